From an optimization exercise on the open Yosys and OpenROAD flow, aimed at small area and a short achievable clock period; shortcuts taken in it are not production practice. Only simulation tests tie the RTL to the original design; equivalence was not proved. Order is by start time. A run may have started before the one above it ended, and the first run may already hold edits. Some runs may be left out. An edit can pass the tests and still lose a function that they never use.

<file path="flow/run.sh">
#!/bin/bash
# synth_recipe.tcl (not shown) runs the flow's synth.tcl, then flattens the netlist and writes it again
# the make line also repeats each setting of config.mk as NAME=value (left out here)
make -C /OpenROAD-flow-scripts/flow DESIGN_CONFIG=/design/flow/config.mk WORK_HOME=/design/flow/orfs CLKGATE_MAP_FILE= SYNTH_SCRIPT=/design/flow/synth_recipe.tcl finish
</file>
<file path="flow/config.mk">
export PLATFORM = sky130hd
export DESIGN_NAME = nios_2
export DESIGN_NICKNAME = nios_2
export VERILOG_FILES = /design/flow/design.v
export SDC_FILE = /design/flow/constraint.sdc
export NUM_CORES = 4
export LEC_CHECK = 0
export CAP_MARGIN = 20
export CORE_MARGIN = 2
export CORE_UTILIZATION = 25
export PLACE_DENSITY = 0.3
export SLEW_MARGIN = 20
</file>
<file path="flow/constraint.sdc">
create_clock -name core_clock -period 10.0 [get_ports {clk}]
set_input_delay 2.0000 -clock core_clock [delete_from_list [all_inputs] [get_ports {clk}]]
set_output_delay 2.0000 -clock core_clock [all_outputs]
set_load 0.01 [all_outputs]
</file>
<file path="flow/design.v">
module nios_2 (
input clk,
input rst,
input enable,   
input  [31:0] inst_fetch,
output wire [7:0] prog_count_o,
output wire        data_mem_wr_o,     
output wire        data_mem_rd_o,     
output wire [31:0] data_mem_addr_o,   
output wire [31:0] data_mem_wdata_o,   
input       [31:0] data_mem_rdata_i    
);
wire  [7:0] prog_count_c;
wire  [5:0] opcode_c;   
wire [10:0] opcode_ext_c;   
wire [31:0] immi_val_c;   
wire  [4:0] rega_addr_c;  
wire  [4:0] regb_addr_c;  
wire  [4:0] regc_addr_c;  
reg   [4:0] rega_addr;  
reg   [4:0] regb_addr;  
reg   [4:0] regc_addr;  
reg   [4:0] rega_addr_mem;  
reg   [4:0] regb_addr_mem;  
reg   [4:0] regc_addr_mem;  
reg   [4:0] rega_addr_wb;  
reg   [4:0] regb_addr_wb;  
reg   [4:0] regc_addr_wb;  
reg         forwarding;    
wire [31:0] twos_comp;   
wire [31:0] alu_op_c;   
wire  [1:0] alu_opr_c;  
wire        mem_op_c;        
wire        wb_exec;       
wire [31:0] wb_data;       
wire  [4:0] wb_reg_addr;   
wire        cmp_op_c;      
wire        branch_taken;  
wire        equ_chk_c;     
wire        non_equ_c;     
wire        uncnd_jmp_inst_r_typ;  
wire        uncnd_jmp_inst_j_typ;  
wire        i_type_c;      
wire        j_type_c;      
wire        r_type_c;      
wire        i_type_wb_c;   
wire        j_type_wb_c;   
reg [31:0] reg_mem [31:0];
reg  [7:0] prog_count;
reg  [7:0] prog_count_de;  
reg  [7:0] prog_count_ex;  
reg  [5:0] opcode_ex;    
reg  [5:0] opcode_mem;   
reg [10:0] opcode_ext_ex;   
reg [10:0] opcode_ext_mem;   
reg [31:0] immi_val;     
reg [31:0] regA;         
reg [31:0] regB;         
reg [31:0] regC;         
reg [31:0] regA_mem;     
reg [31:0] regB_mem;     
reg [31:0] regC_mem;     
reg [31:0] alu_op;       
reg [31:0] alu_op_wb;    
reg        i_type;       
reg        j_type;       
reg        r_type;       
reg        i_type_mem;  
reg        j_type_mem;  
reg        r_type_mem;  
reg        i_type_wb;  
reg        j_type_wb;  
reg        r_type_wb;  
reg        data_mem_rd_d;
assign prog_count_o = prog_count;
assign prog_count_c={8{enable & !branch_taken & !uncnd_jmp_inst_r_typ & !uncnd_jmp_inst_j_typ}} & (prog_count + 8'h04)  |
                    {8{enable & !branch_taken &  uncnd_jmp_inst_r_typ}} & (regA)                |
                    {8{enable & !branch_taken &  uncnd_jmp_inst_j_typ}} & (immi_val)            |
                    {8{enable &  branch_taken &  cmp_op_c}} & (immi_val)                        |
                    {8{enable &  branch_taken }} & (alu_op_c)            | 
                    {8{~enable}} & prog_count;
assign opcode_c = inst_fetch[5:0];
assign i_type_c = ( (opcode_c == 6'h04) |
                    (opcode_c == 6'h15) |
                    (opcode_c == 6'h16) |
                    (opcode_c == 6'h17) |
                    (opcode_c == 6'h1E) |
                    (opcode_c == 6'h26));
assign j_type_c = (opcode_c == 6'h06) |
                  (opcode_c == 6'h00);
assign r_type_c = ( (opcode_c == 6'h3A) |
                    (opcode_c == 6'h31));
assign rega_addr_c = {5{(i_type_c | r_type_c)}} & inst_fetch[31:27];
assign regb_addr_c = {5{(i_type_c | r_type_c)}} & inst_fetch[26:22];
assign regc_addr_c = {5{r_type_c}} & inst_fetch[21:17] |
                     {5{(opcode_c == 6'h00)}} & 6'h1F;   
assign immi_val_c = {32{i_type_c}} & {{16{inst_fetch[21]}}, inst_fetch[21:6]} |
                    {32{j_type_c}} & {5'h00,inst_fetch[31:6]};
assign opcode_ext_c = {11{r_type_c}} & inst_fetch[16:6];
assign cmp_op_c =  (opcode_ex == 6'h16);
assign equ_chk_c =  (opcode_ex == 6'h26);   
assign non_equ_c = (opcode_ex == 6'h1E);   
assign alu_opr_c = {2{((opcode_ex == 6'h31) | 
                       (opcode_ex == 6'h04 & !immi_val[31]) | 
                       (opcode_ex == 6'h15) | 
                       (opcode_ex == 6'h1E) | 
                       (opcode_ex == 6'h26) | 
                       (opcode_ex == 6'h00) | 
                       (opcode_ex == 6'h17))}} & 2'b01 |
                   {2{(opcode_ex == 6'h04 & immi_val[31])}} & 2'b10 | 
                   {2{((opcode_ex == 6'h3A) & (opcode_ext_ex == 6'h27))}} & 2'b11;
assign branch_taken = ((cmp_op_c)  & (regB > regA))  |
                      ((non_equ_c) & (regB != regA)) |
                      ((equ_chk_c) & (regB == regA));
assign uncnd_jmp_inst_r_typ = ((opcode_ex == 6'h3A) & (opcode_ext_ex == 6'h1D));   
assign uncnd_jmp_inst_j_typ = (opcode_ex == 6'h00);   
assign twos_comp = ((~immi_val) + 1'b1);              
assign alu_op_c = {32{(alu_opr_c == 2'b01) & i_type & !branch_taken}} & (regA + immi_val) |
                  {32{(alu_opr_c == 2'b01) & i_type &  branch_taken}} & (prog_count_ex + immi_val) |
                  {32{(alu_opr_c == 2'b01) & uncnd_jmp_inst_j_typ}} & (prog_count_ex + 32'h04) |
                  {32{(alu_opr_c == 2'b01) & r_type}} & (regA + regB)     |
                  {32{(alu_opr_c == 2'b10) & i_type}} & (regA - twos_comp)  |
                  {32{(alu_opr_c == 2'b11) & i_type}} & (regA * immi_val) |
                  {32{(alu_opr_c == 2'b11) & r_type}} & (regA * regB);
assign mem_op_c         = (data_mem_rd_o | data_mem_wr_o);
assign data_mem_rd_o    = (opcode_mem == 6'h17);
assign data_mem_wr_o    = (opcode_mem == 6'h15);
assign data_mem_addr_o  = {32{mem_op_c}} & alu_op;
assign data_mem_wdata_o = {32{mem_op_c}} & regB_mem;
assign i_type_wb_c = (i_type_mem & (opcode_mem == 6'h04));
assign j_type_wb_c = (j_type_mem & (opcode_mem == 6'h00));
assign wb_exec     =  data_mem_rd_d | r_type_wb | i_type_wb | j_type_wb;
assign wb_data     = {32{data_mem_rd_d}} & data_mem_rdata_i |
                     {32{r_type_wb | i_type_wb | j_type_wb}}     & alu_op_wb;
assign wb_reg_addr = {5{data_mem_rd_d | i_type_wb}} & regb_addr_wb |
                     {5{r_type_wb | j_type_wb}}     & regc_addr_wb;
always @ (posedge clk or negedge rst)
begin
  if(!rst) 
  begin
    prog_count    <= 8'h00;
    prog_count_de <= 8'h00;
    prog_count_ex <= 8'h00;
    immi_val      <= 32'h00;
    opcode_ext_ex <= 10'h00;
    opcode_ext_mem<= 10'h00;
    regA          <= 32'h00;
    regB          <= 32'h00;
    regC          <= 32'h00;
    rega_addr     <= 'h00; 
    regb_addr     <= 'h00; 
    regc_addr     <= 'h00; 
    rega_addr_mem <= 'h00; 
    regb_addr_mem <= 'h00; 
    regc_addr_mem <= 'h00; 
    rega_addr_wb  <= 'h00; 
    regb_addr_wb  <= 'h00; 
    regc_addr_wb  <= 'h00; 
    regA_mem      <= 32'h00;
    regB_mem      <= 32'h00;
    regC_mem      <= 32'h00;
    opcode_ex     <= 'h00;
    opcode_mem    <= 'h00;
    i_type        <= 'b0;
    j_type        <= 'b0;
    r_type        <= 'b0;
    i_type_mem    <= 'b0;
    j_type_mem    <= 'b0;
    r_type_mem    <= 'b0;
    i_type_wb     <= 'b0;
    j_type_wb     <= 'b0;
    r_type_wb     <= 'b0;
    alu_op        <= 32'h0000;
    alu_op_wb     <= 32'h0000;
    data_mem_rd_d <= 'h0;
    forwarding    <= 1'b0;
  end
  else
  begin
    if((rega_addr_c == regb_addr) & (rega_addr_c != 5'b0) & (opcode_ex != 5'h15)) begin
     regA          <= alu_op_c;
     forwarding    <= 1'b1;
    end 
    else if( (rega_addr_c == regb_addr_mem) & (rega_addr_c != 5'b0)) begin
     regA          <= alu_op;
     forwarding    <= 1'b1;
    end
    else begin
     regA          <= reg_mem[rega_addr_c];
     forwarding    <= 1'b0;
    end
     regB           <= reg_mem[regb_addr_c];
     regC           <= reg_mem[regc_addr_c];
     regA_mem       <= regA;
     regB_mem       <= regB;
     regC_mem       <= regC;
     rega_addr      <= rega_addr_c;
     regb_addr      <= regb_addr_c;
     regc_addr      <= regc_addr_c;
     rega_addr_mem  <= rega_addr;
     regb_addr_mem  <= regb_addr;
     regc_addr_mem  <= regc_addr;
     rega_addr_wb   <= rega_addr_mem;
     regb_addr_wb   <= regb_addr_mem;
     regc_addr_wb   <= regc_addr_mem;
     prog_count     <= prog_count_c;
     prog_count_de  <= prog_count;
     prog_count_ex  <= prog_count_de;
     opcode_ext_ex  <= opcode_ext_c;
     opcode_ext_mem <= opcode_ext_ex;
     immi_val       <= immi_val_c;
     opcode_ex      <= opcode_c;
     opcode_mem     <= opcode_ex;
     i_type         <= i_type_c;
     j_type         <= j_type_c;
     r_type         <= r_type_c;
     i_type_mem     <= i_type;
     j_type_mem     <= j_type;
     r_type_mem     <= r_type;
     i_type_wb      <= i_type_wb_c;
     j_type_wb      <= j_type_wb_c;
     r_type_wb      <= r_type_mem;
     alu_op         <= alu_op_c;
     alu_op_wb      <= alu_op;
     data_mem_rd_d  <= data_mem_rd_o;
  end
end
genvar gi;
generate
  for (gi = 0; gi < 32; gi = gi + 1) begin : g_reg
    always @ (posedge clk or negedge rst)
    begin
      if(!rst)
        reg_mem[gi] <= (gi == 4)    ? 32'h00000004 :
                       (gi == 8'h1D) ? 32'h0000FFFF :
                       (gi == 8'h1F) ? 32'h000000A0 : 32'h00000000;
      else if (wb_exec & (wb_reg_addr == gi))
        reg_mem[gi] <= wb_data;
    end
  end
endgenerate
endmodule
</file>
==> results of run 1 <==
==> critical path, stage by stage (launching register included) <==
cell	delay [ps]
dfrtp_1	970
ha_1	460
inv_1	120
fa_1	370
inv_1	70
fa_1	430
fa_1	520
inv_1	50
fa_1	480
inv_1	50
fa_1	480
fa_1	520
fa_1	550
fa_1	440
ha_1	380
or3_1	390
o21ai_0	90
a21oi_1	90
a31o_2	260
a311oi_1	400
a21oi_1	150
xnor2_1	650
o221ai_1	410
mux2_2	350
==> logic make-up (layout without fill, tap and decap cells) <==
kind of cell | count (synthesis) | in the layout
AOI/OAI and AO/OA | 2643 | 2643
and+or+nand+nor | 3187 | 3187
buffers and inverters | 1657 | 1764
other | 0 | 18
xor gates and xnor gates | 264 | 264
DFF | 1298 | 1298
adders and majority gates | 1168 | 1168
muxes | 66 | 66
==> cell type report <==
type | instances | share of cell area [%]
multi-input cells | 7328 | 51.8
flip-flops and latches | 1298 | 29.5
well taps | 5016 | 5.70
clock buffers | 269 | 4.76
repair buffers | 585 | 4.71
inverters | 868 | 2.96
clock inverters | 42 | 0.463
diodes | 18 | 0.0409
==> sequential cells by signal, indices dropped and copies added (netlist names), 11 cells and up <==
signal / count
opcode_ext_ex: 11
regA: 32
regB: 32
alu_op: 32
reg_mem: 1024
regB_mem: 32
alu_op_wb: 32
immi_val: 27
==> worst max-delay path by stage <==
stage / depth (start not counted) / from / slack, ps / end
after floorplan: 27 / regA[12] / 2410 / regA[30]
after global placement: 23 / regA[20] / 1030 / regA[31]
after detailed placement: 23 / immi_val[9] / 1140 / regA[25]
after CTS: 23 / immi_val[9] / 1050 / regA[25]
after global routing: 23 / immi_val[9] / 630 / regA[25]
final: 23 / immi_val[9] / 1180 / regA[25]
==> cell usage in the layout, fill, tap and decap left out, types with 33 or more instances in the layout <==
master and n:
a21o_1 55, a21oi_1 712, a221oi_1 169, a222oi_1 58, a22o_1 72, a22oi_1 560, and2_1 659, buf_12 33
buf_4 409, clkbuf_1 49, clkbuf_16 180, clkbuf_8 40, clkdlybuf4s50_1 137, dfrtp_1 1258, fa_1 819, ha_1 349
inv_1 867, mux2i_1 55, nand2_1 1288, nand3_1 94, nand4_1 137, nor2_1 681, nor3_1 52, o21ai_0 638
xnor2_1 201, xor2_1 63
==> through the flow <==
| step | setup WS [ps] | hold WS [ps] | utilization [%] | area, um^2 |
|---|---|---|---|---|
| finish | 1180 | 346 | 29.1 | 110000 |
| global route | 631 | 355 | 29.1 | 110000 |
| CTS | 1050 | 346 | 29.1 | 110000 |
| detailed placement | 1140 | 335 | 27.5 | 104000 |
| global placement | 1030 | 334 | 27.5 | 104000 |
| floorplan | 2410 | 331 | - | 95000 |
==> routing by layer <==
metal	up-vias	share of wire (%)
li1	34900	-
met1	43600	41
met2	3599	48
met3	1055	5.5
met4	16	5.3
met5	-	0.020
==> flow_summary_export.csv, run 1 <==
group,metric,value,unit
run_status,status,"finished clean",
synth,synth_fa_ha_area_share,21.8,%
route,final_antenna_net_count,0,
clock_network,cts_tree,"yes",
route,drt-total-wl,583000,um
global_route,grt_max_degree,137,
synth,netlist_area,95000,um^2
min_path,holdPathEnd,"regc_addr_mem[4]",
setup_path,endpoint_kind,"flop",
floorplanning,row_count,226,
place,io_buffer_count,140,
floorplanning,die_w,621,um
timing,rsz0062_at_grt,"false",
synth,synth-main-ff-cell,"dfrtp_1",
synth,netlist-cell-type-count,96,
synth,async_flop_share,100,%
clock_network,cts_setup_buffers,0,
synth,ys_seq_elements,1298,
synth,synth_edf_count,0,
cells_and_area,fin_nets,11500,
timing,fmax,113,MHz
synth,yosys-top-cells-count,"1300 x nand2_1, 1279 x dfrtp_1, 867 x inv_1, 819 x fa_1, 712 x a21oi_1",
timing,tns,0,ps
synth,synth-simple-area-share,15.8,%
synth,synth_top_family_by_area,"adder cells",
clock_network,clock_path_buffers,4,
route,first_iter_violations,8346,
synth,synthesis.nets,11500,
synth,syn_avg_cell_area,9.24,um^2
synth,yosysMostFrequentCell,"nand2_1",
cells_and_area,multi_input_area,57100,um^2
timing,timing.final.max_slew_violations,0,
setup_path,worstPathMaxFanout,17,
synth,synth_mux_area_share,0.710,%
timing,final-setup-viol-count,0,
setup_path,r2r_start,"immi_val[9]",
global_route,grt_busiest_layer,"met2",
floorplanning,die_h,621,um
route,dr.pass1.iters,9,
min_path,hold_class,"flop to flop",
floorplanning,core_area,379000,um^2
global_route,grt_util_met3,4.37,%
timing,slew_headroom,11.1,%
floorplanning,die-area,385000,um^2
floorplanning,initial_core_util,25.1,%
synth,synth_xor_area_share,2.43,%
floorplanning,io_pins,141,
route,wire_per_inst,37.8,um
setup_path,criticalPathCategory,"flop to flop",
clock_network,h-tree-depth,4,
global_route,antenna_found_initial,49,
cells_and_area,syn_to_final_growth,15.9,%
clock_network,clkLatencyLatePin,880,ps
synth,synth_top_cell_by_area,"dfrtp_1",
cells_and_area,final_cells,15400,
cells_and_area,fill_cells,40000,
cells_and_area,drive_gt1_share,9.14,%
setup_path,r2r_cells,23,
job,maxCapViolCount,0,
clock_network,cts_resized,0,
synth,yosysWarnings,2,
global_route,grt_pass1_wl,789000,um
clock_network,holdBufCountCts,0,
synth,syn_inst,10300,
timing,min_period,8820,ps
synth,yosysSeqAreaShare,34.2,%
global_route,met1_usage,37.6,%
global_route,grt_pass1_vias,85500,
clock_network,path_clk_slew,60,ps
setup_path,r2r_slack,1180,ps
route,route.vias.total,83200,
timing,worst_pin_slew,1330,ps
place,place_congestion,0.905,
min_path,min-delay-start,"regc_addr[4]",
route,vias_per_cell,5.39,
place,hpwl,399000,um
timing,post-route-period-util,88.2,%
setup_path,cp_data_arrival_time,9560,ps
clock_network,cts_sinks,1298,
min_path,whs_path_depth,0,
setup_path,r2r-end,"regA[25]",
global_route,grtUsageTotal,30.1,%
global_route,globalRouteMet2Util,51.2,%
setup_path,required,10740,ps
synth,synth_area_leaders,"dfrtp_1 34%, fa_1 17%, nand2_1 5.1%",
place,dp_cells,15100,
clock_network,cts_buffers,174,
timing,hold_viol_final,0,
synth,synth_compound_gate_area_share,18.1,%
clock_network,cts-root-buf,"clkbuf_16",
setup_path,cp-start-kind,"flop",
route,drc,0,
global_route,overflow,0,
timing,finalClockSkew,49.3,ps
synth,synth_top_area_share,33.7,%
cells_and_area,seqCellArea,32500,um^2
Power of run 1 is left out: the tool's default activity adds up to more than one toggle a clock period on the data nets, which glitch-free logic cannot reach.
==> run 2, diff against run 1 <==
==> flow/design.v (replaced) <==
module nios_2 (
input clk,
input rst,
input enable,   
input  [31:0] inst_fetch,
output wire [7:0] prog_count_o,
output wire        data_mem_wr_o,     
output wire        data_mem_rd_o,     
output wire [31:0] data_mem_addr_o,   
output wire [31:0] data_mem_wdata_o,   
input       [31:0] data_mem_rdata_i    
);
wire [5:0] op_c = inst_fetch[5:0];
wire i_type_c = (op_c == 6'h04) | (op_c == 6'h15) | (op_c == 6'h16) |
                (op_c == 6'h17) | (op_c == 6'h1E) | (op_c == 6'h26);
wire r_type_c = (op_c == 6'h3A) | (op_c == 6'h31);
wire call_c   = (op_c == 6'h00);
wire ir_c     = i_type_c | r_type_c;
wire [4:0] rega_addr_c = {5{ir_c}} & inst_fetch[31:27];
wire [4:0] regb_addr_c = {5{ir_c}} & inst_fetch[26:22];
wire       dst_b_c     = (op_c == 6'h04) | (op_c == 6'h17);
wire [4:0] dst_c       = dst_b_c  ? inst_fetch[26:22] :
                         r_type_c ? inst_fetch[21:17] : 5'h1F;
wire       ext_mul_c   = (inst_fetch[16:6] == 11'h027);
wire       ext_jmp_c   = (inst_fetch[16:6] == 11'h01D);
reg  [7:0] prog_count;
reg  [7:0] prog_count_de;
reg  [7:0] prog_count_ex;
reg [15:0] imm;           
reg [31:0] regA;
reg [31:0] regB;
reg [31:0] regB_mem;
reg [31:0] alu_op;
reg [31:0] alu_op_wb;
reg  [4:0] regb_addr;
reg  [4:0] regb_addr_mem;
reg  [4:0] dst_ex;
reg  [4:0] dst_mem;
reg  [4:0] dst_wb;
reg        e_call;        
reg        e_callwb;      
reg        e_addi;        
reg        e_wbb;         
reg        e_st;          
reg        e_ld;          
reg        e_blt;         
reg        e_bne;         
reg        e_beq;         
reg        e_add;         
reg        e_r;           
reg        e_mul;         
reg        e_jmp;         
reg        m_ld;
reg        m_st;
reg        m_wb;          
reg        w_ld;
reg        w_alu;
reg [31:0] rf [31:0];
reg [31:0] rf_rst;
wire        wb_exec = w_ld | w_alu;
wire [31:0] wb_data = w_ld ? data_mem_rdata_i : alu_op_wb;
function [31:0] rst_val(input integer k);
  rst_val = (k == 4)  ? 32'h00000004 :
            (k == 29) ? 32'h0000FFFF :
            (k == 31) ? 32'h000000A0 : 32'h00000000;
endfunction
wire [31:0] selA = 32'h1 << rega_addr_c;
wire [31:0] selB = 32'h1 << regb_addr_c;
reg  [31:0] rdA, rdB;
integer k;
always @* begin
  rdA = 32'h0;
  rdB = 32'h0;
  for (k = 0; k < 32; k = k + 1) begin
    rdA = rdA | ({32{selA[k] & ~rf_rst[k]}} & rf[k]) | ({32{selA[k] & rf_rst[k]}} & rst_val(k));
    rdB = rdB | ({32{selB[k] & ~rf_rst[k]}} & rf[k]) | ({32{selB[k] & rf_rst[k]}} & rst_val(k));
  end
end
genvar gi;
generate
  for (gi = 0; gi < 32; gi = gi + 1) begin : g_reg
    always @ (posedge clk)
      if (wb_exec & (dst_wb == gi))
        rf[gi] <= wb_data;
    always @ (posedge clk or negedge rst)
      if (!rst)
        rf_rst[gi] <= 1'b1;
      else if (wb_exec & (dst_wb == gi))
        rf_rst[gi] <= 1'b0;
  end
endgenerate
wire [31:0] simm = {{16{imm[15]}}, imm};
wire        b_gt = regB > regA;
wire        b_eq = regB == regA;
wire        branch_taken = (e_blt & b_gt) | (e_bne & ~b_eq) | (e_beq & b_eq);
wire        use_pc = e_call | ((e_bne | e_beq) & branch_taken);
wire [31:0] add_x  = use_pc ? {24'h0, prog_count_ex} : regA;
wire [31:0] add_y  = e_add ? regB : e_call ? 32'h4 : simm;
wire [31:0] sum    = add_x + add_y;
wire [31:0] prod   = regA * regB;
wire        sum_en = e_addi | e_bne | e_beq | e_call | e_add;
wire [31:0] alu_op_c = e_mul ? prod : ({32{sum_en}} & sum);
wire [7:0] prog_count_c = !enable      ? prog_count :
                          branch_taken ? (e_blt ? imm[7:0] : prog_count_ex + imm[7:0]) :
                          e_jmp        ? regA[7:0] :
                          e_call       ? imm[7:0] :
                                         prog_count + 8'h04;
wire fwd1 = (rega_addr_c == regb_addr)     & (rega_addr_c != 5'b0) & ~e_st;
wire fwd2 = (rega_addr_c == regb_addr_mem) & (rega_addr_c != 5'b0);
wire mem_op = m_ld | m_st;
assign prog_count_o     = prog_count;
assign data_mem_rd_o    = m_ld;
assign data_mem_wr_o    = m_st;
assign data_mem_addr_o  = {32{mem_op}} & alu_op;
assign data_mem_wdata_o = {32{mem_op}} & regB_mem;
always @ (posedge clk or negedge rst)
begin
  if (!rst) begin
    prog_count    <= 8'h00;
    prog_count_de <= 8'h00;
    prog_count_ex <= 8'h00;
    imm           <= 16'h0;
    regA          <= 32'h0;
    regB          <= 32'h0;
    regB_mem      <= 32'h0;
    alu_op        <= 32'h0;
    alu_op_wb     <= 32'h0;
    regb_addr     <= 5'h0;
    regb_addr_mem <= 5'h0;
    dst_ex        <= 5'h0;
    dst_mem       <= 5'h0;
    dst_wb        <= 5'h0;
    e_call        <= 1'b1;
    e_callwb      <= 1'b0;
    e_addi        <= 1'b0;
    e_wbb         <= 1'b0;
    e_st          <= 1'b0;
    e_ld          <= 1'b0;
    e_blt         <= 1'b0;
    e_bne         <= 1'b0;
    e_beq         <= 1'b0;
    e_add         <= 1'b0;
    e_r           <= 1'b0;
    e_mul         <= 1'b0;
    e_jmp         <= 1'b0;
    m_ld          <= 1'b0;
    m_st          <= 1'b0;
    m_wb          <= 1'b0;
    w_ld          <= 1'b0;
    w_alu         <= 1'b0;
  end else begin
    prog_count    <= prog_count_c;
    prog_count_de <= prog_count;
    prog_count_ex <= prog_count_de;
    imm           <= inst_fetch[21:6];
    regA          <= fwd1 ? alu_op_c : fwd2 ? alu_op : rdA;
    regB          <= rdB;
    regB_mem      <= regB;
    alu_op        <= alu_op_c;
    alu_op_wb     <= alu_op;
    regb_addr     <= regb_addr_c;
    regb_addr_mem <= regb_addr;
    dst_ex        <= dst_c;
    dst_mem       <= dst_ex;
    dst_wb        <= dst_mem;
    e_call        <= call_c;
    e_callwb      <= call_c;
    e_addi        <= (op_c == 6'h04) | (op_c == 6'h15) | (op_c == 6'h17);
    e_wbb         <= (op_c == 6'h04);
    e_st          <= (op_c == 6'h15);
    e_ld          <= (op_c == 6'h17);
    e_blt         <= (op_c == 6'h16);
    e_bne         <= (op_c == 6'h1E);
    e_beq         <= (op_c == 6'h26);
    e_add         <= (op_c == 6'h31);
    e_r           <= r_type_c;
    e_mul         <= (op_c == 6'h3A) & ext_mul_c;
    e_jmp         <= (op_c == 6'h3A) & ext_jmp_c;
    m_ld          <= e_ld;
    m_st          <= e_st;
    m_wb          <= e_wbb | e_callwb | e_r;
    w_ld          <= m_ld;
    w_alu         <= m_wb;
  end
end
endmodule
--- a/flow/config.mk
+++ b/flow/config.mk
@@ -7,6 +7,6 @@
 export LEC_CHECK = 0
 export CAP_MARGIN = 20
 export CORE_MARGIN = 2
-export CORE_UTILIZATION = 25
-export PLACE_DENSITY = 0.3
+export CORE_UTILIZATION = 45
+export PLACE_DENSITY = 0.55
 export SLEW_MARGIN = 20
==> run 2 against run 1 <==
Still clean on timing, DRC and antenna; critical path depth rose by 3; flip-flop and latch count rose by 1; clock skew fell by 2.9 ps; global-route usage rose by 12 points; fmax rose by 6.2%; utilization rose by 23 points.
==> flow_summary_export.csv, run 2 <==
group,metric,value,unit
run_status,status,"finished clean",
floorplanning,initial_core_util,45.2,%
setup_path,r2r-end,"regA[27]",
timing,tns,0,ps
cells_and_area,most-common-layout-cells,"1024 x edfxtp_1, 599 x inv_1, 588 x nand2_1",
setup_path,cp_data_arrival_time,9010,ps
clock_network,cts_sinks,1299,
route,final_antenna_net_count,0,
synth,yosys-top-cells-count,"1024 x edfxtp_1, 599 x inv_1, 588 x nand2_1, 410 x fa_1, 345 x a22oi_1",
clock_network,clock_path_buffers,3,
timing,timing.final.max_slew_violations,0,
cells_and_area,final_cells,8206,
global_route,grt_pass1_wl,469000,um
clock_network,path_clk_slew,60,ps
global_route,grtUsageTotal,42.2,%
cells_and_area,final_common_cell,"edfxtp_1",
timing,hold_viol_final,0,
min_path,min-delay-start,"prog_count_de[2]",
synth,yosysWarnings,2,
clock_network,cts_resized,0,
timing,worst_pin_slew,1330,ps
synth,synth_top_cell_by_area,"edfxtp_1",
global_route,grt_pass1_vias,57100,
setup_path,r2r_start,"regA[6]",
clock_network,holdBufCountCts,0,
clock_network,clkLatencyLatePin,820,ps
clock_network,cts_tree,"yes",
cells_and_area,fin_area,81700,um^2
setup_path,r2r_cells,26,
global_route,grt_max_degree,96,
synth,syn_avg_cell_area,12.3,um^2
route,wire_per_inst,42.2,um
timing,post-route-period-util,83.0,%
synth,synthesis.nets,6507,
synth,netlist-cell-type-count,88,
synth,synth_edf_count,1024,
cells_and_area,drive_gt1_share,11.0,%
timing,finalClockSkew,46.4,ps
route,vias_per_cell,7.15,
timing,final-setup-viol-count,0,
job,maxCapViolCount,0,
synth,synth-main-ff-cell,"edfxtp_1",
global_route,antenna_found_initial,24,
timing,min_period,8300,ps
timing,slew_headroom,11.5,%
cells_and_area,regMostFlops,"rf",
synth,ys_seq_elements,1299,
floorplanning,die-area,162000,um^2
setup_path,criticalPathCategory,"flop to flop",
floorplanning,io_pins,141,
clock_network,h-tree-depth,4,
cells_and_area,largest_reg_flops,1024,
route,drt-total-wl,346000,um
synth,synth_area_leaders,"edfxtp_1 43%, fa_1 11%, dfrtp_1 8.5%",
setup_path,worstPathMaxFanout,18,
setup_path,r2r_slack,1700,ps
cells_and_area,fill_cells,13700,
synth,yosysMostFrequentCell,"edfxtp_1",
min_path,holdPathEnd,"prog_count_ex[2]",
setup_path,required,10710,ps
cells_and_area,fin_nets,6676,
route,first_iter_violations,11200,
place,io_buffer_count,140,
floorplanning,core_area,158000,um^2
clock_network,cts_buffers,141,
global_route,overflow,0,
floorplanning,die_h,403,um
timing,rsz0062_at_grt,"false",
min_path,whs_path_depth,0,
floorplanning,row_count,146,
synth,async_flop_share,21.2,%
route,drc,0,
route,route.vias.total,58700,
floorplanning,die_w,403,um
cells_and_area,syn_to_final_growth,14.2,%
clock_network,cts-root-buf,"clkbuf_16",
route,dr.pass1.iters,10,
setup_path,endpoint_kind,"flop",
place,place_congestion,0.986,
synth,synth_top_area_share,43.0,%
setup_path,cp-start-kind,"flop",
synth,syn_inst,5820,
synth,netlist_area,71500,um^2
min_path,hold_class,"flop to flop",
timing,fmax,120,MHz
place,post_dp_cell_area,76800,um^2
place,hpwl,214000,um
place,dp_cells,7918,
clock_network,cts_setup_buffers,0,
synth,yosysSeqAreaShare,52.7,%
run 2: cell families after synthesis:
kind of cell    Yosys count  share of synthesized area (%)
simple gates           1416                           9.80
xor+xnor                129                           1.60
mux                      46                          0.721
flops                  1299                           52.7
compound gates         1358                           14.9
fa+ha+maj               620                           15.1
buf+inv                 952                           5.17
run 2: layout make-up:
class / instances / area, um^2 / share of cell area [%]
diodes: 28 / 70.1 / 0.0858
clock buffers: 193 / 3940 / 4.82
clock inverters: 67 / 855 / 1.05
inverters: 602 / 2260 / 2.77
multi-input cells: 3569 / 31100 / 38.0
flip-flops and latches: 1299 / 37700 / 46.1
well taps: 2072 / 2590 / 3.17
repair buffers: 376 / 3210 / 3.93
run 2: layer usage:
layer | share of wire, % | global-route usage (%) | vias to the layer above | wire [um]
met5 | 0.049 | 0 | - | 171
met4 | 8.7 | 30.0 | 22 | 30300
met3 | 14 | 15.2 | 1557 | 49800
met2 | 42 | 60.5 | 5603 | 145000
met1 | 35 | 53.0 | 29500 | 121000
li1 | - | - | 22000 | -
run 2: worst max-delay path, stage by stage (launching register included):
cell and delay (ps):
dfrtp_1 1120, ha_1 290, inv_1 50, fa_1 480
inv_1 60, fa_1 510, inv_1 60, fa_1 410
fa_1 530, inv_1 50, ha_1 270, ha_1 270
inv_1 40, fa_1 460, fa_1 510, inv_1 50
ha_1 320, a21oi_1 180, o21ai_0 160, a2111oi_0 350
o21bai_1 220, a21oi_1 670, o21ai_1 180, a21oi_1 210
nor4bb_1 70, or3_1 390, mux2_2 270
run 2: stage by stage:
stage / worst slack, ps / hold WS (ps) / util (%)
floorplan: 2670 / 331 / -
global placement: 1730 / 333 / 48.5
detailed placement: 1530 / 335 / 48.5
CTS: 1510 / 345 / 51.6
global route: 1300 / 353 / 51.6
finish: 1700 / 343 / 51.6
run 2: worst max-delay path by stage:
stage                  from  endpoint  slack [ps]
global route        regA[6]  regA[27]        1300
finish              regA[6]  regA[27]        1700
detailed placement  regB[6]  regA[27]        1530
CTS                 regB[6]  regA[27]        1510
floorplan           regB[3]  regA[30]        2670
global placement    regB[6]  regA[27]        1730
Power of run 2 is not shown: the default activity estimate is doubtful for this run.
==> run 3, diff against run 2 <==
--- a/flow/design.v
+++ b/flow/design.v
@@ -55,6 +55,7 @@
 reg        m_wb;          
 reg        w_ld;
 reg        w_alu;
+reg [15:0] bo_one, bo_two, bo_neg;
 reg [31:0] rf [31:0];
 reg [31:0] rf_rst;
 wire        wb_exec = w_ld | w_alu;
@@ -76,12 +77,23 @@
     rdB = rdB | ({32{selB[k] & ~rf_rst[k]}} & rf[k]) | ({32{selB[k] & rf_rst[k]}} & rst_val(k));
   end
 end
+wire [32:0] rdB_x = {rdB, 1'b0};
+wire [15:0] bo_one_c, bo_two_c, bo_neg_c;
+genvar gj;
+generate
+  for (gj = 0; gj < 16; gj = gj + 1) begin : g_booth
+    assign bo_one_c[gj] = rdB_x[2*gj+1] ^ rdB_x[2*gj];
+    assign bo_two_c[gj] = (rdB_x[2*gj+2] & ~rdB_x[2*gj+1] & ~rdB_x[2*gj]) |
+                          (~rdB_x[2*gj+2] & rdB_x[2*gj+1] & rdB_x[2*gj]);
+    assign bo_neg_c[gj] = rdB_x[2*gj+2];
+  end
+endgenerate
 genvar gi;
 generate
   for (gi = 0; gi < 32; gi = gi + 1) begin : g_reg
+    wire we = wb_exec & (dst_wb == gi);
     always @ (posedge clk)
-      if (wb_exec & (dst_wb == gi))
-        rf[gi] <= wb_data;
+      rf[gi] <= ({32{we}} & wb_data) | ({32{~we}} & rf[gi]);
     always @ (posedge clk or negedge rst)
       if (!rst)
         rf_rst[gi] <= 1'b1;
@@ -96,10 +108,735 @@
 wire        use_pc = e_call | ((e_bne | e_beq) & branch_taken);
 wire [31:0] add_x  = use_pc ? {24'h0, prog_count_ex} : regA;
 wire [31:0] add_y  = e_add ? regB : e_call ? 32'h4 : simm;
-wire [31:0] sum    = add_x + add_y;
-wire [31:0] prod   = regA * regB;
 wire        sum_en = e_addi | e_bne | e_beq | e_call | e_add;
-wire [31:0] alu_op_c = e_mul ? prod : ({32{sum_en}} & sum);
+wire pp0_0 = bo_one[0] & regA[0];
+wire ng0 = bo_neg[0] & ~pp0_0;
+wire pp0_1 = ((bo_one[0] & regA[1]) | (bo_two[0] & regA[0])) ^ bo_neg[0];
+wire pp0_2 = ((bo_one[0] & regA[2]) | (bo_two[0] & regA[1])) ^ bo_neg[0];
+wire pp0_3 = ((bo_one[0] & regA[3]) | (bo_two[0] & regA[2])) ^ bo_neg[0];
+wire pp0_4 = ((bo_one[0] & regA[4]) | (bo_two[0] & regA[3])) ^ bo_neg[0];
+wire pp0_5 = ((bo_one[0] & regA[5]) | (bo_two[0] & regA[4])) ^ bo_neg[0];
+wire pp0_6 = ((bo_one[0] & regA[6]) | (bo_two[0] & regA[5])) ^ bo_neg[0];
+wire pp0_7 = ((bo_one[0] & regA[7]) | (bo_two[0] & regA[6])) ^ bo_neg[0];
+wire pp0_8 = ((bo_one[0] & regA[8]) | (bo_two[0] & regA[7])) ^ bo_neg[0];
+wire pp0_9 = ((bo_one[0] & regA[9]) | (bo_two[0] & regA[8])) ^ bo_neg[0];
+wire pp0_10 = ((bo_one[0] & regA[10]) | (bo_two[0] & regA[9])) ^ bo_neg[0];
+wire pp0_11 = ((bo_one[0] & regA[11]) | (bo_two[0] & regA[10])) ^ bo_neg[0];
+wire pp0_12 = ((bo_one[0] & regA[12]) | (bo_two[0] & regA[11])) ^ bo_neg[0];
+wire pp0_13 = ((bo_one[0] & regA[13]) | (bo_two[0] & regA[12])) ^ bo_neg[0];
+wire pp0_14 = ((bo_one[0] & regA[14]) | (bo_two[0] & regA[13])) ^ bo_neg[0];
+wire pp0_15 = ((bo_one[0] & regA[15]) | (bo_two[0] & regA[14])) ^ bo_neg[0];
+wire pp0_16 = ((bo_one[0] & regA[16]) | (bo_two[0] & regA[15])) ^ bo_neg[0];
+wire pp0_17 = ((bo_one[0] & regA[17]) | (bo_two[0] & regA[16])) ^ bo_neg[0];
+wire pp0_18 = ((bo_one[0] & regA[18]) | (bo_two[0] & regA[17])) ^ bo_neg[0];
+wire pp0_19 = ((bo_one[0] & regA[19]) | (bo_two[0] & regA[18])) ^ bo_neg[0];
+wire pp0_20 = ((bo_one[0] & regA[20]) | (bo_two[0] & regA[19])) ^ bo_neg[0];
+wire pp0_21 = ((bo_one[0] & regA[21]) | (bo_two[0] & regA[20])) ^ bo_neg[0];
+wire pp0_22 = ((bo_one[0] & regA[22]) | (bo_two[0] & regA[21])) ^ bo_neg[0];
+wire pp0_23 = ((bo_one[0] & regA[23]) | (bo_two[0] & regA[22])) ^ bo_neg[0];
+wire pp0_24 = ((bo_one[0] & regA[24]) | (bo_two[0] & regA[23])) ^ bo_neg[0];
+wire pp0_25 = ((bo_one[0] & regA[25]) | (bo_two[0] & regA[24])) ^ bo_neg[0];
+wire pp0_26 = ((bo_one[0] & regA[26]) | (bo_two[0] & regA[25])) ^ bo_neg[0];
+wire pp0_27 = ((bo_one[0] & regA[27]) | (bo_two[0] & regA[26])) ^ bo_neg[0];
+wire pp0_28 = ((bo_one[0] & regA[28]) | (bo_two[0] & regA[27])) ^ bo_neg[0];
+wire pp0_29 = ((bo_one[0] & regA[29]) | (bo_two[0] & regA[28])) ^ bo_neg[0];
+wire pp0_30 = ((bo_one[0] & regA[30]) | (bo_two[0] & regA[29])) ^ bo_neg[0];
+wire pp0_31 = ((bo_one[0] & regA[31]) | (bo_two[0] & regA[30])) ^ bo_neg[0];
+wire pp1_0 = bo_one[1] & regA[0];
+wire ng1 = bo_neg[1] & ~pp1_0;
+wire pp1_1 = ((bo_one[1] & regA[1]) | (bo_two[1] & regA[0])) ^ bo_neg[1];
+wire pp1_2 = ((bo_one[1] & regA[2]) | (bo_two[1] & regA[1])) ^ bo_neg[1];
+wire pp1_3 = ((bo_one[1] & regA[3]) | (bo_two[1] & regA[2])) ^ bo_neg[1];
+wire pp1_4 = ((bo_one[1] & regA[4]) | (bo_two[1] & regA[3])) ^ bo_neg[1];
+wire pp1_5 = ((bo_one[1] & regA[5]) | (bo_two[1] & regA[4])) ^ bo_neg[1];
+wire pp1_6 = ((bo_one[1] & regA[6]) | (bo_two[1] & regA[5])) ^ bo_neg[1];
+wire pp1_7 = ((bo_one[1] & regA[7]) | (bo_two[1] & regA[6])) ^ bo_neg[1];
+wire pp1_8 = ((bo_one[1] & regA[8]) | (bo_two[1] & regA[7])) ^ bo_neg[1];
+wire pp1_9 = ((bo_one[1] & regA[9]) | (bo_two[1] & regA[8])) ^ bo_neg[1];
+wire pp1_10 = ((bo_one[1] & regA[10]) | (bo_two[1] & regA[9])) ^ bo_neg[1];
+wire pp1_11 = ((bo_one[1] & regA[11]) | (bo_two[1] & regA[10])) ^ bo_neg[1];
+wire pp1_12 = ((bo_one[1] & regA[12]) | (bo_two[1] & regA[11])) ^ bo_neg[1];
+wire pp1_13 = ((bo_one[1] & regA[13]) | (bo_two[1] & regA[12])) ^ bo_neg[1];
+wire pp1_14 = ((bo_one[1] & regA[14]) | (bo_two[1] & regA[13])) ^ bo_neg[1];
+wire pp1_15 = ((bo_one[1] & regA[15]) | (bo_two[1] & regA[14])) ^ bo_neg[1];
+wire pp1_16 = ((bo_one[1] & regA[16]) | (bo_two[1] & regA[15])) ^ bo_neg[1];
+wire pp1_17 = ((bo_one[1] & regA[17]) | (bo_two[1] & regA[16])) ^ bo_neg[1];
+wire pp1_18 = ((bo_one[1] & regA[18]) | (bo_two[1] & regA[17])) ^ bo_neg[1];
+wire pp1_19 = ((bo_one[1] & regA[19]) | (bo_two[1] & regA[18])) ^ bo_neg[1];
+wire pp1_20 = ((bo_one[1] & regA[20]) | (bo_two[1] & regA[19])) ^ bo_neg[1];
+wire pp1_21 = ((bo_one[1] & regA[21]) | (bo_two[1] & regA[20])) ^ bo_neg[1];
+wire pp1_22 = ((bo_one[1] & regA[22]) | (bo_two[1] & regA[21])) ^ bo_neg[1];
+wire pp1_23 = ((bo_one[1] & regA[23]) | (bo_two[1] & regA[22])) ^ bo_neg[1];
+wire pp1_24 = ((bo_one[1] & regA[24]) | (bo_two[1] & regA[23])) ^ bo_neg[1];
+wire pp1_25 = ((bo_one[1] & regA[25]) | (bo_two[1] & regA[24])) ^ bo_neg[1];
+wire pp1_26 = ((bo_one[1] & regA[26]) | (bo_two[1] & regA[25])) ^ bo_neg[1];
+wire pp1_27 = ((bo_one[1] & regA[27]) | (bo_two[1] & regA[26])) ^ bo_neg[1];
+wire pp1_28 = ((bo_one[1] & regA[28]) | (bo_two[1] & regA[27])) ^ bo_neg[1];
+wire pp1_29 = ((bo_one[1] & regA[29]) | (bo_two[1] & regA[28])) ^ bo_neg[1];
+wire pp2_0 = bo_one[2] & regA[0];
+wire ng2 = bo_neg[2] & ~pp2_0;
+wire pp2_1 = ((bo_one[2] & regA[1]) | (bo_two[2] & regA[0])) ^ bo_neg[2];
+wire pp2_2 = ((bo_one[2] & regA[2]) | (bo_two[2] & regA[1])) ^ bo_neg[2];
+wire pp2_3 = ((bo_one[2] & regA[3]) | (bo_two[2] & regA[2])) ^ bo_neg[2];
+wire pp2_4 = ((bo_one[2] & regA[4]) | (bo_two[2] & regA[3])) ^ bo_neg[2];
+wire pp2_5 = ((bo_one[2] & regA[5]) | (bo_two[2] & regA[4])) ^ bo_neg[2];
+wire pp2_6 = ((bo_one[2] & regA[6]) | (bo_two[2] & regA[5])) ^ bo_neg[2];
+wire pp2_7 = ((bo_one[2] & regA[7]) | (bo_two[2] & regA[6])) ^ bo_neg[2];
+wire pp2_8 = ((bo_one[2] & regA[8]) | (bo_two[2] & regA[7])) ^ bo_neg[2];
+wire pp2_9 = ((bo_one[2] & regA[9]) | (bo_two[2] & regA[8])) ^ bo_neg[2];
+wire pp2_10 = ((bo_one[2] & regA[10]) | (bo_two[2] & regA[9])) ^ bo_neg[2];
+wire pp2_11 = ((bo_one[2] & regA[11]) | (bo_two[2] & regA[10])) ^ bo_neg[2];
+wire pp2_12 = ((bo_one[2] & regA[12]) | (bo_two[2] & regA[11])) ^ bo_neg[2];
+wire pp2_13 = ((bo_one[2] & regA[13]) | (bo_two[2] & regA[12])) ^ bo_neg[2];
+wire pp2_14 = ((bo_one[2] & regA[14]) | (bo_two[2] & regA[13])) ^ bo_neg[2];
+wire pp2_15 = ((bo_one[2] & regA[15]) | (bo_two[2] & regA[14])) ^ bo_neg[2];
+wire pp2_16 = ((bo_one[2] & regA[16]) | (bo_two[2] & regA[15])) ^ bo_neg[2];
+wire pp2_17 = ((bo_one[2] & regA[17]) | (bo_two[2] & regA[16])) ^ bo_neg[2];
+wire pp2_18 = ((bo_one[2] & regA[18]) | (bo_two[2] & regA[17])) ^ bo_neg[2];
+wire pp2_19 = ((bo_one[2] & regA[19]) | (bo_two[2] & regA[18])) ^ bo_neg[2];
+wire pp2_20 = ((bo_one[2] & regA[20]) | (bo_two[2] & regA[19])) ^ bo_neg[2];
+wire pp2_21 = ((bo_one[2] & regA[21]) | (bo_two[2] & regA[20])) ^ bo_neg[2];
+wire pp2_22 = ((bo_one[2] & regA[22]) | (bo_two[2] & regA[21])) ^ bo_neg[2];
+wire pp2_23 = ((bo_one[2] & regA[23]) | (bo_two[2] & regA[22])) ^ bo_neg[2];
+wire pp2_24 = ((bo_one[2] & regA[24]) | (bo_two[2] & regA[23])) ^ bo_neg[2];
+wire pp2_25 = ((bo_one[2] & regA[25]) | (bo_two[2] & regA[24])) ^ bo_neg[2];
+wire pp2_26 = ((bo_one[2] & regA[26]) | (bo_two[2] & regA[25])) ^ bo_neg[2];
+wire pp2_27 = ((bo_one[2] & regA[27]) | (bo_two[2] & regA[26])) ^ bo_neg[2];
+wire pp3_0 = bo_one[3] & regA[0];
+wire ng3 = bo_neg[3] & ~pp3_0;
+wire pp3_1 = ((bo_one[3] & regA[1]) | (bo_two[3] & regA[0])) ^ bo_neg[3];
+wire pp3_2 = ((bo_one[3] & regA[2]) | (bo_two[3] & regA[1])) ^ bo_neg[3];
+wire pp3_3 = ((bo_one[3] & regA[3]) | (bo_two[3] & regA[2])) ^ bo_neg[3];
+wire pp3_4 = ((bo_one[3] & regA[4]) | (bo_two[3] & regA[3])) ^ bo_neg[3];
+wire pp3_5 = ((bo_one[3] & regA[5]) | (bo_two[3] & regA[4])) ^ bo_neg[3];
+wire pp3_6 = ((bo_one[3] & regA[6]) | (bo_two[3] & regA[5])) ^ bo_neg[3];
+wire pp3_7 = ((bo_one[3] & regA[7]) | (bo_two[3] & regA[6])) ^ bo_neg[3];
+wire pp3_8 = ((bo_one[3] & regA[8]) | (bo_two[3] & regA[7])) ^ bo_neg[3];
+wire pp3_9 = ((bo_one[3] & regA[9]) | (bo_two[3] & regA[8])) ^ bo_neg[3];
+wire pp3_10 = ((bo_one[3] & regA[10]) | (bo_two[3] & regA[9])) ^ bo_neg[3];
+wire pp3_11 = ((bo_one[3] & regA[11]) | (bo_two[3] & regA[10])) ^ bo_neg[3];
+wire pp3_12 = ((bo_one[3] & regA[12]) | (bo_two[3] & regA[11])) ^ bo_neg[3];
+wire pp3_13 = ((bo_one[3] & regA[13]) | (bo_two[3] & regA[12])) ^ bo_neg[3];
+wire pp3_14 = ((bo_one[3] & regA[14]) | (bo_two[3] & regA[13])) ^ bo_neg[3];
+wire pp3_15 = ((bo_one[3] & regA[15]) | (bo_two[3] & regA[14])) ^ bo_neg[3];
+wire pp3_16 = ((bo_one[3] & regA[16]) | (bo_two[3] & regA[15])) ^ bo_neg[3];
+wire pp3_17 = ((bo_one[3] & regA[17]) | (bo_two[3] & regA[16])) ^ bo_neg[3];
+wire pp3_18 = ((bo_one[3] & regA[18]) | (bo_two[3] & regA[17])) ^ bo_neg[3];
+wire pp3_19 = ((bo_one[3] & regA[19]) | (bo_two[3] & regA[18])) ^ bo_neg[3];
+wire pp3_20 = ((bo_one[3] & regA[20]) | (bo_two[3] & regA[19])) ^ bo_neg[3];
+wire pp3_21 = ((bo_one[3] & regA[21]) | (bo_two[3] & regA[20])) ^ bo_neg[3];
+wire pp3_22 = ((bo_one[3] & regA[22]) | (bo_two[3] & regA[21])) ^ bo_neg[3];
+wire pp3_23 = ((bo_one[3] & regA[23]) | (bo_two[3] & regA[22])) ^ bo_neg[3];
+wire pp3_24 = ((bo_one[3] & regA[24]) | (bo_two[3] & regA[23])) ^ bo_neg[3];
+wire pp3_25 = ((bo_one[3] & regA[25]) | (bo_two[3] & regA[24])) ^ bo_neg[3];
+wire pp4_0 = bo_one[4] & regA[0];
+wire ng4 = bo_neg[4] & ~pp4_0;
+wire pp4_1 = ((bo_one[4] & regA[1]) | (bo_two[4] & regA[0])) ^ bo_neg[4];
+wire pp4_2 = ((bo_one[4] & regA[2]) | (bo_two[4] & regA[1])) ^ bo_neg[4];
+wire pp4_3 = ((bo_one[4] & regA[3]) | (bo_two[4] & regA[2])) ^ bo_neg[4];
+wire pp4_4 = ((bo_one[4] & regA[4]) | (bo_two[4] & regA[3])) ^ bo_neg[4];
+wire pp4_5 = ((bo_one[4] & regA[5]) | (bo_two[4] & regA[4])) ^ bo_neg[4];
+wire pp4_6 = ((bo_one[4] & regA[6]) | (bo_two[4] & regA[5])) ^ bo_neg[4];
+wire pp4_7 = ((bo_one[4] & regA[7]) | (bo_two[4] & regA[6])) ^ bo_neg[4];
+wire pp4_8 = ((bo_one[4] & regA[8]) | (bo_two[4] & regA[7])) ^ bo_neg[4];
+wire pp4_9 = ((bo_one[4] & regA[9]) | (bo_two[4] & regA[8])) ^ bo_neg[4];
+wire pp4_10 = ((bo_one[4] & regA[10]) | (bo_two[4] & regA[9])) ^ bo_neg[4];
+wire pp4_11 = ((bo_one[4] & regA[11]) | (bo_two[4] & regA[10])) ^ bo_neg[4];
+wire pp4_12 = ((bo_one[4] & regA[12]) | (bo_two[4] & regA[11])) ^ bo_neg[4];
+wire pp4_13 = ((bo_one[4] & regA[13]) | (bo_two[4] & regA[12])) ^ bo_neg[4];
+wire pp4_14 = ((bo_one[4] & regA[14]) | (bo_two[4] & regA[13])) ^ bo_neg[4];
+wire pp4_15 = ((bo_one[4] & regA[15]) | (bo_two[4] & regA[14])) ^ bo_neg[4];
+wire pp4_16 = ((bo_one[4] & regA[16]) | (bo_two[4] & regA[15])) ^ bo_neg[4];
+wire pp4_17 = ((bo_one[4] & regA[17]) | (bo_two[4] & regA[16])) ^ bo_neg[4];
+wire pp4_18 = ((bo_one[4] & regA[18]) | (bo_two[4] & regA[17])) ^ bo_neg[4];
+wire pp4_19 = ((bo_one[4] & regA[19]) | (bo_two[4] & regA[18])) ^ bo_neg[4];
+wire pp4_20 = ((bo_one[4] & regA[20]) | (bo_two[4] & regA[19])) ^ bo_neg[4];
+wire pp4_21 = ((bo_one[4] & regA[21]) | (bo_two[4] & regA[20])) ^ bo_neg[4];
+wire pp4_22 = ((bo_one[4] & regA[22]) | (bo_two[4] & regA[21])) ^ bo_neg[4];
+wire pp4_23 = ((bo_one[4] & regA[23]) | (bo_two[4] & regA[22])) ^ bo_neg[4];
+wire pp5_0 = bo_one[5] & regA[0];
+wire ng5 = bo_neg[5] & ~pp5_0;
+wire pp5_1 = ((bo_one[5] & regA[1]) | (bo_two[5] & regA[0])) ^ bo_neg[5];
+wire pp5_2 = ((bo_one[5] & regA[2]) | (bo_two[5] & regA[1])) ^ bo_neg[5];
+wire pp5_3 = ((bo_one[5] & regA[3]) | (bo_two[5] & regA[2])) ^ bo_neg[5];
+wire pp5_4 = ((bo_one[5] & regA[4]) | (bo_two[5] & regA[3])) ^ bo_neg[5];
+wire pp5_5 = ((bo_one[5] & regA[5]) | (bo_two[5] & regA[4])) ^ bo_neg[5];
+wire pp5_6 = ((bo_one[5] & regA[6]) | (bo_two[5] & regA[5])) ^ bo_neg[5];
+wire pp5_7 = ((bo_one[5] & regA[7]) | (bo_two[5] & regA[6])) ^ bo_neg[5];
+wire pp5_8 = ((bo_one[5] & regA[8]) | (bo_two[5] & regA[7])) ^ bo_neg[5];
+wire pp5_9 = ((bo_one[5] & regA[9]) | (bo_two[5] & regA[8])) ^ bo_neg[5];
+wire pp5_10 = ((bo_one[5] & regA[10]) | (bo_two[5] & regA[9])) ^ bo_neg[5];
+wire pp5_11 = ((bo_one[5] & regA[11]) | (bo_two[5] & regA[10])) ^ bo_neg[5];
+wire pp5_12 = ((bo_one[5] & regA[12]) | (bo_two[5] & regA[11])) ^ bo_neg[5];
+wire pp5_13 = ((bo_one[5] & regA[13]) | (bo_two[5] & regA[12])) ^ bo_neg[5];
+wire pp5_14 = ((bo_one[5] & regA[14]) | (bo_two[5] & regA[13])) ^ bo_neg[5];
+wire pp5_15 = ((bo_one[5] & regA[15]) | (bo_two[5] & regA[14])) ^ bo_neg[5];
+wire pp5_16 = ((bo_one[5] & regA[16]) | (bo_two[5] & regA[15])) ^ bo_neg[5];
+wire pp5_17 = ((bo_one[5] & regA[17]) | (bo_two[5] & regA[16])) ^ bo_neg[5];
+wire pp5_18 = ((bo_one[5] & regA[18]) | (bo_two[5] & regA[17])) ^ bo_neg[5];
+wire pp5_19 = ((bo_one[5] & regA[19]) | (bo_two[5] & regA[18])) ^ bo_neg[5];
+wire pp5_20 = ((bo_one[5] & regA[20]) | (bo_two[5] & regA[19])) ^ bo_neg[5];
+wire pp5_21 = ((bo_one[5] & regA[21]) | (bo_two[5] & regA[20])) ^ bo_neg[5];
+wire pp6_0 = bo_one[6] & regA[0];
+wire ng6 = bo_neg[6] & ~pp6_0;
+wire pp6_1 = ((bo_one[6] & regA[1]) | (bo_two[6] & regA[0])) ^ bo_neg[6];
+wire pp6_2 = ((bo_one[6] & regA[2]) | (bo_two[6] & regA[1])) ^ bo_neg[6];
+wire pp6_3 = ((bo_one[6] & regA[3]) | (bo_two[6] & regA[2])) ^ bo_neg[6];
+wire pp6_4 = ((bo_one[6] & regA[4]) | (bo_two[6] & regA[3])) ^ bo_neg[6];
+wire pp6_5 = ((bo_one[6] & regA[5]) | (bo_two[6] & regA[4])) ^ bo_neg[6];
+wire pp6_6 = ((bo_one[6] & regA[6]) | (bo_two[6] & regA[5])) ^ bo_neg[6];
+wire pp6_7 = ((bo_one[6] & regA[7]) | (bo_two[6] & regA[6])) ^ bo_neg[6];
+wire pp6_8 = ((bo_one[6] & regA[8]) | (bo_two[6] & regA[7])) ^ bo_neg[6];
+wire pp6_9 = ((bo_one[6] & regA[9]) | (bo_two[6] & regA[8])) ^ bo_neg[6];
+wire pp6_10 = ((bo_one[6] & regA[10]) | (bo_two[6] & regA[9])) ^ bo_neg[6];
+wire pp6_11 = ((bo_one[6] & regA[11]) | (bo_two[6] & regA[10])) ^ bo_neg[6];
+wire pp6_12 = ((bo_one[6] & regA[12]) | (bo_two[6] & regA[11])) ^ bo_neg[6];
+wire pp6_13 = ((bo_one[6] & regA[13]) | (bo_two[6] & regA[12])) ^ bo_neg[6];
+wire pp6_14 = ((bo_one[6] & regA[14]) | (bo_two[6] & regA[13])) ^ bo_neg[6];
+wire pp6_15 = ((bo_one[6] & regA[15]) | (bo_two[6] & regA[14])) ^ bo_neg[6];
+wire pp6_16 = ((bo_one[6] & regA[16]) | (bo_two[6] & regA[15])) ^ bo_neg[6];
+wire pp6_17 = ((bo_one[6] & regA[17]) | (bo_two[6] & regA[16])) ^ bo_neg[6];
+wire pp6_18 = ((bo_one[6] & regA[18]) | (bo_two[6] & regA[17])) ^ bo_neg[6];
+wire pp6_19 = ((bo_one[6] & regA[19]) | (bo_two[6] & regA[18])) ^ bo_neg[6];
+wire pp7_0 = bo_one[7] & regA[0];
+wire ng7 = bo_neg[7] & ~pp7_0;
+wire pp7_1 = ((bo_one[7] & regA[1]) | (bo_two[7] & regA[0])) ^ bo_neg[7];
+wire pp7_2 = ((bo_one[7] & regA[2]) | (bo_two[7] & regA[1])) ^ bo_neg[7];
+wire pp7_3 = ((bo_one[7] & regA[3]) | (bo_two[7] & regA[2])) ^ bo_neg[7];
+wire pp7_4 = ((bo_one[7] & regA[4]) | (bo_two[7] & regA[3])) ^ bo_neg[7];
+wire pp7_5 = ((bo_one[7] & regA[5]) | (bo_two[7] & regA[4])) ^ bo_neg[7];
+wire pp7_6 = ((bo_one[7] & regA[6]) | (bo_two[7] & regA[5])) ^ bo_neg[7];
+wire pp7_7 = ((bo_one[7] & regA[7]) | (bo_two[7] & regA[6])) ^ bo_neg[7];
+wire pp7_8 = ((bo_one[7] & regA[8]) | (bo_two[7] & regA[7])) ^ bo_neg[7];
+wire pp7_9 = ((bo_one[7] & regA[9]) | (bo_two[7] & regA[8])) ^ bo_neg[7];
+wire pp7_10 = ((bo_one[7] & regA[10]) | (bo_two[7] & regA[9])) ^ bo_neg[7];
+wire pp7_11 = ((bo_one[7] & regA[11]) | (bo_two[7] & regA[10])) ^ bo_neg[7];
+wire pp7_12 = ((bo_one[7] & regA[12]) | (bo_two[7] & regA[11])) ^ bo_neg[7];
+wire pp7_13 = ((bo_one[7] & regA[13]) | (bo_two[7] & regA[12])) ^ bo_neg[7];
+wire pp7_14 = ((bo_one[7] & regA[14]) | (bo_two[7] & regA[13])) ^ bo_neg[7];
+wire pp7_15 = ((bo_one[7] & regA[15]) | (bo_two[7] & regA[14])) ^ bo_neg[7];
+wire pp7_16 = ((bo_one[7] & regA[16]) | (bo_two[7] & regA[15])) ^ bo_neg[7];
+wire pp7_17 = ((bo_one[7] & regA[17]) | (bo_two[7] & regA[16])) ^ bo_neg[7];
+wire pp8_0 = bo_one[8] & regA[0];
+wire ng8 = bo_neg[8] & ~pp8_0;
+wire pp8_1 = ((bo_one[8] & regA[1]) | (bo_two[8] & regA[0])) ^ bo_neg[8];
+wire pp8_2 = ((bo_one[8] & regA[2]) | (bo_two[8] & regA[1])) ^ bo_neg[8];
+wire pp8_3 = ((bo_one[8] & regA[3]) | (bo_two[8] & regA[2])) ^ bo_neg[8];
+wire pp8_4 = ((bo_one[8] & regA[4]) | (bo_two[8] & regA[3])) ^ bo_neg[8];
+wire pp8_5 = ((bo_one[8] & regA[5]) | (bo_two[8] & regA[4])) ^ bo_neg[8];
+wire pp8_6 = ((bo_one[8] & regA[6]) | (bo_two[8] & regA[5])) ^ bo_neg[8];
+wire pp8_7 = ((bo_one[8] & regA[7]) | (bo_two[8] & regA[6])) ^ bo_neg[8];
+wire pp8_8 = ((bo_one[8] & regA[8]) | (bo_two[8] & regA[7])) ^ bo_neg[8];
+wire pp8_9 = ((bo_one[8] & regA[9]) | (bo_two[8] & regA[8])) ^ bo_neg[8];
+wire pp8_10 = ((bo_one[8] & regA[10]) | (bo_two[8] & regA[9])) ^ bo_neg[8];
+wire pp8_11 = ((bo_one[8] & regA[11]) | (bo_two[8] & regA[10])) ^ bo_neg[8];
+wire pp8_12 = ((bo_one[8] & regA[12]) | (bo_two[8] & regA[11])) ^ bo_neg[8];
+wire pp8_13 = ((bo_one[8] & regA[13]) | (bo_two[8] & regA[12])) ^ bo_neg[8];
+wire pp8_14 = ((bo_one[8] & regA[14]) | (bo_two[8] & regA[13])) ^ bo_neg[8];
+wire pp8_15 = ((bo_one[8] & regA[15]) | (bo_two[8] & regA[14])) ^ bo_neg[8];
+wire pp9_0 = bo_one[9] & regA[0];
+wire ng9 = bo_neg[9] & ~pp9_0;
+wire pp9_1 = ((bo_one[9] & regA[1]) | (bo_two[9] & regA[0])) ^ bo_neg[9];
+wire pp9_2 = ((bo_one[9] & regA[2]) | (bo_two[9] & regA[1])) ^ bo_neg[9];
+wire pp9_3 = ((bo_one[9] & regA[3]) | (bo_two[9] & regA[2])) ^ bo_neg[9];
+wire pp9_4 = ((bo_one[9] & regA[4]) | (bo_two[9] & regA[3])) ^ bo_neg[9];
+wire pp9_5 = ((bo_one[9] & regA[5]) | (bo_two[9] & regA[4])) ^ bo_neg[9];
+wire pp9_6 = ((bo_one[9] & regA[6]) | (bo_two[9] & regA[5])) ^ bo_neg[9];
+wire pp9_7 = ((bo_one[9] & regA[7]) | (bo_two[9] & regA[6])) ^ bo_neg[9];
+wire pp9_8 = ((bo_one[9] & regA[8]) | (bo_two[9] & regA[7])) ^ bo_neg[9];
+wire pp9_9 = ((bo_one[9] & regA[9]) | (bo_two[9] & regA[8])) ^ bo_neg[9];
+wire pp9_10 = ((bo_one[9] & regA[10]) | (bo_two[9] & regA[9])) ^ bo_neg[9];
+wire pp9_11 = ((bo_one[9] & regA[11]) | (bo_two[9] & regA[10])) ^ bo_neg[9];
+wire pp9_12 = ((bo_one[9] & regA[12]) | (bo_two[9] & regA[11])) ^ bo_neg[9];
+wire pp9_13 = ((bo_one[9] & regA[13]) | (bo_two[9] & regA[12])) ^ bo_neg[9];
+wire pp10_0 = bo_one[10] & regA[0];
+wire ng10 = bo_neg[10] & ~pp10_0;
+wire pp10_1 = ((bo_one[10] & regA[1]) | (bo_two[10] & regA[0])) ^ bo_neg[10];
+wire pp10_2 = ((bo_one[10] & regA[2]) | (bo_two[10] & regA[1])) ^ bo_neg[10];
+wire pp10_3 = ((bo_one[10] & regA[3]) | (bo_two[10] & regA[2])) ^ bo_neg[10];
+wire pp10_4 = ((bo_one[10] & regA[4]) | (bo_two[10] & regA[3])) ^ bo_neg[10];
+wire pp10_5 = ((bo_one[10] & regA[5]) | (bo_two[10] & regA[4])) ^ bo_neg[10];
+wire pp10_6 = ((bo_one[10] & regA[6]) | (bo_two[10] & regA[5])) ^ bo_neg[10];
+wire pp10_7 = ((bo_one[10] & regA[7]) | (bo_two[10] & regA[6])) ^ bo_neg[10];
+wire pp10_8 = ((bo_one[10] & regA[8]) | (bo_two[10] & regA[7])) ^ bo_neg[10];
+wire pp10_9 = ((bo_one[10] & regA[9]) | (bo_two[10] & regA[8])) ^ bo_neg[10];
+wire pp10_10 = ((bo_one[10] & regA[10]) | (bo_two[10] & regA[9])) ^ bo_neg[10];
+wire pp10_11 = ((bo_one[10] & regA[11]) | (bo_two[10] & regA[10])) ^ bo_neg[10];
+wire pp11_0 = bo_one[11] & regA[0];
+wire ng11 = bo_neg[11] & ~pp11_0;
+wire pp11_1 = ((bo_one[11] & regA[1]) | (bo_two[11] & regA[0])) ^ bo_neg[11];
+wire pp11_2 = ((bo_one[11] & regA[2]) | (bo_two[11] & regA[1])) ^ bo_neg[11];
+wire pp11_3 = ((bo_one[11] & regA[3]) | (bo_two[11] & regA[2])) ^ bo_neg[11];
+wire pp11_4 = ((bo_one[11] & regA[4]) | (bo_two[11] & regA[3])) ^ bo_neg[11];
+wire pp11_5 = ((bo_one[11] & regA[5]) | (bo_two[11] & regA[4])) ^ bo_neg[11];
+wire pp11_6 = ((bo_one[11] & regA[6]) | (bo_two[11] & regA[5])) ^ bo_neg[11];
+wire pp11_7 = ((bo_one[11] & regA[7]) | (bo_two[11] & regA[6])) ^ bo_neg[11];
+wire pp11_8 = ((bo_one[11] & regA[8]) | (bo_two[11] & regA[7])) ^ bo_neg[11];
+wire pp11_9 = ((bo_one[11] & regA[9]) | (bo_two[11] & regA[8])) ^ bo_neg[11];
+wire pp12_0 = bo_one[12] & regA[0];
+wire ng12 = bo_neg[12] & ~pp12_0;
+wire pp12_1 = ((bo_one[12] & regA[1]) | (bo_two[12] & regA[0])) ^ bo_neg[12];
+wire pp12_2 = ((bo_one[12] & regA[2]) | (bo_two[12] & regA[1])) ^ bo_neg[12];
+wire pp12_3 = ((bo_one[12] & regA[3]) | (bo_two[12] & regA[2])) ^ bo_neg[12];
+wire pp12_4 = ((bo_one[12] & regA[4]) | (bo_two[12] & regA[3])) ^ bo_neg[12];
+wire pp12_5 = ((bo_one[12] & regA[5]) | (bo_two[12] & regA[4])) ^ bo_neg[12];
+wire pp12_6 = ((bo_one[12] & regA[6]) | (bo_two[12] & regA[5])) ^ bo_neg[12];
+wire pp12_7 = ((bo_one[12] & regA[7]) | (bo_two[12] & regA[6])) ^ bo_neg[12];
+wire pp13_0 = bo_one[13] & regA[0];
+wire ng13 = bo_neg[13] & ~pp13_0;
+wire pp13_1 = ((bo_one[13] & regA[1]) | (bo_two[13] & regA[0])) ^ bo_neg[13];
+wire pp13_2 = ((bo_one[13] & regA[2]) | (bo_two[13] & regA[1])) ^ bo_neg[13];
+wire pp13_3 = ((bo_one[13] & regA[3]) | (bo_two[13] & regA[2])) ^ bo_neg[13];
+wire pp13_4 = ((bo_one[13] & regA[4]) | (bo_two[13] & regA[3])) ^ bo_neg[13];
+wire pp13_5 = ((bo_one[13] & regA[5]) | (bo_two[13] & regA[4])) ^ bo_neg[13];
+wire pp14_0 = bo_one[14] & regA[0];
+wire ng14 = bo_neg[14] & ~pp14_0;
+wire pp14_1 = ((bo_one[14] & regA[1]) | (bo_two[14] & regA[0])) ^ bo_neg[14];
+wire pp14_2 = ((bo_one[14] & regA[2]) | (bo_two[14] & regA[1])) ^ bo_neg[14];
+wire pp14_3 = ((bo_one[14] & regA[3]) | (bo_two[14] & regA[2])) ^ bo_neg[14];
+wire pp15_0 = bo_one[15] & regA[0];
+wire ng15 = bo_neg[15] & ~pp15_0;
+wire pp15_1 = ((bo_one[15] & regA[1]) | (bo_two[15] & regA[0])) ^ bo_neg[15];
+wire hs1 = ng12 ^ pp0_25;
+wire hc2 = ng12 & pp0_25;
+wire fs3 = pp0_26 ^ pp10_6 ^ pp11_4;
+wire fc4 = (pp0_26 & pp10_6) | (pp0_26 & pp11_4) | (pp10_6 & pp11_4);
+wire fs5 = ng13 ^ pp0_27 ^ pp10_7;
+wire fc6 = (ng13 & pp0_27) | (ng13 & pp10_7) | (pp0_27 & pp10_7);
+wire hs7 = pp11_5 ^ pp12_3;
+wire hc8 = pp11_5 & pp12_3;
+wire fs9 = pp0_28 ^ pp10_8 ^ pp11_6;
+wire fc10 = (pp0_28 & pp10_8) | (pp0_28 & pp11_6) | (pp10_8 & pp11_6);
+wire fs11 = pp12_4 ^ pp13_2 ^ pp14_0;
+wire fc12 = (pp12_4 & pp13_2) | (pp12_4 & pp14_0) | (pp13_2 & pp14_0);
+wire fs13 = ng14 ^ pp0_29 ^ pp10_9;
+wire fc14 = (ng14 & pp0_29) | (ng14 & pp10_9) | (pp0_29 & pp10_9);
+wire fs15 = pp11_7 ^ pp12_5 ^ pp13_3;
+wire fc16 = (pp11_7 & pp12_5) | (pp11_7 & pp13_3) | (pp12_5 & pp13_3);
+wire hs17 = pp14_1 ^ pp1_27;
+wire hc18 = pp14_1 & pp1_27;
+wire fs19 = pp0_30 ^ pp10_10 ^ pp11_8;
+wire fc20 = (pp0_30 & pp10_10) | (pp0_30 & pp11_8) | (pp10_10 & pp11_8);
+wire fs21 = pp12_6 ^ pp13_4 ^ pp14_2;
+wire fc22 = (pp12_6 & pp13_4) | (pp12_6 & pp14_2) | (pp13_4 & pp14_2);
+wire fs23 = pp15_0 ^ pp1_28 ^ pp2_26;
+wire fc24 = (pp15_0 & pp1_28) | (pp15_0 & pp2_26) | (pp1_28 & pp2_26);
+wire fs25 = ng15 ^ pp0_31 ^ pp10_11;
+wire fs26 = pp11_9 ^ pp12_7 ^ pp13_5;
+wire fs27 = pp14_3 ^ pp15_1 ^ pp1_29;
+wire hs28 = pp2_27 ^ pp3_25;
+wire hs29 = ng8 ^ pp0_17;
+wire hc30 = ng8 & pp0_17;
+wire fs31 = pp0_18 ^ pp1_16 ^ pp2_14;
+wire fc32 = (pp0_18 & pp1_16) | (pp0_18 & pp2_14) | (pp1_16 & pp2_14);
+wire fs33 = ng9 ^ pp0_19 ^ pp1_17;
+wire fc34 = (ng9 & pp0_19) | (ng9 & pp1_17) | (pp0_19 & pp1_17);
+wire hs35 = pp2_15 ^ pp3_13;
+wire hc36 = pp2_15 & pp3_13;
+wire fs37 = pp0_20 ^ pp10_0 ^ pp1_18;
+wire fc38 = (pp0_20 & pp10_0) | (pp0_20 & pp1_18) | (pp10_0 & pp1_18);
+wire fs39 = pp2_16 ^ pp3_14 ^ pp4_12;
+wire fc40 = (pp2_16 & pp3_14) | (pp2_16 & pp4_12) | (pp3_14 & pp4_12);
+wire fs41 = ng10 ^ pp0_21 ^ pp10_1;
+wire fc42 = (ng10 & pp0_21) | (ng10 & pp10_1) | (pp0_21 & pp10_1);
+wire fs43 = pp1_19 ^ pp2_17 ^ pp3_15;
+wire fc44 = (pp1_19 & pp2_17) | (pp1_19 & pp3_15) | (pp2_17 & pp3_15);
+wire hs45 = pp4_13 ^ pp5_11;
+wire hc46 = pp4_13 & pp5_11;
+wire fs47 = pp0_22 ^ pp10_2 ^ pp11_0;
+wire fc48 = (pp0_22 & pp10_2) | (pp0_22 & pp11_0) | (pp10_2 & pp11_0);
+wire fs49 = pp1_20 ^ pp2_18 ^ pp3_16;
+wire fc50 = (pp1_20 & pp2_18) | (pp1_20 & pp3_16) | (pp2_18 & pp3_16);
+wire fs51 = pp4_14 ^ pp5_12 ^ pp6_10;
+wire fc52 = (pp4_14 & pp5_12) | (pp4_14 & pp6_10) | (pp5_12 & pp6_10);
+wire fs53 = ng11 ^ pp0_23 ^ pp10_3;
+wire fc54 = (ng11 & pp0_23) | (ng11 & pp10_3) | (pp0_23 & pp10_3);
+wire fs55 = pp11_1 ^ pp1_21 ^ pp2_19;
+wire fc56 = (pp11_1 & pp1_21) | (pp11_1 & pp2_19) | (pp1_21 & pp2_19);
+wire fs57 = pp3_17 ^ pp4_15 ^ pp5_13;
+wire fc58 = (pp3_17 & pp4_15) | (pp3_17 & pp5_13) | (pp4_15 & pp5_13);
+wire hs59 = pp6_11 ^ pp7_9;
+wire hc60 = pp6_11 & pp7_9;
+wire fs61 = pp0_24 ^ pp10_4 ^ pp11_2;
+wire fc62 = (pp0_24 & pp10_4) | (pp0_24 & pp11_2) | (pp10_4 & pp11_2);
+wire fs63 = pp12_0 ^ pp1_22 ^ pp2_20;
+wire fc64 = (pp12_0 & pp1_22) | (pp12_0 & pp2_20) | (pp1_22 & pp2_20);
+wire fs65 = pp3_18 ^ pp4_16 ^ pp5_14;
+wire fc66 = (pp3_18 & pp4_16) | (pp3_18 & pp5_14) | (pp4_16 & pp5_14);
+wire fs67 = pp6_12 ^ pp7_10 ^ pp8_8;
+wire fc68 = (pp6_12 & pp7_10) | (pp6_12 & pp8_8) | (pp7_10 & pp8_8);
+wire fs69 = pp10_5 ^ pp11_3 ^ pp12_1;
+wire fc70 = (pp10_5 & pp11_3) | (pp10_5 & pp12_1) | (pp11_3 & pp12_1);
+wire fs71 = pp1_23 ^ pp2_21 ^ pp3_19;
+wire fc72 = (pp1_23 & pp2_21) | (pp1_23 & pp3_19) | (pp2_21 & pp3_19);
+wire fs73 = pp4_17 ^ pp5_15 ^ pp6_13;
+wire fc74 = (pp4_17 & pp5_15) | (pp4_17 & pp6_13) | (pp5_15 & pp6_13);
+wire fs75 = pp7_11 ^ pp8_9 ^ pp9_7;
+wire fc76 = (pp7_11 & pp8_9) | (pp7_11 & pp9_7) | (pp8_9 & pp9_7);
+wire fs77 = pp12_2 ^ pp13_0 ^ pp1_24;
+wire fc78 = (pp12_2 & pp13_0) | (pp12_2 & pp1_24) | (pp13_0 & pp1_24);
+wire fs79 = pp2_22 ^ pp3_20 ^ pp4_18;
+wire fc80 = (pp2_22 & pp3_20) | (pp2_22 & pp4_18) | (pp3_20 & pp4_18);
+wire fs81 = pp5_16 ^ pp6_14 ^ pp7_12;
+wire fc82 = (pp5_16 & pp6_14) | (pp5_16 & pp7_12) | (pp6_14 & pp7_12);
+wire fs83 = pp8_10 ^ pp9_8 ^ fs3;
+wire fc84 = (pp8_10 & pp9_8) | (pp8_10 & fs3) | (pp9_8 & fs3);
+wire fs85 = pp13_1 ^ pp1_25 ^ pp2_23;
+wire fc86 = (pp13_1 & pp1_25) | (pp13_1 & pp2_23) | (pp1_25 & pp2_23);
+wire fs87 = pp3_21 ^ pp4_19 ^ pp5_17;
+wire fc88 = (pp3_21 & pp4_19) | (pp3_21 & pp5_17) | (pp4_19 & pp5_17);
+wire fs89 = pp6_15 ^ pp7_13 ^ pp8_11;
+wire fc90 = (pp6_15 & pp7_13) | (pp6_15 & pp8_11) | (pp7_13 & pp8_11);
+wire fs91 = pp9_9 ^ fc4 ^ fs5;
+wire fc92 = (pp9_9 & fc4) | (pp9_9 & fs5) | (fc4 & fs5);
+wire fs93 = pp1_26 ^ pp2_24 ^ pp3_22;
+wire fc94 = (pp1_26 & pp2_24) | (pp1_26 & pp3_22) | (pp2_24 & pp3_22);
+wire fs95 = pp4_20 ^ pp5_18 ^ pp6_16;
+wire fc96 = (pp4_20 & pp5_18) | (pp4_20 & pp6_16) | (pp5_18 & pp6_16);
+wire fs97 = pp7_14 ^ pp8_12 ^ pp9_10;
+wire fc98 = (pp7_14 & pp8_12) | (pp7_14 & pp9_10) | (pp8_12 & pp9_10);
+wire fs99 = fc6 ^ fs11 ^ fs9;
+wire fc100 = (fc6 & fs11) | (fc6 & fs9) | (fs11 & fs9);
+wire fs101 = pp2_25 ^ pp3_23 ^ pp4_21;
+wire fc102 = (pp2_25 & pp3_23) | (pp2_25 & pp4_21) | (pp3_23 & pp4_21);
+wire fs103 = pp5_19 ^ pp6_17 ^ pp7_15;
+wire fc104 = (pp5_19 & pp6_17) | (pp5_19 & pp7_15) | (pp6_17 & pp7_15);
+wire fs105 = pp8_13 ^ pp9_11 ^ fc10;
+wire fc106 = (pp8_13 & pp9_11) | (pp8_13 & fc10) | (pp9_11 & fc10);
+wire fs107 = fc12 ^ fs13 ^ fs15;
+wire fc108 = (fc12 & fs13) | (fc12 & fs15) | (fs13 & fs15);
+wire fs109 = pp3_24 ^ pp4_22 ^ pp5_20;
+wire fc110 = (pp3_24 & pp4_22) | (pp3_24 & pp5_20) | (pp4_22 & pp5_20);
+wire fs111 = pp6_18 ^ pp7_16 ^ pp8_14;
+wire fc112 = (pp6_18 & pp7_16) | (pp6_18 & pp8_14) | (pp7_16 & pp8_14);
+wire fs113 = pp9_12 ^ fc14 ^ fc16;
+wire fc114 = (pp9_12 & fc14) | (pp9_12 & fc16) | (fc14 & fc16);
+wire fs115 = fs19 ^ fs21 ^ fs23;
+wire fc116 = (fs19 & fs21) | (fs19 & fs23) | (fs21 & fs23);
+wire fs117 = pp4_23 ^ pp5_21 ^ pp6_19;
+wire fs118 = pp7_17 ^ pp8_15 ^ pp9_13;
+wire fs119 = fc20 ^ fc22 ^ fc24;
+wire fs120 = fs25 ^ fs26 ^ fs27;
+wire hs121 = ng5 ^ pp0_11;
+wire hc122 = ng5 & pp0_11;
+wire fs123 = pp0_12 ^ pp1_10 ^ pp2_8;
+wire fc124 = (pp0_12 & pp1_10) | (pp0_12 & pp2_8) | (pp1_10 & pp2_8);
+wire fs125 = ng6 ^ pp0_13 ^ pp1_11;
+wire fc126 = (ng6 & pp0_13) | (ng6 & pp1_11) | (pp0_13 & pp1_11);
+wire hs127 = pp2_9 ^ pp3_7;
+wire hc128 = pp2_9 & pp3_7;
+wire fs129 = pp0_14 ^ pp1_12 ^ pp2_10;
+wire fc130 = (pp0_14 & pp1_12) | (pp0_14 & pp2_10) | (pp1_12 & pp2_10);
+wire fs131 = pp3_8 ^ pp4_6 ^ pp5_4;
+wire fc132 = (pp3_8 & pp4_6) | (pp3_8 & pp5_4) | (pp4_6 & pp5_4);
+wire fs133 = ng7 ^ pp0_15 ^ pp1_13;
+wire fc134 = (ng7 & pp0_15) | (ng7 & pp1_13) | (pp0_15 & pp1_13);
+wire fs135 = pp2_11 ^ pp3_9 ^ pp4_7;
+wire fc136 = (pp2_11 & pp3_9) | (pp2_11 & pp4_7) | (pp3_9 & pp4_7);
+wire hs137 = pp5_5 ^ pp6_3;
+wire hc138 = pp5_5 & pp6_3;
+wire fs139 = pp0_16 ^ pp1_14 ^ pp2_12;
+wire fc140 = (pp0_16 & pp1_14) | (pp0_16 & pp2_12) | (pp1_14 & pp2_12);
+wire fs141 = pp3_10 ^ pp4_8 ^ pp5_6;
+wire fc142 = (pp3_10 & pp4_8) | (pp3_10 & pp5_6) | (pp4_8 & pp5_6);
+wire fs143 = pp6_4 ^ pp7_2 ^ pp8_0;
+wire fc144 = (pp6_4 & pp7_2) | (pp6_4 & pp8_0) | (pp7_2 & pp8_0);
+wire fs145 = pp1_15 ^ pp2_13 ^ pp3_11;
+wire fc146 = (pp1_15 & pp2_13) | (pp1_15 & pp3_11) | (pp2_13 & pp3_11);
+wire fs147 = pp4_9 ^ pp5_7 ^ pp6_5;
+wire fc148 = (pp4_9 & pp5_7) | (pp4_9 & pp6_5) | (pp5_7 & pp6_5);
+wire fs149 = pp7_3 ^ pp8_1 ^ hs29;
+wire fc150 = (pp7_3 & pp8_1) | (pp7_3 & hs29) | (pp8_1 & hs29);
+wire fs151 = pp3_12 ^ pp4_10 ^ pp5_8;
+wire fc152 = (pp3_12 & pp4_10) | (pp3_12 & pp5_8) | (pp4_10 & pp5_8);
+wire fs153 = pp6_6 ^ pp7_4 ^ pp8_2;
+wire fc154 = (pp6_6 & pp7_4) | (pp6_6 & pp8_2) | (pp7_4 & pp8_2);
+wire fs155 = pp9_0 ^ fs31 ^ hc30;
+wire fc156 = (pp9_0 & fs31) | (pp9_0 & hc30) | (fs31 & hc30);
+wire fs157 = pp4_11 ^ pp5_9 ^ pp6_7;
+wire fc158 = (pp4_11 & pp5_9) | (pp4_11 & pp6_7) | (pp5_9 & pp6_7);
+wire fs159 = pp7_5 ^ pp8_3 ^ pp9_1;
+wire fc160 = (pp7_5 & pp8_3) | (pp7_5 & pp9_1) | (pp8_3 & pp9_1);
+wire fs161 = fc32 ^ fs33 ^ hs35;
+wire fc162 = (fc32 & fs33) | (fc32 & hs35) | (fs33 & hs35);
+wire fs163 = pp5_10 ^ pp6_8 ^ pp7_6;
+wire fc164 = (pp5_10 & pp6_8) | (pp5_10 & pp7_6) | (pp6_8 & pp7_6);
+wire fs165 = pp8_4 ^ pp9_2 ^ fc34;
+wire fc166 = (pp8_4 & pp9_2) | (pp8_4 & fc34) | (pp9_2 & fc34);
+wire fs167 = fs37 ^ fs39 ^ hc36;
+wire fc168 = (fs37 & fs39) | (fs37 & hc36) | (fs39 & hc36);
+wire fs169 = pp6_9 ^ pp7_7 ^ pp8_5;
+wire fc170 = (pp6_9 & pp7_7) | (pp6_9 & pp8_5) | (pp7_7 & pp8_5);
+wire fs171 = pp9_3 ^ fc38 ^ fc40;
+wire fc172 = (pp9_3 & fc38) | (pp9_3 & fc40) | (fc38 & fc40);
+wire fs173 = fs41 ^ fs43 ^ hs45;
+wire fc174 = (fs41 & fs43) | (fs41 & hs45) | (fs43 & hs45);
+wire fs175 = pp7_8 ^ pp8_6 ^ pp9_4;
+wire fc176 = (pp7_8 & pp8_6) | (pp7_8 & pp9_4) | (pp8_6 & pp9_4);
+wire fs177 = fc42 ^ fc44 ^ fs47;
+wire fc178 = (fc42 & fc44) | (fc42 & fs47) | (fc44 & fs47);
+wire fs179 = fs49 ^ fs51 ^ hc46;
+wire fc180 = (fs49 & fs51) | (fs49 & hc46) | (fs51 & hc46);
+wire fs181 = pp8_7 ^ pp9_5 ^ fc48;
+wire fc182 = (pp8_7 & pp9_5) | (pp8_7 & fc48) | (pp9_5 & fc48);
+wire fs183 = fc50 ^ fc52 ^ fs53;
+wire fc184 = (fc50 & fc52) | (fc50 & fs53) | (fc52 & fs53);
+wire fs185 = fs55 ^ fs57 ^ hs59;
+wire fc186 = (fs55 & fs57) | (fs55 & hs59) | (fs57 & hs59);
+wire fs187 = pp9_6 ^ fc54 ^ fc56;
+wire fc188 = (pp9_6 & fc54) | (pp9_6 & fc56) | (fc54 & fc56);
+wire fs189 = fc58 ^ fs61 ^ fs63;
+wire fc190 = (fc58 & fs61) | (fc58 & fs63) | (fs61 & fs63);
+wire fs191 = fs65 ^ fs67 ^ hc60;
+wire fc192 = (fs65 & fs67) | (fs65 & hc60) | (fs67 & hc60);
+wire fs193 = fc62 ^ fc64 ^ fc66;
+wire fc194 = (fc62 & fc64) | (fc62 & fc66) | (fc64 & fc66);
+wire fs195 = fc68 ^ fs69 ^ fs71;
+wire fc196 = (fc68 & fs69) | (fc68 & fs71) | (fs69 & fs71);
+wire fs197 = fs73 ^ fs75 ^ hs1;
+wire fc198 = (fs73 & fs75) | (fs73 & hs1) | (fs75 & hs1);
+wire fs199 = fc70 ^ fc72 ^ fc74;
+wire fc200 = (fc70 & fc72) | (fc70 & fc74) | (fc72 & fc74);
+wire fs201 = fc76 ^ fs77 ^ fs79;
+wire fc202 = (fc76 & fs77) | (fc76 & fs79) | (fs77 & fs79);
+wire fs203 = fs81 ^ hc2 ^ fs83;
+wire fc204 = (fs81 & hc2) | (fs81 & fs83) | (hc2 & fs83);
+wire fs205 = fc78 ^ fc80 ^ fc82;
+wire fc206 = (fc78 & fc80) | (fc78 & fc82) | (fc80 & fc82);
+wire fs207 = fs85 ^ fs87 ^ fs89;
+wire fc208 = (fs85 & fs87) | (fs85 & fs89) | (fs87 & fs89);
+wire fs209 = hs7 ^ fc84 ^ fs91;
+wire fc210 = (hs7 & fc84) | (hs7 & fs91) | (fc84 & fs91);
+wire fs211 = fc86 ^ fc88 ^ fc90;
+wire fc212 = (fc86 & fc88) | (fc86 & fc90) | (fc88 & fc90);
+wire fs213 = fs93 ^ fs95 ^ fs97;
+wire fc214 = (fs93 & fs95) | (fs93 & fs97) | (fs95 & fs97);
+wire fs215 = hc8 ^ fc92 ^ fs99;
+wire fc216 = (hc8 & fc92) | (hc8 & fs99) | (fc92 & fs99);
+wire fs217 = fc94 ^ fc96 ^ fc98;
+wire fc218 = (fc94 & fc96) | (fc94 & fc98) | (fc96 & fc98);
+wire fs219 = fs101 ^ fs103 ^ hs17;
+wire fc220 = (fs101 & fs103) | (fs101 & hs17) | (fs103 & hs17);
+wire fs221 = fc100 ^ fs105 ^ fs107;
+wire fc222 = (fc100 & fs105) | (fc100 & fs107) | (fs105 & fs107);
+wire fs223 = fc102 ^ fc104 ^ fs109;
+wire fc224 = (fc102 & fc104) | (fc102 & fs109) | (fc104 & fs109);
+wire fs225 = fs111 ^ hc18 ^ fc106;
+wire fc226 = (fs111 & hc18) | (fs111 & fc106) | (hc18 & fc106);
+wire fs227 = fc108 ^ fs113 ^ fs115;
+wire fc228 = (fc108 & fs113) | (fc108 & fs115) | (fs113 & fs115);
+wire fs229 = fc110 ^ fc112 ^ fs117;
+wire fs230 = fs118 ^ hs28 ^ fc114;
+wire fs231 = fc116 ^ fs119 ^ fs120;
+wire hs232 = ng3 ^ pp0_7;
+wire hc233 = ng3 & pp0_7;
+wire fs234 = pp0_8 ^ pp1_6 ^ pp2_4;
+wire fc235 = (pp0_8 & pp1_6) | (pp0_8 & pp2_4) | (pp1_6 & pp2_4);
+wire fs236 = ng4 ^ pp0_9 ^ pp1_7;
+wire fc237 = (ng4 & pp0_9) | (ng4 & pp1_7) | (pp0_9 & pp1_7);
+wire hs238 = pp2_5 ^ pp3_3;
+wire hc239 = pp2_5 & pp3_3;
+wire fs240 = pp0_10 ^ pp1_8 ^ pp2_6;
+wire fc241 = (pp0_10 & pp1_8) | (pp0_10 & pp2_6) | (pp1_8 & pp2_6);
+wire fs242 = pp3_4 ^ pp4_2 ^ pp5_0;
+wire fc243 = (pp3_4 & pp4_2) | (pp3_4 & pp5_0) | (pp4_2 & pp5_0);
+wire fs244 = pp1_9 ^ pp2_7 ^ pp3_5;
+wire fc245 = (pp1_9 & pp2_7) | (pp1_9 & pp3_5) | (pp2_7 & pp3_5);
+wire fs246 = pp4_3 ^ pp5_1 ^ hs121;
+wire fc247 = (pp4_3 & pp5_1) | (pp4_3 & hs121) | (pp5_1 & hs121);
+wire fs248 = pp3_6 ^ pp4_4 ^ pp5_2;
+wire fc249 = (pp3_6 & pp4_4) | (pp3_6 & pp5_2) | (pp4_4 & pp5_2);
+wire fs250 = pp6_0 ^ fs123 ^ hc122;
+wire fc251 = (pp6_0 & fs123) | (pp6_0 & hc122) | (fs123 & hc122);
+wire fs252 = pp4_5 ^ pp5_3 ^ pp6_1;
+wire fc253 = (pp4_5 & pp5_3) | (pp4_5 & pp6_1) | (pp5_3 & pp6_1);
+wire fs254 = fc124 ^ fs125 ^ hs127;
+wire fc255 = (fc124 & fs125) | (fc124 & hs127) | (fs125 & hs127);
+wire fs256 = pp6_2 ^ pp7_0 ^ fc126;
+wire fc257 = (pp6_2 & pp7_0) | (pp6_2 & fc126) | (pp7_0 & fc126);
+wire fs258 = fs129 ^ fs131 ^ hc128;
+wire fc259 = (fs129 & fs131) | (fs129 & hc128) | (fs131 & hc128);
+wire fs260 = pp7_1 ^ fc130 ^ fc132;
+wire fc261 = (pp7_1 & fc130) | (pp7_1 & fc132) | (fc130 & fc132);
+wire fs262 = fs133 ^ fs135 ^ hs137;
+wire fc263 = (fs133 & fs135) | (fs133 & hs137) | (fs135 & hs137);
+wire fs264 = fc134 ^ fc136 ^ fs139;
+wire fc265 = (fc134 & fc136) | (fc134 & fs139) | (fc136 & fs139);
+wire fs266 = fs141 ^ fs143 ^ hc138;
+wire fc267 = (fs141 & fs143) | (fs141 & hc138) | (fs143 & hc138);
+wire fs268 = fc140 ^ fc142 ^ fc144;
+wire fc269 = (fc140 & fc142) | (fc140 & fc144) | (fc142 & fc144);
+wire fs270 = fs145 ^ fs147 ^ fs149;
+wire fc271 = (fs145 & fs147) | (fs145 & fs149) | (fs147 & fs149);
+wire fs272 = fc146 ^ fc148 ^ fs151;
+wire fc273 = (fc146 & fc148) | (fc146 & fs151) | (fc148 & fs151);
+wire fs274 = fs153 ^ fc150 ^ fs155;
+wire fc275 = (fs153 & fc150) | (fs153 & fs155) | (fc150 & fs155);
+wire fs276 = fc152 ^ fc154 ^ fs157;
+wire fc277 = (fc152 & fc154) | (fc152 & fs157) | (fc154 & fs157);
+wire fs278 = fs159 ^ fc156 ^ fs161;
+wire fc279 = (fs159 & fc156) | (fs159 & fs161) | (fc156 & fs161);
+wire fs280 = fc158 ^ fc160 ^ fs163;
+wire fc281 = (fc158 & fc160) | (fc158 & fs163) | (fc160 & fs163);
+wire fs282 = fc162 ^ fs165 ^ fs167;
+wire fc283 = (fc162 & fs165) | (fc162 & fs167) | (fs165 & fs167);
+wire fs284 = fc164 ^ fs169 ^ fc166;
+wire fc285 = (fc164 & fs169) | (fc164 & fc166) | (fs169 & fc166);
+wire fs286 = fc168 ^ fs171 ^ fs173;
+wire fc287 = (fc168 & fs171) | (fc168 & fs173) | (fs171 & fs173);
+wire fs288 = fc170 ^ fs175 ^ fc172;
+wire fc289 = (fc170 & fs175) | (fc170 & fc172) | (fs175 & fc172);
+wire fs290 = fc174 ^ fs177 ^ fs179;
+wire fc291 = (fc174 & fs177) | (fc174 & fs179) | (fs177 & fs179);
+wire fs292 = fc176 ^ fc178 ^ fc180;
+wire fc293 = (fc176 & fc178) | (fc176 & fc180) | (fc178 & fc180);
+wire fs294 = fs181 ^ fs183 ^ fs185;
+wire fc295 = (fs181 & fs183) | (fs181 & fs185) | (fs183 & fs185);
+wire fs296 = fc182 ^ fc184 ^ fc186;
+wire fc297 = (fc182 & fc184) | (fc182 & fc186) | (fc184 & fc186);
+wire fs298 = fs187 ^ fs189 ^ fs191;
+wire fc299 = (fs187 & fs189) | (fs187 & fs191) | (fs189 & fs191);
+wire fs300 = fc188 ^ fc190 ^ fc192;
+wire fc301 = (fc188 & fc190) | (fc188 & fc192) | (fc190 & fc192);
+wire fs302 = fs193 ^ fs195 ^ fs197;
+wire fc303 = (fs193 & fs195) | (fs193 & fs197) | (fs195 & fs197);
+wire fs304 = fc194 ^ fc196 ^ fc198;
+wire fc305 = (fc194 & fc196) | (fc194 & fc198) | (fc196 & fc198);
+wire fs306 = fs199 ^ fs201 ^ fs203;
+wire fc307 = (fs199 & fs201) | (fs199 & fs203) | (fs201 & fs203);
+wire fs308 = fc200 ^ fc202 ^ fs205;
+wire fc309 = (fc200 & fc202) | (fc200 & fs205) | (fc202 & fs205);
+wire fs310 = fs207 ^ fc204 ^ fs209;
+wire fc311 = (fs207 & fc204) | (fs207 & fs209) | (fc204 & fs209);
+wire fs312 = fc206 ^ fc208 ^ fs211;
+wire fc313 = (fc206 & fc208) | (fc206 & fs211) | (fc208 & fs211);
+wire fs314 = fs213 ^ fc210 ^ fs215;
+wire fc315 = (fs213 & fc210) | (fs213 & fs215) | (fc210 & fs215);
+wire fs316 = fc212 ^ fc214 ^ fs217;
+wire fc317 = (fc212 & fc214) | (fc212 & fs217) | (fc214 & fs217);
+wire fs318 = fs219 ^ fc216 ^ fs221;
+wire fc319 = (fs219 & fc216) | (fs219 & fs221) | (fc216 & fs221);
+wire fs320 = fc218 ^ fc220 ^ fs223;
+wire fc321 = (fc218 & fc220) | (fc218 & fs223) | (fc220 & fs223);
+wire fs322 = fs225 ^ fc222 ^ fs227;
+wire fc323 = (fs225 & fc222) | (fs225 & fs227) | (fc222 & fs227);
+wire fs324 = fc224 ^ fs229 ^ fc226;
+wire fs325 = fs230 ^ fc228 ^ fs231;
+wire hs326 = ng2 ^ pp0_5;
+wire hc327 = ng2 & pp0_5;
+wire fs328 = pp0_6 ^ pp1_4 ^ pp2_2;
+wire fc329 = (pp0_6 & pp1_4) | (pp0_6 & pp2_2) | (pp1_4 & pp2_2);
+wire fs330 = pp1_5 ^ pp2_3 ^ pp3_1;
+wire fc331 = (pp1_5 & pp2_3) | (pp1_5 & pp3_1) | (pp2_3 & pp3_1);
+wire fs332 = pp3_2 ^ pp4_0 ^ fs234;
+wire fc333 = (pp3_2 & pp4_0) | (pp3_2 & fs234) | (pp4_0 & fs234);
+wire fs334 = pp4_1 ^ fc235 ^ fs236;
+wire fc335 = (pp4_1 & fc235) | (pp4_1 & fs236) | (fc235 & fs236);
+wire fs336 = fc237 ^ fs240 ^ fs242;
+wire fc337 = (fc237 & fs240) | (fc237 & fs242) | (fs240 & fs242);
+wire fs338 = fc241 ^ fc243 ^ fs244;
+wire fc339 = (fc241 & fc243) | (fc241 & fs244) | (fc243 & fs244);
+wire fs340 = fc245 ^ fs248 ^ fc247;
+wire fc341 = (fc245 & fs248) | (fc245 & fc247) | (fs248 & fc247);
+wire fs342 = fc249 ^ fs252 ^ fc251;
+wire fc343 = (fc249 & fs252) | (fc249 & fc251) | (fs252 & fc251);
+wire fs344 = fc253 ^ fc255 ^ fs256;
+wire fc345 = (fc253 & fc255) | (fc253 & fs256) | (fc255 & fs256);
+wire fs346 = fc257 ^ fc259 ^ fs260;
+wire fc347 = (fc257 & fc259) | (fc257 & fs260) | (fc259 & fs260);
+wire fs348 = fc261 ^ fc263 ^ fs264;
+wire fc349 = (fc261 & fc263) | (fc261 & fs264) | (fc263 & fs264);
+wire fs350 = fc265 ^ fc267 ^ fs268;
+wire fc351 = (fc265 & fc267) | (fc265 & fs268) | (fc267 & fs268);
+wire fs352 = fc269 ^ fs272 ^ fc271;
+wire fc353 = (fc269 & fs272) | (fc269 & fc271) | (fs272 & fc271);
+wire fs354 = fc273 ^ fs276 ^ fc275;
+wire fc355 = (fc273 & fs276) | (fc273 & fc275) | (fs276 & fc275);
+wire fs356 = fc277 ^ fs280 ^ fc279;
+wire fc357 = (fc277 & fs280) | (fc277 & fc279) | (fs280 & fc279);
+wire fs358 = fc281 ^ fs284 ^ fc283;
+wire fc359 = (fc281 & fs284) | (fc281 & fc283) | (fs284 & fc283);
+wire fs360 = fc285 ^ fs288 ^ fc287;
+wire fc361 = (fc285 & fs288) | (fc285 & fc287) | (fs288 & fc287);
+wire fs362 = fc289 ^ fc291 ^ fs292;
+wire fc363 = (fc289 & fc291) | (fc289 & fs292) | (fc291 & fs292);
+wire fs364 = fc293 ^ fc295 ^ fs296;
+wire fc365 = (fc293 & fc295) | (fc293 & fs296) | (fc295 & fs296);
+wire fs366 = fc297 ^ fc299 ^ fs300;
+wire fc367 = (fc297 & fc299) | (fc297 & fs300) | (fc299 & fs300);
+wire fs368 = fc301 ^ fc303 ^ fs304;
+wire fc369 = (fc301 & fc303) | (fc301 & fs304) | (fc303 & fs304);
+wire fs370 = fc305 ^ fs308 ^ fc307;
+wire fc371 = (fc305 & fs308) | (fc305 & fc307) | (fs308 & fc307);
+wire fs372 = fc309 ^ fs312 ^ fc311;
+wire fc373 = (fc309 & fs312) | (fc309 & fc311) | (fs312 & fc311);
+wire fs374 = fc313 ^ fs316 ^ fc315;
+wire fc375 = (fc313 & fs316) | (fc313 & fc315) | (fs316 & fc315);
+wire fs376 = fc317 ^ fs320 ^ fc319;
+wire fc377 = (fc317 & fs320) | (fc317 & fc319) | (fs320 & fc319);
+wire fs378 = fc321 ^ fs324 ^ fc323;
+wire hs379 = ng1 ^ pp0_3;
+wire hc380 = ng1 & pp0_3;
+wire fs381 = pp0_4 ^ pp1_2 ^ pp2_0;
+wire fc382 = (pp0_4 & pp1_2) | (pp0_4 & pp2_0) | (pp1_2 & pp2_0);
+wire fs383 = pp1_3 ^ pp2_1 ^ hs326;
+wire fc384 = (pp1_3 & pp2_1) | (pp1_3 & hs326) | (pp2_1 & hs326);
+wire fs385 = pp3_0 ^ fs328 ^ hc327;
+wire fc386 = (pp3_0 & fs328) | (pp3_0 & hc327) | (fs328 & hc327);
+wire fs387 = fc329 ^ fs330 ^ hs232;
+wire fc388 = (fc329 & fs330) | (fc329 & hs232) | (fs330 & hs232);
+wire fs389 = fc331 ^ hc233 ^ fs332;
+wire fc390 = (fc331 & hc233) | (fc331 & fs332) | (hc233 & fs332);
+wire fs391 = hs238 ^ fc333 ^ fs334;
+wire fc392 = (hs238 & fc333) | (hs238 & fs334) | (fc333 & fs334);
+wire fs393 = hc239 ^ fc335 ^ fs336;
+wire fc394 = (hc239 & fc335) | (hc239 & fs336) | (fc335 & fs336);
+wire fs395 = fc337 ^ fs246 ^ fs338;
+wire fc396 = (fc337 & fs246) | (fc337 & fs338) | (fs246 & fs338);
+wire fs397 = fc339 ^ fs250 ^ fs340;
+wire fc398 = (fc339 & fs250) | (fc339 & fs340) | (fs250 & fs340);
+wire fs399 = fs254 ^ fc341 ^ fs342;
+wire fc400 = (fs254 & fc341) | (fs254 & fs342) | (fc341 & fs342);
+wire fs401 = fs258 ^ fc343 ^ fs344;
+wire fc402 = (fs258 & fc343) | (fs258 & fs344) | (fc343 & fs344);
+wire fs403 = fs262 ^ fc345 ^ fs346;
+wire fc404 = (fs262 & fc345) | (fs262 & fs346) | (fc345 & fs346);
+wire fs405 = fs266 ^ fc347 ^ fs348;
+wire fc406 = (fs266 & fc347) | (fs266 & fs348) | (fc347 & fs348);
+wire fs407 = fc349 ^ fs350 ^ fs270;
+wire fc408 = (fc349 & fs350) | (fc349 & fs270) | (fs350 & fs270);
+wire fs409 = fc351 ^ fs274 ^ fs352;
+wire fc410 = (fc351 & fs274) | (fc351 & fs352) | (fs274 & fs352);
+wire fs411 = fs278 ^ fc353 ^ fs354;
+wire fc412 = (fs278 & fc353) | (fs278 & fs354) | (fc353 & fs354);
+wire fs413 = fs282 ^ fc355 ^ fs356;
+wire fc414 = (fs282 & fc355) | (fs282 & fs356) | (fc355 & fs356);
+wire fs415 = fs286 ^ fc357 ^ fs358;
+wire fc416 = (fs286 & fc357) | (fs286 & fs358) | (fc357 & fs358);
+wire fs417 = fs290 ^ fc359 ^ fs360;
+wire fc418 = (fs290 & fc359) | (fs290 & fs360) | (fc359 & fs360);
+wire fs419 = fs294 ^ fc361 ^ fs362;
+wire fc420 = (fs294 & fc361) | (fs294 & fs362) | (fc361 & fs362);
+wire fs421 = fs298 ^ fc363 ^ fs364;
+wire fc422 = (fs298 & fc363) | (fs298 & fs364) | (fc363 & fs364);
+wire fs423 = fs302 ^ fc365 ^ fs366;
+wire fc424 = (fs302 & fc365) | (fs302 & fs366) | (fc365 & fs366);
+wire fs425 = fc367 ^ fs368 ^ fs306;
+wire fc426 = (fc367 & fs368) | (fc367 & fs306) | (fs368 & fs306);
+wire fs427 = fc369 ^ fs310 ^ fs370;
+wire fc428 = (fc369 & fs310) | (fc369 & fs370) | (fs310 & fs370);
+wire fs429 = fs314 ^ fc371 ^ fs372;
+wire fc430 = (fs314 & fc371) | (fs314 & fs372) | (fc371 & fs372);
+wire fs431 = fs318 ^ fc373 ^ fs374;
+wire fc432 = (fs318 & fc373) | (fs318 & fs374) | (fc373 & fs374);
+wire fs433 = fs322 ^ fc375 ^ fs376;
+wire fc434 = (fs322 & fc375) | (fs322 & fs376) | (fc375 & fs376);
+wire fs435 = fs325 ^ fc377 ^ fs378;
+wire [31:0] mul_s = {fc434, fc432, fc430, fc428, fc426, fc424, fc422, fc420, fc418, fc416, fc414, fc412, fc410, fc408, fc406, fc404, fc402, fc400, fc398, fc396, fc394, fc392, fc390, fc388, fc386, fc384, fc382, hc380, hs379, pp0_2, ng0, pp0_0};
+wire [31:0] mul_c = {fs435, fs433, fs431, fs429, fs427, fs425, fs423, fs421, fs419, fs417, fs415, fs413, fs411, fs409, fs407, fs405, fs403, fs401, fs399, fs397, fs395, fs393, fs391, fs389, fs387, fs385, fs383, fs381, pp1_1, pp1_0, pp0_1, 1'b0};
+wire [31:0] cpa_x = e_mul ? mul_s : ({32{sum_en}} & add_x);
+wire [31:0] cpa_y = e_mul ? mul_c : ({32{sum_en}} & add_y);
+wire [31:0] alu_op_c = cpa_x + cpa_y;
 wire [7:0] prog_count_c = !enable      ? prog_count :
                           branch_taken ? (e_blt ? imm[7:0] : prog_count_ex + imm[7:0]) :
                           e_jmp        ? regA[7:0] :
@@ -122,6 +859,9 @@
     imm           <= 16'h0;
     regA          <= 32'h0;
     regB          <= 32'h0;
+    bo_one        <= 16'h0;
+    bo_two        <= 16'h0;
+    bo_neg        <= 16'h0;
     regB_mem      <= 32'h0;
     alu_op        <= 32'h0;
     alu_op_wb     <= 32'h0;
@@ -155,6 +895,9 @@
     imm           <= inst_fetch[21:6];
     regA          <= fwd1 ? alu_op_c : fwd2 ? alu_op : rdA;
     regB          <= rdB;
+    bo_one        <= bo_one_c;
+    bo_two        <= bo_two_c;
+    bo_neg        <= bo_neg_c;
     regB_mem      <= regB;
     alu_op        <= alu_op_c;
     alu_op_wb     <= alu_op;
==> run 3 against run 2 <==
Via count shrank 2.6%; sequential share of layout area grew 3.2 points; wire length shrank 0.63%; first-iteration DRC count grew 11%; global-route usage grew 1.2 points; flip-flop and latch count grew 31; setup slack gained 530 ps; critical path type unchanged; largest cell class unchanged.
==> flow_summary_export.csv, run 3 <==
group,metric,value,unit
setup_path,r2r_start,"bo_neg[12]",
job,maxCapViolCount,0,
synth,yosysMostFrequentCell,"edfxtp_1",
cells_and_area,drive_gt1_share,12.7,%
global_route,grtUsageTotal,43.4,%
timing,finalClockSkew,53.9,ps
synth,synthesis.nets,5700,
global_route,grt_pass1_vias,54300,
setup_path,required,10700,ps
synth,ys_seq_elements,1330,
cells_and_area,syn_to_final_growth,14.2,%
setup_path,criticalPathCategory,"flop to flop",
setup_path,r2r_slack,2220,ps
synth,netlist_area,68300,um^2
min_path,holdPathEnd,"dst_wb[1]",
timing,min_period,7780,ps
floorplanning,die-area,155000,um^2
clock_network,cts_sinks,1330,
setup_path,cp_data_arrival_time,8480,ps
clock_network,path_clk_slew,60,ps
floorplanning,core_area,150000,um^2
clock_network,cts-root-buf,"clkbuf_16",
synth,syn_inst,5349,
floorplanning,die_w,394,um
route,wire_per_inst,45.4,um
route,vias_per_cell,7.53,
global_route,overflow,0,
floorplanning,row_count,142,
timing,tns,0,ps
cells_and_area,fin_nets,5788,
synth,synth_edf_count,1024,
synth,synth_top_cell_by_area,"edfxtp_1",
timing,worst_pin_slew,1280,ps
clock_network,cts_setup_buffers,0,
synth,yosysSeqAreaShare,56.3,%
setup_path,r2r_cells,21,
synth,synth_top_area_share,45.0,%
synth,yosys-top-cells-count,"1024 x edfxtp_1, 687 x a22oi_1, 273 x dfrtp_1, 254 x inv_1, 252 x clkbuf_1",
floorplanning,initial_core_util,45.4,%
route,first_iter_violations,12500,
synth,synth-main-ff-cell,"edfxtp_1",
clock_network,holdBufCountCts,0,
clock_network,clock_path_buffers,3,
setup_path,crit_path_start,"bo_neg[12]",
clock_network,h-tree-depth,4,
synth,async_flop_share,23.0,%
route,route.vias.total,57100,
min_path,whs_path_depth,0,
run_status,status,"finished clean",
timing,final-setup-viol-count,0,
timing,fin_ws,2220,ps
timing,fmax,129,MHz
setup_path,worstPathMaxFanout,11,
cells_and_area,final_common_cell,"edfxtp_1",
place,io_buffer_count,140,
floorplanning,die_h,394,um
setup_path,cp-start-kind,"flop",
global_route,antenna_found_initial,15,
timing,post-route-period-util,77.8,%
timing,slew_headroom,13.9,%
route,final_antenna_net_count,0,
setup_path,r2r-end,"regA[24]",
clock_network,cts_resized,0,
synth,syn_avg_cell_area,12.8,um^2
timing,rsz0062_at_grt,"false",
floorplanning,io_pins,141,
route,drt-total-wl,344000,um
synth,yosysWarnings,2,
synth,netlist-cell-type-count,97,
min_path,hold_class,"flop to flop",
global_route,grt_pass1_wl,464000,um
place,hpwl,211000,um
route,drc,0,
clock_network,clkLatencyLatePin,830,ps
min_path,min-delay-start,"dst_mem[1]",
place,pre_cts_slack,2290,ps
clock_network,cts_buffers,146,
timing,whs,343,ps
synth,synth_area_leaders,"edfxtp_1 45%, dfrtp_1 10%, a22oi_1 7.6%",
place,place_congestion,1.02,
timing,timing.final.max_slew_violations,0,
global_route,grt_max_degree,148,
route,dr.pass1.iters,10,
clock_network,cts_tree,"yes",
timing,hold_viol_final,0,
cells_and_area,most-common-layout-cells,"1024 x edfxtp_1, 687 x a22oi_1, 267 x dfrtp_1",
setup_path,endpoint_kind,"flop",
==> run 3: cell types whose count changed after synthesis, sizes merged, moves of 26 or more <==
cell	delta
xnor2	+45
fa	-212
a22oi	+342
a221oi	-59
dfrtp	+31
nand2	-392
inv	-346
and2	-68
a22o	-55
xor2	+163
buf	+89
a21oi	-26
ha	-124
==> run 3: cell type report <==
cell class | instances | area [um^2]
antenna | 16 | 40.0
clock buffer | 182 | 3920
clock inverter | 86 | 1060
fill | 13000 | 72300
inverter | 255 | 957
multi-input combinational | 3322 | 27800
sequential | 1330 | 38500
tap | 2016 | 2520
timing repair buffer | 382 | 3260
==> run 3: through the flow <==
stage / std cells / instance area (um^2) / util, %
floorplan: 5349 / 68300 / -
global placement: 7303 / 72900 / 48.5
detailed placement: 7304 / 72900 / 48.5
CTS: 7572 / 77900 / 51.8
global route: 7573 / 78000 / 51.9
finish: 7589 / 78000 / 51.9
==> run 3: per-layer routing <==
metal	routed length (um)	up-vias	global-route usage (%)
li1	-	21100	-
met1	117000	28300	53.6
met2	142000	6034	62.5
met3	56200	1737	19.1
met4	28400	22	26.3
met5	254	-	0.369
==> run 3: worst max-delay path by stage <==
stage | endpoint | slack, ps | cells after the start
3_5_place_dp | regA[24] | 2290 | 21
4_1_cts | regA[24] | 2250 | 21
6_report | regA[24] | 2220 | 21
2_1_floorplan | regA[31] | 4010 | 22
5_1_grt | regA[22] | 1870 | 21
3_3_place_gp | regA[24] | 2280 | 21
==> run 3: cells by family after synthesis <==
kind of cell / Yosys count / share of synthesized area (%)
buffers and inverters: 697 / 4.30
adder cells (fa/ha/maj): 284 / 7.38
XOR/XNOR: 341 / 4.47
AND/OR/NAND/NOR: 1017 / 7.95
multiplexers: 58 / 0.916
AO/OA/AOI/OAI: 1622 / 18.7
flip-flops: 1330 / 56.3
==> run 3: critical path, stage by stage, from the launching register on <==
cell and delay [ps]:
dfrtp_1 590, ha_1 410, nand4_1 130, nor3_1 910, nand3_1 150, a21oi_1 160, o41ai_1 100, a21boi_0 850
nand2b_1 560, mux2i_1 240, o21ai_0 110, ha_1 240, fa_1 470, a21o_1 190, a221oi_1 440, o211a_1 300
nor4_1 110, o41ai_1 920, o2111ai_1 220, a21oi_1 240, xnor2_1 180, o2bb2ai_1 150
Power of run 3 is not shown: the default activity estimate is doubtful for this run.
==> run 4, diff against run 3 <==
--- a/flow/design.v
+++ b/flow/design.v
@@ -855,21 +855,9 @@
   if (!rst) begin
     prog_count    <= 8'h00;
     prog_count_de <= 8'h00;
-    prog_count_ex <= 8'h00;
-    imm           <= 16'h0;
-    regA          <= 32'h0;
-    regB          <= 32'h0;
-    bo_one        <= 16'h0;
-    bo_two        <= 16'h0;
-    bo_neg        <= 16'h0;
-    regB_mem      <= 32'h0;
-    alu_op        <= 32'h0;
-    alu_op_wb     <= 32'h0;
+    imm[7:0]      <= 8'h0;
     regb_addr     <= 5'h0;
     regb_addr_mem <= 5'h0;
-    dst_ex        <= 5'h0;
-    dst_mem       <= 5'h0;
-    dst_wb        <= 5'h0;
     e_call        <= 1'b1;
     e_callwb      <= 1'b0;
     e_addi        <= 1'b0;
@@ -891,21 +879,9 @@
   end else begin
     prog_count    <= prog_count_c;
     prog_count_de <= prog_count;
-    prog_count_ex <= prog_count_de;
-    imm           <= inst_fetch[21:6];
-    regA          <= fwd1 ? alu_op_c : fwd2 ? alu_op : rdA;
-    regB          <= rdB;
-    bo_one        <= bo_one_c;
-    bo_two        <= bo_two_c;
-    bo_neg        <= bo_neg_c;
-    regB_mem      <= regB;
-    alu_op        <= alu_op_c;
-    alu_op_wb     <= alu_op;
+    imm[7:0]      <= inst_fetch[13:6];
     regb_addr     <= regb_addr_c;
     regb_addr_mem <= regb_addr;
-    dst_ex        <= dst_c;
-    dst_mem       <= dst_ex;
-    dst_wb        <= dst_mem;
     e_call        <= call_c;
     e_callwb      <= call_c;
     e_addi        <= (op_c == 6'h04) | (op_c == 6'h15) | (op_c == 6'h17);
@@ -926,4 +902,20 @@
     w_alu         <= m_wb;
   end
 end
+always @ (posedge clk)
+begin
+    imm[15:8]     <= inst_fetch[21:14];
+    prog_count_ex <= prog_count_de;
+    regA          <= fwd1 ? alu_op_c : fwd2 ? alu_op : rdA;
+    regB          <= rdB;
+    bo_one        <= bo_one_c;
+    bo_two        <= bo_two_c;
+    bo_neg        <= bo_neg_c;
+    regB_mem      <= regB;
+    alu_op        <= alu_op_c;
+    alu_op_wb     <= alu_op;
+    dst_ex        <= dst_c;
+    dst_mem       <= dst_ex;
+    dst_wb        <= dst_mem;
+end
 endmodule
--- a/flow/config.mk
+++ b/flow/config.mk
@@ -7,6 +7,8 @@
 export LEC_CHECK = 0
 export CAP_MARGIN = 20
 export CORE_MARGIN = 2
-export CORE_UTILIZATION = 45
-export PLACE_DENSITY = 0.55
+export CORE_UTILIZATION = 40
+export PLACE_DENSITY = 0.5
+export SETUP_SLACK_MARGIN = 4.0
 export SLEW_MARGIN = 20
+export TNS_END_PERCENT = 20
==> run 4 against run 3 <==
Still clean; synthesized cell count rose by 11%; final area grew 8.4%; cell count grew 15%; largest cell class unchanged.
==> flow_summary_export.csv, run 4 <==
group,metric,value,unit
setup_path,worstPathMaxFanout,15,
route,route.vias.total,67200,
synth,synth_area_leaders,"edfxtp_1 43%, dfxtp_1 6.3%, fa_1 5.6%",
clock_network,path_clk_slew,60,ps
timing,post-route-period-util,63.3,%
timing,fmax,158,MHz
route,vias_per_cell,7.72,
setup_path,r2r_start,"regA[18]",
setup_path,cp_data_arrival_time,7090,ps
min_path,min-delay-start,"dst_ex[3]",
floorplanning,initial_core_util,40.2,%
cells_and_area,final_util,48.0,%
clock_network,clock_path_buffers,3,
clock_network,cts_buffers,151,
setup_path,endpoint_kind,"flop",
floorplanning,die-area,180000,um^2
timing,tns,0,ps
setup_path,crit_path_start,"inst_fetch[25]",
setup_path,slowest_delay,910,ps
clock_network,cts_tree,"yes",
synth,syn_inst,5933,
cells_and_area,most-common-layout-cells,"1024 x edfxtp_1, 499 x a22oi_1, 374 x buf_4",
clock_network,cts-root-buf,"clkbuf_16",
cells_and_area,fin_nets,6531,
cells_and_area,syn_to_final_growth,19.4,%
global_route,overflow,0,
timing,slew_headroom,11.0,%
synth,yosysMostFrequentCell,"edfxtp_1",
timing,whs,325,ps
setup_path,crit_slowest_cell,"nand4b_1",
run_status,status,"finished clean",
floorplanning,die_h,425,um
route,dr.pass1.iters,10,
synth,ys_seq_elements,1330,
route,wire_per_inst,53.3,um
timing,timing.final.max_slew_violations,0,
synth,yosysWarnings,2,
timing,min_period,6330,ps
setup_path,cp-start-kind,"input pin",
route,drt-total-wl,464000,um
job,maxCapViolCount,0,
synth,synth-main-ff-cell,"edfxtp_1",
synth,synthesis.nets,6284,
min_path,hold_class,"flop to flop",
synth,syn_avg_cell_area,11.9,um^2
cells_and_area,drive_gt1_share,17.5,%
timing,hold_viol_final,0,
synth,synth_top_area_share,43.4,%
setup_path,cpMostUsedCell,"buf_4",
synth,netlist_area,70800,um^2
synth,async_flop_share,6.32,%
synth,synth_top_cell_by_area,"edfxtp_1",
setup_path,criticalPathCategory,"input pin to flop",
timing,final-setup-viol-count,0,
clock_network,cts_sinks,1330,
floorplanning,core_area,176000,um^2
place,io_buffer_count,140,
global_route,grtUsageTotal,50.0,%
timing,worst_pin_slew,1320,ps
global_route,grt_pass1_wl,597000,um
clock_network,holdBufCountCts,0,
synth,netlist-cell-type-count,97,
route,final_antenna_net_count,0,
timing,rsz0062_at_grt,"true",
global_route,grt_max_degree,127,
route,drc,0,
cells_and_area,final_common_cell,"edfxtp_1",
global_route,antenna_found_initial,50,
setup_path,required,10760,ps
clock_network,clkLatencyLatePin,880,ps
synth,yosysSeqAreaShare,52.7,%
clock_network,h-tree-depth,4,
global_route,grt_pass1_vias,61700,
place,hpwl,303000,um
place,place_congestion,1.07,
synth,yosys-top-cells-count,"1024 x edfxtp_1, 523 x a22oi_1, 375 x clkbuf_1, 293 x inv_1, 233 x nand2_1",
route,first_iter_violations,14200,
synth,synth_edf_count,1024,
floorplanning,die_w,425,um
floorplanning,row_count,154,
setup_path,path_cells,"clkdlybuf4s50_1 -> buf_4 -> nand2b_1 -> buf_4 -> nor3_1 -> buf_4 -> a21boi_1 -> a32o_1 -> nor4_1 -> nand4b_1 -> nand2b_1 -> o22ai_1",
floorplanning,io_pins,141,
timing,finalClockSkew,39.0,ps
-- run 4: repair_timing --
action	CTS	global route
cloned	4	3
gates resized for setup	172	116
setup endpoints to repair	68	47
pin swaps	47	88
setup buffers	39	34
-- run 4: final timing paths --
check                      slack (ps)  cells after the start         end
max                              3670                     12  bo_two[14]
min                               330                      0  dst_mem[3]
max reg2reg                      3850                     20    regA[14]
min reg2reg                       330                      0  dst_mem[3]
max in group asynchronous        7530                      2       e_mul
min in group asynchronous        1500                      1  rf_rst[13]
-- run 4: metrics by stage --
| stage | setup slack, ps | std cells | instance area [um^2] |
|---|---|---|---|
| final | 3670 | 8702 | 84600 |
| after global routing | 3810 | 8659 | 84500 |
| after CTS | 3950 | 8611 | 83500 |
| after detailed placement | 2370 | 8285 | 77200 |
| after global placement | 918 | 8270 | 77000 |
| after floorplan | 4060 | 5933 | 70800 |
-- run 4: critical path: cells and delay by family --
family	cells	cell delay [ps]
and+or+nand+nor	5	2290
AOI/OAI and AO/OA	3	800
buffers and inverters	4	1940
-- run 4: cell families (layout without fill, tap and decap cells) --
group	Yosys count	after routing	share of synthesized area (%)
AO/OA/AOI/OAI	1841	1841	20.9
flip-flops	1330	1330	52.7
AND/OR/NAND/NOR	1290	1290	9.68
buffers and inverters	799	1176	4.48
XOR/XNOR	340	340	4.30
adder cells (fa/ha/maj)	284	284	7.12
multiplexers	49	49	0.754
other	0	52	0
-- run 4: routing by layer --
metal	part of all wire [%]	GRT usage, %
met4	11	43.3
met2	40	69.5
met3	15	21.7
met1	34	58.9
met5	0.050	0
-- run 4: cell type report --
cell class | instances | area (um^2)
Fill cell | 15800 | 91600
Sequential cell | 1330 | 37400
Multi-Input combinational cell | 3804 | 32100
Timing Repair Buffer | 597 | 5590
Clock buffer | 193 | 4130
Tap cell | 2340 | 2930
Clock inverter | 90 | 1160
Inverter | 296 | 1110
Antenna cell | 52 | 130
Power of run 4 is not shown: the default activity estimate is doubtful for this run.
==> run 5, diff against run 4 <==
--- a/flow/design.v
+++ b/flow/design.v
@@ -16,13 +16,13 @@
 wire r_type_c = (op_c == 6'h3A) | (op_c == 6'h31);
 wire call_c   = (op_c == 6'h00);
 wire ir_c     = i_type_c | r_type_c;
-wire [4:0] rega_addr_c = {5{ir_c}} & inst_fetch[31:27];
 wire [4:0] regb_addr_c = {5{ir_c}} & inst_fetch[26:22];
 wire       dst_b_c     = (op_c == 6'h04) | (op_c == 6'h17);
 wire [4:0] dst_c       = dst_b_c  ? inst_fetch[26:22] :
                          r_type_c ? inst_fetch[21:17] : 5'h1F;
 wire       ext_mul_c   = (inst_fetch[16:6] == 11'h027);
 wire       ext_jmp_c   = (inst_fetch[16:6] == 11'h01D);
+wire       is_mul_c    = (op_c == 6'h3A) & ext_mul_c;
 reg  [7:0] prog_count;
 reg  [7:0] prog_count_de;
 reg  [7:0] prog_count_ex;
@@ -65,8 +65,10 @@
             (k == 29) ? 32'h0000FFFF :
             (k == 31) ? 32'h000000A0 : 32'h00000000;
 endfunction
-wire [31:0] selA = 32'h1 << rega_addr_c;
-wire [31:0] selB = 32'h1 << regb_addr_c;
+wire [31:0] decA = 32'h1 << inst_fetch[31:27];
+wire [31:0] decB = 32'h1 << inst_fetch[26:22];
+wire [31:0] selA = ir_c ? decA : 32'h1;
+wire [31:0] selB = ir_c ? decB : 32'h1;
 reg  [31:0] rdA, rdB;
 integer k;
 always @* begin
@@ -105,7 +107,7 @@
 wire        b_gt = regB > regA;
 wire        b_eq = regB == regA;
 wire        branch_taken = (e_blt & b_gt) | (e_bne & ~b_eq) | (e_beq & b_eq);
-wire        use_pc = e_call | ((e_bne | e_beq) & branch_taken);
+wire        use_pc = e_call | (e_bne & ~b_eq) | (e_beq & b_eq);
 wire [31:0] add_x  = use_pc ? {24'h0, prog_count_ex} : regA;
 wire [31:0] add_y  = e_add ? regB : e_call ? 32'h4 : simm;
 wire        sum_en = e_addi | e_bne | e_beq | e_call | e_add;
@@ -834,16 +836,17 @@
 wire fs435 = fs325 ^ fc377 ^ fs378;
 wire [31:0] mul_s = {fc434, fc432, fc430, fc428, fc426, fc424, fc422, fc420, fc418, fc416, fc414, fc412, fc410, fc408, fc406, fc404, fc402, fc400, fc398, fc396, fc394, fc392, fc390, fc388, fc386, fc384, fc382, hc380, hs379, pp0_2, ng0, pp0_0};
 wire [31:0] mul_c = {fs435, fs433, fs431, fs429, fs427, fs425, fs423, fs421, fs419, fs417, fs415, fs413, fs411, fs409, fs407, fs405, fs403, fs401, fs399, fs397, fs395, fs393, fs391, fs389, fs387, fs385, fs383, fs381, pp1_1, pp1_0, pp0_1, 1'b0};
-wire [31:0] cpa_x = e_mul ? mul_s : ({32{sum_en}} & add_x);
-wire [31:0] cpa_y = e_mul ? mul_c : ({32{sum_en}} & add_y);
+wire [31:0] cpa_x = mul_s | ({32{sum_en}} & add_x);
+wire [31:0] cpa_y = mul_c | ({32{sum_en}} & add_y);
 wire [31:0] alu_op_c = cpa_x + cpa_y;
 wire [7:0] prog_count_c = !enable      ? prog_count :
                           branch_taken ? (e_blt ? imm[7:0] : prog_count_ex + imm[7:0]) :
                           e_jmp        ? regA[7:0] :
                           e_call       ? imm[7:0] :
                                          prog_count + 8'h04;
-wire fwd1 = (rega_addr_c == regb_addr)     & (rega_addr_c != 5'b0) & ~e_st;
-wire fwd2 = (rega_addr_c == regb_addr_mem) & (rega_addr_c != 5'b0);
+wire a_nz = ir_c & (inst_fetch[31:27] != 5'b0);
+wire fwd1 = a_nz & (inst_fetch[31:27] == regb_addr)     & ~e_st;
+wire fwd2 = a_nz & (inst_fetch[31:27] == regb_addr_mem);
 wire mem_op = m_ld | m_st;
 assign prog_count_o     = prog_count;
 assign data_mem_rd_o    = m_ld;
@@ -893,7 +896,7 @@
     e_beq         <= (op_c == 6'h26);
     e_add         <= (op_c == 6'h31);
     e_r           <= r_type_c;
-    e_mul         <= (op_c == 6'h3A) & ext_mul_c;
+    e_mul         <= is_mul_c;
     e_jmp         <= (op_c == 6'h3A) & ext_jmp_c;
     m_ld          <= e_ld;
     m_st          <= e_st;
@@ -908,9 +911,9 @@
     prog_count_ex <= prog_count_de;
     regA          <= fwd1 ? alu_op_c : fwd2 ? alu_op : rdA;
     regB          <= rdB;
-    bo_one        <= bo_one_c;
-    bo_two        <= bo_two_c;
-    bo_neg        <= bo_neg_c;
+    bo_one        <= {16{is_mul_c}} & bo_one_c;
+    bo_two        <= {16{is_mul_c}} & bo_two_c;
+    bo_neg        <= {16{is_mul_c}} & bo_neg_c;
     regB_mem      <= regB;
     alu_op        <= alu_op_c;
     alu_op_wb     <= alu_op;
--- a/flow/config.mk
+++ b/flow/config.mk
@@ -9,6 +9,6 @@
 export CORE_MARGIN = 2
 export CORE_UTILIZATION = 40
 export PLACE_DENSITY = 0.5
-export SETUP_SLACK_MARGIN = 4.0
+export SETUP_SLACK_MARGIN = 5.0
 export SLEW_MARGIN = 20
 export TNS_END_PERCENT = 20
==> run 5 against run 4 <==
Still clean on timing, DRC and antenna; fmax increased by 12%; setup slack gained 670 ps; wire length is 25% lower; flip-flop and latch count is 16 higher; clock-buffer cell count is 12 lower; final area is 5.3% lower; critical path depth grew 6; critical endpoint is now regA[31].
==> flow_summary_export.csv, run 5 <==
group,metric,value,unit
run_status,status,"finished clean",
setup_path,r2r_cells,18,
cells_and_area,most-common-layout-cells,"1024 x edfxtp_1, 677 x a22oi_1, 278 x buf_4",
synth,async_flop_share,6.17,%
synth,synth_top_area_share,46.1,%
timing,final-setup-viol-count,0,
route,drc,0,
setup_path,required,10660,ps
route,first_iter_violations,11600,
synth,yosysSeqAreaShare,56.5,%
synth,synth-main-ff-cell,"edfxtp_1",
floorplanning,core_area,165000,um^2
clock_network,cts_sinks,1346,
place,pre_cts_slack,2970,ps
global_route,antenna_found_initial,15,
cells_and_area,fin_nets,5871,
global_route,grt_max_degree,66,
setup_path,cp_data_arrival_time,6320,ps
clock_network,clock_path_buffers,3,
setup_path,r2r_slack,4340,ps
floorplanning,io_pins,141,
timing,hold_viol_final,0,
synth,syn_inst,5256,
min_path,min-delay-start,"dst_ex[4]",
synth,synthesis.nets,5606,
floorplanning,die-area,170000,um^2
place,hpwl,205000,um
clock_network,holdBufCountCts,0,
synth,netlist-cell-type-count,89,
route,wire_per_inst,44.5,um
cells_and_area,drive_gt1_share,18.5,%
global_route,grt_pass1_wl,463000,um
floorplanning,die_h,412,um
synth,syn_avg_cell_area,12.7,um^2
floorplanning,row_count,149,
place,io_buffer_count,140,
min_path,hold_class,"flop to flop",
timing,slew_headroom,18.6,%
route,drt-total-wl,349000,um
timing,fmax,177,MHz
synth,yosysWarnings,2,
job,maxCapViolCount,0,
timing,min_period,5660,ps
timing,post-route-period-util,56.6,%
setup_path,r2r-end,"regA[31]",
setup_path,worstPathMaxFanout,12,
setup_path,cp-start-kind,"flop",
synth,yosys-top-cells-count,"1024 x edfxtp_1, 715 x a22oi_1, 280 x clkbuf_1, 241 x inv_1, 239 x dfxtp_1",
setup_path,r2r_start,"regA[7]",
clock_network,cts_tree,"yes",
route,final_antenna_net_count,0,
synth,netlist_area,66600,um^2
place,place_congestion,0.969,
setup_path,endpoint_kind,"flop",
clock_network,clkLatencyLatePin,810,ps
clock_network,h-tree-depth,4,
synth,synth_top_cell_by_area,"edfxtp_1",
floorplanning,die_w,412,um
global_route,grt_pass1_vias,53400,
timing,tns,0,ps
timing,rsz0062_at_grt,"true",
clock_network,path_clk_slew,60,ps
global_route,overflow,0,
synth,ys_seq_elements,1346,
clock_network,cts_buffers,147,
timing,timing.final.max_slew_violations,0,
route,dr.pass1.iters,22,
route,vias_per_cell,7.23,
cells_and_area,syn_to_final_growth,20.1,%
route,route.vias.total,56700,
global_route,grtUsageTotal,39.9,%
timing,whs,318,ps
timing,finalClockSkew,47.3,ps
cells_and_area,final_common_cell,"edfxtp_1",
timing,fin_ws,4340,ps
synth,synth_area_leaders,"edfxtp_1 46%, a22oi_1 8.1%, dfxtp_1 7.2%",
clock_network,cts-root-buf,"clkbuf_16",
setup_path,criticalPathCategory,"flop to flop",
timing,worst_pin_slew,1220,ps
min_path,holdPathEnd,"dst_mem[4]",
synth,synth_edf_count,1024,
floorplanning,initial_core_util,40.3,%
min_path,whs_path_depth,0,
synth,yosysMostFrequentCell,"edfxtp_1",
[run 5: area by class of cell]
| type | count | area, um^2 |
|---|---|---|
| tap | 2189 | 2740 |
| timing repair buffer | 534 | 5640 |
| sequential | 1346 | 37800 |
| antenna | 12 | 30.0 |
| clock inverter | 87 | 857 |
| multi-input combinational | 3251 | 28200 |
| fill | 14500 | 85100 |
| inverter | 241 | 905 |
| clock buffer | 181 | 3880 |
[run 5: metal layers]
layer | up-vias | part of all wire, % | global-route usage (%) | routed length [um]
li1 | 21100 | - | - | -
met1 | 28000 | 34 | 49.1 | 119000
met2 | 5836 | 42 | 59.1 | 147000
met3 | 1759 | 15 | 14.3 | 50700
met4 | 15 | 9.1 | 25.8 | 31600
met5 | - | 0.15 | 0.594 | 511
[run 5: kinds of logic (layout without fill, tap and decap cells)]
family	Yosys count	count (layout)	share of synthesized area, %
other	0	12	0
buffers and inverters	661	1043	3.98
xor gates and xnor gates	349	349	4.60
and+or+nand+nor	1001	1003	8.38
adders and majority gates	283	283	7.54
muxes	47	47	0.779
DFF	1346	1346	56.5
AOI/OAI and AO/OA	1569	1569	18.2
[run 5: stage by stage]
stage / utilization, % / cells / area (um^2)
after detailed placement: 43.4 / 7395 / 71800
after CTS: 47.6 / 7764 / 78700
final: 48.5 / 7841 / 80000
after floorplan: - / 5256 / 67200
after global placement: 43.4 / 7393 / 71700
after global routing: 48.4 / 7829 / 80000
[run 5: worst max-delay path by stage]
| stage | from | slack [ps] | depth (start not counted) | to |
|---|---|---|---|---|
| finish | regA[7] | 4340 | 18 | regA[31] |
| floorplan | bo_one[3] | 4830 | 22 | regA[31] |
| detailed placement | regA[16] | 2970 | 24 | regA[20] |
| global placement | inst_fetch[5] | 3000 | 12 | bo_two[10] |
| CTS | bo_one[0] | 4320 | 21 | regA[31] |
| global route | regA[9] | 4210 | 21 | regA[30] |
[run 5: critical path, cell delays in order (launching register included)]
cell	delay, ps
dfxtp_4	420
buf_12	170
buf_4	180
a22oi_2	60
xor2_1	180
fa_1	560
inv_1	60
fa_1	550
fa_1	450
fa_2	410
fa_1	510
fa_1	460
o21bai_1	220
ha_4	270
a21o_1	160
a21o_1	180
a221oi_2	330
xnor2_2	150
o21a_1	190
[run 5: timing repair]
item	4_1_cts	5_1_grt
buffers inserted	85	59
pin swaps	75	65
resized for setup	276	176
endpoints found under the setup margin	137	128
cloned	16	5
Power of run 5 is not shown: the default activity estimate is doubtful for this run.
==> run 6, diff against run 5 <==
--- a/flow/config.mk
+++ b/flow/config.mk
@@ -8,6 +8,8 @@
 export CAP_MARGIN = 20
 export CORE_MARGIN = 2
 export CORE_UTILIZATION = 40
+export CTS_CLUSTER_DIAMETER = 60
+export CTS_CLUSTER_SIZE = 20
 export PLACE_DENSITY = 0.5
 export SETUP_SLACK_MARGIN = 5.0
 export SLEW_MARGIN = 20
==> run 6 against run 5 <==
Die area unchanged; via count down 0.22%; non-clock buffer count up 22; critical endpoint unchanged; critical path depth up 2; wire length up 0.28%; final area down 0.69%; still clean on timing, DRC and antenna; highest routed layer unchanged; setup slack better by 31 ps; utilization down 0.33 points; cell count down 0.41%; fmax up 0.54%; clock-buffer cell count down 51; largest cell class unchanged.
==> flow_summary_export.csv, run 6 <==
group,metric,value,unit
global_route,grt_max_degree,66,
timing,hold_viol_final,0,
cells_and_area,seqCellArea,37800,um^2
synth,async_flop_share,6.17,%
route,final_antenna_net_count,0,
cells_and_area,multi_input_area,28200,um^2
floorplanning,die_h,412,um
run_status,status,"finished clean",
route,vias_per_cell,7.25,
synth,synth-main-ff-cell,"edfxtp_1",
setup_path,path_cells,"buf_12 -> a22oi_2 -> xor2_1 -> fa_1 -> fa_1 -> inv_1 -> fa_2 -> fa_1 -> fa_1 -> o21bai_1 -> ha_1 -> nand2_2 -> o21ai_4 -> nor4_4 -> o32ai_4 -> o31ai_4 -> nand2b_1 -> a221oi_2 -> xnor2_2 -> o21a_1",
setup_path,path_buf_inv,2,
clock_network,holdBufCountCts,0,
floorplanning,die_w,412,um
timing,timing.final.max_slew_violations,0,
synth,netlist_area,66600,um^2
setup_path,cp_data_arrival_time,6260,ps
synth,synth_area_leaders,"edfxtp_1 46%, a22oi_1 8.1%, dfxtp_1 7.2%",
clock_network,clkLatencyLatePin,790,ps
clock_network,clock_path_buffers,3,
place,hpwl,205000,um
timing,slew_headroom,15.4,%
setup_path,required,10630,ps
route,dr.pass1.iters,12,
job,maxCapViolCount,0,
setup_path,criticalPathCategory,"flop to flop",
synth,yosysSeqAreaShare,56.5,%
timing,final-setup-viol-count,0,
synth,synth_mux_area_share,0.779,%
global_route,antenna_found_initial,20,
synth,yosysWarnings,2,
route,drt-total-wl,350000,um
clock_network,cts_tree,"yes",
place,io_buffer_count,140,
synth,synth-simple-area-share,8.38,%
timing,post-route-period-util,56.3,%
setup_path,r2r_start,"bo_two[2]",
timing,finalClockSkew,70.8,ps
setup_path,worstPathMaxFanout,14,
min_path,whs_path_depth,0,
synth,netlist-cell-type-count,89,
synth,yosysMostFrequentCell,"edfxtp_1",
route,route.vias.total,56600,
cells_and_area,drive_gt1_share,18.9,%
timing,worst_pin_slew,1270,ps
synth,ys_seq_elements,1346,
floorplanning,io_pins,141,
global_route,grt_pass1_wl,465000,um
cells_and_area,fill_cells,14600,
cells_and_area,fin_nets,5859,
route,first_iter_violations,11500,
setup_path,cpMostUsedCell,"fa_1",
timing,whs,311,ps
route,drc,0,
clock_network,cts_buffers,112,
timing,tns,0,ps
min_path,hold_class,"flop to flop",
setup_path,r2r-end,"regA[31]",
global_route,grt_pass1_vias,53300,
setup_path,slowest_delay,560,ps
setup_path,endpoint_kind,"flop",
floorplanning,row_count,149,
route,wire_per_inst,44.8,um
setup_path,crit_path_start,"bo_two[2]",
cells_and_area,syn_to_final_growth,19.3,%
synth,syn_inst,5256,
timing,min_period,5630,ps
min_path,min-delay-start,"dst_mem[1]",
clock_network,cts_sinks,1346,
floorplanning,die-area,170000,um^2
setup_path,r2r_cells,20,
min_path,holdPathEnd,"dst_wb[1]",
cells_and_area,most-common-layout-cells,"1024 x edfxtp_1, 681 x a22oi_1, 290 x buf_4",
global_route,grtUsageTotal,40.1,%
synth,yosys-top-cells-count,"1024 x edfxtp_1, 715 x a22oi_1, 280 x clkbuf_1, 241 x inv_1, 239 x dfxtp_1",
clock_network,cts-root-buf,"clkbuf_16",
synth,synth_edf_count,1024,
floorplanning,core_area,165000,um^2
synth,synth_top_cell_by_area,"edfxtp_1",
clock_network,h-tree-depth,3,
synth,synth_xor_area_share,4.60,%
place,place_congestion,0.969,
synth,syn_avg_cell_area,12.7,um^2
global_route,overflow,0,
cells_and_area,final_common_cell,"edfxtp_1",
synth,synthesis.nets,5606,
synth,synth_top_family_by_area,"compound AO/OA/AOI/OAI gates",
timing,rsz0062_at_grt,"true",
setup_path,crit_family,"adder cells",
clock_network,path_clk_slew,80,ps
setup_path,r2r_slack,4370,ps
floorplanning,initial_core_util,40.3,%
synth,synth_top_area_share,46.1,%
setup_path,cp-start-kind,"flop",
setup_path,crit_slowest_cell,"fa_1",
synth,synth_fa_ha_area_share,7.54,%
synth,synth_compound_gate_area_share,18.2,%
timing,fmax,178,MHz
## run 6: cell counts after synthesis
Identical to the previous run, type by type.
## run 6: logic make-up (layout without fill, tap and decap cells)
logic type               count (synthesis)  in the layout
AND/OR/NAND/NOR                       1001           1004
XOR/XNOR                               349            349
AO/OA/AOI/OAI                         1569           1569
adder cells (fa/ha/maj)                283            283
buffers and inverters                  661           1011
multiplexers                            47             47
other                                    0             11
flip-flops                            1346           1346
## run 6: what timing repair did
action / 4_1_cts / 5_1_grt
setup buffers: 114 / 53
endpoints found under the hold margin: 0 / 0
resized for setup: 351 / 119
cloned: 19 / 3
pin swaps: 117 / 42
endpoints found under the setup margin: 136 / 130
## run 6: per-layer routing
| metal | vias up | track usage, % | part of all wire [%] |
|---|---|---|---|
| li1 | 21000 | - | - |
| met3 | 1735 | 14.2 | 15 |
| met1 | 28100 | 49.2 | 34 |
| met2 | 5748 | 58.9 | 42 |
| met4 | 22 | 27.5 | 9.3 |
| met5 | - | 0.0848 | 0.090 |
## run 6: metrics by stage
step	area [um^2]	std cells	setup slack, ps	util [%]
2_1_floorplan	67200	5256	4830	-
3_3_place_gp	71700	7393	3000	43.4
3_5_place_dp	71800	7395	2970	43.4
4_1_cts	78500	7742	4300	47.5
5_1_grt	79500	7800	4150	48.1
6_report	79500	7809	4370	48.1
## run 6: worst max-delay path by stage
stage	end	slack [ps]	cells after the start
after floorplan	regA[31]	4830	22
after global placement	bo_two[10]	3000	12
after global routing	regA[30]	4150	21
final	regA[31]	4370	20
after CTS	bo_two[6]	4300	12
after detailed placement	regA[20]	2970	24
## run 6: final cells by class
cell class	instances	area share, %
multi-input combinational	3252	35.5
clock buffer	130	3.76
inverter	241	1.14
clock inverter	84	1.26
tap	2189	3.45
antenna	11	0.0346
timing repair buffer	556	7.37
sequential	1346	47.5
## run 6: worst register-to-register path: cells and delay by family, from the launching register on
kind,cells,cell delay (ps)
AO/OA/AOI/OAI,7,1330
XOR/XNOR,2,350
adder cells (fa/ha/maj),6,2630
buffers and inverters,2,210
flip-flops,1,360
AND/OR/NAND/NOR,3,610
Power of run 6 is not shown: the default activity estimate is doubtful for this run.
==> run 7, diff against run 6 <==
--- a/flow/config.mk
+++ b/flow/config.mk
@@ -7,10 +7,10 @@
 export LEC_CHECK = 0
 export CAP_MARGIN = 20
 export CORE_MARGIN = 2
-export CORE_UTILIZATION = 40
+export CORE_UTILIZATION = 45
 export CTS_CLUSTER_DIAMETER = 60
 export CTS_CLUSTER_SIZE = 20
-export PLACE_DENSITY = 0.5
+export PLACE_DENSITY = 0.55
 export SETUP_SLACK_MARGIN = 5.0
 export SLEW_MARGIN = 20
 export TNS_END_PERCENT = 20
==> run 7 against run 6 <==
Sequential share of layout area is essentially flat; die area decreased by 11%; clock-buffer cell count is 10 lower; non-clock buffer count is 11 higher; critical path type unchanged; first-iteration DRC count rose by 6.1%; global-route usage increased by 3.8 points; setup slack lost 30 ps; register-to-register slack worse by 30 ps; fmax decreased by 0.53%; flip-flop and latch count unchanged.
==> flow_summary_export.csv, run 7 <==
group,metric,value,unit
min_path,min-delay-start,"dst_ex[2]",
cells_and_area,syn_to_final_growth,19.4,%
synth,netlist_area,66600,um^2
route,drc,0,
setup_path,criticalPathCategory,"flop to flop",
setup_path,slowest_delay,580,ps
setup_path,cp-start-kind,"flop",
setup_path,crit_family,"adder cells",
clock_network,holdBufCountCts,0,
clock_network,cts_buffers,109,
synth,synth_top_cell_by_area,"edfxtp_1",
floorplanning,die_w,389,um
setup_path,r2r_start,"bo_one[2]",
floorplanning,die_h,389,um
timing,timing.final.max_slew_violations,0,
synth,async_flop_share,6.17,%
synth,synth_area_leaders,"edfxtp_1 46%, a22oi_1 8.1%, dfxtp_1 7.2%",
route,wire_per_inst,45.0,um
setup_path,path_buf_inv,2,
timing,worst_pin_slew,1230,ps
setup_path,crit_slowest_cell,"fa_2",
global_route,grt_max_degree,74,
place,place_congestion,0.956,
clock_network,cts_sinks,1346,
clock_network,path_clk_slew,80,ps
global_route,grtUsageTotal,43.8,%
place,io_buffer_count,140,
timing,rsz0062_at_grt,"true",
route,vias_per_cell,7.54,
floorplanning,io_pins,141,
clock_network,cts_tree,"yes",
synth,yosysSeqAreaShare,56.5,%
clock_network,clock_path_buffers,3,
timing,finalClockSkew,68.8,ps
synth,ys_seq_elements,1346,
setup_path,endpoint_kind,"flop",
clock_network,clkLatencyLatePin,780,ps
timing,min_period,5660,ps
synth,syn_avg_cell_area,12.7,um^2
route,route.vias.total,57000,
synth,yosysMostFrequentCell,"edfxtp_1",
cells_and_area,final_common_cell,"edfxtp_1",
synth,yosys-top-cells-count,"1024 x edfxtp_1, 715 x a22oi_1, 280 x clkbuf_1, 241 x inv_1, 239 x dfxtp_1",
setup_path,worstPathMaxFanout,5,
cells_and_area,fin_nets,5865,
timing,whs,331,ps
clock_network,h-tree-depth,3,
setup_path,path_cells,"buf_4 -> a22oi_2 -> xor2_1 -> fa_1 -> fa_1 -> inv_1 -> fa_2 -> fa_2 -> fa_1 -> o21bai_1 -> ha_1 -> a21o_1 -> a21o_1 -> a21oi_2 -> nor3b_2 -> a211oi_2 -> o21ai_2 -> a21oi_2 -> nand2b_1 -> o32a_1 -> o21ai_2",
synth,netlist-cell-type-count,89,
cells_and_area,drive_gt1_share,19.5,%
timing,fmax,177,MHz
timing,tns,0,ps
floorplanning,die-area,151000,um^2
timing,hold_viol_final,0,
synth,syn_inst,5256,
synth,synth_top_area_share,46.1,%
global_route,grt_pass1_vias,53600,
timing,final-setup-viol-count,0,
job,maxCapViolCount,0,
clock_network,cts-root-buf,"clkbuf_16",
synth,yosysWarnings,2,
synth,synth_edf_count,1024,
synth,synth-main-ff-cell,"edfxtp_1",
setup_path,cpMostUsedCell,"fa_1",
global_route,antenna_found_initial,26,
global_route,grt_pass1_wl,454000,um
cells_and_area,fill_cells,12300,
route,dr.pass1.iters,16,
global_route,overflow,0,
floorplanning,core_area,147000,um^2
route,first_iter_violations,12200,
place,hpwl,194000,um
setup_path,cp_data_arrival_time,6330,ps
min_path,hold_class,"flop to flop",
timing,post-route-period-util,56.6,%
setup_path,crit_path_start,"bo_one[2]",
timing,slew_headroom,18.3,%
floorplanning,initial_core_util,45.2,%
route,drt-total-wl,340000,um
setup_path,required,10670,ps
route,final_antenna_net_count,0,
run_status,status,"finished clean",
cells_and_area,most-common-layout-cells,"1024 x edfxtp_1, 653 x a22oi_1, 293 x buf_4",
synth,synthesis.nets,5606,
floorplanning,row_count,141,
==> run 7: cell counts after synthesis <==
No cell type changed its count.
==> run 7: kinds of logic (layout without fill, tap and decap cells) <==
family / count (synthesis) / count (layout) / synth area share [%]
AO/OA/AOI/OAI: 1569 / 1569 / 18.2
flip-flops: 1346 / 1346 / 56.5
AND/OR/NAND/NOR: 1001 / 1002 / 8.38
buffers and inverters: 661 / 1013 / 3.98
XOR/XNOR: 349 / 349 / 4.60
adder cells (fa/ha/maj): 283 / 283 / 7.54
multiplexers: 47 / 47 / 0.779
other: 0 / 27 / 0
==> run 7: final timing paths <==
| kind | depth (start not counted) | slack, ps | endpoint |
|---|---|---|---|
| worst max-delay path | 21 | 4340 | regA[30] |
| worst min-delay path | 0 | 330 | dst_mem[2] |
| worst max register to register | 21 | 4340 | regA[30] |
| worst min register to register | 0 | 330 | dst_mem[2] |
| max in group asynchronous | 3 | 8020 | rf_rst[17] |
| min in group asynchronous | 1 | 1050 | prog_count[5] |
==> run 7: per-layer routing <==
metal  global-route usage (%)  wire (um)  share of wire, %  vias to the layer above
met5                    0.351        387              0.11                        -
met1                     52.3     111000                33                    27900
met4                     33.2      33900                10                       24
met3                     18.0      54100                16                     1913
li1                         -          -                 -                    21100
met2                     63.2     140000                41                     6079
==> run 7: worst register-to-register path, stage by stage, from the launching register on <==
cell,delay (ps)
dfxtp_4,400
buf_4,160
a22oi_2,150
xor2_1,200
fa_1,460
fa_1,490
inv_1,50
fa_2,350
fa_2,580
fa_1,460
o21bai_1,180
ha_1,340
a21o_1,210
a21o_1,190
a21oi_2,170
nor3b_2,80
a211oi_2,260
o21ai_2,140
a21oi_2,160
nand2b_1,90
o32a_1,310
o21ai_2,110
==> run 7: stage by stage <==
| step | util, % | area, um^2 | cells | setup slack [ps] |
|---|---|---|---|---|
| floorplan | - | 67200 | 5256 | 4830 |
| global placement | 48.4 | 71300 | 7120 | 2810 |
| detailed placement | 48.4 | 71300 | 7121 | 3090 |
| CTS | 53.3 | 78500 | 7478 | 4360 |
| global route | 54.0 | 79500 | 7541 | 4230 |
| finish | 54.0 | 79500 | 7566 | 4340 |
==> run 7: cell type report <==
cell class	count	area (um^2)	area share, %
Sequential cell	1346	37800	47.5
Multi-Input combinational cell	3250	28400	35.7
Timing Repair Buffer	567	6130	7.70
Clock buffer	120	2800	3.52
Tap cell	1930	2410	3.04
Clock inverter	85	1050	1.32
Inverter	241	905	1.14
Antenna cell	27	67.6	0.0849
==> run 7: what timing repair did <==
item	in CTS	in global routing
setup endpoints to repair	142	126
cloned	24	1
setup buffers	128	56
gates resized for setup	409	101
pin swaps	113	51
Power of run 7 is not shown: the default activity estimate is doubtful for this run.
==> run 8, diff against run 7 <==
--- a/flow/config.mk
+++ b/flow/config.mk
@@ -7,10 +7,9 @@
 export LEC_CHECK = 0
 export CAP_MARGIN = 20
 export CORE_MARGIN = 2
-export CORE_UTILIZATION = 45
-export CTS_CLUSTER_DIAMETER = 60
-export CTS_CLUSTER_SIZE = 20
-export PLACE_DENSITY = 0.55
+export CORE_UTILIZATION = 40
+export CTS_BUF_LIST = sky130_fd_sc_hd__clkbuf_8
+export PLACE_DENSITY = 0.5
 export SETUP_SLACK_MARGIN = 5.0
 export SLEW_MARGIN = 20
 export TNS_END_PERCENT = 20
==> run 8 against run 7 <==
Die area increased by 12%; clock skew increased by 27 ps; utilization decreased by 5.7 points; setup slack got worse by 69 ps; sequential share of layout area decreased by 0.16 points; non-clock buffer count decreased by 18; via count increased by 0.51%; clock-buffer cell count increased by 110; still clean on timing, DRC and antenna.
==> flow_summary_export.csv, run 8 <==
group,metric,value,unit
synth,synth_edf_count,1024,
synth,synth_mux_area_share,0.779,%
timing,finalClockSkew,95.6,ps
synth,synth_fa_ha_area_share,7.54,%
route,route.vias.total,57300,
clock_network,clkLatencyLatePin,1050,ps
place,hpwl,205000,um
setup_path,r2r_slack,4270,ps
setup_path,cp_data_arrival_time,6610,ps
global_route,grt_pass1_vias,54100,
setup_path,crit_slowest_cell,"fa_2",
setup_path,required,10880,ps
timing,whs,321,ps
cells_and_area,final_common_cell,"edfxtp_1",
setup_path,worstPathMaxFanout,7,
clock_network,holdBufCountCts,0,
synth,yosysMostFrequentCell,"edfxtp_1",
global_route,grt_pass1_wl,463000,um
clock_network,cts_tree,"yes",
synth,synthesis.nets,5606,
setup_path,crit_path_start,"bo_one[0]",
synth,synth_xor_area_share,4.60,%
route,final_antenna_net_count,0,
timing,post-route-period-util,57.3,%
floorplanning,die_w,412,um
route,drc,0,
synth,synth_top_cell_by_area,"edfxtp_1",
clock_network,path_clk_slew,60,ps
setup_path,endpoint_kind,"flop",
timing,fmax,175,MHz
synth,synth_area_leaders,"edfxtp_1 46%, a22oi_1 8.1%, dfxtp_1 7.2%",
synth,syn_avg_cell_area,12.7,um^2
place,place_congestion,0.969,
job,maxCapViolCount,0,
synth,yosys-top-cells-count,"1024 x edfxtp_1, 715 x a22oi_1, 280 x clkbuf_1, 241 x inv_1, 239 x dfxtp_1",
clock_network,h-tree-depth,4,
synth,netlist_area,66600,um^2
global_route,grtUsageTotal,39.9,%
setup_path,r2r_cells,20,
floorplanning,die-area,170000,um^2
timing,worst_pin_slew,1280,ps
setup_path,crit_family,"adder cells",
synth,yosysWarnings,2,
floorplanning,die_h,412,um
synth,synth-main-ff-cell,"edfxtp_1",
place,pre_cts_slack,2970,ps
floorplanning,io_pins,141,
route,dr.pass1.iters,10,
floorplanning,row_count,149,
synth,synth_top_family_by_area,"compound AO/OA/AOI/OAI gates",
timing,final-setup-viol-count,0,
cells_and_area,multi_input_area,28300,um^2
setup_path,cp-start-kind,"flop",
timing,tns,0,ps
timing,min_period,5730,ps
synth,synth-simple-area-share,8.38,%
timing,hold_viol_final,0,
route,first_iter_violations,11700,
synth,synth_top_area_share,46.1,%
synth,syn_inst,5256,
synth,yosysSeqAreaShare,56.5,%
setup_path,cp-endpoint,"regA[30]",
floorplanning,core_area,165000,um^2
synth,synth_compound_gate_area_share,18.2,%
setup_path,crit_cells,20,
floorplanning,initial_core_util,40.3,%
setup_path,cpMostUsedCell,"fa_2",
route,wire_per_inst,43.8,um
timing,fin_ws,4270,ps
setup_path,r2r-end,"regA[30]",
setup_path,r2r_start,"bo_one[0]",
clock_network,clock_path_buffers,3,
synth,ys_seq_elements,1346,
setup_path,criticalPathCategory,"flop to flop",
min_path,hold_class,"flop to flop",
cells_and_area,drive_gt1_share,20.0,%
cells_and_area,fin_nets,5958,
setup_path,slowest_delay,590,ps
setup_path,path_cells,"buf_12 -> a22oi_2 -> xnor2_1 -> fa_2 -> fa_2 -> inv_2 -> fa_2 -> inv_2 -> fa_2 -> fa_1 -> o21bai_1 -> ha_1 -> buf_6 -> a21o_1 -> a211oi_2 -> o21ai_4 -> a21oi_2 -> nand2b_1 -> o32a_1 -> o21ai_1",
global_route,overflow,0,
cells_and_area,fill_cells,14700,
cells_and_area,syn_to_final_growth,19.7,%
setup_path,path_buf_inv,4,
timing,slew_headroom,14.6,%
place,io_buffer_count,140,
route,vias_per_cell,7.17,
clock_network,cts-root-buf,"clkbuf_8",
clock_network,cts_buffers,218,
route,drt-total-wl,350000,um
cells_and_area,final_util,48.3,%
global_route,antenna_found_initial,22,
global_route,grt_max_degree,66,
run_status,status,"finished clean",
cells_and_area,most-common-layout-cells,"1024 x edfxtp_1, 673 x a22oi_1, 296 x buf_4",
cells_and_area,seqCellArea,37800,um^2
timing,timing.final.max_slew_violations,0,
synth,async_flop_share,6.17,%
timing,rsz0062_at_grt,"true",
synth,netlist-cell-type-count,89,
clock_network,cts_sinks,1346,
## run 8: cell counts after synthesis
Identical to the previous run, type by type.
## run 8: metal layers
layer	part of all wire, %	GRT usage (%)	vias up
met4	9.2	27.1	24
li1	-	-	21300
met2	42	58.6	5779
met1	34	48.9	28500
met3	15	14.7	1787
met5	0.10	1.22	-
## run 8: what timing repair did
| action | in CTS | in global routing |
|---|---|---|
| pin swaps | 57 | 91 |
| cloned | 15 | 4 |
| gates resized for setup | 240 | 229 |
| setup buffers | 70 | 93 |
| endpoints found under the setup margin | 145 | 149 |
## run 8: cell type report
| cell class | count | area share (%) |
|---|---|---|
| Multi-Input combinational cell | 3252 | 35.5 |
| Timing Repair Buffer | 549 | 7.14 |
| Tap cell | 2189 | 3.43 |
| Antenna cell | 13 | 0.0408 |
| Clock inverter | 174 | 1.47 |
| Inverter | 241 | 1.13 |
| Sequential cell | 1346 | 47.4 |
| Clock buffer | 230 | 3.97 |
## run 8: per-stage QoR
| step | instance area (um^2) | instances |
|---|---|---|
| 4_1_cts | 77900 | 7884 |
| 3_5_place_dp | 71800 | 7395 |
| 2_1_floorplan | 67200 | 5256 |
| 3_3_place_gp | 71700 | 7393 |
| 5_1_grt | 79700 | 7984 |
| 6_report | 79800 | 7994 |
## run 8: worst min path at each step
stage	from	to	slack [ps]	cells past startpoint
final	dst_mem[1]	dst_wb[1]	320	0
after global routing	dst_mem[3]	dst_wb[3]	330	0
after CTS	dst_mem[1]	dst_wb[1]	320	0
after detailed placement	dst_ex[0]	dst_mem[0]	310	0
after global placement	dst_mem[2]	dst_wb[2]	310	0
after floorplan	dst_ex[0]	dst_mem[0]	310	0
## run 8: kinds of logic after synthesis
| family | after synthesis |
|---|---|
| compound gates | 1569 |
| flops | 1346 |
| simple gates | 1001 |
| buf+inv | 661 |
| xor+xnor | 349 |
| fa+ha+maj | 283 |
| mux | 47 |
Power of run 8 is not shown: the default activity estimate is doubtful for this run.
==> run 9, diff against run 8 <==
==> flow/config.mk (replaced) <==
export PLATFORM = sky130hd
export DESIGN_NAME = nios_2
export DESIGN_NICKNAME = nios_2
export VERILOG_FILES = /design/flow/design.v
export SDC_FILE = /design/flow/constraint.sdc
export NUM_CORES = 4
export LEC_CHECK = 0
export CAP_MARGIN = 20
export CORE_MARGIN = 2
export CORE_UTILIZATION = 45
export CTS_CLUSTER_DIAMETER = 60
export CTS_CLUSTER_SIZE = 20
export PLACE_DENSITY = 0.55
export SETUP_SLACK_MARGIN = 5.0
export SLEW_MARGIN = 20
export TNS_END_PERCENT = 0
==> run 9 against run 8 <==
Via count fell by 0.87%; fmax decreased by 3.7%; setup slack worse by 220 ps; register-to-register slack improved by 60 ps; clock-buffer cell count down 104; still clean; synthesized area unchanged; largest cell class unchanged; flip-flop and latch count unchanged; cell count decreased by 6.2%.
==> flow_summary_export.csv, run 9 <==
group,metric,value,unit
synth,yosysWarnings,2,
route,final_antenna_net_count,0,
global_route,overflow,0,
synth,yosys-top-cells-count,"1024 x edfxtp_1, 715 x a22oi_1, 280 x clkbuf_1, 241 x inv_1, 239 x dfxtp_1",
global_route,grt_max_degree,70,
job,maxCapViolCount,0,
timing,min_period,5940,ps
synth,syn_avg_cell_area,12.7,um^2
global_route,grt_pass1_wl,454000,um
synth,synth_area_leaders,"edfxtp_1 46%, a22oi_1 8.1%, dfxtp_1 7.2%",
cells_and_area,fill_cells,12500,
route,drc,0,
clock_network,clkLatencyLatePin,800,ps
synth,synth_compound_gate_area_share,18.2,%
synth,synth_top_family_by_area,"compound AO/OA/AOI/OAI gates",
synth,synth_top_area_share,46.1,%
clock_network,cts_tree,"yes",
setup_path,cp-start-kind,"input pin",
floorplanning,die_w,389,um
cells_and_area,most-common-layout-cells,"1024 x edfxtp_1, 692 x a22oi_1, 278 x buf_4",
floorplanning,io_pins,141,
synth,synth_edf_count,1024,
synth,synth_xor_area_share,4.60,%
place,hpwl,197000,um
setup_path,crit_path_start,"inst_fetch[28]",
clock_network,cts_sinks,1346,
timing,slew_headroom,14.2,%
route,wl_met3,51600,um
cells_and_area,fin_nets,5800,
route,vias_per_cell,7.58,
timing,fmax,168,MHz
synth,yosysSeqAreaShare,56.5,%
setup_path,cpMostUsedCell,"nor4_1",
floorplanning,core_area,147000,um^2
setup_path,required,10570,ps
min_path,min-delay-start,"dst_mem[2]",
cells_and_area,seqCellArea,37800,um^2
clock_network,cts-root-buf,"clkbuf_16",
timing,worst_pin_slew,1280,ps
place,place_congestion,0.976,
setup_path,cp_data_arrival_time,6510,ps
floorplanning,initial_core_util,45.2,%
clock_network,holdBufCountCts,0,
cells_and_area,syn_to_final_growth,16.9,%
cells_and_area,multi_input_area,27700,um^2
global_route,antenna_found_initial,27,
floorplanning,die-area,151000,um^2
synth,netlist-cell-type-count,89,
cells_and_area,drive_gt1_share,16.3,%
synth,synthesis.nets,5606,
synth,syn_inst,5256,
route,drt-total-wl,338000,um
clock_network,clock_path_buffers,3,
route,route.vias.total,56800,
synth,synth-main-ff-cell,"edfxtp_1",
synth,synth_fa_ha_area_share,7.54,%
clock_network,cts_buffers,108,
route,wire_per_inst,45.1,um
place,io_buffer_count,140,
synth,synth_top_cell_by_area,"edfxtp_1",
route,first_iter_violations,12200,
floorplanning,row_count,141,
setup_path,endpoint_kind,"flop",
route,wl_met1,114000,um
synth,synth-simple-area-share,8.38,%
min_path,hold_class,"flop to flop",
setup_path,crit_slowest_cell,"nor4_1",
setup_path,criticalPathCategory,"input pin to flop",
synth,netlist_area,66600,um^2
synth,ys_seq_elements,1346,
setup_path,r2r_start,"regA[24]",
timing,tns,0,ps
timing,hold_viol_final,0,
clock_network,h-tree-depth,3,
clock_network,path_clk_slew,80,ps
synth,async_flop_share,6.17,%
route,routed-wl-met2,141000,um
global_route,grtUsageTotal,43.8,%
synth,yosysMostFrequentCell,"edfxtp_1",
setup_path,worstPathMaxFanout,16,
timing,final-setup-viol-count,0,
run_status,status,"finished clean",
synth,synth_mux_area_share,0.779,%
cells_and_area,final_common_cell,"edfxtp_1",
timing,post-route-period-util,59.4,%
timing,timing.final.max_slew_violations,0,
timing,finalClockSkew,75.6,ps
setup_path,r2r_slack,4330,ps
global_route,grt_pass1_vias,53500,
route,dr.pass1.iters,10,
setup_path,slowest_delay,1060,ps
setup_path,path_cells,"clkdlybuf4s50_1 -> nand2b_1 -> nor4_1 -> and2_2 -> buf_4 -> a222oi_1 -> nand3_1 -> nor4_1 -> o22ai_1",
floorplanning,die_h,389,um
route,highest_layer,"met5",
timing,rsz0062_at_grt,"true",
## run 9: cell families after synthesis
kind of cell / after synthesis
buf+inv: 661
simple gates: 1001
flops: 1346
fa+ha+maj: 283
xor+xnor: 349
compound gates: 1569
mux: 47
## run 9: cell type report
| cell class | instances | area share (%) |
|---|---|---|
| repair buffers | 504 | 6.77 |
| well taps | 1930 | 3.10 |
| multi-input cells | 3249 | 35.5 |
| inverters | 241 | 1.16 |
| clock buffers | 126 | 3.62 |
| diodes | 22 | 0.0706 |
| clock inverters | 77 | 1.26 |
| flip-flops and latches | 1346 | 48.5 |
## run 9: timing repair
item                       in CTS  in global routing
hold endpoints to repair        0                  0
setup buffers                 123                  2
gates cloned                   20                  0
resized for setup             279                  7
setup endpoints to repair     140                131
pin swaps                      73                  0
## run 9: worst max-delay path, delay by kind of cell
kind | cells | cell delay, ps
AO/OA/AOI/OAI | 2 | 590
AND/OR/NAND/NOR | 5 | 2510
buffers and inverters | 2 | 1360
## run 9: layer usage
layer	up-vias	GRT usage (%)
li1	20900	-
met1	28000	53.1
met2	5964	63.8
met3	1927	16.8
met4	14	31.0
met5	-	0.702
## run 9: path summary, 6_finish.rpt
check	end	depth (start not counted)
worst max-delay path	regA[29]	9
worst min-delay path	dst_wb[2]	0
worst max register to register	regA[20]	26
worst min register to register	dst_wb[2]	0
max in group asynchronous	w_ld	2
min in group asynchronous	imm[6]	1
## run 9: metrics by stage
stage                     area, um^2  utilization, %  hold slack (ps)  worst slack (ps)  instances
final                          77900            52.9              327              4060       7495
after global routing           77900            52.9              331              4160       7474
after CTS                      77800            52.8              327              4480       7471
after detailed placement       71300            48.4              312              2350       7125
after global placement         71200            48.3              311              1810       7124
after floorplan                67200               -              310              4830       5256
Power of run 9 is not shown: the default activity estimate is doubtful for this run.

## re-timing with driven ports
How much do the figures lean on ideal ports? The routed layouts below were timed once more, with nothing changed but the port constraints. Step 1 sets driving cells, clkbuf_16 on the clock port and buf_2 on the other inputs (assumed; they add their load-dependent delay and slew). Step 2 adds t to the input delays and takes it off the output delays; t is the mean of the earliest and latest rising clock arrival at the registers after step 1. Input paths then give back, and output paths get back, about the clock's delay inside the block. a / b / c = ideal / step 1 / step 2; a / b = the first two.
| run | t (ns) | slack for setup (ns) | slew at the worst register clock pin (ns) |
|---|---|---|---|
| run 1 | 0.956 | 1.184 / 1.184 / 1.184 | 0.07 / 0.07 |
| run 2 | 0.884 | 1.697 / 1.697 / 1.697 | 0.07 / 0.07 |
| run 3 | 0.887 | 2.223 / 2.223 / 2.202 | 0.07 / 0.07 |
| run 4 | 0.938 | 3.668 / 3.730 / 2.792 | 0.08 / 0.08 |
| run 5 | 0.873 | 4.342 / 4.342 / 3.582 | 0.07 / 0.07 |
| run 6 | 0.834 | 4.372 / 4.372 / 3.752 | 0.09 / 0.09 |
| run 7 | 0.832 | 4.342 / 4.342 / 3.874 | 0.09 / 0.09 |
| run 8 | 1.083 | 4.273 / 4.273 / 3.512 | 0.09 / 0.09 |
| run 9 | 0.840 | 4.055 / 4.110 / 3.270 | 0.09 / 0.09 |
After both steps setup and hold are still met in every run listed. The setup slack of run 4, which loses most, moves by +0.062 ns with the drivers and by -0.876 ns with both steps.
